This is an optimization exercise on Yosys and OpenROAD, whose aim is small area, a short achievable clock period and few clock cycles, not a production implementation.
At most, simulation tests tie the RTL to the original design; equivalence was not proved.
Runs are listed by start time; runs that overlapped did not see each other's results, and the first one shown may already differ from the original design.
The series may have gaps, and a smaller design here may also do less where the tests do not look.
For runs 4 to 7, 11 to 14, 17 to 19 and 21 to 26, only the layout was checked, not whether the RTL still works.
Power and IR drop assume default switching activity.

==> flow/design.v <==
module processor (
    input         clk,
    input         rst,
    output [15:0] imem_addr,
    input  [15:0] imem_rdata,
    output [15:0] dmem_addr,
    input  [15:0] dmem_rdata,
    output [15:0] dmem_wdata,
    output        dmem_we
);
    reg  [15:0] pc;         
    reg  [15:0] ir;
    reg         iv;         
    reg         ld2;        
    reg         br2;        
    reg  [3:0]  brd;        
    reg  [15:0] maddr;
    reg  [15:0] wdata_r;
    reg         we_r;
    reg  [15:0] rf [0:15];
    wire [3:0] op = ir[15:12];
    wire [3:0] fd = ir[11:8];
    wire [3:0] fa = ir[7:4];
    wire [3:0] fb = ir[3:0];
    wire op_rr  = (op == 4'h8) | (op == 4'hB) | (op == 4'hC) | (op == 4'hF);
    wire op_br  = (op == 4'h4) | (op == 4'h5);
    wire op_mem = (op == 4'h1) | (op == 4'h2);
    reg [3:0] ra_addr;
    always @(*) begin
        if (br2)                 ra_addr = brd;
        else if (op_mem)         ra_addr = {2'b10, fd[1:0]};
        else if (op_rr | op_br)  ra_addr = fa;
        else                     ra_addr = fd;
    end
    wire [3:0]  rb_addr = (op == 4'h2) ? {2'b11, fd[3:2]} : fb;
    wire [15:0] ra = rf[ra_addr];
    wire [15:0] rb = rf[rb_addr];
    wire [15:0] sx8 = {{8{ir[7]}}, ir[7:0]};
    wire [15:0] zx8 = {8'h00, ir[7:0]};
    wire        zimm = (op == 4'hA) | (op == 4'hE);
    wire [15:0] opb = op_rr ? rb : op_mem ? {sx8[14:0], 1'b0} : zimm ? zx8 : sx8;
    wire        sub = (op == 4'hC) | (op == 4'hD) | (op == 4'hE);
    wire [15:0] sum = ra + (sub ? ~opb : opb) + {15'b0, sub};
    wire [15:0] lor = ra | opb;
    wire [15:0] lnand = ~(ra & opb);
    wire        sh_left = (fb[1:0] == 2'b01);
    wire        sh_fill = (fb[1:0] == 2'b11) & ra[15];
    wire [15:0] ra_rev;
    wire [15:0] shr;
    wire [15:0] shr_rev;
    genvar gi;
    generate for (gi = 0; gi < 16; gi = gi + 1) begin : g_rev
        assign ra_rev[gi] = ra[15 - gi];
        assign shr_rev[gi] = shr[15 - gi];
    end endgenerate
    wire [15:0] sh_in = sh_left ? ra_rev : ra;
    wire [15:0] sh1 = fa[0] ? {sh_fill, sh_in[15:1]} : sh_in;
    wire [15:0] sh2 = fa[1] ? {{2{sh_fill}}, sh1[15:2]} : sh1;
    wire [15:0] sh4 = fa[2] ? {{4{sh_fill}}, sh2[15:4]} : sh2;
    assign shr      = fa[3] ? {{8{sh_fill}}, sh4[15:8]} : sh4;
    wire [15:0] shres = sh_left ? shr_rev : shr;
    reg [15:0] alu;
    always @(*) begin
        case (op)
            4'h0:        alu = shres;
            4'h6, 4'hF:  alu = lor;
            4'h7, 4'hB:  alu = lnand;
            default:     alu = sum;
        endcase
    end
    wire alu_wr = iv & ~br2 & ~ld2 & ((op == 4'h0) | (op[3] | (op[2] & op[1])));
    wire rf_we = alu_wr | ld2;
    wire [3:0]  waddr = ld2 ? {2'b11, fd[3:2]} : fd;
    wire [15:0] wdata = ld2 ? dmem_rdata : alu;
    always @(posedge clk)
        if (rf_we) rf[waddr] <= wdata;
    wire eq     = (ra == rb);
    wire ex     = iv & ~br2 & ~ld2;
    wire taken  = ex & op_br & (eq ^ op[0]);
    wire is_ld  = ex & (op == 4'h1);
    wire is_jmp = ex & (op == 4'h3);
    wire [15:0] pc_inc = pc + (is_jmp ? {{4{ir[11]}}, ir[11:0]} : 16'd2);
    always @(posedge clk) begin
        maddr   <= sum;
        wdata_r <= rb;
        brd     <= fd;
        if (rst) begin
            pc  <= 16'h0000;
            iv  <= 1'b0;
            ld2 <= 1'b0;
            br2 <= 1'b0;
            we_r <= 1'b0;
        end else begin
            we_r <= ex & (op == 4'h2);
            ld2  <= is_ld;
            br2  <= taken;
            if (br2) begin
                pc <= ra;
                iv <= 1'b0;
            end else if (is_jmp) begin
                pc <= pc_inc;
                iv <= 1'b0;
            end else if (!is_ld) begin
                pc <= pc_inc;
                ir <= imem_rdata;
                iv <= ~taken;
            end
        end
    end
    assign imem_addr  = pc;
    assign dmem_addr  = maddr;
    assign dmem_wdata = wdata_r;
    assign dmem_we    = we_r;
endmodule
==> flow/run.sh <==
#!/bin/bash
# synth_recipe.tcl (not shown) runs the flow's synth.tcl, then flattens the netlist and writes it again
# the make line also repeats each setting of config.mk as NAME=value (left out here)
make -C /OpenROAD-flow-scripts/flow DESIGN_CONFIG=/design/flow/config.mk WORK_HOME=/design/flow/orfs CLKGATE_MAP_FILE= SYNTH_SCRIPT=/design/flow/synth_recipe.tcl finish
==> flow/config.mk <==
export PLATFORM = sky130hd
export DESIGN_NAME = processor
export DESIGN_NICKNAME = processor
export VERILOG_FILES = /design/flow/design.v
export SDC_FILE = /design/flow/constraint.sdc
export NUM_CORES = 4
export LEC_CHECK = 0
export CAP_MARGIN = 20
export CORE_MARGIN = 2
export CORE_UTILIZATION = 40
export SLEW_MARGIN = 20
==> flow/constraint.sdc <==
create_clock -name core_clock -period 11.0 [get_ports {clk}]
set_input_delay 2.2000 -clock core_clock [delete_from_list [all_inputs] [get_ports {clk}]]
set_output_delay 2.2000 -clock core_clock [all_outputs]
set_load 0.01 [all_outputs]
==> results.py, run 1 <==
metrics = {
    "sta": {
        "rsz0062_at_grt": "no",
        "tns_ns": 0,
        "clock-skew-final_ns": 0.03520,
        "fmax_ghz": 0.1276,
        "tightest_slew_ns": 1.118,
        "setup_slack_ns": 3.160,
        "setup_viol": 0,
        "slew_violations": 0,
        "whs_ns": 0.4773,
        "relSlewSlack": 0.2550,
        "finalCritPeriodShare": 0.7127,
        "finalCriticalPeriod_ns": 7.840,
        "hold_viol": 0,
    },
    "critical_path": {
        "crit_family": "compound AO/OA/AOI/OAI gates",
        "critPathKind": "reg2reg",
        "end_kind": "register",
        "critPathArrivalTime_ns": 8.10,
        "r2r_setup_slack_ns": 3.16,
        "cp-start-kind": "register",
        "critPathBufInv": 3,
        "slowest_stage": "edfxtp_1",
        "critical_path.max_fanout": 40,
        "worst_ep_required_time_ns": 11.26,
        "r2r_cells": 20,
        "slowest_delay_ns": 0.85,
        "crit_chain": "nor4b_4 > buf_6 > mux2_4 > buf_4 > buf_4 > mux2i_1 > mux2i_1 > mux2i_1 > mux2i_1 > nand2_1 > o21ai_0 > xnor2_1 > ha_1 > and3_1 > a41oi_1 > o311ai_1 > a32o_1 > o211ai_1 > o21ai_0 > a211oi_4",
        "rr_endpoint": "rf[2][7]$_DFFE_PP_",
        "reg2reg_from": "ir[13]$_DFFE_PP_",
        "crit_top_cell": "mux2i_1",
    },
    "flow_run": {
        "drv_cap": 0,
    },
    "floorplan": {
        "dieWidth_um": 227.4,
        "rows": 81,
        "fp.coreArea_um2": 49150,
        "io_pins": 83,
        "fp.dieH_um": 227.4,
        "start_util": 0.4062,
        "dieArea_um2": 51710,
    },
    "power": {
        "p_per_area_nw_per_um2": 189.4,
        "vdd_drop_max_uv": 105.0,
        "leakage_nw": 8.225,
    },
    "synth": {
        "synth_top_area_share": 0.4091,
        "syn-cell-area_um2": 19960,
        "synth.top_cells.by_count": "edfxtp_1, mux2i_1, nand2_1",
        "yosysMostFrequentCell": "edfxtp_1",
        "synth_seq_cells": 328,
        "async_flop_share": 0,
        "yosysUniqueCellTypes": 89,
        "yosys_warnings": 1,
        "ys_seq_area_frac": 0.4653,
        "synth_edf_count": 272,
        "synth_top_flop_cell": "edfxtp_1",
        "netlist_instances": 1723,
        "avgSynthCellArea_um2": 11.59,
        "syn-num-nets": 1787,
        "synth_area_leaders": "edfxtp_1, mux2i_1, mux4_2",
        "yosysTopAreaCell": "edfxtp_1",
    },
    "drt": {
        "drc": 0,
        "post_drt_wl_per_cell_um": 28.71,
        "vias": 15830,
        "drtAntennaViolNets": 0,
        "finalWirelength_um": 71060,
        "drt_pass1_iterations": 8,
        "routed_via_density": 6.396,
        "dr.first_iter.drc_count": 1646,
    },
    "clock_tree": {
        "cts_root_buf": "clkbuf_16",
        "cts_tree": "yes",
        "cts.path.max_buffers": 3,
        "cts_resized": 0,
        "cts_setup_buffers": 0,
        "htree_levels": 2,
        "postCtsHoldBufs": 0,
        "clock_latency_ns": 0.57,
        "cts_sinks": 328,
        "numCtsBuffers": 37,
        "path_clk_slew_ns": 0.07,
    },
    "hold_path": {
        "holdPathStages": 0,
        "min-delay-start": "ir[8]$_DFFE_PP_",
        "hp-class": "reg2reg",
        "whs_endpoint": "brd[0]$_DFF_P_",
    },
    "placement": {
        "dp_hpwl_um": 48220,
        "io_buffers": 82,
        "dp_slack_ns": 2.845,
        "gp_congestion": 0.9497,
    },
    "grt": {
        "grt_pass1_wl_um": 102900,
        "antenna_found_initial": 0,
        "overflow": 0,
        "grt.total_usage": 0.2754,
        "grt_pass1_vias": 15380,
        "grt_max_degree": 53,
    },
    "final_layout": {
        "multi_input_area_um2": 10190,
        "syn2layout_area_growth_pct": 14.40,
        "layout.nets": 1846,
        "fin_util": 0.4646,
        "n_fill_cell": 4400,
        "layout-drive-gt1-share": 0.1409,
        "seq_area_um2": 9290,
    },
    "status": {
        "outcome": "no timing/DRC/antenna violations",
    },
}
-- logic make-up after synthesis --
family	synth area share
xor+xnor	0.02720
mux	0.2162
simple gates	0.09946
buf+inv	0.03541
compound gates	0.1373
flops	0.4653
fa+ha+maj	0.01918
-- flip-flops by register name, indices dropped and copies added (netlist names) --
name and flops:
ir 16, brd 4, pc 16, iv 1
rf 256, we_r 1, ld2 1, wdata_r 16
maddr 16, br2 1
-- stage by stage --
step / total power [mW] / cell area (um2) / cells
final: 4.326 / 22840 / 2475
after global routing: 4.497 / 22840 / 2474
after CTS: 4.313 / 22790 / 2472
after detailed placement: 3.134 / 21660 / 2405
after global placement: 3.114 / 21640 / 2403
after floorplan: 2.551 / 19960 / 1723
-- cell usage in the layout, fill, tap and decap left out, types with 17 or more instances in the layout --
cell | synthesis | final
and2_1 | 19 | 19
a211oi_1 | 36 | 35
a21oi_1 | 86 | 84
nand3_1 | 35 | 35
nor3_1 | 40 | 36
a31oi_1 | 23 | 22
clkdlybuf4s50_1 | 0 | 82
dfxtp_1 | 56 | 55
clkbuf_16 | 0 | 38
o21ai_0 | 53 | 53
xnor2_1 | 41 | 41
xor2_1 | 21 | 21
a22oi_1 | 26 | 26
nor2_1 | 108 | 96
mux4_2 | 76 | 76
inv_1 | 30 | 30
mux2i_1 | 234 | 232
ha_1 | 29 | 29
nand2_1 | 151 | 151
edfxtp_1 | 272 | 272
buf_4 | 17 | 56
mux2_2 | 20 | 19
o211ai_1 | 17 | 17
-- metal layers --
layer	up-vias	GRT usage	part of all wire	wire (um)
li1	6857	-	-	-
met4	0	0.1400	0.049	3508
met2	864	0.4488	0.47	33190
met3	167	0.04066	0.085	6074
met5	-	0	0	0
met1	7942	0.3580	0.40	28290
-- final cells by class --
type	count	area share
repair buffers	142	0.05605
clock buffers	41	0.04213
inverters	32	0.005259
clock inverters	26	0.007013
multi-input cells	1241	0.4463
well taps	664	0.03638
diodes	1	0.0001096
flip-flops and latches	328	0.4068
-- power breakdown --
part | switching (mW) | internal [mW]
clock | 0.521 | 0.655
sequential | 0.0462 | 1.62
combinational | 0.952 | 0.536
-- worst max path at each step --
stage	start	endpoint	depth (start not counted)
2_1_floorplan	ir[15]$_DFFE_PP_	rf[0][14]$_DFFE_PP_	25
3_3_place_gp	ir[13]$_DFFE_PP_	rf[6][7]$_DFFE_PP_	19
3_5_place_dp	ir[13]$_DFFE_PP_	rf[5][7]$_DFFE_PP_	19
4_1_cts	ir[13]$_DFFE_PP_	rf[15][7]$_DFFE_PP_	19
5_1_grt	ir[13]$_DFFE_PP_	rf[1][7]$_DFFE_PP_	20
6_report	ir[13]$_DFFE_PP_	rf[2][7]$_DFFE_PP_	20
Testbench counts, summed over its fixed seeds: cycles 37,232.
==> inputs of run 2 (changes only) <==
==> flow/design.v (replaced) <==
module processor (
    input         clk,
    input         rst,
    output [15:0] imem_addr,
    input  [15:0] imem_rdata,
    output [15:0] dmem_addr,
    input  [15:0] dmem_rdata,
    output [15:0] dmem_wdata,
    output        dmem_we
);
    reg  [15:0] rf [0:15];
    reg  [15:0] pc;         
    reg  [15:0] ir;
    reg         dv;         
    reg  [3:0]  ra_a;       
    reg  [3:0]  rb_a;       
    reg         br2;        
    wire [3:0] nop = imem_rdata[15:12];
    wire       n_mem = (nop == 4'h1) | (nop == 4'h2);
    wire       n_ra  = (nop == 4'h4) | (nop == 4'h5) | (nop == 4'h8) |
                       (nop == 4'hB) | (nop == 4'hC) | (nop == 4'hF);
    wire [3:0] n_ra_a = n_mem ? {2'b10, imem_rdata[9:8]} :
                        n_ra  ? imem_rdata[7:4] : imem_rdata[11:8];
    wire [3:0] n_rb_a = (nop == 4'h2) ? {2'b11, imem_rdata[11:10]} : imem_rdata[3:0];
    reg  [15:0] opa, opb;
    reg         e_cin;
    reg  [1:0]  e_sel;      
    reg  [3:0]  e_sham;
    reg         e_shl, e_fill;
    reg         e_wen, e_ld, e_st;
    reg  [3:0]  e_wd;
    reg  [15:0] maddr;
    wire [15:0] sum   = opa + opb + {15'b0, e_cin};
    wire [15:0] lor   = opa | opb;
    wire [15:0] lnand = ~(opa & opb);
    wire [15:0] sh1 = e_sham[0] ? {e_fill, opa[15:1]} : opa;
    wire [15:0] sh2 = e_sham[1] ? {{2{e_fill}}, sh1[15:2]} : sh1;
    wire [15:0] sh4 = e_sham[2] ? {{4{e_fill}}, sh2[15:4]} : sh2;
    wire [15:0] sh8 = e_sham[3] ? {{8{e_fill}}, sh4[15:8]} : sh4;
    wire [15:0] sh8_rev;
    genvar gi;
    generate for (gi = 0; gi < 16; gi = gi + 1) begin : g_rev
        assign sh8_rev[gi] = sh8[15 - gi];
    end endgenerate
    wire [15:0] shres = e_shl ? sh8_rev : sh8;
    reg  [15:0] alu;
    always @(*) begin
        case (e_sel)
            2'd0: alu = sum;
            2'd1: alu = lor;
            2'd2: alu = lnand;
            default: alu = shres;
        endcase
    end
    wire [15:0] wdata = e_ld ? dmem_rdata : alu;
    always @(posedge clk)
        if (e_wen) rf[e_wd] <= wdata;
    wire [3:0] op = ir[15:12];
    wire [3:0] fd = ir[11:8];
    wire [3:0] fa = ir[7:4];
    wire       dval = dv & ~br2;
    wire [15:0] ra = rf[ra_a];
    wire [15:0] rb = rf[rb_a];
    wire        hza = e_wen & (e_wd == ra_a);
    wire        hzb = e_wen & (e_wd == rb_a);
    wire [15:0] fwa = hza ? wdata : ra;
    wire [15:0] fwb = hzb ? wdata : rb;
    wire d_mem = (op == 4'h1) | (op == 4'h2);
    wire d_br  = (op == 4'h4) | (op == 4'h5);
    wire d_jmp = (op == 4'h3);
    wire d_rr  = (op == 4'h8) | (op == 4'hB) | (op == 4'hC) | (op == 4'hF);
    wire d_zx  = (op == 4'hA) | (op == 4'hE);
    wire d_sub = (op == 4'hC) | (op == 4'hD) | (op == 4'hE);
    wire d_alu = (op == 4'h0) | (op[3] | (op[2] & op[1]));
    wire d_shl = (ir[1:0] == 2'b01);
    wire d_sha = (ir[1:0] == 2'b11);
    wire stall = dval & e_wen & ((d_mem & (e_wd == ra_a)) |
                                 (d_br & ((e_wd == ra_a) | (e_wd == rb_a))));
    wire go    = dval & ~stall;
    wire taken = go & d_br & ((ra == rb) ^ op[0]);
    wire jump  = go & d_jmp;
    wire [15:0] sx8 = {{8{ir[7]}}, ir[7:0]};
    wire [15:0] imm = d_zx ? {8'h00, ir[7:0]} : sx8;
    wire [15:0] bsrc = (d_rr | (op == 4'h2)) ? fwb : imm;
    wire [15:0] fwa_rev;
    generate for (gi = 0; gi < 16; gi = gi + 1) begin : g_rev2
        assign fwa_rev[gi] = fwa[15 - gi];
    end endgenerate
    wire [15:0] pc_next = pc + (jump ? {{4{ir[11]}}, ir[11:0]} : 16'd2);
    always @(posedge clk) begin
        opa    <= (op == 4'h0 && d_shl) ? fwa_rev : fwa;
        opb    <= d_sub ? ~bsrc : bsrc;
        e_cin  <= d_sub;
        e_sel  <= (op == 4'h0) ? 2'd3 :
                  ((op == 4'h6) | (op == 4'hF)) ? 2'd1 :
                  ((op == 4'h7) | (op == 4'hB)) ? 2'd2 : 2'd0;
        e_sham <= fa;
        e_shl  <= d_shl;
        e_fill <= d_sha & fwa[15];
        e_ld   <= (op == 4'h1);
        e_wd   <= (op == 4'h1) ? {2'b11, fd[3:2]} : fd;
        maddr  <= ra + {sx8[14:0], 1'b0};
        if (rst) begin
            pc    <= 16'h0000;
            dv    <= 1'b0;
            br2   <= 1'b0;
            e_wen <= 1'b0;
            e_st  <= 1'b0;
        end else begin
            e_wen <= go & (d_alu | (op == 4'h1));
            e_st  <= go & (op == 4'h2);
            br2   <= taken;
            if (br2) begin
                pc <= ra;
                dv <= 1'b0;
            end else if (!stall) begin
                pc   <= pc_next;
                ir   <= imem_rdata;
                dv   <= ~(taken | jump);
                ra_a <= taken ? fd : n_ra_a;
                rb_a <= n_rb_a;
            end
        end
    end
    assign imem_addr  = pc;
    assign dmem_addr  = maddr;
    assign dmem_wdata = opb;
    assign dmem_we    = e_st;
endmodule
==> run 2 against run 1 <==
  * Critical path depth shrank 2
  * Sequential power grew 13%
  * Utilization grew 0.42 points
  * Via count shrank 16%
  * Die area shrank 0.47%
  * Design area grew 0.49%
  * Register-to-register slack gained 2.7 ns
  * First-iteration DRC count shrank 20%
  * Synthesized cell count shrank 14%
  * Routed wire length shrank 20%
  * Power grew 4.8%
==> results.py, run 2 <==
metrics = {
    "clock_tree": {
        "cts_resized": 0,
        "cts_tree": "yes",
        "htree_levels": 2,
        "cts.path.max_buffers": 3,
        "clock_latency_ns": 0.58,
        "cts_sinks": 366,
        "path_clk_slew_ns": 0.06,
        "cts_setup_buffers": 0,
        "cts_root_buf": "clkbuf_16",
        "numCtsBuffers": 41,
        "postCtsHoldBufs": 0,
    },
    "final_layout": {
        "antennaDiodeCount": 0,
        "layout-drive-gt1-share": 0.2105,
        "seq_area_um2": 10130,
        "mostFrequentLayoutCells": "edfxtp_1, mux4_2, nand2_1",
        "layout_commonest_cell": "edfxtp_1",
        "multi_input_area_um2": 9246,
        "largest_register_ffs": 256,
        "n_fill_cell": 4333,
        "regMostFlops": "rf",
        "syn2layout_area_growth_pct": 15.50,
        "fin_cells": 2265,
        "layout.nets": 1665,
    },
    "drt": {
        "drc": 0,
        "post_drt_wl_per_cell_um": 25.09,
        "routed_via_density": 5.905,
        "dr.first_iter.drc_count": 1314,
        "drt_pass1_iterations": 5,
        "finalWirelength_um": 56820,
        "vias": 13380,
        "drtAntennaViolNets": 0,
    },
    "synth": {
        "synth_seq_cells": 366,
        "synth.top_cells.by_count": "edfxtp_1, mux4_2, nand2_1",
        "ys_seq_area_frac": 0.5098,
        "netlist_instances": 1485,
        "yosysUniqueCellTypes": 72,
        "synth_edf_count": 280,
        "synth_top_area_share": 0.4232,
        "yosysMostFrequentCell": "edfxtp_1",
        "synth_top_flop_cell": "edfxtp_1",
        "syn-cell-area_um2": 19870,
        "yosys_warnings": 1,
        "avgSynthCellArea_um2": 13.38,
        "syn-num-nets": 1580,
        "synth_area_leaders": "edfxtp_1, mux4_2, dfxtp_1",
        "async_flop_share": 0,
        "yosysTopAreaCell": "edfxtp_1",
    },
    "sta": {
        "finalCriticalPeriod_ns": 5.117,
        "rsz0062_at_grt": "no",
        "hold_viol": 0,
        "clock-skew-final_ns": 0.01552,
        "setup_slack_ns": 5.883,
        "fmax_ghz": 0.1954,
        "whs_ns": 0.5235,
        "setup_viol": 0,
        "finalCritPeriodShare": 0.4652,
        "relSlewSlack": 0.2912,
        "tightest_slew_ns": 1.063,
        "slew_violations": 0,
        "tns_ns": 0,
    },
    "floorplan": {
        "fp.dieH_um": 226.9,
        "rows": 81,
        "dieWidth_um": 226.9,
        "io_pins": 83,
        "dieArea_um2": 51470,
        "start_util": 0.4059,
        "fp.coreArea_um2": 48950,
    },
    "status": {
        "outcome": "no timing/DRC/antenna violations",
    },
    "grt": {
        "grt_max_degree": 42,
        "grt_pass1_vias": 13070,
        "grt_pass1_wl_um": 83080,
        "overflow": 0,
        "antenna_found_initial": 0,
        "grt.total_usage": 0.2225,
    },
    "flow_run": {
        "drv_cap": 0,
    },
    "critical_path": {
        "crit_family": "compound AO/OA/AOI/OAI gates",
        "reg2reg_from": "rb_a[0]$_DFFE_PP_",
        "crit_top_cell": "a21o_1",
        "worst_ep_required_time_ns": 11.42,
        "crit_path_start": "rb_a[0]$_DFFE_PP_",
        "cp-start-kind": "register",
        "critPathBufInv": 1,
        "slowest_delay_ns": 0.56,
        "critPathArrivalTime_ns": 5.54,
        "crit_chain": "buf_4 > xor2_1 > nor4_1 > a21o_1 > a2111oi_4 > and2_1 > ha_1 > fa_1 > a21o_1 > a21oi_1 > nor2b_1 > o21a_1 > o41a_1 > nand4_1 > and4b_1 > mux2i_1 > nor3_1 > a2111oi_0",
        "slowest_stage": "buf_4",
        "end_kind": "register",
        "critPathKind": "reg2reg",
        "critical_path.max_fanout": 35,
    },
    "placement": {
        "dp_slack_ns": 5.739,
        "dpl.cell_count": 2191,
        "io_buffers": 82,
        "gp_congestion": 0.9262,
        "dp_hpwl_um": 38840,
    },
    "power": {
        "p_per_area_nw_per_um2": 197.6,
        "leakage_nw": 7.988,
        "vdd_drop_max_uv": 101.4,
    },
    "hold_path": {
        "min-delay-start": "pc[4]$_SDFFE_PP0P_",
        "hp-class": "reg2reg",
    },
}
==> run 2: changes by cell type after synthesis, moves of 15 or more <==
cell      change
buf_4        -15
nor2_1       -22
dfxtp_1      +30
mux2i_1     -184
a22oi_1      +30
ha_1         +28
a21oi_1      -40
inv_1        +34
a31oi_1      -18
a211oi_1     -24
mux4_2       +80
nand2_1      -47
nand3_1      -15
nor3_1       -18
==> run 2: report_power, final <==
group | switching (mW) | leakage (nW) | internal (mW) | total (mW)
clock network | 0.554 | 0.654 | 0.784 | 1.34
registers | 0.104 | 3.25 | 1.77 | 1.88
logic | 0.782 | 4.08 | 0.539 | 1.32
total | 1.44 | 7.99 | 3.09 | 4.54
==> run 2: path summary, 6_finish.rpt <==
| kind | end | slack [ns] | depth (start not counted) |
|---|---|---|---|
| max | pc[14]$_SDFFE_PP0P_ | 5.88 | 18 |
| min | pc[4]$_SDFFE_PP0P_ | 0.52 | 2 |
| max reg2reg | pc[14]$_SDFFE_PP0P_ | 5.88 | 18 |
| min reg2reg | pc[4]$_SDFFE_PP0P_ | 0.52 | 2 |
==> run 2: worst register-to-register path, stage by stage, from the launching register on <==
cell and delay, ns:
edfxtp_1 0.33, buf_4 0.56, xor2_1 0.14, nor4_1 0.56, a21o_1 0.29, a2111oi_4 0.16
and2_1 0.20, ha_1 0.21, fa_1 0.43, a21o_1 0.18, a21oi_1 0.22, nor2b_1 0.07
o21a_1 0.18, o41a_1 0.36, nand4_1 0.11, and4b_1 0.25, mux2i_1 0.23, nor3_1 0.06
a2111oi_0 0.42
==> run 2: final cells by class <==
cell class | count | share of cell area
inverters | 65 | 0.01063
repair buffers | 128 | 0.05081
flip-flops and latches | 366 | 0.4416
clock buffers | 57 | 0.05185
multi-input cells | 968 | 0.4029
well taps | 664 | 0.03620
clock inverters | 17 | 0.005997
==> run 2: logic make-up after synthesis <==
family / synth area share
buffers and inverters: 0.02997
and+or+nand+nor: 0.08224
adders and majority gates: 0.03992
muxes: 0.2185
xor gates and xnor gates: 0.03086
AOI/OAI and AO/OA: 0.08873
DFF: 0.5098
==> run 2: per-layer routing <==
metal | GRT usage | wire [um] | up-vias | part of all wire
met5 | 0 | 0 | - | 0
li1 | - | - | 5957 | -
met4 | 0.07789 | 1877 | 0 | 0.033
met2 | 0.3716 | 27390 | 575 | 0.48
met1 | 0.2903 | 22850 | 6733 | 0.40
met3 | 0.04199 | 4698 | 110 | 0.083
==> run 2: through the flow <==
stage | total power [mW] | instance area [um2] | util
floorplan | 2.680 | 19870 | -
global placement | 3.193 | 21610 | 0.4415
detailed placement | 3.214 | 21610 | 0.4415
CTS | 4.549 | 22940 | 0.4686
global route | 4.735 | 22950 | 0.4688
finish | 4.535 | 22950 | 0.4688
Testbench counts for the RTL of run 2, summed over its fixed seeds: cycles 35,302.
==> inputs of run 3 (changes only) <==
--- a/flow/config.mk
+++ b/flow/config.mk
@@ -8,4 +8,5 @@
 export CAP_MARGIN = 20
 export CORE_MARGIN = 2
 export CORE_UTILIZATION = 40
+export SETUP_SLACK_MARGIN = 5
 export SLEW_MARGIN = 20
==> run 3 against run 2 <==
  * Clock-buffer cell count stayed put
  * Clock power hardly changed
  * Highest routed layer unchanged
  * Routed wire length stayed put
  * Power stayed put
  * Worst hold slack stayed put
  * Area after synthesis stayed put
  * Maximum frequency stayed put
  * Worst setup slack stayed put
  * Synthesized cell count stayed put
  * Critical path depth stayed put
  * Largest cell class unchanged
  * Global-route usage stayed put
  * Utilization stayed put
==> results.py, run 3 <==
metrics = {
    "status": {
        "outcome": "no timing/DRC/antenna violations",
    },
    "clock_tree": {
        "cts_sinks": 366,
        "cts_root_buf": "clkbuf_16",
        "cts.path.max_buffers": 3,
        "numCtsBuffers": 41,
        "htree_levels": 2,
        "cts_setup_buffers": 0,
        "clock_latency_ns": 0.58,
        "cts_tree": "yes",
        "cts_resized": 0,
        "postCtsHoldBufs": 0,
        "path_clk_slew_ns": 0.06,
    },
    "synth": {
        "ys_seq_area_frac": 0.5098,
        "synth_edf_count": 280,
        "syn-num-nets": 1580,
        "synth_area_leaders": "edfxtp_1, mux4_2, dfxtp_1",
        "synth_top_flop_cell": "edfxtp_1",
        "syn-cell-area_um2": 19870,
        "synth_seq_cells": 366,
        "avgSynthCellArea_um2": 13.38,
        "async_flop_share": 0,
        "synth_top_area_share": 0.4232,
        "netlist_instances": 1485,
        "yosysTopAreaCell": "edfxtp_1",
        "yosysMostFrequentCell": "edfxtp_1",
        "synth.top_cells.by_count": "edfxtp_1, mux4_2, nand2_1",
        "yosys_warnings": 1,
        "yosysUniqueCellTypes": 72,
    },
    "sta": {
        "rsz0062_at_grt": "no",
        "finalCritPeriodShare": 0.4652,
        "clock-skew-final_ns": 0.01552,
        "slew_violations": 0,
        "relSlewSlack": 0.2912,
        "fmax_ghz": 0.1954,
        "whs_ns": 0.5235,
        "tns_ns": 0,
        "hold_viol": 0,
        "setup_viol": 0,
        "setup_slack_ns": 5.883,
        "tightest_slew_ns": 1.063,
        "finalCriticalPeriod_ns": 5.117,
    },
    "critical_path": {
        "slowest_stage": "buf_4",
        "crit_chain": "buf_4 > xor2_1 > nor4_1 > a21o_1 > a2111oi_4 > and2_1 > ha_1 > fa_1 > a21o_1 > a21oi_1 > nor2b_1 > o21a_1 > o41a_1 > nand4_1 > and4b_1 > mux2i_1 > nor3_1 > a2111oi_0",
        "critPathKind": "reg2reg",
        "slowest_delay_ns": 0.56,
        "crit_top_cell": "a21o_1",
        "cp-start-kind": "register",
        "critical_path.max_fanout": 35,
        "r2r_cells": 18,
        "end_kind": "register",
        "rr_endpoint": "pc[14]$_SDFFE_PP0P_",
        "critPathBufInv": 1,
        "worst_ep_required_time_ns": 11.42,
        "reg2reg_from": "rb_a[0]$_DFFE_PP_",
        "crit_family": "compound AO/OA/AOI/OAI gates",
        "r2r_setup_slack_ns": 5.88,
        "critPathArrivalTime_ns": 5.54,
    },
    "placement": {
        "dp_hpwl_um": 38840,
        "placed_area_um2": 21610,
        "dp_slack_ns": 5.739,
        "io_buffers": 82,
        "gp_congestion": 0.9262,
    },
    "grt": {
        "grt_max_degree": 42,
        "grt.total_usage": 0.2225,
        "antenna_found_initial": 0,
        "grt_pass1_vias": 13070,
        "overflow": 0,
        "grt_pass1_wl_um": 83080,
    },
    "power": {
        "p_int_mw": 3.095,
        "vdd_drop_max_uv": 101.4,
        "p_sw_frac": 0.3176,
        "p_per_area_nw_per_um2": 197.6,
        "pwr-share-clk": 0.295,
        "leakage_nw": 7.988,
        "seqPwrFrac": 0.414,
        "p_comb_frac": 0.291,
        "p_sw_mw": 1.440,
    },
    "drt": {
        "drc": 0,
        "vias": 13380,
        "routed_via_density": 5.905,
        "post_drt_wl_per_cell_um": 25.09,
        "dr.first_iter.drc_count": 1314,
        "drtAntennaViolNets": 0,
        "finalWirelength_um": 56820,
        "drt_pass1_iterations": 5,
    },
    "final_layout": {
        "antennaDiodeCount": 0,
        "syn2layout_area_growth_pct": 15.50,
        "mostFrequentLayoutCells": "edfxtp_1, mux4_2, nand2_1",
        "layout.nets": 1665,
        "layout-drive-gt1-share": 0.2105,
        "layout_commonest_cell": "edfxtp_1",
        "seq_area_um2": 10130,
        "multi_input_area_um2": 9246,
        "regMostFlops": "rf",
        "n_fill_cell": 4333,
        "fin_area_um2": 22950,
        "largest_register_ffs": 256,
    },
    "floorplan": {
        "dieWidth_um": 226.9,
        "io_pins": 83,
        "fp.coreArea_um2": 48950,
        "dieArea_um2": 51470,
        "fp.dieH_um": 226.9,
        "start_util": 0.4059,
        "rows": 81,
    },
    "flow_run": {
        "drv_cap": 0,
    },
    "hold_path": {
        "hp-class": "reg2reg",
        "holdPathStages": 2,
        "min-delay-start": "pc[4]$_SDFFE_PP0P_",
        "whs_endpoint": "pc[4]$_SDFFE_PP0P_",
    },
}
run 3: cell counts after synthesis:
No cell type changed its count.
run 3: power groups by stage:
stage	Sequential, mW	Combinational (mW)	Clock (mW)
after floorplan	1.87	0.811	0
after global placement	1.90	1.29	0
after detailed placement	1.91	1.31	0
after CTS	1.88	1.31	1.36
after global routing	1.89	1.43	1.42
final	1.88	1.32	1.34
run 3: how the worst max path moves through the flow:
stage / start / endpoint / slack [ns] / cells past startpoint
floorplan: rst / register / 6.25 / 2
global placement: rb_a[0]$_DFFE_PP_ / pc[14]$_SDFFE_PP0P_ / 5.87 / 17
detailed placement: rb_a[0]$_DFFE_PP_ / pc[14]$_SDFFE_PP0P_ / 5.74 / 17
CTS: rb_a[0]$_DFFE_PP_ / pc[14]$_SDFFE_PP0P_ / 5.70 / 17
global route: rb_a[0]$_DFFE_PP_ / pc[14]$_SDFFE_PP0P_ / 5.43 / 18
finish: rb_a[0]$_DFFE_PP_ / pc[14]$_SDFFE_PP0P_ / 5.88 / 18
run 3: per-layer routing:
layer / up-vias / share of wire / track usage
met5: - / 0 / 0
met4: 0 / 0.033 / 0.07789
met3: 110 / 0.083 / 0.04199
met2: 575 / 0.48 / 0.3716
met1: 6733 / 0.40 / 0.2903
li1: 5957 / - / -
run 3: through the flow:
step	instances	total power [mW]	util
floorplan	1485	2.680	-
global placement	2191	3.193	0.4415
detailed placement	2191	3.214	0.4415
CTS	2265	4.549	0.4686
global route	2265	4.735	0.4688
finish	2265	4.535	0.4688
run 3: cells by family (layout without fill, tap and decap cells):
| family | after synthesis | count (layout) | share of synthesized area |
|---|---|---|---|
| flops | 366 | 366 | 0.5098 |
| simple gates | 337 | 337 | 0.08224 |
| compound gates | 265 | 265 | 0.08873 |
| mux | 235 | 235 | 0.2185 |
| buf+inv | 151 | 267 | 0.02997 |
| xor+xnor | 70 | 70 | 0.03086 |
| fa+ha+maj | 61 | 61 | 0.03992 |
run 3: worst min-delay path, stage by stage (launching register included):
cell	delay [ns]
dfxtp_1	0.32
nor2_1	0.10
a211oi_1	0.05
run 3: area by class of cell:
type,count,share of cell area
multi-input combinational,968,0.4029
clock buffer,57,0.05185
inverter,65,0.01063
clock inverter,17,0.005997
sequential,366,0.4416
tap,664,0.03620
timing repair buffer,128,0.05081
==> inputs of run 4 (changes only) <==
--- a/flow/design.v
+++ b/flow/design.v
@@ -15,12 +15,12 @@
     reg  [3:0]  ra_a;       
     reg  [3:0]  rb_a;       
     reg         br2;        
+    reg         hz;         
     wire [3:0] nop = imem_rdata[15:12];
     wire       n_mem = (nop == 4'h1) | (nop == 4'h2);
     wire       n_ra  = (nop == 4'h4) | (nop == 4'h5) | (nop == 4'h8) |
                        (nop == 4'hB) | (nop == 4'hC) | (nop == 4'hF);
-    wire [3:0] n_ra_a = n_mem ? {2'b10, imem_rdata[9:8]} :
-                        n_ra  ? imem_rdata[7:4] : imem_rdata[11:8];
+    wire [3:0] n_ra_a = n_ra ? imem_rdata[7:4] : imem_rdata[11:8];
     wire [3:0] n_rb_a = (nop == 4'h2) ? {2'b11, imem_rdata[11:10]} : imem_rdata[3:0];
     reg  [15:0] opa, opb;
     reg         e_cin;
@@ -74,11 +74,25 @@
     wire d_alu = (op == 4'h0) | (op[3] | (op[2] & op[1]));
     wire d_shl = (ir[1:0] == 2'b01);
     wire d_sha = (ir[1:0] == 2'b11);
-    wire stall = dval & e_wen & ((d_mem & (e_wd == ra_a)) |
-                                 (d_br & ((e_wd == ra_a) | (e_wd == rb_a))));
-    wire go    = dval & ~stall;
+    wire stall = dval & hz;
+    wire go    = dval & ~hz;
     wire taken = go & d_br & ((ra == rb) ^ op[0]);
-    wire jump  = go & d_jmp;
+    wire jump  = dval & d_jmp;
+    wire       d_wen = d_alu | (op == 4'h1);
+    wire [3:0] d_wd  = (op == 4'h1) ? {2'b11, fd[3:2]} : fd;
+    wire       n_hz  = go & d_wen &
+                       ((n_mem & (d_wd[3:2] == 2'b10) & (imem_rdata[9:8] == d_wd[1:0])) |
+                        ((nop == 4'h4 || nop == 4'h5) &
+                         ((imem_rdata[7:4] == d_wd) | (imem_rdata[3:0] == d_wd))));
+    reg [15:0] base;
+    always @(*) begin
+        case (fd[1:0])
+            2'd0: base = rf[8];
+            2'd1: base = rf[9];
+            2'd2: base = rf[10];
+            default: base = rf[11];
+        endcase
+    end
     wire [15:0] sx8 = {{8{ir[7]}}, ir[7:0]};
     wire [15:0] imm = d_zx ? {8'h00, ir[7:0]} : sx8;
     wire [15:0] bsrc = (d_rr | (op == 4'h2)) ? fwb : imm;
@@ -98,22 +112,25 @@
         e_shl  <= d_shl;
         e_fill <= d_sha & fwa[15];
         e_ld   <= (op == 4'h1);
-        e_wd   <= (op == 4'h1) ? {2'b11, fd[3:2]} : fd;
-        maddr  <= ra + {sx8[14:0], 1'b0};
+        e_wd   <= d_wd;
+        maddr  <= base + {sx8[14:0], 1'b0};
         if (rst) begin
             pc    <= 16'h0000;
             dv    <= 1'b0;
             br2   <= 1'b0;
+            hz    <= 1'b0;
             e_wen <= 1'b0;
             e_st  <= 1'b0;
         end else begin
-            e_wen <= go & (d_alu | (op == 4'h1));
+            e_wen <= go & d_wen;
             e_st  <= go & (op == 4'h2);
             br2   <= taken;
+            hz    <= 1'b0;
             if (br2) begin
                 pc <= ra;
                 dv <= 1'b0;
             end else if (!stall) begin
+                hz   <= n_hz;
                 pc   <= pc_next;
                 ir   <= imem_rdata;
                 dv   <= ~(taken | jump);
==> flow/flow/run.sh (new file) <==
#!/bin/bash
# Standard ORFS layout (standard.sh), with repair_timing asked for
# a larger setup margin so that it shortens the critical paths further.
set -euo pipefail
echo "export SETUP_SLACK_MARGIN = 7.7" >> config.mk
bash standard.sh finish > standard_flow.log 2>&1 || { tail -50 standard_flow.log; exit 1; }
tail -5 standard_flow.log
==> flow/standard.sh (new file) <==
#!/bin/bash
# synth_recipe.tcl (not shown) runs the flow's synth.tcl, then flattens the netlist and writes it again
# the make line also repeats each setting of config.mk as NAME=value (left out here)
make -C /OpenROAD-flow-scripts/flow DESIGN_CONFIG=/design/flow/config.mk WORK_HOME=/design/flow/orfs CLKGATE_MAP_FILE= SYNTH_SCRIPT=/design/flow/synth_recipe.tcl "${@:-finish}"
--- a/flow/config.mk
+++ b/flow/config.mk
@@ -8,5 +8,5 @@
 export CAP_MARGIN = 20
 export CORE_MARGIN = 2
 export CORE_UTILIZATION = 40
-export SETUP_SLACK_MARGIN = 5
 export SLEW_MARGIN = 20
+export SETUP_SLACK_MARGIN = 7.7
removed: flow/run.sh
==> run 4 against run 3 <==
  * Still clean on timing, DRC and antenna
  * Power increased by 0.51%
  * Combinational power about the same
  * Clock skew down 0.0032 ns
  * Clock power grew 7%
  * Via count increased by 14%
  * Utilization increased by 2.8 points
  * Clock-buffer cell count fell by 1
  * Sequential share of layout area fell by 4.2 points
  * Global-route usage up 2.5 points
  * Cell count up 10%
  * Worst setup slack improved by 1.4 ns
  * Critical path type unchanged
==> results.py, run 4 <==
metrics = {
    "drt": {
        "drc": 0,
        "finalWirelength_um": 67840,
        "routed_via_density": 6.088,
        "dr.first_iter.drc_count": 1662,
        "drtAntennaViolNets": 0,
        "vias": 15220,
        "post_drt_wl_per_cell_um": 27.14,
        "drt_pass1_iterations": 5,
    },
    "sta": {
        "slew_violations": 0,
        "setup_slack_ns": 7.310,
        "setup_viol": 0,
        "relSlewSlack": 0.2286,
        "finalCritPeriodShare": 0.3355,
        "clock-skew-final_ns": 0.01228,
        "tns_ns": 0,
        "tightest_slew_ns": 1.153,
        "fmax_ghz": 0.2710,
        "finalCriticalPeriod_ns": 3.690,
        "hold_viol": 0,
        "rsz0062_at_grt": "yes",
    },
    "floorplan": {
        "start_util": 0.4047,
        "fp.dieH_um": 232.1,
        "rows": 83,
        "io_pins": 83,
        "dieArea_um2": 53850,
        "fp.coreArea_um2": 51410,
        "dieWidth_um": 232.1,
    },
    "synth": {
        "yosysMostFrequentCell": "edfxtp_1",
        "yosysUniqueCellTypes": 83,
        "yosys_warnings": 1,
        "netlist_instances": 1609,
        "synth_top_flop_cell": "edfxtp_1",
        "synth_top_area_share": 0.4042,
        "syn-num-nets": 1708,
        "yosysTopAreaCell": "edfxtp_1",
        "synth_area_leaders": "edfxtp_1, mux4_2, dfxtp_1",
        "async_flop_share": 0,
        "avgSynthCellArea_um2": 12.93,
        "ys_seq_area_frac": 0.4879,
        "synth_seq_cells": 367,
        "syn-cell-area_um2": 20800,
        "synth_edf_count": 280,
        "synth.top_cells.by_count": "edfxtp_1, mux4_2, nor2_1",
    },
    "grt": {
        "grt.total_usage": 0.2479,
        "grt_pass1_vias": 15100,
        "overflow": 0,
        "grt_pass1_wl_um": 98410,
        "grt_max_degree": 35,
        "antenna_found_initial": 0,
    },
    "flow_run": {
        "drv_cap": 0,
    },
    "final_layout": {
        "largest_register_ffs": 256,
        "syn2layout_area_growth_pct": 22.83,
        "antennaDiodeCount": 0,
        "layout.nets": 1887,
        "n_fill_cell": 4468,
        "layout-drive-gt1-share": 0.3357,
        "layout_commonest_cell": "edfxtp_1",
        "multi_input_area_um2": 10500,
        "mostFrequentLayoutCells": "edfxtp_1, mux4_2, buf_4",
        "seq_area_um2": 10220,
        "regMostFlops": "rf",
    },
    "critical_path": {
        "critical_path.max_fanout": 11,
        "worst_ep_required_time_ns": 11.46,
        "critPathArrivalTime_ns": 4.15,
        "r2r_cells": 11,
        "end_kind": "register",
        "critPathKind": "reg2reg",
        "cp-start-kind": "register",
    },
    "power": {
        "leakage_nw": 9.472,
        "vdd_drop_max_uv": 107.0,
        "p_per_area_nw_per_um2": 178.4,
    },
    "placement": {
        "gp_congestion": 0.9155,
        "io_buffers": 82,
        "dp_slack_ns": 6.148,
        "dp_hpwl_um": 43850,
    },
    "clock_tree": {
        "htree_levels": 2,
        "clock_latency_ns": 0.57,
        "cts_sinks": 367,
        "path_clk_slew_ns": 0.06,
        "postCtsHoldBufs": 0,
        "cts.path.max_buffers": 3,
        "numCtsBuffers": 41,
        "cts_tree": "yes",
        "cts_root_buf": "clkbuf_16",
    },
    "hold_path": {
        "holdPathStages": 2,
        "min-delay-start": "pc[2]$_SDFFE_PP0P_",
        "hp-class": "reg2reg",
    },
    "status": {
        "outcome": "no timing/DRC/antenna violations",
    },
}
run 4: changes by cell type after synthesis, moves of 8 or more:
cell,delta
a21oi_1,+17
a221oi_1,+23
a22oi_1,-17
buf_2,-9
buf_4,+8
buf_6,+8
inv_1,+15
mux2_2,-8
mux2i_1,+50
mux4_2,-12
nand2_1,-9
nor2_1,+18
nor3_1,+11
o21a_1,+12
run 4: routing by layer:
metal  wire [um]  track usage
met4        2252      0.08494
met5           0            0
met1       27220       0.3222
met2       33240       0.4200
met3        5128      0.04101
run 4: cells by family after synthesis:
logic type      after synthesis  share of synthesized area
buf+inv                     176                    0.03879
flops                       367                     0.4879
simple gates                339                    0.07669
mux                         272                     0.2215
xor+xnor                     70                    0.02947
compound gates              320                     0.1051
fa+ha+maj                    65                    0.04054
run 4: power by group:
part | internal [mW] | switching (mW)
combinational | 0.544 | 0.768
clock | 0.868 | 0.576
sequential | 1.73 | 0.0767
total | 3.14 | 1.42
run 4: worst paths after layout:
| check | slack, ns | end |
|---|---|---|
| setup / recovery | 7.31 | register |
| hold / removal | 0.47 | pc[2]$_SDFFE_PP0P_ |
| setup reg to reg | 7.31 | register |
| hold reg to reg | 0.47 | pc[2]$_SDFFE_PP0P_ |
run 4: critical path, cell delays in order (launching register included):
cell	delay [ns]
dfxtp_4	0.42
buf_4	0.15
bufbuf_16	0.30
mux4_2	0.50
a22oi_1	0.22
o21a_1	0.27
xor2_1	0.24
nand4_1	0.20
nor3_2	0.31
mux2_4	0.39
mux2_4	0.32
mux2_2	0.26
run 4: layout make-up:
cell class	count	area share
multi-input combinational	1066	0.4108
clock buffer	56	0.04598
sequential	367	0.4001
tap	680	0.03330
timing repair inverter	2	0.0005876
timing repair buffer	229	0.08775
inverter	81	0.01249
clock inverter	19	0.009059
run 4: what timing repair did:
item,in CTS,in global routing
endpoints found under the setup margin,271,116
cloned,9,4
buffers inserted,67,23
pin swaps,31,47
resized for setup,353,90
run 4: through the flow:
step | total power [mW] | std cells | hold slack [ns] | instance area (um2) | util
2_1_floorplan | 2.531 | 1609 | 0.3904 | 20890 | -
3_3_place_gp | 2.932 | 2322 | 0.4746 | 22440 | 0.4366
3_5_place_dp | 2.952 | 2322 | 0.4691 | 22440 | 0.4366
4_1_cts | 4.484 | 2473 | 0.4648 | 24890 | 0.4842
5_1_grt | 4.725 | 2500 | 0.4822 | 25550 | 0.4970
6_report | 4.558 | 2500 | 0.4665 | 25550 | 0.4970
==> inputs of run 5 (changes only) <==
==> flow/flow/run.sh (replaced) <==
#!/bin/bash
# Standard ORFS layout (standard.sh), with repair_timing asked for
# a larger setup margin so that it shortens the critical paths further.
set -euo pipefail
echo "export SETUP_SLACK_MARGIN = 7.0" >> config.mk
bash standard.sh finish > standard_flow.log 2>&1 || { tail -50 standard_flow.log; exit 1; }
tail -5 standard_flow.log
--- a/flow/config.mk
+++ b/flow/config.mk
@@ -9,4 +9,4 @@
 export CORE_MARGIN = 2
 export CORE_UTILIZATION = 40
 export SLEW_MARGIN = 20
-export SETUP_SLACK_MARGIN = 7.7
+export SETUP_SLACK_MARGIN = 7.0
==> run 5 against run 4 <==
  * Clock power about the same
  * Clock skew up 0.022 ns
  * Power down 3.2%
  * Area after synthesis unchanged
  * Worst setup slack worse by 0.26 ns
  * Non-clock buffer count down 81
  * Utilization down 2.4 points
  * Critical path type unchanged
  * Via count down 3.4%
  * Global-route usage down 1.0 points
  * Routed wire length down 5.2%
  * Largest cell class is now registers
  * Largest power group unchanged
==> results.py, run 5 <==
metrics = {
    "drt": {
        "routed_via_density": 6.085,
        "finalWirelength_um": 64300,
        "vias": 14710,
        "drc": 0,
        "drt_pass1_iterations": 7,
        "dr.first_iter.drc_count": 1495,
        "post_drt_wl_per_cell_um": 26.60,
        "drtAntennaViolNets": 0,
    },
    "critical_path": {
        "crit_family": "multiplexers",
        "r2r_cells": 12,
        "critical_path.max_fanout": 17,
        "cp-start-kind": "register",
        "reg2reg_from": "rb_a[0]$_DFFE_PP_",
        "crit_path_start": "rb_a[0]$_DFFE_PP_",
        "critPathKind": "reg2reg",
        "critPathBufInv": 3,
        "crit_cells": 12,
        "critPathArrivalTime_ns": 4.41,
        "worst_ep_required_time_ns": 11.46,
        "slowest_stage": "mux4_2",
        "end_kind": "register",
        "crit_chain": "buf_4 > buf_4 > bufbuf_16 > mux4_2 > a22oi_1 > o21ai_0 > xor2_1 > nand4_1 > nor3_2 > mux2_4 > mux2_4 > mux2_2",
        "slowest_delay_ns": 0.53,
        "r2r_setup_slack_ns": 7.05,
    },
    "grt": {
        "grt.busiest_layer": "met2",
        "antenna_found_initial": 0,
        "grt_pass1_vias": 14500,
        "globalRouteMet3Util": 0.03905,
        "grt_max_degree": 49,
        "grt_pass1_wl_um": 94350,
        "grt.total_usage": 0.2377,
        "overflow": 0,
        "use_met2": 0.3984,
        "use_met1": 0.3144,
    },
    "clock_tree": {
        "htree_levels": 2,
        "cts_sinks": 367,
        "cts_root_buf": "clkbuf_16",
        "clock_latency_ns": 0.58,
        "numCtsBuffers": 40,
        "cts_tree": "yes",
        "path_clk_slew_ns": 0.06,
        "cts.path.max_buffers": 3,
    },
    "synth": {
        "avgSynthCellArea_um2": 12.93,
        "synth_top_area_share": 0.4042,
        "async_flop_share": 0,
        "synth_area_leaders": "edfxtp_1, mux4_2, dfxtp_1",
        "yosys_warnings": 1,
        "synth_top_flop_cell": "edfxtp_1",
        "synth_seq_cells": 367,
        "syn-num-nets": 1708,
        "yosysUniqueCellTypes": 83,
        "synth_edf_count": 280,
        "netlist_instances": 1609,
        "ys_seq_area_frac": 0.4879,
        "yosysTopAreaCell": "edfxtp_1",
        "syn-cell-area_um2": 20800,
        "synth.top_cells.by_count": "edfxtp_1, mux4_2, nor2_1",
        "yosysMostFrequentCell": "edfxtp_1",
    },
    "sta": {
        "hold_viol": 0,
        "tightest_slew_ns": 0.9464,
        "fmax_ghz": 0.2534,
        "clock-skew-final_ns": 0.03460,
        "tns_ns": 0,
        "setup_viol": 0,
        "finalCritPeriodShare": 0.3587,
        "relSlewSlack": 0.3624,
        "rsz0062_at_grt": "yes",
        "finalCriticalPeriod_ns": 3.946,
        "slew_violations": 0,
    },
    "hold_path": {
        "hp-class": "reg2reg",
    },
    "final_layout": {
        "syn2layout_area_growth_pct": 16.85,
        "largest_register_ffs": 256,
        "layout-drive-gt1-share": 0.2097,
        "fin_cells": 2417,
        "mostFrequentLayoutCells": "edfxtp_1, mux4_2, mux2i_1",
        "layout_commonest_cell": "edfxtp_1",
        "layout.nets": 1803,
        "regMostFlops": "rf",
    },
    "floorplan": {
        "rows": 83,
        "start_util": 0.4047,
        "io_pins": 83,
        "dieWidth_um": 232.1,
        "dieArea_um2": 53850,
        "fp.dieH_um": 232.1,
        "fp.coreArea_um2": 51410,
    },
    "power": {
        "p_int_mw": 3.043,
        "p_comb_frac": 0.268,
        "vdd_drop_max_uv": 94.76,
        "p_sw_frac": 0.3104,
        "leakage_nw": 8.761,
        "p_per_area_nw_per_um2": 181.5,
        "p_sw_mw": 1.369,
        "pwr-share-clk": 0.322,
        "seqPwrFrac": 0.410,
    },
    "placement": {
        "gp_congestion": 0.8823,
        "dp_hpwl_um": 43530,
        "dpl.cell_count": 2315,
        "io_buffers": 82,
    },
    "status": {
        "outcome": "no timing/DRC/antenna violations",
    },
    "flow_run": {
        "drv_cap": 0,
    },
}
run 5: cell count changes in the layout (fill, tap and decap cells not counted), moves of 9 or more:
| cell | before | now |
|---|---|---|
| buf_2 | 45 | 0 |
| buf_6 | 12 | 0 |
| buf_12 | 15 | 6 |
| buf_4 | 109 | 52 |
| nand2_1 | 79 | 94 |
| dfxtp_4 | 10 | 1 |
| dfxtp_2 | 28 | 3 |
| clkdlybuf4s50_1 | 29 | 81 |
| o21ai_0 | 44 | 58 |
| o21ai_2 | 12 | 0 |
| dfxtp_1 | 49 | 83 |
| nand2_2 | 14 | 1 |
run 5: repair_timing:
action                     4_1_cts  5_1_grt
gates cloned                     5        0
hold buffers                     0        0
gates resized for setup         34       25
setup buffers                   14        8
setup endpoints to repair       89       67
pin swaps                        1        5
run 5: worst reg2reg max path: cells and delay by family, from the launching register on:
family | cells | cell delay (ns)
AO/OA/AOI/OAI | 2 | 0.54
AND/OR/NAND/NOR | 2 | 0.48
XOR/XNOR | 1 | 0.30
buffers and inverters | 3 | 0.60
flip-flops | 1 | 0.41
multiplexers | 4 | 1.51
run 5: logic make-up (layout without fill, tap and decap cells):
logic type	Yosys count	in the layout	share of synthesized area
and+or+nand+nor	339	339	0.07669
other	0	1	0
AOI/OAI and AO/OA	320	320	0.1051
DFF	367	367	0.4879
buffers and inverters	176	303	0.03879
adders and majority gates	65	65	0.04054
xor gates and xnor gates	70	70	0.02947
muxes	272	272	0.2215
run 5: metrics by stage:
step	setup slack [ns]	total power [mW]	instance area, um2	util	hold WS [ns]
CTS	7.001	4.410	24180	0.4703	0.4914
finish	7.054	4.412	24310	0.4729	0.4929
global route	6.922	4.578	24310	0.4728	0.5242
global placement	5.892	2.928	22330	0.4343	0.4762
detailed placement	5.860	2.955	22340	0.4346	0.4820
floorplan	7.218	2.526	20800	-	0.3904
run 5: how the worst min path moves through the flow:
stage                                   from                 end  slack, ns  depth (start not counted)
after global routing      pc[2]$_SDFFE_PP0P_  pc[2]$_SDFFE_PP0P_       0.52                          2
final                     pc[2]$_SDFFE_PP0P_  pc[2]$_SDFFE_PP0P_       0.49                          2
after detailed placement  pc[2]$_SDFFE_PP0P_  pc[2]$_SDFFE_PP0P_       0.48                          2
after global placement    pc[2]$_SDFFE_PP0P_  pc[2]$_SDFFE_PP0P_       0.48                          2
after CTS                 pc[2]$_SDFFE_PP0P_  pc[2]$_SDFFE_PP0P_       0.49                          2
after floorplan              ir[5]$_DFFE_PP_   e_sham[1]$_DFF_P_       0.39                          0
run 5: per-layer routing:
layer	share of wire	vias to the layer above
met5	0	-
met4	0.032	0
met3	0.077	130
met2	0.49	710
met1	0.41	7405
li1	-	6463
run 5: final cells by class:
class                      count  area [um2]
antenna                        1       2.502
multi-input combinational   1066       10020
clock buffer                  51        1135
clock inverter                23       251.5
timing repair buffer         148        1575
inverter                      81       312.8
sequential                   367       10160
fill                        4509       27100
tap                          680       850.8
run 5: power by group through the flow:
stage          logic, mW  clock network [mW]  registers, mW
6_report            1.18                1.42           1.81
5_1_grt             1.27                1.50           1.82
3_3_place_gp        1.09                   0           1.84
4_1_cts             1.16                1.44           1.81
2_1_floorplan      0.723                   0           1.80
3_5_place_dp        1.11                   0           1.84
==> inputs of run 6 (changes only) <==
--- a/flow/design.v
+++ b/flow/design.v
@@ -28,6 +28,8 @@
     reg  [3:0]  e_sham;
     reg         e_shl, e_fill;
     reg         e_wen, e_ld, e_st;
+    reg         e_br, e_bne;    
+    reg  [3:0]  e_brd;          
     reg  [3:0]  e_wd;
     reg  [15:0] maddr;
     wire [15:0] sum   = opa + opb + {15'b0, e_cin};
@@ -74,16 +76,14 @@
     wire d_alu = (op == 4'h0) | (op[3] | (op[2] & op[1]));
     wire d_shl = (ir[1:0] == 2'b01);
     wire d_sha = (ir[1:0] == 2'b11);
+    wire taken = e_br & ((opa == opb) ^ e_bne);
     wire stall = dval & hz;
-    wire go    = dval & ~hz;
-    wire taken = go & d_br & ((ra == rb) ^ op[0]);
-    wire jump  = dval & d_jmp;
+    wire go    = dval & ~hz & ~taken;
+    wire jump  = dval & d_jmp & ~taken;
     wire       d_wen = d_alu | (op == 4'h1);
     wire [3:0] d_wd  = (op == 4'h1) ? {2'b11, fd[3:2]} : fd;
     wire       n_hz  = go & d_wen &
-                       ((n_mem & (d_wd[3:2] == 2'b10) & (imem_rdata[9:8] == d_wd[1:0])) |
-                        ((nop == 4'h4 || nop == 4'h5) &
-                         ((imem_rdata[7:4] == d_wd) | (imem_rdata[3:0] == d_wd))));
+                       n_mem & (d_wd[3:2] == 2'b10) & (imem_rdata[9:8] == d_wd[1:0]);
     reg [15:0] base;
     always @(*) begin
         case (fd[1:0])
@@ -95,7 +95,7 @@
     end
     wire [15:0] sx8 = {{8{ir[7]}}, ir[7:0]};
     wire [15:0] imm = d_zx ? {8'h00, ir[7:0]} : sx8;
-    wire [15:0] bsrc = (d_rr | (op == 4'h2)) ? fwb : imm;
+    wire [15:0] bsrc = (d_rr | d_br | (op == 4'h2)) ? fwb : imm;
     wire [15:0] fwa_rev;
     generate for (gi = 0; gi < 16; gi = gi + 1) begin : g_rev2
         assign fwa_rev[gi] = fwa[15 - gi];
@@ -113,6 +113,8 @@
         e_fill <= d_sha & fwa[15];
         e_ld   <= (op == 4'h1);
         e_wd   <= d_wd;
+        e_bne  <= op[0];
+        e_brd  <= fd;
         maddr  <= base + {sx8[14:0], 1'b0};
         if (rst) begin
             pc    <= 16'h0000;
@@ -121,7 +123,9 @@
             hz    <= 1'b0;
             e_wen <= 1'b0;
             e_st  <= 1'b0;
+            e_br  <= 1'b0;
         end else begin
+            e_br  <= go & d_br;
             e_wen <= go & d_wen;
             e_st  <= go & (op == 4'h2);
             br2   <= taken;
@@ -129,12 +133,12 @@
             if (br2) begin
                 pc <= ra;
                 dv <= 1'b0;
-            end else if (!stall) begin
+            end else if (!stall | taken) begin
                 hz   <= n_hz;
                 pc   <= pc_next;
                 ir   <= imem_rdata;
                 dv   <= ~(taken | jump);
-                ra_a <= taken ? fd : n_ra_a;
+                ra_a <= taken ? e_brd : n_ra_a;
                 rb_a <= n_rb_a;
             end
         end
==> flow/flow/run.sh (replaced) <==
#!/bin/bash
# Standard ORFS layout (standard.sh), with repair_timing asked for
# a larger setup margin so that it shortens the critical paths further.
set -euo pipefail
echo "export SETUP_SLACK_MARGIN = 7.7" >> config.mk
bash standard.sh finish > standard_flow.log 2>&1 || { tail -50 standard_flow.log; exit 1; }
tail -5 standard_flow.log
--- a/flow/config.mk
+++ b/flow/config.mk
@@ -9,4 +9,4 @@
 export CORE_MARGIN = 2
 export CORE_UTILIZATION = 40
 export SLEW_MARGIN = 20
-export SETUP_SLACK_MARGIN = 7.0
+export SETUP_SLACK_MARGIN = 7.7
==> run 6 against run 5 <==
  * Still clean
  * Sequential share of layout area grew 0.64 points
  * Sequential power is essentially flat
  * Sequential cell count grew 6
  * Critical path depth grew 6
  * Via count shrank 6.1%
  * Cell count shrank 5.4%
  * Power grew 1.6%
  * Clock power shrank 7%
  * Area after synthesis shrank 1.7%
  * Clock skew shrank 0.010 ns
  * Utilization grew 1.4 points
  * Non-clock buffer count grew 29
==> results.py, run 6 <==
metrics = {
    "status": {
        "outcome": "no timing/DRC/antenna violations",
    },
    "final_layout": {
        "antennaDiodeCount": 0,
        "syn2layout_area_growth_pct": 19.87,
        "mostFrequentLayoutCells": "edfxtp_1, mux4_2, nor2_1",
        "largest_register_ffs": 256,
        "layout-drive-gt1-share": 0.3699,
        "layout.nets": 1680,
        "fin_cells": 2286,
        "n_fill_cell": 4359,
        "layout_commonest_cell": "edfxtp_1",
        "regMostFlops": "rf",
    },
    "drt": {
        "routed_via_density": 6.040,
        "post_drt_wl_per_cell_um": 28.23,
        "vias": 13810,
        "drt_pass1_iterations": 5,
        "drc": 0,
        "finalWirelength_um": 64530,
        "drtAntennaViolNets": 0,
        "dr.first_iter.drc_count": 1119,
    },
    "floorplan": {
        "dieArea_um2": 52920,
        "rows": 82,
        "start_util": 0.4066,
        "io_pins": 83,
        "fp.coreArea_um2": 50270,
        "dieWidth_um": 230.1,
        "fp.dieH_um": 230.1,
    },
    "synth": {
        "yosysTopAreaCell": "edfxtp_1",
        "synth_top_flop_cell": "edfxtp_1",
        "synth_top_area_share": 0.4114,
        "yosysUniqueCellTypes": 75,
        "synth_area_leaders": "edfxtp_1, mux4_2, dfxtp_1",
        "yosysMostFrequentCell": "edfxtp_1",
        "syn-cell-area_um2": 20440,
        "async_flop_share": 0,
        "netlist_instances": 1457,
        "synth_edf_count": 280,
        "ys_seq_area_frac": 0.5024,
        "synth_seq_cells": 373,
        "synth.top_cells.by_count": "edfxtp_1, mux4_2, nor2_1",
        "yosys_warnings": 1,
        "syn-num-nets": 1552,
        "avgSynthCellArea_um2": 14.03,
    },
    "sta": {
        "finalCriticalPeriod_ns": 4.056,
        "tns_ns": 0,
        "setup_slack_ns": 6.944,
        "setup_viol": 0,
        "slew_violations": 0,
        "relSlewSlack": 0.2975,
        "clock-skew-final_ns": 0.02443,
        "finalCritPeriodShare": 0.3687,
        "tightest_slew_ns": 1.051,
        "rsz0062_at_grt": "yes",
        "fmax_ghz": 0.2465,
        "hold_viol": 0,
    },
    "clock_tree": {
        "path_clk_slew_ns": 0.07,
        "cts_sinks": 373,
        "postCtsHoldBufs": 0,
        "numCtsBuffers": 40,
        "clock_latency_ns": 0.55,
        "htree_levels": 2,
        "cts_root_buf": "clkbuf_16",
        "cts_tree": "yes",
        "cts.path.max_buffers": 3,
    },
    "critical_path": {
        "critPathKind": "reg2reg",
        "crit_family": "simple AND/OR/NAND/NOR gates",
        "rr_endpoint": "pc[14]$_SDFFE_PP0P_",
        "r2r_cells": 18,
        "r2r_setup_slack_ns": 6.94,
        "reg2reg_from": "opa[12]$_DFF_P_",
        "slowest_stage": "dfxtp_4",
        "cp-start-kind": "register",
        "crit_path_end": "pc[14]$_SDFFE_PP0P_",
        "critical_path.max_fanout": 7,
        "critPathBufInv": 1,
        "worst_ep_required_time_ns": 11.40,
        "slowest_delay_ns": 0.38,
        "critPathArrivalTime_ns": 4.46,
        "crit_cells": 18,
        "end_kind": "register",
        "crit_chain": "inv_4 > ha_4 > nor4_4 > nand4_1 > xnor2_2 > a21oi_4 > and2_4 > ha_4 > fa_2 > a21o_1 > nand4_1 > a31oi_2 > and4_4 > a2111oi_4 > mux2i_1 > o21ai_1 > a222oi_1 > nor2_1",
        "crit_path_start": "opa[12]$_DFF_P_",
    },
    "flow_run": {
        "drv_cap": 0,
    },
    "grt": {
        "use_met2": 0.4160,
        "globalRouteMet3Util": 0.03299,
        "grt_max_degree": 66,
        "overflow": 0,
        "grt.total_usage": 0.2412,
        "grt_pass1_wl_um": 93520,
        "grt_pass1_vias": 13890,
        "grt.busiest_layer": "met2",
        "antenna_found_initial": 0,
        "use_met1": 0.3014,
    },
    "placement": {
        "dp_hpwl_um": 42950,
        "gp_congestion": 0.9223,
        "dp_slack_ns": 6.149,
        "dpl.cell_count": 2156,
        "io_buffers": 82,
    },
    "power": {
        "p_per_area_nw_per_um2": 183.1,
        "vdd_drop_max_uv": 94.29,
        "leakage_nw": 8.672,
    },
    "hold_path": {
        "hp-class": "reg2reg",
    },
}
-- run 6: changes by cell type after synthesis, moves of 9 or more --
cell      before  now
a221oi_1      28    5
a22oi_1       39    6
buf_4         10    1
inv_1         79   61
mux2i_1      100   62
mux4_2       144  184
nand2_1       95   60
o21ai_0       66   51
xnor2_1       47   24
-- run 6: worst min-delay path by stage --
stage	from	to	slack, ns	depth (start not counted)
after CTS	pc[2]$_SDFFE_PP0P_	pc[2]$_SDFFE_PP0P_	0.50	2
after floorplan	ir[8]$_DFFE_PP_	e_brd[0]$_DFF_P_	0.35	0
final	pc[2]$_SDFFE_PP0P_	pc[2]$_SDFFE_PP0P_	0.50	2
after global routing	pc[8]$_SDFFE_PP0P_	pc[8]$_SDFFE_PP0P_	0.53	2
after detailed placement	ir[12]$_DFFE_PP_	e_bne$_DFF_P_	0.51	0
after global placement	ir[12]$_DFFE_PP_	e_bne$_DFF_P_	0.51	0
-- run 6: final cells by class --
type | count | area, um2 | share of cell area
repair buffers | 177 | 1464 | 0.05975
clock inverters | 13 | 103.9 | 0.004239
repair inverters | 1 | 7.507 | 0.0003064
inverters | 61 | 247.7 | 0.01011
multi-input cells | 931 | 10270 | 0.4191
well taps | 672 | 840.8 | 0.03432
clock buffers | 58 | 1174 | 0.04790
flip-flops and latches | 373 | 10400 | 0.4243
-- run 6: metal layers --
| layer | vias to the layer above | routed length, um |
|---|---|---|
| met3 | 142 | 4173 |
| met4 | 0 | 3420 |
| met2 | 581 | 32260 |
| met1 | 7076 | 24670 |
| met5 | - | 0 |
| li1 | 6009 | - |
-- run 6: metrics by stage --
| stage | hold slack (ns) | utilization | total power [mW] | instance area [um2] |
|---|---|---|---|---|
| after global routing | 0.5327 | 0.4874 | 4.651 | 24500 |
| after CTS | 0.5026 | 0.4823 | 4.428 | 24250 |
| after global placement | 0.5059 | 0.4406 | 2.958 | 22150 |
| after detailed placement | 0.5148 | 0.4406 | 2.961 | 22150 |
| final | 0.5018 | 0.4874 | 4.485 | 24500 |
| after floorplan | 0.3462 | - | 2.530 | 20620 |
-- run 6: timing repair --
item,4_1_cts,5_1_grt
gates resized for setup,343,62
gates cloned,1,0
endpoints found under the hold margin,0,0
setup buffers,42,16
endpoints found under the setup margin,363,206
pin swaps,36,29
-- run 6: tightest hold or removal path, cell delays in order (launching register included) --
cell,delay [ns]
dfxtp_2,0.35
nand2_1,0.06
a21oi_1,0.05
-- run 6: kinds of logic after synthesis --
group	share of synthesized area
and+or+nand+nor	0.07468
adders and majority gates	0.03881
buffers and inverters	0.03312
muxes	0.2528
DFF	0.5024
xor gates and xnor gates	0.02057
AOI/OAI and AO/OA	0.07762
-- run 6: report_power, final --
part	switching, mW	internal, mW	total (mW)
clock	0.554	0.768	1.32
combinational	0.774	0.557	1.33
sequential	0.0846	1.75	1.83
total	1.41	3.07	4.49
==> inputs of run 7 (changes only) <==
==> flow/flow/run.sh (replaced) <==
#!/bin/bash
# Standard ORFS layout (standard.sh), with repair_timing asked for
# a larger setup margin so that it shortens the critical paths further.
set -euo pipefail
echo "export SETUP_SLACK_MARGIN = 8.0" >> config.mk
bash standard.sh finish > standard_flow.log 2>&1 || { tail -50 standard_flow.log; exit 1; }
tail -5 standard_flow.log
--- a/flow/config.mk
+++ b/flow/config.mk
@@ -9,4 +9,4 @@
 export CORE_MARGIN = 2
 export CORE_UTILIZATION = 40
 export SLEW_MARGIN = 20
-export SETUP_SLACK_MARGIN = 7.7
+export SETUP_SLACK_MARGIN = 8.0
==> run 7 against run 6 <==
  * Still clean
  * Clock-buffer cell count shrank 3
  * Design area up 6.6%
  * Routed wire length up 1.4%
  * Worst hold slack better by 0.030 ns
  * Non-clock buffer count up 82
  * Sequential power hardly changed
  * Sequential share of layout area decreased by 2.6 points
  * Via count grew 3.1%
  * Cell count increased by 3.7%
  * Clock power about the same
==> results.py, run 7 <==
metrics = {
    "critical_path": {
        "critPathArrivalTime_ns": 4.58,
        "crit_path_start": "opb[13]$_DFF_P_",
        "crit_chain": "inv_2 > ha_4 > nor4_4 > nand4_1 > xnor2_2 > a21oi_4 > buf_4 > buf_4 > and2_4 > ha_4 > and3_1 > a21oi_2 > a31oi_4 > and4_4 > a2111oi_4 > mux2i_1 > o21ai_1 > a222oi_1 > nor2_1",
        "slowest_delay_ns": 0.37,
        "critical_path.max_fanout": 4,
        "slowest_stage": "nor4_4",
        "end_kind": "register",
        "critPathBufInv": 3,
        "r2r_setup_slack_ns": 6.83,
        "cp-start-kind": "register",
        "crit_family": "simple AND/OR/NAND/NOR gates",
        "worst_ep_required_time_ns": 11.41,
        "critPathKind": "reg2reg",
        "reg2reg_from": "opb[13]$_DFF_P_",
    },
    "floorplan": {
        "fp.dieH_um": 230.1,
        "fp.coreArea_um2": 50270,
        "io_pins": 83,
        "rows": 82,
        "start_util": 0.4066,
        "dieWidth_um": 230.1,
        "dieArea_um2": 52920,
    },
    "clock_tree": {
        "path_clk_slew_ns": 0.06,
        "numCtsBuffers": 40,
        "cts.path.max_buffers": 3,
        "cts_root_buf": "clkbuf_16",
        "htree_levels": 2,
        "postCtsHoldBufs": 0,
        "clock_latency_ns": 0.55,
        "cts_sinks": 373,
        "cts_tree": "yes",
    },
    "sta": {
        "tns_ns": 0,
        "setup_viol": 0,
        "clock-skew-final_ns": 0.02309,
        "rsz0062_at_grt": "yes",
        "finalCriticalPeriod_ns": 4.167,
        "fmax_ghz": 0.2400,
        "tightest_slew_ns": 0.9669,
        "finalCritPeriodShare": 0.3788,
        "relSlewSlack": 0.3519,
        "slew_violations": 0,
        "hold_viol": 0,
    },
    "synth": {
        "synth_seq_cells": 373,
        "yosys_warnings": 1,
        "async_flop_share": 0,
        "yosysUniqueCellTypes": 75,
        "synth.top_cells.by_count": "edfxtp_1, mux4_2, nor2_1",
        "syn-cell-area_um2": 20440,
        "yosysTopAreaCell": "edfxtp_1",
        "synth_top_area_share": 0.4114,
        "yosysMostFrequentCell": "edfxtp_1",
        "ys_seq_area_frac": 0.5024,
        "avgSynthCellArea_um2": 14.03,
        "synth_edf_count": 280,
        "syn-num-nets": 1552,
        "netlist_instances": 1457,
        "synth_top_flop_cell": "edfxtp_1",
        "synth_area_leaders": "edfxtp_1, mux4_2, dfxtp_1",
    },
    "drt": {
        "vias": 14240,
        "dr.first_iter.drc_count": 1390,
        "routed_via_density": 6.004,
        "drtAntennaViolNets": 0,
        "drc": 0,
        "drt_pass1_iterations": 7,
        "finalWirelength_um": 65460,
        "post_drt_wl_per_cell_um": 27.61,
    },
    "power": {
        "total_power_mw": 4.802,
        "vdd_drop_max_uv": 94.05,
        "p_per_area_nw_per_um2": 183.9,
        "leakage_nw": 9.286,
    },
    "placement": {
        "io_buffers": 82,
        "gp_congestion": 0.8863,
        "dp_hpwl_um": 42440,
    },
    "flow_run": {
        "drv_cap": 0,
    },
    "grt": {
        "overflow": 0,
        "grt_pass1_vias": 14160,
        "antenna_found_initial": 0,
        "grt_max_degree": 47,
        "grt.total_usage": 0.2416,
        "grt_pass1_wl_um": 93880,
    },
    "final_layout": {
        "layout.nets": 1765,
        "seq_area_um2": 10410,
        "mostFrequentLayoutCells": "edfxtp_1, mux4_2, buf_4",
        "syn2layout_area_growth_pct": 27.75,
        "multi_input_area_um2": 10830,
        "regMostFlops": "rf",
        "largest_register_ffs": 256,
        "layout_commonest_cell": "edfxtp_1",
        "antennaDiodeCount": 0,
        "layout-drive-gt1-share": 0.4503,
        "n_fill_cell": 4173,
    },
    "status": {
        "outcome": "no timing/DRC/antenna violations",
    },
    "hold_path": {
        "hp-class": "reg2reg",
        "min-delay-start": "ra_a[3]$_DFFE_PP_",
    },
}
==> run 7: cell counts after synthesis <==
No cell type changed its count.
==> run 7: timing repair <==
action / CTS / global route
resized for setup: 489 / 138
setup endpoints to repair: 372 / 295
cloned: 5 / 2
pin swaps: 65 / 62
endpoints found under the hold margin: 0 / 0
setup buffers: 91 / 43
==> run 7: layer usage <==
metal  vias to the layer above  track usage  routed length (um)
met5                         -            0                   0
met4                         0       0.1107                3399
met3                       151      0.03398                4190
met2                       616       0.4211               32740
met1                      7290       0.2976               25130
li1                       6179            -                   -
==> run 7: kinds of logic after synthesis <==
kind of cell / after synthesis / share of synthesized area
AOI/OAI and AO/OA: 241 / 0.07762
buffers and inverters: 153 / 0.03312
and+or+nand+nor: 310 / 0.07468
xor gates and xnor gates: 48 / 0.02057
muxes: 271 / 0.2528
DFF: 373 / 0.5024
adders and majority gates: 61 / 0.03881
==> run 7: path summary, 6_finish.rpt <==
| kind | to | depth (start not counted) |
|---|---|---|
| worst max-delay path | pc[14]$_SDFFE_PP0P_ | 19 |
| worst min-delay path | register | 1 |
| worst max register to register | pc[14]$_SDFFE_PP0P_ | 19 |
| worst min register to register | register | 1 |
==> run 7: cell type report <==
type | instances | share of cell area
Multi-Input combinational cell | 933 | 0.4146
Timing Repair inverter | 2 | 0.0004792
Inverter | 61 | 0.01030
Clock inverter | 16 | 0.005750
Clock buffer | 55 | 0.04169
Sequential cell | 373 | 0.3986
Timing Repair Buffer | 259 | 0.09636
Tap cell | 672 | 0.03220
==> run 7: where the power goes <==
part	switching, mW	total (mW)	leakage (nW)	internal, mW
clock	0.549	1.29	0.600	0.743
combinational	0.888	1.68	5.36	0.797
sequential	0.0786	1.82	3.32	1.75
total	1.51	4.80	9.29	3.29
==> run 7: stage by stage <==
step / setup WS [ns] / std cells / hold slack, ns / util / instance area [um2]
final: 6.834 / 2371 / 0.5318 / 0.5194 / 26110
after global routing: 6.695 / 2371 / 0.5541 / 0.5194 / 26110
after CTS: 6.894 / 2326 / 0.5346 / 0.5013 / 25200
after detailed placement: 6.107 / 2159 / 0.4804 / 0.4427 / 22260
after global placement: 6.175 / 2159 / 0.4979 / 0.4427 / 22260
after floorplan: 7.050 / 1457 / 0.3462 / - / 20720
==> inputs of run 8 (changes only) <==
--- a/flow/design.v
+++ b/flow/design.v
@@ -29,7 +29,6 @@
     reg         e_shl, e_fill;
     reg         e_wen, e_ld, e_st;
     reg         e_br, e_bne;    
-    reg  [3:0]  e_brd;          
     reg  [3:0]  e_wd;
     reg  [15:0] maddr;
     wire [15:0] sum   = opa + opb + {15'b0, e_cin};
@@ -79,7 +78,7 @@
     wire taken = e_br & ((opa == opb) ^ e_bne);
     wire stall = dval & hz;
     wire go    = dval & ~hz & ~taken;
-    wire jump  = dval & d_jmp & ~taken;
+    wire jump  = dval & d_jmp;    
     wire       d_wen = d_alu | (op == 4'h1);
     wire [3:0] d_wd  = (op == 4'h1) ? {2'b11, fd[3:2]} : fd;
     wire       n_hz  = go & d_wen &
@@ -114,7 +113,6 @@
         e_ld   <= (op == 4'h1);
         e_wd   <= d_wd;
         e_bne  <= op[0];
-        e_brd  <= fd;
         maddr  <= base + {sx8[14:0], 1'b0};
         if (rst) begin
             pc    <= 16'h0000;
@@ -133,13 +131,21 @@
             if (br2) begin
                 pc <= ra;
                 dv <= 1'b0;
-            end else if (!stall | taken) begin
-                hz   <= n_hz;
-                pc   <= pc_next;
-                ir   <= imem_rdata;
-                dv   <= ~(taken | jump);
-                ra_a <= taken ? e_brd : n_ra_a;
-                rb_a <= n_rb_a;
+            end else begin
+                if (!stall) begin
+                    hz   <= n_hz;
+                    pc   <= pc_next;
+                    ir   <= imem_rdata;
+                    rb_a <= n_rb_a;
+                end
+                if (taken) begin
+                    hz   <= 1'b0;
+                    dv   <= 1'b0;
+                    ra_a <= e_wd;
+                end else if (!stall) begin
+                    dv   <= ~jump;
+                    ra_a <= n_ra_a;
+                end
             end
         end
     end
==> run 8 against run 7 <==
  * Worst setup slack improved by 0.89 ns
  * Area after synthesis increased by 0.18%
  * Sequential share of layout area increased by 0.58 points
  * Highest routed layer unchanged
==> results.py, run 8 <==
metrics = {
    "synth": {
        "avgSynthCellArea_um2": 13.86,
        "synth.top_cells.by_count": "edfxtp_1, mux4_2, nor2_1",
        "yosysUniqueCellTypes": 72,
        "yosysMostFrequentCell": "edfxtp_1",
        "yosysTopAreaCell": "edfxtp_1",
        "syn-num-nets": 1576,
        "synth_seq_cells": 369,
        "syn-cell-area_um2": 20480,
        "ys_seq_area_frac": 0.4976,
        "yosys_warnings": 1,
        "synth_edf_count": 280,
        "netlist_instances": 1477,
        "synth_area_leaders": "edfxtp_1, mux4_2, dfxtp_1",
        "async_flop_share": 0,
        "synth_top_area_share": 0.4106,
        "synth_top_flop_cell": "edfxtp_1",
    },
    "drt": {
        "post_drt_wl_per_cell_um": 26.83,
        "routed_via_density": 6.011,
        "drtAntennaViolNets": 0,
        "dr.first_iter.drc_count": 1342,
        "drt_pass1_iterations": 6,
        "drc": 0,
        "finalWirelength_um": 63220,
        "vias": 14160,
    },
    "hold_path": {
        "hp-class": "reg2reg",
        "holdPathStages": 1,
    },
    "critical_path": {
        "crit_family": "flip-flops",
        "critPathArrivalTime_ns": 1.07,
        "crit_chain": "buf_6",
        "critPathKind": "reg2out",
        "r2r_cells": 9,
        "critical_path.max_fanout": 3,
        "slowest_delay_ns": 0.38,
        "worst_ep_required_time_ns": 8.80,
        "crit_cells": 1,
        "slowest_stage": "dfxtp_4",
        "cp-start-kind": "register",
        "end_kind": "output pin",
        "r2r_setup_slack_ns": 7.80,
        "critPathBufInv": 1,
    },
    "final_layout": {
        "layout.nets": 1750,
        "seq_area_um2": 10310,
        "mostFrequentLayoutCells": "edfxtp_1, mux4_2, buf_4",
        "layout_commonest_cell": "edfxtp_1",
        "n_fill_cell": 4246,
        "regMostFlops": "rf",
        "layout-drive-gt1-share": 0.4103,
        "largest_register_ffs": 256,
        "syn2layout_area_growth_pct": 24.54,
        "fin_cells": 2356,
        "multi_input_area_um2": 10600,
        "antennaDiodeCount": 0,
    },
    "power": {
        "p_per_area_nw_per_um2": 184.5,
        "vdd_drop_max_uv": 121.6,
        "leakage_nw": 9.098,
    },
    "sta": {
        "hold_viol": 0,
        "relSlewSlack": 0.3278,
        "fmax_ghz": 0.3057,
        "setup_viol": 0,
        "tns_ns": 0,
        "tightest_slew_ns": 1.008,
        "slew_violations": 0,
        "finalCritPeriodShare": 0.2974,
        "clock-skew-final_ns": 0.02025,
        "finalCriticalPeriod_ns": 3.272,
        "whs_ns": 0.5398,
        "rsz0062_at_grt": "yes",
    },
    "grt": {
        "globalRouteMet3Util": 0.03497,
        "grt.total_usage": 0.2379,
        "grt.busiest_layer": "met2",
        "grt_pass1_vias": 14120,
        "grt_pass1_wl_um": 93070,
        "antenna_found_initial": 0,
        "overflow": 0,
        "use_met2": 0.4036,
        "use_met1": 0.3130,
        "grt_max_degree": 67,
    },
    "status": {
        "outcome": "no timing/DRC/antenna violations",
    },
    "clock_tree": {
        "cts_root_buf": "clkbuf_16",
        "cts_sinks": 369,
        "htree_levels": 2,
        "postCtsHoldBufs": 0,
        "cts.path.max_buffers": 3,
        "path_clk_slew_ns": 0.06,
        "clock_latency_ns": 0.58,
        "cts_tree": "yes",
        "numCtsBuffers": 41,
    },
    "placement": {
        "gp_congestion": 0.9392,
        "dpl.cell_count": 2178,
        "io_buffers": 82,
        "dp_hpwl_um": 42650,
    },
    "floorplan": {
        "fp.dieH_um": 230.3,
        "dieArea_um2": 53020,
        "start_util": 0.4065,
        "dieWidth_um": 230.3,
        "rows": 82,
        "fp.coreArea_um2": 50380,
        "io_pins": 83,
    },
    "flow_run": {
        "drv_cap": 0,
    },
}
## run 8: cell types whose count changed after synthesis, moves of 9 or more
cell and change:
xnor2_1 +15, mux2i_1 -24, clkbuf_1 +9, nand3_1 +10, xor2_1 -11, a21oi_1 -13, mux4_2 +11, nand2_1 +13
## run 8: final cells by class
class | instances | share of cell area
multi-input combinational | 953 | 0.4155
timing repair buffer | 216 | 0.07977
clock buffer | 49 | 0.04386
tap | 672 | 0.03297
clock inverter | 27 | 0.01295
inverter | 70 | 0.01055
sequential | 369 | 0.4044
## run 8: kinds of logic (layout without fill, tap and decap cells)
family	Yosys count	count (layout)	share of synthesized area
flops	369	369	0.4976
simple gates	320	321	0.07534
compound gates	254	254	0.08463
mux	261	261	0.2495
fa+ha+maj	65	65	0.04118
xor+xnor	52	52	0.02224
buf+inv	156	362	0.02945
## run 8: final timing paths
| path | start | to |
|---|---|---|
| worst min register to register | ra_a[0]$_DFFE_PP_ | register |
| worst min-delay path | ra_a[0]$_DFFE_PP_ | register |
| worst max-delay path | opb[11]$_DFF_P_ | dmem_wdata[11] |
| worst max register to register | e_sham[0]$_DFF_P_ | opa[1]$_DFF_P_ |
## run 8: timing repair
action / CTS / global route
cloned: 2 / 0
setup buffers: 68 / 32
pin swaps: 31 / 28
gates resized for setup: 440 / 83
endpoints found under the setup margin: 368 / 185
## run 8: per-stage QoR
| stage | worst slack [ns] | util | cell area (um2) | power (mW) |
|---|---|---|---|---|
| after floorplan | 7.652 | - | 20780 | 2.549 |
| after global placement | 6.539 | 0.4440 | 22370 | 2.974 |
| after detailed placement | 6.496 | 0.4443 | 22380 | 2.990 |
| after CTS | 7.636 | 0.4951 | 24940 | 4.619 |
| after global routing | 7.670 | 0.5063 | 25500 | 4.884 |
| final | 7.728 | 0.5063 | 25500 | 4.705 |
## run 8: metal layers
layer / vias up / wire length (um)
met1: 7279 / 25630
met3: 117 / 4190
met2: 543 / 31390
li1: 6224 / -
met5: - / 0
met4: 0 / 2014
## run 8: report_power, final
| part | switching [mW] | internal, mW |
|---|---|---|
| clock network | 0.590 | 0.877 |
| logic | 0.790 | 0.618 |
| registers | 0.0912 | 1.74 |
| total | 1.47 | 3.23 |
Testbench counts for the RTL of run 8, summed over its fixed seeds: cycles 36,361.
==> inputs of run 9 (changes only) <==
==> flow/flow/run.sh (replaced) <==
#!/bin/bash
# Standard ORFS layout (standard.sh), with repair_timing asked for
# a larger setup margin so that it shortens the critical paths further.
set -euo pipefail
echo "export SETUP_SLACK_MARGIN = 7.7" >> config.mk
bash standard.sh finish > standard_flow.log 2>&1 || { tail -50 standard_flow.log; exit 1; }
tail -5 standard_flow.log
--- a/flow/config.mk
+++ b/flow/config.mk
@@ -9,4 +9,4 @@
 export CORE_MARGIN = 2
 export CORE_UTILIZATION = 40
 export SLEW_MARGIN = 20
-export SETUP_SLACK_MARGIN = 8.0
+export SETUP_SLACK_MARGIN = 7.7
==> run 9 against run 8 <==
  * Maximum frequency down 2.2%
  * Area after synthesis unchanged
  * Routed wire length up 0.94%
  * Worst setup slack worse by 0.074 ns
  * Largest power group unchanged
==> results.py, run 9 <==
metrics = {
    "drt": {
        "routed_via_density": 6.195,
        "dr.first_iter.drc_count": 1523,
        "vias": 14310,
        "drc": 0,
        "drtAntennaViolNets": 0,
        "post_drt_wl_per_cell_um": 27.63,
        "finalWirelength_um": 63820,
        "drt_pass1_iterations": 5,
    },
    "critical_path": {
        "critical_path.max_fanout": 7,
        "reg2reg_from": "ir[13]$_DFFE_PP_",
        "end_kind": "register",
        "critPathKind": "reg2reg",
        "cp-start-kind": "register",
        "crit_path_start": "ir[13]$_DFFE_PP_",
        "r2r_cells": 12,
        "critPathArrivalTime_ns": 3.79,
        "crit_path_end": "pc[14]$_SDFFE_PP0P_",
        "rr_endpoint": "pc[14]$_SDFFE_PP0P_",
        "r2r_setup_slack_ns": 7.65,
        "worst_ep_required_time_ns": 11.45,
    },
    "status": {
        "outcome": "no timing/DRC/antenna violations",
    },
    "hold_path": {
        "hp-class": "reg2reg",
    },
    "synth": {
        "synth_top_flop_cell": "edfxtp_1",
        "avgSynthCellArea_um2": 13.86,
        "synth_top_area_share": 0.4106,
        "syn-cell-area_um2": 20480,
        "synth_edf_count": 280,
        "synth_area_leaders": "edfxtp_1, mux4_2, dfxtp_1",
        "synth.top_cells.by_count": "edfxtp_1, mux4_2, nor2_1",
        "yosysUniqueCellTypes": 72,
        "ys_seq_area_frac": 0.4976,
        "yosys_warnings": 1,
        "async_flop_share": 0,
        "yosysMostFrequentCell": "edfxtp_1",
        "yosysTopAreaCell": "edfxtp_1",
        "netlist_instances": 1477,
        "synth_seq_cells": 369,
        "syn-num-nets": 1576,
    },
    "flow_run": {
        "drv_cap": 0,
    },
    "final_layout": {
        "fin_cells": 2310,
        "largest_register_ffs": 256,
        "fin_util": 0.4814,
        "n_fill_cell": 4341,
        "layout-drive-gt1-share": 0.3394,
        "antennaDiodeCount": 0,
        "layout.nets": 1704,
        "mostFrequentLayoutCells": "edfxtp_1, mux4_2, nor2_1",
        "fin_area_um2": 24250,
        "regMostFlops": "rf",
        "layout_commonest_cell": "edfxtp_1",
        "syn2layout_area_growth_pct": 18.43,
    },
    "grt": {
        "grt_max_degree": 67,
        "grt_pass1_vias": 14230,
        "grt_pass1_wl_um": 94940,
        "grt.total_usage": 0.2423,
        "antenna_found_initial": 1,
        "overflow": 0,
    },
    "floorplan": {
        "fp.coreArea_um2": 50380,
        "dieArea_um2": 53020,
        "start_util": 0.4065,
        "dieWidth_um": 230.3,
        "rows": 82,
        "fp.dieH_um": 230.3,
        "io_pins": 83,
    },
    "clock_tree": {
        "cts_tree": "yes",
        "clock_latency_ns": 0.58,
        "htree_levels": 2,
        "cts.path.max_buffers": 3,
        "cts_root_buf": "clkbuf_16",
        "numCtsBuffers": 42,
        "cts_sinks": 369,
        "postCtsHoldBufs": 0,
        "path_clk_slew_ns": 0.06,
    },
    "placement": {
        "dp_slack_ns": 6.337,
        "gp_congestion": 0.9353,
        "io_buffers": 82,
        "dpl.cell_count": 2177,
        "placed_area_um2": 22170,
        "dp_hpwl_um": 42360,
    },
    "sta": {
        "setup_slack_ns": 7.654,
        "rsz0062_at_grt": "yes",
        "hold_viol": 0,
        "finalCriticalPeriod_ns": 3.346,
        "clock-skew-final_ns": 0.02571,
        "relSlewSlack": 0.2826,
        "finalCritPeriodShare": 0.3042,
        "fmax_ghz": 0.2989,
        "setup_viol": 0,
        "tns_ns": 0,
        "slew_violations": 0,
        "tightest_slew_ns": 1.076,
    },
    "power": {
        "leakage_nw": 8.581,
        "vdd_drop_max_uv": 101.5,
        "p_per_area_nw_per_um2": 182.0,
    },
}
-- run 9: cells by family after synthesis --
logic type	share of synthesized area
compound gates	0.08463
simple gates	0.07534
fa+ha+maj	0.04118
buf+inv	0.02945
mux	0.2495
flops	0.4976
xor+xnor	0.02224
-- run 9: timing repair --
action	4_1_cts	5_1_grt
endpoints found under the setup margin	292	110
pin swaps	11	18
setup buffers	38	17
resized for setup	302	64
cloned	1	0
-- run 9: how the worst min path moves through the flow --
stage / startpoint / end / slack (ns) / cells after the start
finish: pc[13]$_SDFFE_PP0P_ / pc[13]$_SDFFE_PP0P_ / 0.51 / 2
global route: ir[10]$_DFFE_PP_ / e_wd[2]$_DFF_P_ / 0.55 / 1
CTS: pc[13]$_SDFFE_PP0P_ / pc[13]$_SDFFE_PP0P_ / 0.51 / 2
detailed placement: ir[12]$_DFFE_PP_ / e_bne$_DFF_P_ / 0.51 / 0
global placement: pc[2]$_SDFFE_PP0P_ / pc[2]$_SDFFE_PP0P_ / 0.49 / 2
floorplan: ir[4]$_DFFE_PP_ / e_sham[0]$_DFF_P_ / 0.39 / 0
-- run 9: routing by layer --
layer | routed length, um | up-vias | track usage
met1 | 25140 | 7377 | 0.3208
met2 | 31050 | 683 | 0.3950
met3 | 5007 | 119 | 0.04191
met4 | 2614 | 2 | 0.1016
met5 | 7 | - | 0
li1 | - | 6129 | -
-- run 9: where the power goes --
part	leakage (nW)	switching, mW	internal, mW
clock network	0.630	0.570	0.759
registers	3.29	0.0974	1.74
logic	4.67	0.726	0.525
total	8.58	1.39	3.02
-- run 9: critical path: stages, from the launching register on --
cell	delay, ns
edfxtp_1	0.42
and4_4	0.26
and2_4	0.17
ha_4	0.15
fa_2	0.35
a21o_1	0.22
a221oi_4	0.32
o21ai_2	0.09
a21o_1	0.19
a221o_1	0.35
a211oi_2	0.22
xor2_1	0.11
a2111oi_2	0.38
-- run 9: through the flow --
step,hold WS (ns),power (mW)
2_1_floorplan,0.3900,2.528
3_3_place_gp,0.4882,2.959
3_5_place_dp,0.5066,2.980
4_1_cts,0.5068,4.358
5_1_grt,0.5455,4.589
6_report,0.5067,4.413
-- run 9: layout make-up --
class                   count  area [um2]  area share
clock inverters            19       140.1    0.005779
inverters                  70       270.3     0.01114
flip-flops and latches    369       10280      0.4241
repair buffers            169        1399     0.05768
clock buffers              58        1152     0.04752
multi-input cells         953       10160      0.4191
well taps                 672       840.8     0.03467
==> inputs of run 10 (changes only) <==
--- a/flow/config.mk
+++ b/flow/config.mk
@@ -8,5 +8,7 @@
 export CAP_MARGIN = 20
 export CORE_MARGIN = 2
 export CORE_UTILIZATION = 40
+export CTS_BUF_LIST = sky130_fd_sc_hd__clkbuf_4 sky130_fd_sc_hd__clkbuf_8
+export CTS_CLUSTER_SIZE = 30
 export SLEW_MARGIN = 20
 export SETUP_SLACK_MARGIN = 7.7
==> run 10 against run 9 <==
  * Still clean on timing, DRC and antenna
  * Critical path depth rose by 1
  * Routed wire length rose by 0.95%
  * Design area rose by 1.0%
  * Sequential cell count did not move
==> results.py, run 10 <==
metrics = {
    "critical_path": {
        "r2r_setup_slack_ns": 7.64,
        "reg2reg_from": "ir[14]$_DFFE_PP_",
        "crit_path_start": "ir[14]$_DFFE_PP_",
        "critical_path.max_fanout": 7,
        "critPathArrivalTime_ns": 3.87,
        "rr_endpoint": "pc[14]$_SDFFE_PP0P_",
        "r2r_cells": 13,
        "critPathKind": "reg2reg",
        "worst_ep_required_time_ns": 11.51,
        "end_kind": "register",
        "cp-start-kind": "register",
        "crit_path_end": "pc[14]$_SDFFE_PP0P_",
    },
    "power": {
        "p_comb_frac": 0.288,
        "leakage_nw": 8.737,
        "p_sw_mw": 1.413,
        "seqPwrFrac": 0.416,
        "pwr-share-clk": 0.296,
        "vdd_drop_max_uv": 78.60,
        "p_sw_frac": 0.3207,
        "p_per_area_nw_per_um2": 179.8,
        "p_int_mw": 2.993,
    },
    "sta": {
        "fmax_ghz": 0.2975,
        "setup_viol": 0,
        "rsz0062_at_grt": "yes",
        "slew_violations": 0,
        "hold_viol": 0,
        "tightest_slew_ns": 1.078,
        "clock-skew-final_ns": 0.03430,
        "tns_ns": 0,
        "finalCriticalPeriod_ns": 3.361,
        "relSlewSlack": 0.2813,
        "finalCritPeriodShare": 0.3055,
    },
    "clock_tree": {
        "numCtsBuffers": 66,
        "path_clk_slew_ns": 0.07,
        "cts_sinks": 369,
        "htree_levels": 3,
        "cts.path.max_buffers": 3,
        "postCtsHoldBufs": 0,
        "clock_latency_ns": 0.63,
        "cts_tree": "yes",
        "cts_root_buf": "clkbuf_8",
    },
    "drt": {
        "drc": 0,
        "drtAntennaViolNets": 0,
        "routed_via_density": 6.082,
        "vias": 14380,
        "finalWirelength_um": 64420,
        "dr.first_iter.drc_count": 1486,
        "drt_pass1_iterations": 5,
        "post_drt_wl_per_cell_um": 27.25,
    },
    "grt": {
        "grt_max_degree": 67,
        "grt_pass1_vias": 14580,
        "grt.total_usage": 0.2454,
        "antenna_found_initial": 0,
        "overflow": 0,
        "grt_pass1_wl_um": 95900,
    },
    "final_layout": {
        "seq_area_um2": 10290,
        "fin_area_um2": 24500,
        "regMostFlops": "rf",
        "layout.nets": 1742,
        "layout_commonest_cell": "edfxtp_1",
        "layout-drive-gt1-share": 0.3641,
        "fin_util": 0.4864,
        "multi_input_area_um2": 10130,
        "syn2layout_area_growth_pct": 19.65,
        "n_fill_cell": 4346,
        "mostFrequentLayoutCells": "edfxtp_1, mux4_2, buf_4",
        "antennaDiodeCount": 0,
        "largest_register_ffs": 256,
    },
    "flow_run": {
        "drv_cap": 0,
    },
    "synth": {
        "synth_edf_count": 280,
        "synth_seq_cells": 369,
        "async_flop_share": 0,
        "synth.top_cells.by_count": "edfxtp_1, mux4_2, nor2_1",
        "synth_top_area_share": 0.4106,
        "ys_seq_area_frac": 0.4976,
        "synth_top_flop_cell": "edfxtp_1",
        "yosysMostFrequentCell": "edfxtp_1",
        "syn-cell-area_um2": 20480,
        "syn-num-nets": 1576,
        "yosys_warnings": 1,
        "avgSynthCellArea_um2": 13.86,
        "yosysTopAreaCell": "edfxtp_1",
        "netlist_instances": 1477,
        "synth_area_leaders": "edfxtp_1, mux4_2, dfxtp_1",
        "yosysUniqueCellTypes": 72,
    },
    "placement": {
        "gp_congestion": 0.9353,
        "placed_area_um2": 22170,
        "dp_hpwl_um": 42360,
        "io_buffers": 82,
    },
    "floorplan": {
        "rows": 82,
        "fp.coreArea_um2": 50380,
        "start_util": 0.4065,
        "dieArea_um2": 53020,
        "dieWidth_um": 230.3,
        "fp.dieH_um": 230.3,
        "io_pins": 83,
    },
    "hold_path": {
        "hp-class": "reg2reg",
    },
    "status": {
        "outcome": "no timing/DRC/antenna violations",
    },
}
-- run 10: cell count changes in the layout (fill, tap and decap cells not counted), moves of 13 or more --
cell | previous run | this run
clkbuf_1 | 13 | 0
buf_6 | 14 | 38
clkbuf_16 | 43 | 0
clkbuf_4 | 0 | 13
buf_2 | 35 | 13
clkbuf_8 | 2 | 72
buf_4 | 79 | 92
-- run 10: worst min path at each step --
| stage | startpoint | to | slack [ns] | cells past startpoint |
|---|---|---|---|---|
| final | ir[10]$_DFFE_PP_ | e_wd[2]$_DFF_P_ | 0.53 | 1 |
| after global routing | ir[10]$_DFFE_PP_ | e_wd[2]$_DFF_P_ | 0.54 | 1 |
| after CTS | ir[10]$_DFFE_PP_ | e_wd[2]$_DFF_P_ | 0.53 | 1 |
| after detailed placement | ir[12]$_DFFE_PP_ | e_bne$_DFF_P_ | 0.51 | 0 |
| after global placement | pc[2]$_SDFFE_PP0P_ | pc[2]$_SDFFE_PP0P_ | 0.49 | 2 |
| after floorplan | ir[4]$_DFFE_PP_ | e_sham[0]$_DFF_P_ | 0.39 | 0 |
-- run 10: through the flow --
stage,setup slack (ns),hold WS [ns],total power [mW],std cells
after CTS,7.606,0.5314,4.360,2349
after global routing,7.495,0.5371,4.586,2364
after detailed placement,6.337,0.5066,2.980,2177
after global placement,6.404,0.4882,2.959,2177
after floorplan,7.621,0.3900,2.528,1477
final,7.639,0.5340,4.406,2364
-- run 10: final cells by class --
type                            instances  share of cell area
Tap cell                              672             0.03432
Clock buffer                           85             0.04443
Sequential cell                       369              0.4201
Timing Repair Buffer                  183             0.06710
Clock inverter                         32            0.009703
Inverter                               70             0.01088
Multi-Input combinational cell        953              0.4134
-- run 10: routing by layer --
metal  share of wire  wire [um]  vias to the layer above  track usage
met2            0.49      31250                      641       0.3992
met1            0.40      25670                     7390       0.3214
met5               0          0                        -            0
met4           0.044       2855                        0       0.1125
li1                -          -                     6217            -
met3           0.072       4647                      130      0.04278
-- run 10: kinds of logic after synthesis --
group | after synthesis | synth area share
XOR/XNOR | 52 | 0.02224
multiplexers | 261 | 0.2495
adder cells (fa/ha/maj) | 65 | 0.04118
AO/OA/AOI/OAI | 254 | 0.08463
AND/OR/NAND/NOR | 320 | 0.07534
buffers and inverters | 156 | 0.02945
flip-flops | 369 | 0.4976
-- run 10: critical path: stages (launching register included) --
cell and delay, ns:
edfxtp_1 0.44, nor2_4 0.06, and4_4 0.22, and2_4 0.17, ha_4 0.15, fa_2 0.34, a21o_1 0.21, a221oi_4 0.32
o21ai_2 0.09, a21o_1 0.19, a221o_1 0.35, a211oi_2 0.22, xor2_1 0.11, a2111oi_2 0.38
-- run 10: power by group through the flow --
stage                     registers (mW)  clock network, mW  logic [mW]
after floorplan                     1.81                  0       0.716
after global placement              1.86                  0        1.10
after detailed placement            1.86                  0        1.11
after CTS                           1.83               1.33        1.20
after global routing                1.84               1.39        1.36
final                               1.83               1.30        1.27
-- run 10: what timing repair did --
item                                    4_1_cts  5_1_grt
gates cloned                                  1        0
setup buffers                                54       15
endpoints found under the setup margin      276      127
gates resized for setup                     335       52
pin swaps                                    12       16
==> inputs of run 11 (changes only) <==
--- a/flow/design.v
+++ b/flow/design.v
@@ -14,8 +14,11 @@
     reg         dv;         
     reg  [3:0]  ra_a;       
     reg  [3:0]  rb_a;       
-    reg         br2;        
+    reg         bp;         
     reg         hz;         
+    reg         dj;         
+    reg         dbr;        
+    reg         dshl;       
     wire [3:0] nop = imem_rdata[15:12];
     wire       n_mem = (nop == 4'h1) | (nop == 4'h2);
     wire       n_ra  = (nop == 4'h4) | (nop == 4'h5) | (nop == 4'h8) |
@@ -59,16 +62,22 @@
     wire [3:0] op = ir[15:12];
     wire [3:0] fd = ir[11:8];
     wire [3:0] fa = ir[7:4];
-    wire       dval = dv & ~br2;
     wire [15:0] ra = rf[ra_a];
     wire [15:0] rb = rf[rb_a];
     wire        hza = e_wen & (e_wd == ra_a);
     wire        hzb = e_wen & (e_wd == rb_a);
     wire [15:0] fwa = hza ? wdata : ra;
+    wire [15:0] wdata_rev, ra_rev;
+    reg  [15:0] opa_n;
+    always @(*) begin
+        case ({hza, dshl})
+            2'b00: opa_n = ra;
+            2'b01: opa_n = ra_rev;
+            2'b10: opa_n = wdata;
+            default: opa_n = wdata_rev;
+        endcase
+    end
     wire [15:0] fwb = hzb ? wdata : rb;
-    wire d_mem = (op == 4'h1) | (op == 4'h2);
-    wire d_br  = (op == 4'h4) | (op == 4'h5);
-    wire d_jmp = (op == 4'h3);
     wire d_rr  = (op == 4'h8) | (op == 4'hB) | (op == 4'hC) | (op == 4'hF);
     wire d_zx  = (op == 4'hA) | (op == 4'hE);
     wire d_sub = (op == 4'hC) | (op == 4'hD) | (op == 4'hE);
@@ -76,9 +85,9 @@
     wire d_shl = (ir[1:0] == 2'b01);
     wire d_sha = (ir[1:0] == 2'b11);
     wire taken = e_br & ((opa == opb) ^ e_bne);
-    wire stall = dval & hz;
-    wire go    = dval & ~hz & ~taken;
-    wire jump  = dval & d_jmp;    
+    wire stall = dv & (hz | (dbr & ~bp));
+    wire go    = dv & ~hz & ~bp;
+    wire jump  = dv & dj;
     wire       d_wen = d_alu | (op == 4'h1);
     wire [3:0] d_wd  = (op == 4'h1) ? {2'b11, fd[3:2]} : fd;
     wire       n_hz  = go & d_wen &
@@ -94,14 +103,14 @@
     end
     wire [15:0] sx8 = {{8{ir[7]}}, ir[7:0]};
     wire [15:0] imm = d_zx ? {8'h00, ir[7:0]} : sx8;
-    wire [15:0] bsrc = (d_rr | d_br | (op == 4'h2)) ? fwb : imm;
-    wire [15:0] fwa_rev;
+    wire [15:0] bsrc = (d_rr | dbr | (op == 4'h2)) ? fwb : imm;
     generate for (gi = 0; gi < 16; gi = gi + 1) begin : g_rev2
-        assign fwa_rev[gi] = fwa[15 - gi];
+        assign ra_rev[gi] = ra[15 - gi];
+        assign wdata_rev[gi] = wdata[15 - gi];
     end endgenerate
     wire [15:0] pc_next = pc + (jump ? {{4{ir[11]}}, ir[11:0]} : 16'd2);
     always @(posedge clk) begin
-        opa    <= (op == 4'h0 && d_shl) ? fwa_rev : fwa;
+        opa    <= opa_n;
         opb    <= d_sub ? ~bsrc : bsrc;
         e_cin  <= d_sub;
         e_sel  <= (op == 4'h0) ? 2'd3 :
@@ -117,35 +126,32 @@
         if (rst) begin
             pc    <= 16'h0000;
             dv    <= 1'b0;
-            br2   <= 1'b0;
+            bp    <= 1'b0;
             hz    <= 1'b0;
             e_wen <= 1'b0;
             e_st  <= 1'b0;
             e_br  <= 1'b0;
         end else begin
-            e_br  <= go & d_br;
+            e_br  <= go & dbr;
             e_wen <= go & d_wen;
             e_st  <= go & (op == 4'h2);
-            br2   <= taken;
+            bp    <= go & dbr;
             hz    <= 1'b0;
-            if (br2) begin
-                pc <= ra;
+            if (taken) begin
+                pc <= ra;               
                 dv <= 1'b0;
-            end else begin
-                if (!stall) begin
-                    hz   <= n_hz;
-                    pc   <= pc_next;
-                    ir   <= imem_rdata;
-                    rb_a <= n_rb_a;
-                end
-                if (taken) begin
-                    hz   <= 1'b0;
-                    dv   <= 1'b0;
-                    ra_a <= e_wd;
-                end else if (!stall) begin
-                    dv   <= ~jump;
-                    ra_a <= n_ra_a;
-                end
+            end else if (!stall) begin
+                hz   <= n_hz;
+                pc   <= pc_next;
+                ir   <= imem_rdata;
+                dv   <= ~jump;
+                dj   <= (nop == 4'h3);
+                dbr  <= (nop == 4'h4) | (nop == 4'h5);
+                dshl <= (nop == 4'h0) & (imem_rdata[1:0] == 2'b01);
+                ra_a <= n_ra_a;
+                rb_a <= n_rb_a;
+            end else if (go & dbr) begin
+                ra_a <= fd;
             end
         end
     end
--- a/flow/config.mk
+++ b/flow/config.mk
@@ -8,7 +8,5 @@
 export CAP_MARGIN = 20
 export CORE_MARGIN = 2
 export CORE_UTILIZATION = 40
-export CTS_BUF_LIST = sky130_fd_sc_hd__clkbuf_4 sky130_fd_sc_hd__clkbuf_8
-export CTS_CLUSTER_SIZE = 30
 export SLEW_MARGIN = 20
 export SETUP_SLACK_MARGIN = 7.7
==> run 11 against run 10 <==
  * Global-route usage shrank 0.48 points
  * Critical path depth shrank 1
  * Sequential power grew 5%
  * Clock skew shrank 0.0043 ns
  * Worst setup slack gained 0.051 ns
  * Critical endpoint is now maddr[15]$_DFF_P_
  * Highest routed layer is now met5
==> results.py, run 11 <==
metrics = {
    "clock_tree": {
        "cts.path.max_buffers": 3,
        "htree_levels": 2,
        "path_clk_slew_ns": 0.07,
        "cts_sinks": 371,
        "cts_tree": "yes",
        "clock_latency_ns": 0.57,
        "cts_root_buf": "clkbuf_16",
        "numCtsBuffers": 42,
    },
    "critical_path": {
        "worst_ep_required_time_ns": 11.45,
        "r2r_setup_slack_ns": 7.69,
        "cp-start-kind": "register",
        "critical_path.max_fanout": 3,
        "critPathKind": "reg2reg",
        "critPathArrivalTime_ns": 3.76,
        "end_kind": "register",
    },
    "floorplan": {
        "dieArea_um2": 53600,
        "io_pins": 83,
        "rows": 83,
        "fp.coreArea_um2": 51200,
        "fp.dieH_um": 231.5,
        "start_util": 0.4044,
        "dieWidth_um": 231.5,
    },
    "grt": {
        "grt_max_degree": 65,
        "grt.total_usage": 0.2406,
        "antenna_found_initial": 2,
        "grt_pass1_vias": 14250,
        "overflow": 0,
        "grt_pass1_wl_um": 94260,
    },
    "synth": {
        "yosysTopAreaCell": "edfxtp_1",
        "yosysUniqueCellTypes": 84,
        "async_flop_share": 0,
        "ys_seq_area_frac": 0.4955,
        "yosysMostFrequentCell": "edfxtp_1",
        "syn-cell-area_um2": 20710,
        "yosys_warnings": 1,
        "netlist_instances": 1494,
        "synth_top_area_share": 0.4104,
        "synth_seq_cells": 371,
        "synth_top_flop_cell": "edfxtp_1",
        "avgSynthCellArea_um2": 13.86,
        "synth_edf_count": 283,
        "syn-num-nets": 1593,
        "synth.top_cells.by_count": "edfxtp_1, mux4_2, nand2_1",
        "synth_area_leaders": "edfxtp_1, mux4_2, dfxtp_1",
    },
    "final_layout": {
        "layout.nets": 1716,
        "syn2layout_area_growth_pct": 17.51,
        "mostFrequentLayoutCells": "edfxtp_1, mux4_2, nand2_1",
        "layout-drive-gt1-share": 0.3269,
        "regMostFlops": "rf",
        "layout_commonest_cell": "edfxtp_1",
        "antennaDiodeCount": 0,
        "largest_register_ffs": 256,
        "fin_cells": 2329,
    },
    "hold_path": {
        "hp-class": "reg2reg",
    },
    "sta": {
        "relSlewSlack": 0.2800,
        "tightest_slew_ns": 1.080,
        "slew_violations": 0,
        "finalCritPeriodShare": 0.3009,
        "clock-skew-final_ns": 0.03001,
        "finalCriticalPeriod_ns": 3.310,
        "tns_ns": 0,
        "fmax_ghz": 0.3021,
        "setup_viol": 0,
        "hold_viol": 0,
        "rsz0062_at_grt": "yes",
    },
    "drt": {
        "drtAntennaViolNets": 0,
        "vias": 14320,
        "route.met2.wl_um": 32050,
        "wl_met1_um": 25040,
        "dr.first_iter.drc_count": 1372,
        "routed_via_density": 6.149,
        "finalWirelength_um": 64040,
        "top_layer": "met5",
        "drc": 0,
        "drt_pass1_iterations": 7,
        "met3WireLength_um": 4309,
        "post_drt_wl_per_cell_um": 27.50,
    },
    "flow_run": {
        "drv_cap": 0,
    },
    "placement": {
        "dpl.cell_count": 2210,
        "gp_congestion": 0.9239,
        "dp_hpwl_um": 43300,
        "io_buffers": 82,
    },
    "status": {
        "outcome": "no timing/DRC/antenna violations",
    },
    "power": {
        "vdd_drop_max_uv": 98.11,
        "leakage_nw": 8.753,
        "p_per_area_nw_per_um2": 201.2,
    },
}
## run 11: cell types whose count changed in the layout (fill, tap and decap cells not counted), moves of 13 or more
cell / change
clkbuf_8: -69
o21ai_0: -14
a21oi_1: -14
buf_2: +30
buf_6: -31
clkbuf_16: +46
nand2_1: +27
clkbuf_4: -13
## run 11: worst max-delay path: stages (launching register included)
cell,delay (ns)
edfxtp_1,0.38
buf_12,0.13
mux4_2,0.54
ha_2,0.22
fa_2,0.37
a21o_1,0.23
a21oi_2,0.20
o21bai_2,0.10
a31oi_2,0.24
o21ai_2,0.11
o41ai_4,0.27
mux2i_1,0.15
a2111oi_2,0.27
## run 11: final cells by class
cell class	instances	area [um2]
fill	4467	26870
sequential	371	10350
multi-input combinational	965	10090
timing repair buffer	169	1320
clock buffer	56	1209
tap	680	850.8
inverter	65	251.5
clock inverter	20	232.7
timing repair inverter	3	22.52
## run 11: cells by family after synthesis
group | share of synthesized area
fa+ha+maj | 0.04073
compound gates | 0.08913
simple gates | 0.07922
xor+xnor | 0.02284
mux | 0.2409
flops | 0.4955
buf+inv | 0.03172
## run 11: what timing repair did
action / CTS / global route
resized for setup: 295 / 39
gates cloned: 2 / 1
buffers inserted: 33 / 7
hold buffers: 0 / 0
setup endpoints to repair: 232 / 182
pin swaps: 10 / 7
## run 11: layer usage
| metal | up-vias | track usage |
|---|---|---|
| met5 | - | 0 |
| met4 | 4 | 0.08911 |
| met3 | 141 | 0.03912 |
| met2 | 601 | 0.4120 |
| met1 | 7360 | 0.3074 |
| li1 | 6215 | - |
## run 11: worst paths after layout
check / startpoint / to / cells past startpoint
worst max-delay path: ir[8]$_DFFE_PP_ / maddr[15]$_DFF_P_ / 12
worst min-delay path: pc[11]$_SDFFE_PP0P_ / pc[11]$_SDFFE_PP0P_ / 2
worst max register to register: ir[8]$_DFFE_PP_ / maddr[15]$_DFF_P_ / 12
worst min register to register: pc[11]$_SDFFE_PP0P_ / pc[11]$_SDFFE_PP0P_ / 2
## run 11: per-stage QoR
stage / worst slack [ns] / total power, mW / cell area, um2 / hold slack, ns / util
floorplan: 7.654 / 2.779 / 20740 / 0.3854 / -
global placement: 6.489 / 3.322 / 22400 / 0.5040 / 0.4374
detailed placement: 6.481 / 3.343 / 22410 / 0.4984 / 0.4376
CTS: 7.542 / 4.866 / 24150 / 0.5039 / 0.4718
global route: 7.597 / 5.084 / 24330 / 0.5324 / 0.4752
finish: 7.690 / 4.895 / 24330 / 0.5005 / 0.4752
## run 11: power breakdown
group | total (mW) | internal [mW] | leakage (nW) | switching [mW]
clock | 1.47 | 0.891 | 0.703 | 0.574
sequential | 1.92 | 1.81 | 3.31 | 0.111
combinational | 1.51 | 0.605 | 4.74 | 0.906
==> inputs of run 12 (changes only) <==
--- a/flow/config.mk
+++ b/flow/config.mk
@@ -5,6 +5,7 @@
 export SDC_FILE = /design/flow/constraint.sdc
 export NUM_CORES = 4
 export LEC_CHECK = 0
+export ABC_AREA = 1
 export CAP_MARGIN = 20
 export CORE_MARGIN = 2
 export CORE_UTILIZATION = 40
==> run 12 against run 11 <==
  * Largest power group unchanged
  * Still clean
  * First-iteration DRC count up 69%
  * Power fell by 8.1%
  * Combinational power shrank 16%
  * Area after synthesis is 4.7% higher
  * Via count is 40% higher
  * Clock power down 5%
==> results.py, run 12 <==
metrics = {
    "final_layout": {
        "largest_register_ffs": 256,
        "antennaDiodeCount": 0,
        "layout.nets": 2833,
        "regMostFlops": "rf",
        "layout-drive-gt1-share": 0.09581,
        "layout_commonest_cell": "nand2_1",
        "multi_input_area_um2": 9562,
        "seq_area_um2": 10340,
        "mostFrequentLayoutCells": "nand2_1, nand3_1, inv_1",
        "fin_cells": 3462,
        "n_fill_cell": 5164,
        "syn2layout_area_growth_pct": 13.27,
    },
    "drt": {
        "drc": 0,
        "routed_via_density": 5.800,
        "drt_pass1_iterations": 6,
        "vias": 20080,
        "dr.first_iter.drc_count": 2324,
        "finalWirelength_um": 76460,
        "drtAntennaViolNets": 0,
        "post_drt_wl_per_cell_um": 22.09,
    },
    "synth": {
        "synth_edf_count": 283,
        "synth_area_leaders": "edfxtp_1, nand2_1, nand3_1",
        "synth_seq_cells": 371,
        "avgSynthCellArea_um2": 8.064,
        "syn-num-nets": 2787,
        "synth_top_flop_cell": "edfxtp_1",
        "yosysMostFrequentCell": "nand2_1",
        "yosys_warnings": 1,
        "async_flop_share": 0,
        "netlist_instances": 2688,
        "yosysTopAreaCell": "edfxtp_1",
        "syn-cell-area_um2": 21680,
        "yosysUniqueCellTypes": 50,
        "synth.top_cells.by_count": "nand2_1, nand3_1, inv_1",
        "synth_top_area_share": 0.3921,
        "ys_seq_area_frac": 0.4733,
    },
    "critical_path": {
        "cp-start-kind": "register",
        "slowest_stage": "dfxtp_4",
        "worst_ep_required_time_ns": 8.80,
        "slowest_delay_ns": 0.41,
        "critPathKind": "reg2out",
        "end_kind": "output pin",
        "crit_family": "flip-flops",
        "crit_chain": "buf_6",
        "critical_path.max_fanout": 3,
        "critPathArrivalTime_ns": 1.10,
        "critPathBufInv": 1,
    },
    "sta": {
        "finalCritPeriodShare": 0.2999,
        "finalCriticalPeriod_ns": 3.299,
        "hold_viol": 0,
        "rsz0062_at_grt": "yes",
        "clock-skew-final_ns": 0.01829,
        "slew_violations": 0,
        "tns_ns": 0,
        "tightest_slew_ns": 1.057,
        "setup_viol": 0,
        "fmax_ghz": 0.3031,
        "relSlewSlack": 0.2948,
    },
    "grt": {
        "antenna_found_initial": 1,
        "grt_pass1_vias": 18640,
        "grt_max_degree": 115,
        "grt.total_usage": 0.2692,
        "overflow": 0,
        "grt_pass1_wl_um": 114700,
    },
    "floorplan": {
        "dieWidth_um": 236.8,
        "dieArea_um2": 56070,
        "fp.coreArea_um2": 53710,
        "rows": 85,
        "io_pins": 83,
        "start_util": 0.4036,
        "fp.dieH_um": 236.8,
    },
    "clock_tree": {
        "cts_tree": "yes",
        "path_clk_slew_ns": 0.06,
        "clock_latency_ns": 0.58,
        "cts.path.max_buffers": 3,
        "cts_root_buf": "clkbuf_16",
        "postCtsHoldBufs": 0,
        "cts_sinks": 371,
        "htree_levels": 2,
        "numCtsBuffers": 42,
    },
    "placement": {
        "gp_congestion": 0.9278,
        "dp_hpwl_um": 51110,
        "dpl.cell_count": 3358,
        "io_buffers": 82,
    },
    "power": {
        "p_per_area_nw_per_um2": 183.3,
        "p_comb_frac": 0.283,
        "vdd_drop_max_uv": 109.5,
        "p_int_mw": 2.912,
        "leakage_nw": 10.38,
        "p_sw_frac": 0.3529,
        "seqPwrFrac": 0.408,
        "pwr-share-clk": 0.309,
        "p_sw_mw": 1.588,
    },
    "hold_path": {
        "hp-class": "reg2reg",
    },
    "status": {
        "outcome": "no timing/DRC/antenna violations",
    },
    "flow_run": {
        "drv_cap": 0,
    },
}
## run 12: final cells by class
cell class / count / share of cell area
Timing Repair Buffer: 146 / 0.04607
Inverter: 344 / 0.05325
Sequential cell: 371 / 0.4213
Multi-Input combinational cell: 1829 / 0.3894
Clock inverter: 20 / 0.006982
Clock buffer: 56 / 0.04750
Tap cell: 696 / 0.03547
## run 12: metal layers
metal	up-vias	part of all wire	GRT usage
li1	9350	-	-
met1	9574	0.42	0.3658
met2	997	0.46	0.4323
met3	160	0.088	0.04173
met4	0	0.036	0.1051
met5	-	0	0
## run 12: per-stage QoR
step / util / setup WS (ns) / instance area, um2 / hold WS, ns / power [mW]
final: 0.4571 / 7.701 / 24550 / 0.4493 / 4.500
after global routing: 0.4571 / 7.611 / 24550 / 0.4671 / 4.696
after CTS: 0.4556 / 7.552 / 24470 / 0.4387 / 4.485
after detailed placement: 0.4288 / 6.925 / 23030 / 0.4259 / 3.103
after global placement: 0.4288 / 6.975 / 23030 / 0.4167 / 3.084
after floorplan: - / 7.736 / 21680 / 0.3765 / 2.600
## run 12: what timing repair did
action / in CTS / in global routing
resized for setup: 243 / 39
endpoints found under the hold margin: 0 / 0
gates cloned: 1 / 0
pin swaps: 1 / 3
endpoints found under the setup margin: 105 / 83
buffers inserted: 20 / 7
## run 12: final timing paths
kind	startpoint	to	slack (ns)	cells past startpoint
worst max-delay path	opb[10]$_DFF_P_	dmem_wdata[10]	7.70	1
worst min-delay path	ir[12]$_DFFE_PP_	e_bne$_DFF_P_	0.45	0
worst max register to register	opa[12]$_DFF_P_	ir[8]$_DFFE_PP_	7.82	10
worst min register to register	ir[12]$_DFFE_PP_	e_bne$_DFF_P_	0.45	0
## run 12: kinds of logic (layout without fill, tap and decap cells)
family | after synthesis | after routing | synth area share
AO/OA/AOI/OAI | 624 | 624 | 0.1605
XOR/XNOR | 28 | 28 | 0.01131
adder cells (fa/ha/maj) | 65 | 65 | 0.03891
buffers and inverters | 489 | 566 | 0.09091
flip-flops | 371 | 371 | 0.4733
multiplexers | 3 | 3 | 0.001385
AND/OR/NAND/NOR | 1108 | 1109 | 0.2237
## run 12: power by group through the flow
stage / Clock [mW] / Combinational (mW) / Sequential [mW]
detailed placement: 0 / 1.24 / 1.86
finish: 1.39 / 1.27 / 1.83
CTS: 1.41 / 1.25 / 1.83
global placement: 0 / 1.22 / 1.86
global route: 1.46 / 1.39 / 1.84
floorplan: 0 / 0.786 / 1.81
==> inputs of run 13 (changes only) <==
--- a/flow/design.v
+++ b/flow/design.v
@@ -28,13 +28,14 @@
     reg  [15:0] opa, opb;
     reg         e_cin;
     reg  [1:0]  e_sel;      
-    reg  [3:0]  e_sham;
-    reg         e_shl, e_fill;
+    reg         e_fill;
     reg         e_wen, e_ld, e_st;
     reg         e_br, e_bne;    
     reg  [3:0]  e_wd;
     reg  [15:0] maddr;
     wire [15:0] sum   = opa + opb + {15'b0, e_cin};
+    wire [3:0]  e_sham = opb[7:4];
+    wire        e_shl  = (opb[1:0] == 2'b01);
     wire [15:0] lor   = opa | opb;
     wire [15:0] lnand = ~(opa & opb);
     wire [15:0] sh1 = e_sham[0] ? {e_fill, opa[15:1]} : opa;
@@ -61,7 +62,6 @@
         if (e_wen) rf[e_wd] <= wdata;
     wire [3:0] op = ir[15:12];
     wire [3:0] fd = ir[11:8];
-    wire [3:0] fa = ir[7:4];
     wire [15:0] ra = rf[ra_a];
     wire [15:0] rb = rf[rb_a];
     wire        hza = e_wen & (e_wd == ra_a);
@@ -82,7 +82,6 @@
     wire d_zx  = (op == 4'hA) | (op == 4'hE);
     wire d_sub = (op == 4'hC) | (op == 4'hD) | (op == 4'hE);
     wire d_alu = (op == 4'h0) | (op[3] | (op[2] & op[1]));
-    wire d_shl = (ir[1:0] == 2'b01);
     wire d_sha = (ir[1:0] == 2'b11);
     wire taken = e_br & ((opa == opb) ^ e_bne);
     wire stall = dv & (hz | (dbr & ~bp));
@@ -116,8 +115,6 @@
         e_sel  <= (op == 4'h0) ? 2'd3 :
                   ((op == 4'h6) | (op == 4'hF)) ? 2'd1 :
                   ((op == 4'h7) | (op == 4'hB)) ? 2'd2 : 2'd0;
-        e_sham <= fa;
-        e_shl  <= d_shl;
         e_fill <= d_sha & fwa[15];
         e_ld   <= (op == 4'h1);
         e_wd   <= d_wd;
--- a/flow/config.mk
+++ b/flow/config.mk
@@ -5,9 +5,10 @@
 export SDC_FILE = /design/flow/constraint.sdc
 export NUM_CORES = 4
 export LEC_CHECK = 0
-export ABC_AREA = 1
 export CAP_MARGIN = 20
 export CORE_MARGIN = 2
 export CORE_UTILIZATION = 40
+export CTS_CLUSTER_DIAMETER = 80
+export CTS_CLUSTER_SIZE = 24
 export SLEW_MARGIN = 20
 export SETUP_SLACK_MARGIN = 7.7
==> run 13 against run 12 <==
  * Still clean
  * Sequential share of layout area is 0.18 points lower
  * Non-clock buffer count is 50 higher
  * Routed wire length is 13% lower
  * Sequential power hardly changed
  * Combinational power is 36% higher
  * Critical path depth is 1 higher
  * Clock power is 28% lower
  * Largest cell class is now multi-input gates
  * Largest power group unchanged
  * Highest routed layer unchanged
==> results.py, run 13 <==
metrics = {
    "sta": {
        "rsz0062_at_grt": "yes",
        "clock-skew-final_ns": 0.02501,
        "fmax_ghz": 0.2965,
        "tns_ns": 0,
        "finalCriticalPeriod_ns": 3.373,
        "relSlewSlack": 0.2971,
        "slew_violations": 0,
        "whs_ns": 0.5628,
        "setup_slack_ns": 7.627,
        "finalCritPeriodShare": 0.3066,
        "tightest_slew_ns": 1.054,
        "setup_viol": 0,
        "hold_viol": 0,
    },
    "clock_tree": {
        "clock_latency_ns": 0.58,
        "numCtsBuffers": 25,
        "cts_root_buf": "clkbuf_16",
        "postCtsHoldBufs": 0,
        "path_clk_slew_ns": 0.10,
        "cts_sinks": 366,
        "cts.path.max_buffers": 3,
        "cts_tree": "yes",
        "htree_levels": 1,
    },
    "final_layout": {
        "fin_cells": 2334,
        "fin_util": 0.4778,
        "layout-drive-gt1-share": 0.3368,
        "largest_register_ffs": 256,
        "fin_area_um2": 24410,
        "syn2layout_area_growth_pct": 18.47,
        "layout_commonest_cell": "edfxtp_1",
        "mostFrequentLayoutCells": "edfxtp_1, mux4_2, nand2_1",
        "antennaDiodeCount": 0,
        "regMostFlops": "rf",
        "layout.nets": 1735,
    },
    "synth": {
        "yosysMostFrequentCell": "edfxtp_1",
        "synth.top_cells.by_count": "edfxtp_1, mux4_2, nand2_1",
        "avgSynthCellArea_um2": 13.63,
        "synth_seq_cells": 366,
        "synth_top_flop_cell": "edfxtp_1",
        "yosys_warnings": 1,
        "synth_edf_count": 283,
        "syn-cell-area_um2": 20610,
        "synth_area_leaders": "edfxtp_1, mux4_2, dfxtp_1",
        "ys_seq_area_frac": 0.4930,
        "async_flop_share": 0,
        "yosysTopAreaCell": "edfxtp_1",
        "netlist_instances": 1512,
        "synth_top_area_share": 0.4124,
        "syn-num-nets": 1611,
        "yosysUniqueCellTypes": 74,
    },
    "drt": {
        "drtAntennaViolNets": 0,
        "post_drt_wl_per_cell_um": 28.62,
        "drt_pass1_iterations": 7,
        "vias": 14570,
        "drc": 0,
        "finalWirelength_um": 66800,
        "dr.first_iter.drc_count": 1576,
        "routed_via_density": 6.243,
    },
    "grt": {
        "overflow": 0,
        "grt_max_degree": 65,
        "grt_pass1_vias": 14160,
        "grt.total_usage": 0.2472,
        "antenna_found_initial": 0,
        "grt_pass1_wl_um": 96620,
    },
    "hold_path": {
        "hp-class": "reg2reg",
    },
    "floorplan": {
        "dieWidth_um": 231.0,
        "io_pins": 83,
        "rows": 83,
        "dieArea_um2": 53350,
        "start_util": 0.4033,
        "fp.coreArea_um2": 51090,
        "fp.dieH_um": 231.0,
    },
    "power": {
        "vdd_drop_max_uv": 99.50,
        "p_sw_mw": 1.668,
        "total_power_mw": 4.595,
        "pwr-share-clk": 0.218,
        "seqPwrFrac": 0.405,
        "leakage_nw": 8.647,
        "p_sw_frac": 0.3629,
        "p_comb_frac": 0.377,
        "p_int_mw": 2.927,
        "p_per_area_nw_per_um2": 188.2,
    },
    "placement": {
        "io_buffers": 82,
        "placed_area_um2": 22270,
        "dp_slack_ns": 6.631,
        "dpl.cell_count": 2212,
        "gp_congestion": 0.9424,
        "dp_hpwl_um": 43790,
    },
    "critical_path": {
        "cp-start-kind": "register",
        "critPathArrivalTime_ns": 1.17,
        "worst_ep_required_time_ns": 8.80,
        "end_kind": "output pin",
        "critical_path.max_fanout": 3,
        "critPathKind": "reg2out",
    },
    "status": {
        "outcome": "no timing/DRC/antenna violations",
    },
    "flow_run": {
        "drv_cap": 0,
    },
}
[run 13: cell count changes after synthesis, sizes merged, moves of 23 or more]
| cell | delta |
|---|---|
| a21oi | -188 |
| o211ai | -59 |
| xnor2 | +34 |
| inv | -279 |
| nand2 | -460 |
| buf | -51 |
| a31oi | +23 |
| nand3 | -396 |
| mux2i | +39 |
| mux4 | +191 |
| o21ai | -198 |
[run 13: what timing repair did]
item | 4_1_cts | 5_1_grt
resized for setup | 339 | 58
setup endpoints to repair | 295 | 151
hold endpoints to repair | 0 | 0
pin swaps | 10 | 20
buffers inserted | 49 | 21
gates cloned | 5 | 2
[run 13: cells by family after synthesis]
| logic type | share of synthesized area |
|---|---|
| AOI/OAI and AO/OA | 0.09538 |
| buffers and inverters | 0.03260 |
| DFF | 0.4930 |
| and+or+nand+nor | 0.07443 |
| xor gates and xnor gates | 0.02252 |
| muxes | 0.2412 |
| adders and majority gates | 0.04092 |
[run 13: worst paths after layout]
kind | depth (start not counted) | slack, ns | start | endpoint
worst max register to register | 13 | 7.69 | opb[0]$_DFF_P_ | opa[7]$_DFF_P_
worst min register to register | 1 | 0.56 | ra_a[2]$_DFFE_PP_ | register
worst min-delay path | 1 | 0.56 | ra_a[2]$_DFFE_PP_ | register
worst max-delay path | 2 | 7.63 | opb[7]$_DFF_P_ | dmem_wdata[7]
[run 13: power by group through the flow]
stage	registers, mW	clock network [mW]	logic, mW
2_1_floorplan	1.85	0	0.937
3_3_place_gp	1.89	0	1.46
3_5_place_dp	1.89	0	1.47
4_1_cts	1.86	1.02	1.61
5_1_grt	1.87	1.07	1.83
6_report	1.86	1.00	1.73
[run 13: layer usage]
metal,share of wire,track usage,vias up,wire length [um]
met5,0,0,-,0
met1,0.39,0.3190,7557,26340
met4,0.044,0.09577,0,2918
li1,-,-,6263,-
met2,0.49,0.4162,636,32620
met3,0.074,0.04249,115,4916
[run 13: critical path, stage by stage (launching register included)]
cell and delay [ns]:
dfxtp_4 0.36, buf_12 0.12, buf_6 0.11
[run 13: layout make-up]
type,count,area (um2)
tap,680,850.8
inverter,62,240.2
clock buffer,30,654.4
timing repair buffer,196,1810
multi-input combinational,984,10410
sequential,366,10240
fill,4428,26680
timing repair inverter,1,7.507
clock inverter,15,197.7
==> inputs of run 14 (changes only) <==
--- a/flow/config.mk
+++ b/flow/config.mk
@@ -8,7 +8,5 @@
 export CAP_MARGIN = 20
 export CORE_MARGIN = 2
 export CORE_UTILIZATION = 40
-export CTS_CLUSTER_DIAMETER = 80
-export CTS_CLUSTER_SIZE = 24
 export SLEW_MARGIN = 20
 export SETUP_SLACK_MARGIN = 7.7
==> run 14 against run 13 <==
  * Still clean
  * First-iteration DRC count fell by 0.63%
  * Non-clock buffer count shrank 14
  * Sequential share of layout area is 0.54 points lower
  * Synthesized cell count unchanged
  * Register-to-register slack better by 0.04 ns
  * Via count decreased by 0.14%
  * Clock-buffer cell count up 29
  * Sequential cell count unchanged
  * Critical path depth stayed put
  * Clock power rose by 33%
==> results.py, run 14 <==
metrics = {
    "synth": {
        "synth_top_area_share": 0.4124,
        "ys_seq_area_frac": 0.4930,
        "async_flop_share": 0,
        "yosysUniqueCellTypes": 74,
        "yosysMostFrequentCell": "edfxtp_1",
        "yosysTopAreaCell": "edfxtp_1",
        "avgSynthCellArea_um2": 13.63,
        "synth_seq_cells": 366,
        "synth_top_flop_cell": "edfxtp_1",
        "syn-cell-area_um2": 20610,
        "synth.top_cells.by_count": "edfxtp_1, mux4_2, nand2_1",
        "yosys_warnings": 1,
        "syn-num-nets": 1611,
        "netlist_instances": 1512,
        "synth_area_leaders": "edfxtp_1, mux4_2, dfxtp_1",
        "synth_edf_count": 283,
    },
    "grt": {
        "overflow": 0,
        "grt_pass1_vias": 14220,
        "grt_pass1_wl_um": 96810,
        "grt_max_degree": 65,
        "grt.total_usage": 0.2498,
        "antenna_found_initial": 0,
    },
    "drt": {
        "post_drt_wl_per_cell_um": 28.54,
        "vias": 14550,
        "wl_met1_um": 26520,
        "drc": 0,
        "finalWirelength_um": 67090,
        "route.met2.wl_um": 32840,
        "drtAntennaViolNets": 0,
        "top_layer": "met4",
        "routed_via_density": 6.189,
        "dr.first_iter.drc_count": 1566,
        "drt_pass1_iterations": 5,
        "met3WireLength_um": 4815,
    },
    "sta": {
        "relSlewSlack": 0.2802,
        "slew_violations": 0,
        "setup_viol": 0,
        "hold_viol": 0,
        "tightest_slew_ns": 1.080,
        "finalCritPeriodShare": 0.3047,
        "clock-skew-final_ns": 0.02489,
        "fmax_ghz": 0.2983,
        "rsz0062_at_grt": "yes",
        "tns_ns": 0,
        "finalCriticalPeriod_ns": 3.352,
    },
    "final_layout": {
        "syn2layout_area_growth_pct": 19.98,
        "largest_register_ffs": 256,
        "antennaDiodeCount": 0,
        "layout.nets": 1739,
        "mostFrequentLayoutCells": "edfxtp_1, mux4_2, nand2_1",
        "layout-drive-gt1-share": 0.3375,
        "layout_commonest_cell": "edfxtp_1",
        "regMostFlops": "rf",
        "n_fill_cell": 4403,
    },
    "power": {
        "pwr-share-clk": 0.269,
        "p_per_area_nw_per_um2": 199.2,
        "total_power_mw": 4.926,
        "p_int_mw": 3.235,
        "p_sw_frac": 0.3433,
        "leakage_nw": 8.780,
        "vdd_drop_max_uv": 98.20,
        "seqPwrFrac": 0.379,
        "p_comb_frac": 0.351,
        "p_sw_mw": 1.691,
    },
    "flow_run": {
        "drv_cap": 0,
    },
    "critical_path": {
        "critical_path.max_fanout": 3,
        "slowest_stage": "dfxtp_4",
        "end_kind": "output pin",
        "rr_endpoint": "maddr[15]$_DFF_P_",
        "r2r_cells": 14,
        "r2r_setup_slack_ns": 7.73,
        "critPathArrivalTime_ns": 1.15,
        "reg2reg_from": "ir[8]$_DFFE_PP_",
        "slowest_delay_ns": 0.35,
        "worst_ep_required_time_ns": 8.80,
        "crit_chain": "buf_12 > buf_6",
        "critPathKind": "reg2out",
        "cp-start-kind": "register",
    },
    "clock_tree": {
        "cts_sinks": 366,
        "cts_root_buf": "clkbuf_16",
        "clock_latency_ns": 0.57,
        "htree_levels": 2,
        "path_clk_slew_ns": 0.06,
        "cts.path.max_buffers": 3,
        "cts_tree": "yes",
        "numCtsBuffers": 42,
    },
    "placement": {
        "io_buffers": 82,
        "dp_hpwl_um": 43790,
        "gp_congestion": 0.9424,
    },
    "hold_path": {
        "hp-class": "reg2reg",
        "min-delay-start": "pc[5]$_SDFFE_PP0P_",
        "whs_endpoint": "pc[5]$_SDFFE_PP0P_",
        "holdPathStages": 2,
    },
    "floorplan": {
        "dieArea_um2": 53350,
        "rows": 83,
        "fp.coreArea_um2": 51090,
        "fp.dieH_um": 231.0,
        "dieWidth_um": 231.0,
        "io_pins": 83,
        "start_util": 0.4033,
    },
    "status": {
        "outcome": "no timing/DRC/antenna violations",
    },
}
==> run 14: changes by cell type in the layout (fill, tap and decap cells not counted), sizes merged <==
cell | before | now
inv | 68 | 62
clkinv | 7 | 10
or2 | 7 | 8
clkinvlp | 3 | 6
clkbuf | 33 | 62
bufinv | 0 | 1
buf | 158 | 143
clkdlybuf4s15 | 1 | 2
==> run 14: through the flow <==
stage	hold slack (ns)	setup slack [ns]	instances	utilization	area, um2
2_1_floorplan	0.4797	7.647	1512	-	20630
3_3_place_gp	0.4997	6.661	2212	0.4355	22250
3_5_place_dp	0.5025	6.631	2212	0.4358	22270
4_1_cts	0.4963	7.616	2326	0.4747	24250
5_1_grt	0.5300	7.593	2351	0.4839	24730
6_report	0.4985	7.648	2351	0.4839	24730
==> run 14: worst max-delay path by stage <==
stage,startpoint,endpoint,slack [ns],cells past startpoint
CTS,opb[6]$_DFF_P_,dmem_wdata[6],7.62,2
global route,ir[8]$_DFFE_PP_,maddr[15]$_DFF_P_,7.59,14
finish,opb[4]$_DFF_P_,dmem_wdata[4],7.65,2
global placement,rst,ir[7]$_DFFE_PP_,6.66,4
detailed placement,rst,ir[7]$_DFFE_PP_,6.63,4
floorplan,imem_rdata[15],register,7.65,6
==> run 14: area by class of cell <==
cell class,instances,area [um2],share of cell area
Timing Repair inverter,1,7.507,0.0003036
Clock buffer,59,1166,0.04716
Inverter,62,240.2,0.009716
Tap cell,680,850.8,0.03441
Clock inverter,16,118.9,0.004807
Multi-Input combinational cell,985,10430,0.4219
Sequential cell,366,10240,0.4141
Timing Repair Buffer,182,1673,0.06765
==> run 14: power by group through the flow <==
stage / Clock [mW] / Combinational (mW) / Sequential (mW)
floorplan: 0 / 0.937 / 1.85
global placement: 0 / 1.46 / 1.89
detailed placement: 0 / 1.47 / 1.89
CTS: 1.34 / 1.60 / 1.87
global route: 1.40 / 1.83 / 1.88
finish: 1.33 / 1.73 / 1.87
==> run 14: routing by layer <==
layer / vias to the layer above / GRT usage
met3: 120 / 0.04681
met4: 0 / 0.1105
met2: 633 / 0.4163
met1: 7507 / 0.3177
met5: - / 0
li1: 6291 / -
==> run 14: repair_timing <==
item	4_1_cts	5_1_grt
gates resized for setup	333	65
buffers inserted	34	23
endpoints found under the setup margin	297	189
gates cloned	5	2
pin swaps	12	24
hold buffers	0	0
==> run 14: cell families (layout without fill, tap and decap cells) <==
logic type | Yosys count | after routing | share of synthesized area
mux | 253 | 253 | 0.2412
fa+ha+maj | 65 | 65 | 0.04092
buf+inv | 163 | 320 | 0.03260
compound gates | 286 | 287 | 0.09538
xor+xnor | 53 | 53 | 0.02252
simple gates | 326 | 327 | 0.07443
flops | 366 | 366 | 0.4930
==> run 14: worst max-delay path: cells and delay by family (launching register included) <==
kind,cells,cell delay (ns)
buffers and inverters,2,0.23
flip-flops,1,0.35
==> inputs of run 15 (changes only) <==
--- a/flow/design.v
+++ b/flow/design.v
@@ -14,10 +14,9 @@
     reg         dv;         
     reg  [3:0]  ra_a;       
     reg  [3:0]  rb_a;       
-    reg         bp;         
+    reg         br2;        
     reg         hz;         
     reg         dj;         
-    reg         dbr;        
     reg         dshl;       
     wire [3:0] nop = imem_rdata[15:12];
     wire       n_mem = (nop == 4'h1) | (nop == 4'h2);
@@ -28,14 +27,13 @@
     reg  [15:0] opa, opb;
     reg         e_cin;
     reg  [1:0]  e_sel;      
-    reg         e_fill;
+    reg  [3:0]  e_sham;
+    reg         e_shl, e_fill;
     reg         e_wen, e_ld, e_st;
     reg         e_br, e_bne;    
     reg  [3:0]  e_wd;
     reg  [15:0] maddr;
     wire [15:0] sum   = opa + opb + {15'b0, e_cin};
-    wire [3:0]  e_sham = opb[7:4];
-    wire        e_shl  = (opb[1:0] == 2'b01);
     wire [15:0] lor   = opa | opb;
     wire [15:0] lnand = ~(opa & opb);
     wire [15:0] sh1 = e_sham[0] ? {e_fill, opa[15:1]} : opa;
@@ -62,6 +60,8 @@
         if (e_wen) rf[e_wd] <= wdata;
     wire [3:0] op = ir[15:12];
     wire [3:0] fd = ir[11:8];
+    wire [3:0] fa = ir[7:4];
+    wire       dval = dv & ~br2;
     wire [15:0] ra = rf[ra_a];
     wire [15:0] rb = rf[rb_a];
     wire        hza = e_wen & (e_wd == ra_a);
@@ -78,15 +78,19 @@
         endcase
     end
     wire [15:0] fwb = hzb ? wdata : rb;
+    wire d_mem = (op == 4'h1) | (op == 4'h2);
+    wire d_br  = (op == 4'h4) | (op == 4'h5);
+    wire d_jmp = (op == 4'h3);
     wire d_rr  = (op == 4'h8) | (op == 4'hB) | (op == 4'hC) | (op == 4'hF);
     wire d_zx  = (op == 4'hA) | (op == 4'hE);
     wire d_sub = (op == 4'hC) | (op == 4'hD) | (op == 4'hE);
     wire d_alu = (op == 4'h0) | (op[3] | (op[2] & op[1]));
+    wire d_shl = (ir[1:0] == 2'b01);
     wire d_sha = (ir[1:0] == 2'b11);
     wire taken = e_br & ((opa == opb) ^ e_bne);
-    wire stall = dv & (hz | (dbr & ~bp));
-    wire go    = dv & ~hz & ~bp;
-    wire jump  = dv & dj;
+    wire stall = dval & hz;
+    wire go    = dval & ~hz & ~taken;
+    wire jump  = dval & dj;       
     wire       d_wen = d_alu | (op == 4'h1);
     wire [3:0] d_wd  = (op == 4'h1) ? {2'b11, fd[3:2]} : fd;
     wire       n_hz  = go & d_wen &
@@ -102,7 +106,7 @@
     end
     wire [15:0] sx8 = {{8{ir[7]}}, ir[7:0]};
     wire [15:0] imm = d_zx ? {8'h00, ir[7:0]} : sx8;
-    wire [15:0] bsrc = (d_rr | dbr | (op == 4'h2)) ? fwb : imm;
+    wire [15:0] bsrc = (d_rr | d_br | (op == 4'h2)) ? fwb : imm;
     generate for (gi = 0; gi < 16; gi = gi + 1) begin : g_rev2
         assign ra_rev[gi] = ra[15 - gi];
         assign wdata_rev[gi] = wdata[15 - gi];
@@ -115,6 +119,8 @@
         e_sel  <= (op == 4'h0) ? 2'd3 :
                   ((op == 4'h6) | (op == 4'hF)) ? 2'd1 :
                   ((op == 4'h7) | (op == 4'hB)) ? 2'd2 : 2'd0;
+        e_sham <= fa;
+        e_shl  <= d_shl;
         e_fill <= d_sha & fwa[15];
         e_ld   <= (op == 4'h1);
         e_wd   <= d_wd;
@@ -123,32 +129,37 @@
         if (rst) begin
             pc    <= 16'h0000;
             dv    <= 1'b0;
-            bp    <= 1'b0;
+            br2   <= 1'b0;
             hz    <= 1'b0;
             e_wen <= 1'b0;
             e_st  <= 1'b0;
             e_br  <= 1'b0;
         end else begin
-            e_br  <= go & dbr;
+            e_br  <= go & d_br;
             e_wen <= go & d_wen;
             e_st  <= go & (op == 4'h2);
-            bp    <= go & dbr;
+            br2   <= taken;
             hz    <= 1'b0;
-            if (taken) begin
-                pc <= ra;               
+            if (br2) begin
+                pc <= ra;
                 dv <= 1'b0;
-            end else if (!stall) begin
-                hz   <= n_hz;
-                pc   <= pc_next;
-                ir   <= imem_rdata;
-                dv   <= ~jump;
-                dj   <= (nop == 4'h3);
-                dbr  <= (nop == 4'h4) | (nop == 4'h5);
-                dshl <= (nop == 4'h0) & (imem_rdata[1:0] == 2'b01);
-                ra_a <= n_ra_a;
-                rb_a <= n_rb_a;
-            end else if (go & dbr) begin
-                ra_a <= fd;
+            end else begin
+                if (!stall) begin
+                    hz   <= n_hz;
+                    pc   <= pc_next;
+                    ir   <= imem_rdata;
+                    dj   <= (nop == 4'h3);
+                    dshl <= (nop == 4'h0) & (imem_rdata[1:0] == 2'b01);
+                    rb_a <= n_rb_a;
+                end
+                if (taken) begin
+                    hz   <= 1'b0;
+                    dv   <= 1'b0;
+                    ra_a <= e_wd;
+                end else if (!stall) begin
+                    dv   <= ~jump;
+                    ra_a <= n_ra_a;
+                end
             end
         end
     end
==> run 15 against run 14 <==
  * Worst hold slack gained 0.012 ns
  * Routed wire length shrank 7.9%
  * Cell count shrank 5.4%
  * First-iteration DRC count shrank 2.3%
  * Register-to-register slack lost 0.04 ns
  * Non-clock buffer count shrank 42
  * Largest cell class is now registers
==> results.py, run 15 <==
metrics = {
    "drt": {
        "drtAntennaViolNets": 0,
        "dr.first_iter.drc_count": 1530,
        "post_drt_wl_per_cell_um": 27.78,
        "routed_via_density": 6.071,
        "drt_pass1_iterations": 5,
        "finalWirelength_um": 61780,
        "drc": 0,
        "vias": 13500,
    },
    "power": {
        "p_sw_mw": 1.382,
        "p_int_mw": 3.053,
        "seqPwrFrac": 0.418,
        "p_per_area_nw_per_um2": 185.9,
        "leakage_nw": 8.518,
        "p_comb_frac": 0.281,
        "pwr-share-clk": 0.301,
        "p_sw_frac": 0.3117,
        "vdd_drop_max_uv": 102.9,
    },
    "clock_tree": {
        "htree_levels": 2,
        "path_clk_slew_ns": 0.06,
        "cts.path.max_buffers": 3,
        "postCtsHoldBufs": 0,
        "cts_tree": "yes",
        "cts_root_buf": "clkbuf_16",
        "numCtsBuffers": 41,
        "clock_latency_ns": 0.56,
        "cts_sinks": 371,
    },
    "critical_path": {
        "worst_ep_required_time_ns": 11.44,
        "slowest_stage": "mux4_2",
        "crit_top_cell": "a21oi_2",
        "critical_path.max_fanout": 3,
        "cp-start-kind": "register",
        "critPathKind": "reg2reg",
        "slowest_delay_ns": 0.49,
        "critPathArrivalTime_ns": 3.75,
        "critPathBufInv": 2,
        "crit_chain": "buf_12 > buf_4 > mux4_2 > ha_1 > a21o_1 > a21oi_2 > nor2b_1 > o21a_1 > o311a_1 > o31ai_2 > o21bai_1 > a21oi_2 > xnor2_2",
        "r2r_cells": 13,
        "crit_cells": 13,
        "crit_family": "compound AO/OA/AOI/OAI gates",
        "end_kind": "register",
    },
    "floorplan": {
        "dieWidth_um": 229.8,
        "io_pins": 83,
        "start_util": 0.4056,
        "dieArea_um2": 52800,
        "rows": 82,
        "fp.dieH_um": 229.8,
        "fp.coreArea_um2": 50270,
    },
    "flow_run": {
        "drv_cap": 0,
    },
    "final_layout": {
        "syn2layout_area_growth_pct": 16.98,
        "mostFrequentLayoutCells": "edfxtp_1, mux4_2, mux2i_1",
        "n_fill_cell": 4356,
        "largest_register_ffs": 256,
        "antennaDiodeCount": 0,
        "multi_input_area_um2": 9957,
        "fin_area_um2": 23860,
        "regMostFlops": "rf",
        "fin_cells": 2224,
        "layout.nets": 1623,
        "seq_area_um2": 10340,
        "layout_commonest_cell": "edfxtp_1",
        "layout-drive-gt1-share": 0.3222,
    },
    "grt": {
        "grt_pass1_wl_um": 90210,
        "grt.total_usage": 0.2326,
        "grt_max_degree": 65,
        "grt_pass1_vias": 13480,
        "antenna_found_initial": 1,
        "overflow": 0,
    },
    "synth": {
        "synth_edf_count": 282,
        "ys_seq_area_frac": 0.5026,
        "yosysTopAreaCell": "edfxtp_1",
        "synth.top_cells.by_count": "edfxtp_1, mux4_2, dfxtp_1",
        "yosys_warnings": 1,
        "avgSynthCellArea_um2": 14.30,
        "synth_area_leaders": "edfxtp_1, mux4_2, dfxtp_1",
        "synth_top_area_share": 0.4153,
        "netlist_instances": 1426,
        "synth_seq_cells": 371,
        "syn-num-nets": 1525,
        "yosysUniqueCellTypes": 71,
        "yosysMostFrequentCell": "edfxtp_1",
        "syn-cell-area_um2": 20390,
        "async_flop_share": 0,
        "synth_top_flop_cell": "edfxtp_1",
    },
    "placement": {
        "gp_congestion": 0.9609,
        "placed_area_um2": 22090,
        "io_buffers": 82,
        "dpl.cell_count": 2121,
        "dp_hpwl_um": 41090,
    },
    "sta": {
        "tightest_slew_ns": 1.103,
        "setup_viol": 0,
        "hold_viol": 0,
        "rsz0062_at_grt": "yes",
        "tns_ns": 0,
        "slew_violations": 0,
        "finalCritPeriodShare": 0.3010,
        "clock-skew-final_ns": 0.02936,
        "finalCriticalPeriod_ns": 3.311,
        "relSlewSlack": 0.2572,
        "fmax_ghz": 0.3020,
    },
    "hold_path": {
        "hp-class": "reg2reg",
        "holdPathStages": 2,
    },
    "status": {
        "outcome": "no timing/DRC/antenna violations",
    },
}
-- run 15: per-stage QoR --
step | setup slack (ns) | total power [mW] | hold WS [ns] | utilization
2_1_floorplan | 7.651 | 2.570 | 0.3462 | -
3_3_place_gp | 6.508 | 3.008 | 0.5109 | 0.4393
3_5_place_dp | 6.492 | 3.025 | 0.5220 | 0.4393
4_1_cts | 7.579 | 4.400 | 0.5131 | 0.4700
5_1_grt | 7.584 | 4.590 | 0.5570 | 0.4745
6_report | 7.689 | 4.435 | 0.5107 | 0.4745
-- run 15: final timing paths --
check	endpoint	start	slack, ns
min	pc[9]$_SDFFE_PP0P_	pc[9]$_SDFFE_PP0P_	0.51
min reg2reg	pc[9]$_SDFFE_PP0P_	pc[9]$_SDFFE_PP0P_	0.51
max reg2reg	maddr[14]$_DFF_P_	ir[8]$_DFFE_PP_	7.69
max	maddr[14]$_DFF_P_	ir[8]$_DFFE_PP_	7.69
-- run 15: power by group through the flow --
| stage | logic, mW | clock network [mW] | registers (mW) |
|---|---|---|---|
| 2_1_floorplan | 0.730 | 0 | 1.84 |
| 3_3_place_gp | 1.13 | 0 | 1.88 |
| 3_5_place_dp | 1.14 | 0 | 1.88 |
| 4_1_cts | 1.19 | 1.36 | 1.85 |
| 5_1_grt | 1.33 | 1.40 | 1.86 |
| 6_report | 1.25 | 1.33 | 1.85 |
-- run 15: metal layers --
| layer | vias to the layer above | part of all wire | global-route usage |
|---|---|---|---|
| li1 | 5872 | - | - |
| met1 | 6933 | 0.40 | 0.3053 |
| met2 | 585 | 0.49 | 0.3910 |
| met3 | 110 | 0.070 | 0.03906 |
| met4 | 2 | 0.036 | 0.08266 |
| met5 | - | 0.00021 | 0 |
-- run 15: final cells by class --
class	instances	area share
sequential	371	0.4336
clock inverter	18	0.007081
timing repair buffer	140	0.04867
multi-input combinational	900	0.4174
clock buffer	53	0.04668
inverter	70	0.01133
tap	672	0.03525
-- run 15: kinds of logic (layout without fill, tap and decap cells) --
family          count (synthesis)  in the layout  synth area share
flops                         371            371            0.5026
mux                           290            290            0.2667
simple gates                  272            273           0.06393
compound gates                219            219           0.07142
buf+inv                       156            281           0.03123
fa+ha+maj                      65             65           0.04135
xor+xnor                       53             53           0.02276
-- run 15: timing repair --
item | 4_1_cts | 5_1_grt
pin swaps | 12 | 10
cloned | 1 | 1
resized for setup | 299 | 45
setup endpoints to repair | 275 | 72
buffers inserted | 21 | 9
-- run 15: tightest hold or removal path: stages, from the launching register on --
cell and delay [ns]:
dfxtp_2 0.33, nor2_1 0.09, nor3_1 0.05
Testbench counts for the RTL of run 15, summed over its fixed seeds: cycles 36,361.
==> inputs of run 16 (changes only) <==
--- a/flow/config.mk
+++ b/flow/config.mk
@@ -7,6 +7,7 @@
 export LEC_CHECK = 0
 export CAP_MARGIN = 20
 export CORE_MARGIN = 2
-export CORE_UTILIZATION = 40
+export CORE_UTILIZATION = 60
+export PLACE_DENSITY = 0.75
 export SLEW_MARGIN = 20
 export SETUP_SLACK_MARGIN = 7.7
==> run 16 against run 15 <==
  * Worst setup slack gained 0.041 ns
  * Via count grew 4.3%
  * Area after synthesis is the same
  * Critical path type is now reg2out
  * Still clean on timing, DRC and antenna
  * Global-route usage grew 11 points
==> results.py, run 16 <==
metrics = {
    "critical_path": {
        "crit_path_start": "maddr[10]$_DFF_P_",
        "crit_chain": "clkdlybuf4s15_1",
        "critPathArrivalTime_ns": 1.07,
        "slowest_delay_ns": 0.31,
        "critical_path.max_fanout": 1,
        "r2r_setup_slack_ns": 7.73,
        "critPathKind": "reg2out",
        "crit_family": "flip-flops",
        "cp-start-kind": "register",
        "worst_ep_required_time_ns": 8.80,
        "crit_cells": 1,
        "end_kind": "output pin",
        "r2r_cells": 13,
        "rr_endpoint": "maddr[14]$_DFF_P_",
        "critPathBufInv": 1,
        "slowest_stage": "dfxtp_1",
        "crit_path_end": "dmem_addr[10]",
        "reg2reg_from": "ir[8]$_DFFE_PP_",
    },
    "synth": {
        "yosys_warnings": 1,
        "synth_seq_cells": 371,
        "avgSynthCellArea_um2": 14.30,
        "synth_top_flop_cell": "edfxtp_1",
        "netlist_instances": 1426,
        "yosysUniqueCellTypes": 71,
        "synth.top_cells.by_count": "edfxtp_1, mux4_2, dfxtp_1",
        "synth_top_area_share": 0.4153,
        "async_flop_share": 0,
        "synth_edf_count": 282,
        "yosysMostFrequentCell": "edfxtp_1",
        "synth_area_leaders": "edfxtp_1, mux4_2, dfxtp_1",
        "syn-cell-area_um2": 20390,
        "ys_seq_area_frac": 0.5026,
        "syn-num-nets": 1525,
        "yosysTopAreaCell": "edfxtp_1",
    },
    "floorplan": {
        "dieWidth_um": 188.4,
        "dieArea_um2": 35480,
        "io_pins": 83,
        "start_util": 0.6081,
        "fp.dieH_um": 188.4,
        "rows": 67,
        "fp.coreArea_um2": 33530,
    },
    "clock_tree": {
        "clock_latency_ns": 0.56,
        "postCtsHoldBufs": 0,
        "cts_sinks": 371,
        "numCtsBuffers": 40,
        "cts_root_buf": "clkbuf_16",
        "path_clk_slew_ns": 0.06,
        "htree_levels": 2,
        "cts_tree": "yes",
        "cts.path.max_buffers": 3,
    },
    "sta": {
        "clock-skew-final_ns": 0.02319,
        "slew_violations": 0,
        "finalCriticalPeriod_ns": 3.270,
        "tightest_slew_ns": 1.090,
        "setup_viol": 0,
        "setup_slack_ns": 7.730,
        "finalCritPeriodShare": 0.2973,
        "fmax_ghz": 0.3058,
        "hold_viol": 0,
        "rsz0062_at_grt": "yes",
        "relSlewSlack": 0.2691,
        "tns_ns": 0,
    },
    "grt": {
        "globalRouteMet3Util": 0.06593,
        "overflow": 0,
        "grt.busiest_layer": "met2",
        "grt_pass1_wl_um": 87990,
        "grt_pass1_vias": 13900,
        "use_met1": 0.4541,
        "use_met2": 0.5478,
        "grt_max_degree": 66,
        "antenna_found_initial": 0,
        "grt.total_usage": 0.3385,
    },
    "drt": {
        "drtAntennaViolNets": 0,
        "drc": 0,
        "dr.first_iter.drc_count": 1592,
        "drt_pass1_iterations": 5,
        "post_drt_wl_per_cell_um": 29.43,
        "vias": 14080,
        "finalWirelength_um": 59440,
        "routed_via_density": 6.971,
    },
    "power": {
        "leakage_nw": 8.606,
        "total_power_mw": 4.423,
        "p_per_area_nw_per_um2": 187.2,
        "vdd_drop_max_uv": 158.9,
    },
    "final_layout": {
        "largest_register_ffs": 256,
        "layout.nets": 1645,
        "regMostFlops": "rf",
        "fin_util": 0.7047,
        "layout_commonest_cell": "edfxtp_1",
        "syn2layout_area_growth_pct": 15.88,
        "layout-drive-gt1-share": 0.3270,
        "fin_cells": 2020,
        "antennaDiodeCount": 0,
        "mostFrequentLayoutCells": "edfxtp_1, mux4_2, mux2i_1",
    },
    "placement": {
        "dp_hpwl_um": 38520,
        "gp_congestion": 0.9069,
        "dpl.cell_count": 1905,
        "dp_slack_ns": 6.484,
        "io_buffers": 82,
    },
    "flow_run": {
        "drv_cap": 0,
    },
    "hold_path": {
        "hp-class": "reg2reg",
    },
    "status": {
        "outcome": "no timing/DRC/antenna violations",
    },
}
[run 16: cell types whose count changed in the layout (fill, tap and decap cells not counted), moves of 5 or more]
cell	before	now
buf_4	51	71
buf_6	9	3
clkbuf_1	10	5
clkbuf_2	3	8
clkdlybuf4s15_1	0	7
nor2_2	4	13
nor2_4	9	0
[run 16: area by class of cell]
| type | instances | area [um2] |
|---|---|---|
| inverter | 70 | 270.3 |
| timing repair buffer | 163 | 1300 |
| fill | 2271 | 9902 |
| multi-input combinational | 900 | 9911 |
| clock inverter | 20 | 177.7 |
| clock buffer | 48 | 1072 |
| sequential | 371 | 10340 |
| tap | 448 | 560.5 |
[run 16: metrics by stage]
stage / instance area (um2) / hold WS [ns]
2_1_floorplan: 20500 / 0.3462
3_3_place_gp: 21820 / 0.4988
3_5_place_dp: 21820 / 0.5045
4_1_cts: 23470 / 0.5091
5_1_grt: 23630 / 0.5237
6_report: 23630 / 0.5059
[run 16: worst min path at each step]
stage | from | endpoint | cells after the start
after floorplan | ir[12]$_DFFE_PP_ | e_bne$_DFF_P_ | 0
after global placement | ir[10]$_DFFE_PP_ | e_wd[2]$_DFF_P_ | 1
after detailed placement | ra_a[0]$_DFFE_PP_ | register | 1
after CTS | pc[10]$_SDFFE_PP0P_ | pc[10]$_SDFFE_PP0P_ | 2
after global routing | pc[10]$_SDFFE_PP0P_ | pc[10]$_SDFFE_PP0P_ | 2
final | pc[10]$_SDFFE_PP0P_ | pc[10]$_SDFFE_PP0P_ | 2
[run 16: logic make-up after synthesis]
| group | share of synthesized area |
|---|---|
| buffers and inverters | 0.03123 |
| XOR/XNOR | 0.02276 |
| multiplexers | 0.2667 |
| flip-flops | 0.5026 |
| AND/OR/NAND/NOR | 0.06393 |
| adder cells (fa/ha/maj) | 0.04135 |
| AO/OA/AOI/OAI | 0.07142 |
[run 16: worst reg2reg max path, delay by kind of cell, from the launching register on]
kind	cells	cell delay, ns
compound gates	7	1.42
xor+xnor	1	0.15
fa+ha+maj	1	0.31
buf+inv	2	0.29
flops	1	0.44
mux	1	0.51
simple gates	1	0.07
[run 16: power breakdown]
| group | leakage (nW) | internal (mW) | switching (mW) |
|---|---|---|---|
| sequential | 3.30 | 1.76 | 0.0915 |
| combinational | 4.68 | 0.531 | 0.744 |
| clock | 0.619 | 0.744 | 0.552 |
[run 16: layer usage]
layer,routed length (um),part of all wire
met1,22210,0.37
met2,28580,0.48
met3,5927,0.10
met4,2730,0.046
met5,0,0
[run 16: timing repair]
item / 4_1_cts / 5_1_grt
setup endpoints to repair: 249 / 39
gates cloned: 1 / 0
setup buffers: 31 / 15
pin swaps: 13 / 18
resized for setup: 265 / 50
==> inputs of run 17 (changes only) <==
==> flow/design.v (replaced) <==
module processor (
    input         clk,
    input         rst,
    output [15:0] imem_addr,
    input  [15:0] imem_rdata,
    output [15:0] dmem_addr,
    input  [15:0] dmem_rdata,
    output [15:0] dmem_wdata,
    output        dmem_we
);
    wire [255:0] rf;
    reg  [15:0] pc;         
    reg  [15:0] ir;
    reg         dv;         
    reg  [3:0]  ra_a;       
    reg  [3:0]  rb_a;       
    reg         bp;         
    reg         hz;         
    reg         dj;         
    reg         dbr;        
    reg         dshl;       
    wire [3:0] nop = imem_rdata[15:12];
    wire       n_mem = (nop == 4'h1) | (nop == 4'h2);
    wire       n_ra  = (nop == 4'h4) | (nop == 4'h5) | (nop == 4'h8) |
                       (nop == 4'hB) | (nop == 4'hC) | (nop == 4'hF);
    wire [3:0] n_ra_a = n_ra ? imem_rdata[7:4] : imem_rdata[11:8];
    wire [3:0] n_rb_a = (nop == 4'h2) ? {2'b11, imem_rdata[11:10]} : imem_rdata[3:0];
    reg  [15:0] opa, opb;
    reg         e_cin;
    reg  [1:0]  e_sel;      
    reg         e_fill;
    reg         e_wen, e_ld, e_st;
    reg         e_br, e_bne;    
    reg  [3:0]  e_wd;
    reg  [15:0] maddr;
    wire [15:0] sum   = opa + opb + {15'b0, e_cin};
    wire [3:0]  e_sham = opb[7:4];
    wire        e_shl  = (opb[1:0] == 2'b01);
    wire [15:0] lor   = opa | opb;
    wire [15:0] lnand = ~(opa & opb);
    wire [15:0] sh1 = e_sham[0] ? {e_fill, opa[15:1]} : opa;
    wire [15:0] sh2 = e_sham[1] ? {{2{e_fill}}, sh1[15:2]} : sh1;
    wire [15:0] sh4 = e_sham[2] ? {{4{e_fill}}, sh2[15:4]} : sh2;
    wire [15:0] sh8 = e_sham[3] ? {{8{e_fill}}, sh4[15:8]} : sh4;
    wire [15:0] sh8_rev;
    genvar gi;
    generate for (gi = 0; gi < 16; gi = gi + 1) begin : g_rev
        assign sh8_rev[gi] = sh8[15 - gi];
    end endgenerate
    wire [15:0] shres = e_shl ? sh8_rev : sh8;
    reg  [15:0] alu;
    always @(*) begin
        case (e_sel)
            2'd0: alu = sum;
            2'd1: alu = lor;
            2'd2: alu = lnand;
            default: alu = shres;
        endcase
    end
    wire [15:0] wdata = e_ld ? dmem_rdata : alu;
    genvar gr;
    generate for (gr = 0; gr < 16; gr = gr + 1) begin : g_rf
        reg [15:0] r;
        always @(posedge clk)
            if (e_wen && e_wd == gr) r <= wdata;
        assign rf[16*gr +: 16] = r;
    end endgenerate
    wire [3:0] op = ir[15:12];
    wire [3:0] fd = ir[11:8];
    wire [15:0] ra = rf[16*ra_a +: 16];
    wire [15:0] rb = rf[16*rb_a +: 16];
    wire        hza = e_wen & (e_wd == ra_a);
    wire        hzb = e_wen & (e_wd == rb_a);
    wire [15:0] fwa = hza ? wdata : ra;
    wire [15:0] wdata_rev, ra_rev;
    reg  [15:0] opa_n;
    always @(*) begin
        case ({hza, dshl})
            2'b00: opa_n = ra;
            2'b01: opa_n = ra_rev;
            2'b10: opa_n = wdata;
            default: opa_n = wdata_rev;
        endcase
    end
    wire [15:0] fwb = hzb ? wdata : rb;
    wire d_rr  = (op == 4'h8) | (op == 4'hB) | (op == 4'hC) | (op == 4'hF);
    wire d_zx  = (op == 4'hA) | (op == 4'hE);
    wire d_sub = (op == 4'hC) | (op == 4'hD) | (op == 4'hE);
    wire d_alu = (op == 4'h0) | (op[3] | (op[2] & op[1]));
    wire d_sha = (ir[1:0] == 2'b11);
    wire taken = e_br & ((opa == opb) ^ e_bne);
    wire stall = dv & (hz | (dbr & ~bp));
    wire go    = dv & ~hz & ~bp;
    wire jump  = dv & dj;
    wire       d_wen = d_alu | (op == 4'h1);
    wire [3:0] d_wd  = (op == 4'h1) ? {2'b11, fd[3:2]} : fd;
    wire       n_hz  = go & d_wen &
                       n_mem & (d_wd[3:2] == 2'b10) & (imem_rdata[9:8] == d_wd[1:0]);
    wire [15:0] base = rf[128 + 16*fd[1:0] +: 16];
    wire [15:0] sx8 = {{8{ir[7]}}, ir[7:0]};
    wire [15:0] imm = d_zx ? {8'h00, ir[7:0]} : sx8;
    wire [15:0] bsrc = (d_rr | dbr | (op == 4'h2)) ? fwb : imm;
    generate for (gi = 0; gi < 16; gi = gi + 1) begin : g_rev2
        assign ra_rev[gi] = ra[15 - gi];
        assign wdata_rev[gi] = wdata[15 - gi];
    end endgenerate
    wire [15:0] pc_next = pc + (jump ? {{4{ir[11]}}, ir[11:0]} : 16'd2);
    always @(posedge clk) begin
        opa    <= opa_n;
        opb    <= d_sub ? ~bsrc : bsrc;
        e_cin  <= d_sub;
        e_sel  <= (op == 4'h0) ? 2'd3 :
                  ((op == 4'h6) | (op == 4'hF)) ? 2'd1 :
                  ((op == 4'h7) | (op == 4'hB)) ? 2'd2 : 2'd0;
        e_fill <= d_sha & fwa[15];
        e_ld   <= (op == 4'h1);
        e_wd   <= d_wd;
        e_bne  <= op[0];
        maddr  <= base + {sx8[14:0], 1'b0};
        if (rst) begin
            pc    <= 16'h0000;
            dv    <= 1'b0;
            bp    <= 1'b0;
            hz    <= 1'b0;
            e_wen <= 1'b0;
            e_st  <= 1'b0;
            e_br  <= 1'b0;
        end else begin
            e_br  <= go & dbr;
            e_wen <= go & d_wen;
            e_st  <= go & (op == 4'h2);
            bp    <= go & dbr;
            hz    <= 1'b0;
            if (taken) begin
                pc <= ra;               
                dv <= 1'b0;
            end else if (!stall) begin
                hz   <= n_hz;
                pc   <= pc_next;
                dv   <= ~jump;
            end
        end
        if (!stall) begin
            ir   <= imem_rdata;
            dj   <= (nop == 4'h3);
            dbr  <= (nop == 4'h4) | (nop == 4'h5);
            dshl <= (nop == 4'h0) & (imem_rdata[1:0] == 2'b01);
            ra_a <= n_ra_a;
            rb_a <= n_rb_a;
        end else if (go & dbr) begin
            ra_a <= fd;
        end
    end
    assign imem_addr  = pc;
    assign dmem_addr  = maddr;
    assign dmem_wdata = opb;
    assign dmem_we    = e_st;
endmodule
--- a/flow/config.mk
+++ b/flow/config.mk
@@ -7,7 +7,6 @@
 export LEC_CHECK = 0
 export CAP_MARGIN = 20
 export CORE_MARGIN = 2
-export CORE_UTILIZATION = 60
-export PLACE_DENSITY = 0.75
+export CORE_UTILIZATION = 40
 export SLEW_MARGIN = 20
 export SETUP_SLACK_MARGIN = 7.7
==> run 17 against run 16 <==
  * Largest cell class unchanged
  * Combinational power is 48% higher
  * Clock skew is 0.0025 ns lower
  * Sequential cell count down 9
  * Critical path type unchanged
  * Clock-buffer cell count is 3 higher
  * Design area up 3.2%
  * Register-to-register slack better by 0.07 ns
  * Worst setup slack got worse by 0.081 ns
  * Power grew 16%
  * Synthesized cell count grew 3.0%
  * Sequential share of layout area down 2.1 points
  * Clock power is 5% higher
  * Maximum frequency fell by 2.4%
==> results.py, run 17 <==
metrics = {
    "status": {
        "outcome": "no timing/DRC/antenna violations",
    },
    "power": {
        "p_per_area_nw_per_um2": 210.3,
        "leakage_nw": 8.742,
        "vdd_drop_max_uv": 88.54,
        "total_power_mw": 5.131,
    },
    "placement": {
        "dp_hpwl_um": 42690,
        "dp_slack_ns": 6.590,
        "io_buffers": 82,
        "gp_congestion": 0.9362,
    },
    "critical_path": {
        "slowest_delay_ns": 0.35,
        "critPathBufInv": 2,
        "crit_family": "flip-flops",
        "critPathArrivalTime_ns": 1.15,
        "end_kind": "output pin",
        "crit_chain": "buf_12 > buf_6",
        "cp-start-kind": "register",
        "worst_ep_required_time_ns": 8.80,
        "critical_path.max_fanout": 3,
        "critPathKind": "reg2out",
        "slowest_stage": "dfxtp_4",
    },
    "drt": {
        "drt_pass1_iterations": 6,
        "drtAntennaViolNets": 0,
        "post_drt_wl_per_cell_um": 27.27,
        "vias": 14180,
        "drc": 0,
        "routed_via_density": 6.099,
        "dr.first_iter.drc_count": 1574,
        "finalWirelength_um": 63370,
    },
    "final_layout": {
        "layout_commonest_cell": "edfxtp_1",
        "layout.nets": 1711,
        "multi_input_area_um2": 10100,
        "regMostFlops": "g_rf.r",
        "mostFrequentLayoutCells": "edfxtp_1, mux4_2, buf_4",
        "syn2layout_area_growth_pct": 18.70,
        "n_fill_cell": 4441,
        "largest_register_ffs": 256,
        "seq_area_um2": 10150,
        "layout-drive-gt1-share": 0.3230,
        "antennaDiodeCount": 0,
    },
    "clock_tree": {
        "cts_sinks": 362,
        "cts.path.max_buffers": 3,
        "cts_tree": "yes",
        "htree_levels": 2,
        "postCtsHoldBufs": 0,
        "clock_latency_ns": 0.56,
        "path_clk_slew_ns": 0.06,
        "numCtsBuffers": 41,
        "cts_root_buf": "clkbuf_16",
    },
    "floorplan": {
        "fp.dieH_um": 230.7,
        "dieArea_um2": 53210,
        "fp.coreArea_um2": 51090,
        "dieWidth_um": 230.7,
        "io_pins": 83,
        "rows": 83,
        "start_util": 0.4022,
    },
    "synth": {
        "ys_seq_area_frac": 0.4904,
        "syn-cell-area_um2": 20550,
        "synth_area_leaders": "edfxtp_1, mux4_2, dfxtp_1",
        "synth_top_flop_cell": "edfxtp_1",
        "synth_top_area_share": 0.4135,
        "synth_seq_cells": 362,
        "yosysMostFrequentCell": "edfxtp_1",
        "netlist_instances": 1469,
        "syn-num-nets": 1568,
        "yosysTopAreaCell": "edfxtp_1",
        "yosys_warnings": 1,
        "synth_edf_count": 283,
        "synth.top_cells.by_count": "edfxtp_1, mux4_2, nand2_1",
        "avgSynthCellArea_um2": 13.99,
        "yosysUniqueCellTypes": 84,
        "async_flop_share": 0,
    },
    "sta": {
        "fmax_ghz": 0.2984,
        "slew_violations": 0,
        "rsz0062_at_grt": "yes",
        "finalCritPeriodShare": 0.3046,
        "clock-skew-final_ns": 0.02071,
        "whs_ns": 0.5135,
        "relSlewSlack": 0.2877,
        "tightest_slew_ns": 1.063,
        "setup_slack_ns": 7.649,
        "hold_viol": 0,
        "finalCriticalPeriod_ns": 3.351,
        "setup_viol": 0,
        "tns_ns": 0,
    },
    "grt": {
        "overflow": 0,
        "grt.total_usage": 0.2388,
        "grt_pass1_wl_um": 92980,
        "antenna_found_initial": 0,
        "grt_max_degree": 45,
        "grt_pass1_vias": 14080,
    },
    "flow_run": {
        "drv_cap": 0,
    },
    "hold_path": {
        "hp-class": "reg2reg",
    },
}
## run 17: changes by cell type after synthesis, sizes merged, moves of 7 or more
cell / change
nand2b: -8
mux2i: -19
buf: +12
a311oi: +7
nand2: +13
a31oi: +8
mux2: -7
nand3: +12
o21a: +8
dfxtp: -10
## run 17: timing repair
item / 4_1_cts / 5_1_grt
endpoints found under the setup margin: 234 / 124
gates cloned: 4 / 1
pin swaps: 6 / 5
setup buffers: 40 / 22
gates resized for setup: 277 / 44
## run 17: area by class of cell
type | count | share of cell area
flip-flops and latches | 362 | 0.4161
well taps | 680 | 0.03488
clock inverters | 24 | 0.009027
inverters | 66 | 0.01031
clock buffers | 51 | 0.04534
repair buffers | 194 | 0.07016
multi-input cells | 947 | 0.4142
## run 17: path summary, 6_finish.rpt
kind | end | depth (start not counted) | slack, ns | start
setup / recovery | dmem_wdata[7] | 2 | 7.65 | opb[7]$_DFF_P_
hold / removal | pc[11]$_SDFFE_PP0P_ | 2 | 0.51 | pc[11]$_SDFFE_PP0P_
setup reg to reg | pc[15]$_SDFFE_PP0P_ | 11 | 7.80 | opb[4]$_DFF_P_
hold reg to reg | pc[11]$_SDFFE_PP0P_ | 2 | 0.51 | pc[11]$_SDFFE_PP0P_
## run 17: kinds of logic after synthesis
family,Yosys count,share of synthesized area
xor+xnor,55,0.02344
fa+ha+maj,65,0.04103
simple gates,310,0.07342
flops,362,0.4904
compound gates,250,0.08474
mux,266,0.2531
buf+inv,161,0.03379
## run 17: where the power goes
group	internal, mW	switching (mW)
logic	0.797	1.09
clock network	0.807	0.548
registers	1.79	0.0965
## run 17: routing by layer
metal	vias to the layer above	global-route usage	share of wire
li1	6170	-	-
met1	7256	0.3157	0.40
met2	617	0.4016	0.49
met3	132	0.03261	0.068
met4	0	0.08992	0.039
met5	-	0	0
## run 17: worst register-to-register path: stages, from the launching register on
cell and delay, ns:
dfxtp_4 0.35, buf_12 0.13, buf_4 0.13, inv_1 0.20
ha_1 0.34, nor4_2 0.35, nand4_1 0.37, xor2_2 0.29
nand2b_4 0.26, nand2_1 0.15, or3_1 0.38, o221ai_1 0.14
## run 17: per-stage QoR
step / std cells / area [um2] / util
after detailed placement: 2182 / 22230 / 0.4350
after floorplan: 1469 / 20600 / -
after global placement: 2181 / 22220 / 0.4349
after global routing: 2324 / 24390 / 0.4774
final: 2324 / 24390 / 0.4774
after CTS: 2301 / 24190 / 0.4735
==> inputs of run 18 (changes only) <==
==> flow/config.mk (replaced) <==
export PLATFORM = sky130hd
export DESIGN_NAME = processor
export DESIGN_NICKNAME = processor
export VERILOG_FILES = /design/flow/design.v
export SDC_FILE = /design/flow/constraint.sdc
export NUM_CORES = 4
export LEC_CHECK = 0
export CAP_MARGIN = 10
export CORE_MARGIN = 2
export CORE_UTILIZATION = 60
export PLACE_DENSITY = 0.75
export SLEW_MARGIN = 10
export SETUP_SLACK_MARGIN = 7.7
==> run 18 against run 17 <==
  * Design area decreased by 2.1%
  * Sequential share of layout area rose by 0.90 points
  * Highest routed layer unchanged
  * Die area decreased by 33%
  * Power down 2.4%
  * First-iteration DRC count rose by 17%
  * Combinational power decreased by 4%
  * Largest power group unchanged
  * Area after synthesis stayed put
  * Routed wire length fell by 4.5%
==> results.py, run 18 <==
metrics = {
    "status": {
        "outcome": "no timing/DRC/antenna violations",
    },
    "final_layout": {
        "layout.nets": 1694,
        "multi_input_area_um2": 10080,
        "regMostFlops": "g_rf.r",
        "n_fill_cell": 2179,
        "fin_area_um2": 23880,
        "largest_register_ffs": 256,
        "syn2layout_area_growth_pct": 16.17,
        "fin_cells": 2070,
        "layout-drive-gt1-share": 0.3115,
        "fin_util": 0.7102,
        "seq_area_um2": 10150,
        "layout_commonest_cell": "edfxtp_1",
        "mostFrequentLayoutCells": "edfxtp_1, mux4_2, buf_4",
    },
    "power": {
        "vdd_drop_max_uv": 140.1,
        "leakage_nw": 8.610,
        "p_per_area_nw_per_um2": 209.8,
    },
    "synth": {
        "synth_top_flop_cell": "edfxtp_1",
        "synth_top_area_share": 0.4135,
        "yosys_warnings": 1,
        "yosysTopAreaCell": "edfxtp_1",
        "synth_seq_cells": 362,
        "yosysMostFrequentCell": "edfxtp_1",
        "synth_area_leaders": "edfxtp_1, mux4_2, dfxtp_1",
        "async_flop_share": 0,
        "yosysUniqueCellTypes": 84,
        "syn-cell-area_um2": 20550,
        "ys_seq_area_frac": 0.4904,
        "avgSynthCellArea_um2": 13.99,
        "synth.top_cells.by_count": "edfxtp_1, mux4_2, nand2_1",
        "synth_edf_count": 283,
        "syn-num-nets": 1568,
        "netlist_instances": 1469,
    },
    "critical_path": {
        "critPathBufInv": 2,
        "critPathKind": "reg2out",
        "rr_endpoint": "g_rf[12].r[11]$_DFFE_PP_",
        "crit_family": "flip-flops",
        "reg2reg_from": "opb[7]$_DFF_P_",
        "end_kind": "output pin",
        "critical_path.max_fanout": 5,
        "critPathArrivalTime_ns": 1.13,
        "r2r_setup_slack_ns": 7.75,
        "worst_ep_required_time_ns": 8.80,
        "slowest_stage": "dfxtp_4",
        "slowest_delay_ns": 0.36,
        "crit_chain": "buf_12 > buf_6",
        "r2r_cells": 12,
        "cp-start-kind": "register",
    },
    "drt": {
        "post_drt_wl_per_cell_um": 29.24,
        "drt_pass1_iterations": 6,
        "routed_via_density": 7.066,
        "drc": 0,
        "vias": 14630,
        "drtAntennaViolNets": 0,
        "dr.first_iter.drc_count": 1847,
        "finalWirelength_um": 60530,
    },
    "sta": {
        "hold_viol": 0,
        "slew_violations": 0,
        "rsz0062_at_grt": "yes",
        "tns_ns": 0,
        "fmax_ghz": 0.3005,
        "finalCriticalPeriod_ns": 3.327,
        "relSlewSlack": 0.1458,
        "finalCritPeriodShare": 0.3025,
        "setup_slack_ns": 7.673,
        "clock-skew-final_ns": 0.01821,
        "tightest_slew_ns": 1.274,
        "setup_viol": 0,
    },
    "clock_tree": {
        "htree_levels": 2,
        "numCtsBuffers": 38,
        "cts_root_buf": "clkbuf_16",
        "cts_sinks": 362,
        "clock_latency_ns": 0.54,
        "cts_tree": "yes",
        "cts.path.max_buffers": 3,
        "path_clk_slew_ns": 0.06,
    },
    "floorplan": {
        "io_pins": 83,
        "start_util": 0.6114,
        "fp.dieH_um": 189.1,
        "fp.coreArea_um2": 33620,
        "dieWidth_um": 189.1,
        "dieArea_um2": 35750,
        "rows": 67,
    },
    "grt": {
        "antenna_found_initial": 1,
        "grt_pass1_vias": 14210,
        "grt.total_usage": 0.3437,
        "overflow": 0,
        "grt_max_degree": 67,
        "grt_pass1_wl_um": 90070,
    },
    "hold_path": {
        "whs_endpoint": "pc[0]$_SDFFE_PP0P_",
        "hp-class": "reg2reg",
        "holdPathStages": 2,
        "min-delay-start": "pc[0]$_SDFFE_PP0P_",
    },
    "placement": {
        "io_buffers": 82,
        "gp_congestion": 0.9358,
        "dpl.cell_count": 1944,
        "placed_area_um2": 21890,
        "dp_hpwl_um": 39650,
        "dp_slack_ns": 6.504,
    },
    "flow_run": {
        "drv_cap": 0,
    },
}
run 18: cell families after synthesis:
kind of cell,Yosys count,synth area share
AOI/OAI and AO/OA,250,0.08474
xor gates and xnor gates,55,0.02344
adders and majority gates,65,0.04103
buffers and inverters,161,0.03379
DFF,362,0.4904
muxes,266,0.2531
and+or+nand+nor,310,0.07342
run 18: worst max path at each step:
stage              startpoint       endpoint  slack, ns  depth (start not counted)
2_1_floorplan             rst  hz$_SDFF_PP0_       7.63                          4
3_3_place_gp              rst  hz$_SDFF_PP0_       6.56                          5
3_5_place_dp              rst  hz$_SDFF_PP0_       6.50                          5
4_1_cts        opb[5]$_DFF_P_  dmem_wdata[5]       7.49                          2
5_1_grt        opb[7]$_DFF_P_  dmem_wdata[7]       7.66                          2
6_report       opb[7]$_DFF_P_  dmem_wdata[7]       7.67                          2
run 18: tightest hold or removal path, cell delays in order, from the launching register on:
cell and delay [ns]:
dfxtp_2 0.33, nand2_1 0.05, a311oi_1 0.07
run 18: area by class of cell:
class / instances / area share
Antenna cell: 1 / 0.0001048
Clock buffer: 51 / 0.04360
Clock inverter: 15 / 0.007808
Inverter: 66 / 0.01053
Multi-Input combinational cell: 947 / 0.4221
Sequential cell: 362 / 0.4251
Tap cell: 448 / 0.02348
Timing Repair Buffer: 180 / 0.06729
run 18: per-stage QoR:
stage | power, mW | hold WS, ns
6_report | 5.010 | 0.4947
5_1_grt | 5.183 | 0.5158
4_1_cts | 4.892 | 0.4994
3_5_place_dp | 3.491 | 0.5050
3_3_place_gp | 3.465 | 0.4975
2_1_floorplan | 2.941 | 0.4625
run 18: report_power, final:
group / total (mW) / internal [mW] / switching, mW
combinational: 1.82 / 0.766 / 1.05
sequential: 1.91 / 1.80 / 0.112
clock: 1.28 / 0.760 / 0.524
total: 5.01 / 3.32 / 1.69
run 18: metal layers:
metal	vias to the layer above	wire, um	GRT usage
li1	6124	-	-
met1	7248	22040	0.4625
met2	1024	28570	0.5516
met3	230	6956	0.07025
met4	0	2968	0.1445
met5	-	0	0
run 18: repair_timing:
action / 4_1_cts / 5_1_grt
gates resized for setup: 230 / 58
setup buffers: 33 / 20
pin swaps: 1 / 8
gates cloned: 5 / 1
endpoints found under the hold margin: 0 / 0
hold buffers: 0 / 0
endpoints found under the setup margin: 216 / 125
==> inputs of run 19 (changes only) <==
==> flow/flow/run.sh (replaced) <==
#!/bin/bash
# Standard ORFS layout (standard.sh), with repair_timing asked for
# a larger setup margin so that it shortens the critical paths further.
set -euo pipefail
echo "export SETUP_SLACK_MARGIN = 8.0" >> config.mk
bash standard.sh finish > standard_flow.log 2>&1 || { tail -50 standard_flow.log; exit 1; }
tail -5 standard_flow.log
--- a/flow/config.mk
+++ b/flow/config.mk
@@ -10,4 +10,4 @@
 export CORE_UTILIZATION = 60
 export PLACE_DENSITY = 0.75
 export SLEW_MARGIN = 10
-export SETUP_SLACK_MARGIN = 7.7
+export SETUP_SLACK_MARGIN = 8.0
==> run 19 against run 18 <==
  * Non-clock buffer count is 33 higher
  * Clock power grew 7%
  * Critical endpoint is now dmem_wdata[6]
  * Register-to-register slack improved by 0.12 ns
  * Utilization is 3.0 points higher
  * Synthesized cell count unchanged
  * First-iteration DRC count is 12% higher
==> results.py, run 19 <==
metrics = {
    "power": {
        "leakage_nw": 9.025,
        "p_per_area_nw_per_um2": 212.4,
        "vdd_drop_max_uv": 138.3,
    },
    "grt": {
        "overflow": 0,
        "grt_pass1_wl_um": 93490,
        "grt_max_degree": 67,
        "grt.total_usage": 0.3597,
        "grt_pass1_vias": 14380,
        "antenna_found_initial": 1,
    },
    "sta": {
        "rsz0062_at_grt": "yes",
        "finalCriticalPeriod_ns": 3.328,
        "tns_ns": 0,
        "fmax_ghz": 0.3005,
        "finalCritPeriodShare": 0.3025,
        "tightest_slew_ns": 1.177,
        "setup_slack_ns": 7.672,
        "relSlewSlack": 0.2040,
        "slew_violations": 0,
        "setup_viol": 0,
        "hold_viol": 0,
        "clock-skew-final_ns": 0.02121,
    },
    "synth": {
        "synth-simple-area-share": 0.07342,
        "avgSynthCellArea_um2": 13.99,
        "synth.top_cells.by_count": "edfxtp_1, mux4_2, nand2_1",
        "synth_xor_area_frac": 0.02344,
        "yosysMostFrequentCell": "edfxtp_1",
        "synth.area.mux_share": 0.2531,
        "yosysTopAreaCell": "edfxtp_1",
        "syn-num-nets": 1568,
        "synth_top_flop_cell": "edfxtp_1",
        "ys_seq_area_frac": 0.4904,
        "synth_top_family_by_area": "multiplexers",
        "async_flop_share": 0,
        "synth_area_leaders": "edfxtp_1, mux4_2, dfxtp_1",
        "synth_compound_area_frac": 0.08474,
        "yosysUniqueCellTypes": 84,
        "syn-cell-area_um2": 20550,
        "netlist_instances": 1469,
        "synth_top_area_share": 0.4135,
        "synth_seq_cells": 362,
        "synthAdderAreaFrac": 0.04103,
        "synth_edf_count": 283,
        "yosys_warnings": 1,
    },
    "placement": {
        "io_buffers": 82,
        "gp_congestion": 0.9205,
        "dp_slack_ns": 6.668,
        "dp_hpwl_um": 39850,
        "dpl.cell_count": 1944,
        "placed_area_um2": 22080,
    },
    "clock_tree": {
        "numCtsBuffers": 39,
        "cts_root_buf": "clkbuf_16",
        "clock_latency_ns": 0.55,
        "path_clk_slew_ns": 0.06,
        "cts_tree": "yes",
        "htree_levels": 2,
        "cts_sinks": 362,
        "cts.path.max_buffers": 3,
    },
    "critical_path": {
        "slowest_stage": "dfxtp_4",
        "critical_path.max_fanout": 2,
        "worst_ep_required_time_ns": 8.80,
        "slowest_delay_ns": 0.35,
        "cp-start-kind": "register",
        "critPathArrivalTime_ns": 1.13,
        "crit_family": "flip-flops",
        "crit_chain": "buf_12 > buf_6",
        "critPathBufInv": 2,
        "end_kind": "output pin",
        "critPathKind": "reg2out",
    },
    "final_layout": {
        "antennaDiodeCount": 0,
        "layout_commonest_cell": "edfxtp_1",
        "mostFrequentLayoutCells": "edfxtp_1, mux4_2, buf_4",
        "regMostFlops": "g_rf.r",
        "fin_area_um2": 24870,
        "fin_cells": 2106,
        "layout.nets": 1728,
        "largest_register_ffs": 256,
        "layout-drive-gt1-share": 0.3721,
        "syn2layout_area_growth_pct": 21.03,
    },
    "floorplan": {
        "start_util": 0.6114,
        "io_pins": 83,
        "fp.coreArea_um2": 33620,
        "rows": 67,
        "dieWidth_um": 189.1,
        "fp.dieH_um": 189.1,
        "dieArea_um2": 35750,
    },
    "status": {
        "outcome": "no timing/DRC/antenna violations",
    },
    "drt": {
        "drc": 0,
        "dr.first_iter.drc_count": 2075,
        "drt_pass1_iterations": 5,
        "routed_via_density": 7.091,
        "finalWirelength_um": 63850,
        "post_drt_wl_per_cell_um": 30.32,
        "vias": 14930,
        "drtAntennaViolNets": 0,
    },
    "flow_run": {
        "drv_cap": 0,
    },
    "hold_path": {
        "hp-class": "reg2reg",
    },
}
run 19: power by group:
group | internal (mW) | switching, mW
clock network | 0.829 | 0.538
registers | 1.79 | 0.115
logic | 0.879 | 1.13
total | 3.50 | 1.78
run 19: cell families (layout without fill, tap and decap cells):
group,Yosys count,after routing
AO/OA/AOI/OAI,250,250
adder cells (fa/ha/maj),65,65
flip-flops,362,362
XOR/XNOR,55,55
multiplexers,266,266
buffers and inverters,161,349
AND/OR/NAND/NOR,310,311
run 19: metal layers:
metal  track usage  part of all wire  wire length, um  up-vias
li1              -                 -                -     6219
met1        0.4744              0.36            22700     7435
met2        0.5861              0.48            30620     1030
met3       0.06803              0.11             7025      250
met4        0.1638             0.055             3501        0
met5             0                 0                0        -
run 19: final cells by class:
cell class / count / area, um2
multi-input combinational: 947 / 10460
sequential: 362 / 10170
fill: 2088 / 8742
timing repair buffer: 213 / 2085
clock buffer: 48 / 1062
tap: 448 / 560.5
clock inverter: 22 / 272.8
inverter: 66 / 265.3
run 19: final timing paths:
kind,slack [ns],to,from,depth (start not counted)
worst min-delay path,0.59,e_br$_SDFF_PP0_,dbr$_DFFE_PN_,1
worst max register to register,7.87,pc[15]$_SDFFE_PP0P_,opa[11]$_DFF_P_,9
worst max-delay path,7.67,dmem_wdata[6],opb[6]$_DFF_P_,2
worst min register to register,0.59,e_br$_SDFF_PP0_,dbr$_DFFE_PN_,1
run 19: worst reg2reg max path: stages, from the launching register on:
cell and delay (ns):
dfxtp_1 0.57, inv_1 0.11, ha_1 0.42, nor4_2 0.37, nand4_1 0.30, xor2_2 0.28
nand2b_4 0.28, nand2_1 0.16, or3_1 0.38, o221ai_1 0.17
run 19: repair_timing:
| action | 4_1_cts | 5_1_grt |
|---|---|---|
| pin swaps | 20 | 27 |
| resized for setup | 364 | 89 |
| endpoints found under the setup margin | 303 | 219 |
| gates cloned | 4 | 1 |
| hold buffers | 0 | 0 |
| buffers inserted | 61 | 26 |
run 19: stage by stage:
stage,hold WS (ns),total power [mW],utilization
after floorplan,0.4625,2.984,-
after global placement,0.4980,3.512,0.6569
after detailed placement,0.5011,3.540,0.6569
after CTS,0.5855,5.119,0.7250
after global routing,0.6003,5.461,0.7399
final,0.5897,5.284,0.7399
==> inputs of run 20 (changes only) <==
--- a/flow/design.v
+++ b/flow/design.v
@@ -137,18 +137,16 @@
             end else if (!stall) begin
                 hz   <= n_hz;
                 pc   <= pc_next;
+                ir   <= imem_rdata;
                 dv   <= ~jump;
+                dj   <= (nop == 4'h3);
+                dbr  <= (nop == 4'h4) | (nop == 4'h5);
+                dshl <= (nop == 4'h0) & (imem_rdata[1:0] == 2'b01);
+                ra_a <= n_ra_a;
+                rb_a <= n_rb_a;
+            end else if (go & dbr) begin
+                ra_a <= fd;
             end
-        end
-        if (!stall) begin
-            ir   <= imem_rdata;
-            dj   <= (nop == 4'h3);
-            dbr  <= (nop == 4'h4) | (nop == 4'h5);
-            dshl <= (nop == 4'h0) & (imem_rdata[1:0] == 2'b01);
-            ra_a <= n_ra_a;
-            rb_a <= n_rb_a;
-        end else if (go & dbr) begin
-            ra_a <= fd;
         end
     end
     assign imem_addr  = pc;
==> flow/flow/run.sh (replaced) <==
#!/bin/bash
# Standard ORFS layout (standard.sh), with repair_timing asked for
# a larger setup margin so that it shortens the critical paths further.
set -euo pipefail
echo "export SETUP_SLACK_MARGIN = 7.7" >> config.mk
bash standard.sh finish > standard_flow.log 2>&1 || { tail -50 standard_flow.log; exit 1; }
tail -5 standard_flow.log
--- a/flow/config.mk
+++ b/flow/config.mk
@@ -10,4 +10,4 @@
 export CORE_UTILIZATION = 60
 export PLACE_DENSITY = 0.75
 export SLEW_MARGIN = 10
-export SETUP_SLACK_MARGIN = 8.0
+export SETUP_SLACK_MARGIN = 7.7
==> run 20 against run 19 <==
  * Die area shrank 1.2%
  * Worst hold slack lost 0.10 ns
  * Critical path type unchanged
  * Still clean
  * Design area shrank 5.1%
  * Sequential share of layout area grew 2.1 points
  * Utilization shrank 3.4 points
  * Critical endpoint is now dmem_wdata[4]
  * Global-route usage shrank 1.5 points
==> results.py, run 20 <==
metrics = {
    "critical_path": {
        "r2r_setup_slack_ns": 7.75,
        "r2r_cells": 13,
        "critPathArrivalTime_ns": 1.14,
        "reg2reg_from": "opb[0]$_DFF_P_",
        "crit_path_start": "opb[4]$_DFF_P_",
        "critical_path.max_fanout": 3,
        "end_kind": "output pin",
        "crit_path_end": "dmem_wdata[4]",
        "cp-start-kind": "register",
        "worst_ep_required_time_ns": 8.80,
        "rr_endpoint": "opa[7]$_DFF_P_",
        "critPathKind": "reg2out",
    },
    "final_layout": {
        "n_fill_cell": 2194,
        "multi_input_area_um2": 9953,
        "fin_cells": 2049,
        "regMostFlops": "g_rf.r",
        "mostFrequentLayoutCells": "edfxtp_1, mux4_2, nand2_1",
        "largest_register_ffs": 256,
        "layout.nets": 1668,
        "layout-drive-gt1-share": 0.3200,
        "seq_area_um2": 10140,
        "layout_commonest_cell": "edfxtp_1",
        "syn2layout_area_growth_pct": 16.23,
    },
    "synth": {
        "synth_area_leaders": "edfxtp_1, mux4_2, dfxtp_1",
        "yosysUniqueCellTypes": 79,
        "syn-num-nets": 1551,
        "netlist_instances": 1452,
        "synth_seq_cells": 362,
        "synth_edf_count": 283,
        "yosysTopAreaCell": "edfxtp_1",
        "synth_top_flop_cell": "edfxtp_1",
        "syn-cell-area_um2": 20300,
        "yosysMostFrequentCell": "edfxtp_1",
        "yosys_warnings": 1,
        "synth_top_area_share": 0.4185,
        "ys_seq_area_frac": 0.4964,
        "synth.top_cells.by_count": "edfxtp_1, mux4_2, nand2_1",
        "avgSynthCellArea_um2": 13.98,
        "async_flop_share": 0,
    },
    "grt": {
        "grt.total_usage": 0.3448,
        "use_met1": 0.4564,
        "grt_pass1_vias": 14140,
        "grt_max_degree": 66,
        "globalRouteMet3Util": 0.05484,
        "overflow": 0,
        "use_met2": 0.5651,
        "antenna_found_initial": 0,
        "grt_pass1_wl_um": 89410,
        "grt.busiest_layer": "met2",
    },
    "clock_tree": {
        "path_clk_slew_ns": 0.06,
        "htree_levels": 2,
        "numCtsBuffers": 39,
        "cts_sinks": 362,
        "postCtsHoldBufs": 0,
        "clock_latency_ns": 0.55,
        "cts_tree": "yes",
        "cts.path.max_buffers": 3,
        "cts_root_buf": "clkbuf_16",
    },
    "floorplan": {
        "dieArea_um2": 35330,
        "start_util": 0.6070,
        "rows": 67,
        "dieWidth_um": 188.0,
        "io_pins": 83,
        "fp.dieH_um": 188.0,
        "fp.coreArea_um2": 33450,
    },
    "drt": {
        "dr.first_iter.drc_count": 1589,
        "finalWirelength_um": 60550,
        "drtAntennaViolNets": 0,
        "drt_pass1_iterations": 7,
        "drc": 0,
        "routed_via_density": 6.943,
        "vias": 14230,
        "post_drt_wl_per_cell_um": 29.55,
    },
    "status": {
        "outcome": "no timing/DRC/antenna violations",
    },
    "hold_path": {
        "hp-class": "reg2reg",
        "min-delay-start": "pc[9]$_SDFFE_PP0P_",
    },
    "sta": {
        "rsz0062_at_grt": "yes",
        "clock-skew-final_ns": 0.04286,
        "finalCritPeriodShare": 0.3038,
        "tightest_slew_ns": 1.069,
        "relSlewSlack": 0.2874,
        "fmax_ghz": 0.2992,
        "tns_ns": 0,
        "slew_violations": 0,
        "setup_viol": 0,
        "hold_viol": 0,
        "finalCriticalPeriod_ns": 3.342,
    },
    "flow_run": {
        "drv_cap": 0,
    },
    "placement": {
        "io_buffers": 82,
        "dp_hpwl_um": 39730,
        "dpl.cell_count": 1927,
        "gp_congestion": 0.9337,
    },
    "power": {
        "vdd_drop_max_uv": 126.4,
        "total_power_mw": 4.593,
        "p_per_area_nw_per_um2": 194.6,
        "leakage_nw": 8.631,
    },
}
==> run 20: cell types whose count changed after synthesis, sizes merged, moves of 9 or more <==
cell and delta:
clkbuf +10, buf -12, mux2 +9, a211oi -14, inv -10
==> run 20: worst max-delay path: stages (launching register included) <==
cell	delay, ns
dfxtp_4	0.36
buf_12	0.13
buf_6	0.11
==> run 20: where the power goes <==
group	switching (mW)	internal, mW	total, mW
sequential	0.0854	1.74	1.82
clock	0.540	0.805	1.34
combinational	0.842	0.586	1.43
total	1.47	3.13	4.59
==> run 20: how the worst min path moves through the flow <==
stage	end	cells past startpoint
after detailed placement	pc[7]$_SDFFE_PP0P_	2
after global routing	pc[5]$_SDFFE_PP0P_	2
after CTS	pc[9]$_SDFFE_PP0P_	2
after global placement	pc[7]$_SDFFE_PP0P_	2
final	pc[9]$_SDFFE_PP0P_	2
after floorplan	e_br$_SDFF_PP0_	1
==> run 20: cell type report <==
type | count | share of cell area
sequential | 362 | 0.4298
clock buffer | 59 | 0.04925
antenna | 1 | 0.0001060
inverter | 54 | 0.008589
multi-input combinational | 944 | 0.4217
tap | 448 | 0.02375
clock inverter | 13 | 0.007316
timing repair buffer | 168 | 0.05948
==> run 20: kinds of logic after synthesis <==
family                   count (synthesis)  share of synthesized area
flip-flops                             362                     0.4964
adder cells (fa/ha/maj)                 65                    0.04153
multiplexers                           265                     0.2511
buffers and inverters                  147                    0.02976
AO/OA/AOI/OAI                          246                    0.08270
AND/OR/NAND/NOR                        308                    0.07302
XOR/XNOR                                59                    0.02545
==> run 20: per-stage QoR <==
stage / setup slack [ns] / hold slack, ns / area, um2 / utilization
after global placement: 6.727 / 0.4921 / 21690 / 0.6484
after floorplan: 7.635 / 0.4743 / 20390 / -
after global routing: 7.647 / 0.5128 / 23600 / 0.7055
after CTS: 7.529 / 0.4962 / 23460 / 0.7013
after detailed placement: 6.699 / 0.4983 / 21690 / 0.6484
final: 7.658 / 0.4879 / 23600 / 0.7056
==> run 20: what timing repair did <==
action                                  in CTS  in global routing
endpoints found under the setup margin     259                 85
resized for setup                          246                 53
buffers inserted                            29                 17
pin swaps                                    5                  8
gates cloned                                 3                  0
==> run 20: metal layers <==
metal,share of wire,wire (um)
met4,0.052,3128
met3,0.096,5783
met1,0.37,22390
met5,0,0
met2,0.48,29250
Testbench counts for the RTL of run 20, summed over its fixed seeds: cycles 36,054.
==> inputs of run 21 (changes only) <==
--- a/flow/design.v
+++ b/flow/design.v
@@ -23,7 +23,8 @@
     wire       n_mem = (nop == 4'h1) | (nop == 4'h2);
     wire       n_ra  = (nop == 4'h4) | (nop == 4'h5) | (nop == 4'h8) |
                        (nop == 4'hB) | (nop == 4'hC) | (nop == 4'hF);
-    wire [3:0] n_ra_a = n_ra ? imem_rdata[7:4] : imem_rdata[11:8];
+    wire [3:0] n_ra_a = n_mem ? {2'b10, imem_rdata[9:8]} :
+                        n_ra  ? imem_rdata[7:4] : imem_rdata[11:8];
     wire [3:0] n_rb_a = (nop == 4'h2) ? {2'b11, imem_rdata[11:10]} : imem_rdata[3:0];
     reg  [15:0] opa, opb;
     reg         e_cin;
@@ -96,7 +97,7 @@
     wire [3:0] d_wd  = (op == 4'h1) ? {2'b11, fd[3:2]} : fd;
     wire       n_hz  = go & d_wen &
                        n_mem & (d_wd[3:2] == 2'b10) & (imem_rdata[9:8] == d_wd[1:0]);
-    wire [15:0] base = rf[128 + 16*fd[1:0] +: 16];
+    wire [15:0] base = ra;
     wire [15:0] sx8 = {{8{ir[7]}}, ir[7:0]};
     wire [15:0] imm = d_zx ? {8'h00, ir[7:0]} : sx8;
     wire [15:0] bsrc = (d_rr | dbr | (op == 4'h2)) ? fwb : imm;
@@ -137,16 +138,18 @@
             end else if (!stall) begin
                 hz   <= n_hz;
                 pc   <= pc_next;
-                ir   <= imem_rdata;
                 dv   <= ~jump;
-                dj   <= (nop == 4'h3);
-                dbr  <= (nop == 4'h4) | (nop == 4'h5);
-                dshl <= (nop == 4'h0) & (imem_rdata[1:0] == 2'b01);
-                ra_a <= n_ra_a;
-                rb_a <= n_rb_a;
-            end else if (go & dbr) begin
-                ra_a <= fd;
             end
+        end
+        if (!stall) begin
+            ir   <= imem_rdata;
+            dj   <= (nop == 4'h3);
+            dbr  <= (nop == 4'h4) | (nop == 4'h5);
+            dshl <= (nop == 4'h0) & (imem_rdata[1:0] == 2'b01);
+            ra_a <= n_ra_a;
+            rb_a <= n_rb_a;
+        end else if (go & dbr) begin
+            ra_a <= fd;
         end
     end
     assign imem_addr  = pc;
==> run 21 against run 20 <==
  * Still clean
  * Sequential power grew 5%
  * Synthesized cell count shrank 0.41%
  * Die area shrank 0.69%
  * Area after synthesis shrank 0.70%
  * Cell count grew 1.9%
  * Global-route usage shrank 0.19 points
  * Critical endpoint is now maddr[15]$_DFF_P_
  * Highest routed layer unchanged
==> results.py, run 21 <==
metrics = {
    "synth": {
        "netlist_instances": 1446,
        "synth.top_cells.by_count": "edfxtp_1, mux4_2, nand2_1",
        "synth_top_flop_cell": "edfxtp_1",
        "syn-cell-area_um2": 20160,
        "yosysUniqueCellTypes": 79,
        "yosysTopAreaCell": "edfxtp_1",
        "yosysMostFrequentCell": "edfxtp_1",
        "syn-num-nets": 1545,
        "avgSynthCellArea_um2": 13.94,
        "synth_seq_cells": 362,
        "synth_top_area_share": 0.4215,
        "synth_edf_count": 283,
        "synth_area_leaders": "edfxtp_1, mux4_2, dfxtp_1",
        "yosys_warnings": 1,
        "async_flop_share": 0,
        "ys_seq_area_frac": 0.4999,
    },
    "clock_tree": {
        "clock_latency_ns": 0.54,
        "postCtsHoldBufs": 0,
        "cts_root_buf": "clkbuf_16",
        "numCtsBuffers": 39,
        "htree_levels": 2,
        "path_clk_slew_ns": 0.06,
        "cts_sinks": 362,
        "cts_tree": "yes",
        "cts.path.max_buffers": 3,
    },
    "drt": {
        "drc": 0,
        "met3WireLength_um": 6175,
        "routed_via_density": 6.893,
        "vias": 14390,
        "wl_met1_um": 21640,
        "drt_pass1_iterations": 5,
        "top_layer": "met4",
        "route.met2.wl_um": 28530,
        "dr.first_iter.drc_count": 1824,
        "finalWirelength_um": 59670,
        "post_drt_wl_per_cell_um": 28.59,
        "drtAntennaViolNets": 0,
    },
    "sta": {
        "finalCritPeriodShare": 0.3505,
        "hold_viol": 0,
        "fmax_ghz": 0.2593,
        "slew_violations": 0,
        "tns_ns": 0,
        "setup_viol": 0,
        "setup_slack_ns": 7.144,
        "finalCriticalPeriod_ns": 3.856,
        "clock-skew-final_ns": 0.02920,
        "relSlewSlack": 0.2881,
        "rsz0062_at_grt": "yes",
        "tightest_slew_ns": 1.066,
    },
    "grt": {
        "grt_max_degree": 66,
        "overflow": 0,
        "grt_pass1_wl_um": 89420,
        "antenna_found_initial": 1,
        "grt_pass1_vias": 14320,
        "grt.total_usage": 0.3429,
    },
    "critical_path": {
        "r2r_setup_slack_ns": 7.14,
        "cp-start-kind": "register",
        "critPathBufInv": 3,
        "slowest_delay_ns": 0.63,
        "critical_path.max_fanout": 4,
        "critPathKind": "reg2reg",
        "critPathArrivalTime_ns": 4.25,
        "crit_chain": "buf_4 > bufbuf_16 > buf_4 > mux4_2 > mux4_2 > ha_1 > o21a_1 > o211ai_1 > a21oi_2 > o31ai_2 > mux2i_1 > a2111oi_1",
        "worst_ep_required_time_ns": 11.40,
        "slowest_stage": "mux4_2",
        "crit_family": "multiplexers",
        "end_kind": "register",
    },
    "floorplan": {
        "fp.dieH_um": 187.3,
        "fp.coreArea_um2": 33280,
        "rows": 67,
        "start_util": 0.6058,
        "dieArea_um2": 35090,
        "dieWidth_um": 187.3,
        "io_pins": 83,
    },
    "power": {
        "total_power_mw": 5.232,
        "leakage_nw": 8.864,
        "p_comb_frac": 0.388,
        "p_per_area_nw_per_um2": 217.6,
        "p_sw_mw": 1.792,
        "seqPwrFrac": 0.365,
        "pwr-share-clk": 0.247,
        "p_sw_frac": 0.3426,
        "vdd_drop_max_uv": 143.5,
        "p_int_mw": 3.440,
    },
    "placement": {
        "dp_slack_ns": 6.143,
        "gp_congestion": 0.9737,
        "io_buffers": 82,
        "dp_hpwl_um": 36790,
        "placed_area_um2": 21440,
    },
    "final_layout": {
        "regMostFlops": "g_rf.r",
        "largest_register_ffs": 256,
        "syn2layout_area_growth_pct": 19.22,
        "layout_commonest_cell": "edfxtp_1",
        "fin_area_um2": 24040,
        "layout.nets": 1707,
        "mostFrequentLayoutCells": "edfxtp_1, mux4_2, buf_4",
        "n_fill_cell": 2133,
        "layout-drive-gt1-share": 0.3339,
    },
    "hold_path": {
        "hp-class": "reg2reg",
    },
    "status": {
        "outcome": "no timing/DRC/antenna violations",
    },
    "flow_run": {
        "drv_cap": 0,
    },
}
[run 21: power groups by stage]
stage / clock [mW] / combinational, mW / sequential (mW)
after floorplan: 0 / 1.10 / 1.91
after global placement: 0 / 1.60 / 1.94
after detailed placement: 0 / 1.63 / 1.94
after CTS: 1.30 / 1.87 / 1.91
after global routing: 1.35 / 2.15 / 1.92
final: 1.29 / 2.03 / 1.91
[run 21: worst paths after layout]
check                          start                 end  cells past startpoint
setup / recovery   ra_a[0]$_DFFE_PP_   maddr[15]$_DFF_P_                     12
hold / removal    pc[7]$_SDFFE_PP0P_  pc[7]$_SDFFE_PP0P_                      2
setup reg to reg   ra_a[0]$_DFFE_PP_   maddr[15]$_DFF_P_                     12
hold reg to reg   pc[7]$_SDFFE_PP0P_  pc[7]$_SDFFE_PP0P_                      2
[run 21: layout make-up]
type	instances	area, um2	share of cell area
Tap cell	448	560.5	0.02332
Multi-Input combinational cell	928	9818	0.4084
Antenna cell	1	2.502	0.0001041
Sequential cell	362	10140	0.4217
Clock buffer	51	1084	0.04507
Clock inverter	20	177.7	0.007391
Inverter	64	252.7	0.01051
Timing Repair Buffer	213	2007	0.08348
[run 21: cells by family after synthesis]
kind of cell	Yosys count	share of synthesized area
XOR/XNOR	54	0.02346
AO/OA/AOI/OAI	236	0.08036
multiplexers	248	0.2384
AND/OR/NAND/NOR	324	0.07738
flip-flops	362	0.4999
adder cells (fa/ha/maj)	65	0.04182
buffers and inverters	157	0.03866
[run 21: timing repair]
action / in CTS / in global routing
resized for setup: 270 / 50
gates cloned: 8 / 0
setup buffers: 59 / 27
setup endpoints to repair: 329 / 153
endpoints found under the hold margin: 0 / 0
pin swaps: 22 / 23
[run 21: routing by layer]
metal  vias to the layer above  track usage
met5                         -            0
met3                       233      0.05666
met2                      1007       0.5575
met1                      7073       0.4549
li1                       6073            -
met4                         0       0.1664
[run 21: stage by stage]
step	hold slack, ns	instances	util
5_1_grt	0.5310	2086	0.7222
6_report	0.5038	2087	0.7223
3_3_place_gp	0.4973	1921	0.6443
2_1_floorplan	0.4669	1446	-
4_1_cts	0.5061	2059	0.7153
3_5_place_dp	0.5075	1921	0.6443
[run 21: worst register-to-register path, cell delays in order, from the launching register on]
cell and delay [ns]:
edfxtp_1 0.39, buf_4 0.15, bufbuf_16 0.27, buf_4 0.15, mux4_2 0.52, mux4_2 0.63
ha_1 0.39, o21a_1 0.15, o211ai_1 0.25, a21oi_2 0.11, o31ai_2 0.25, mux2i_1 0.12
a2111oi_1 0.34
==> inputs of run 22 (changes only) <==
--- a/flow/design.v
+++ b/flow/design.v
@@ -23,8 +23,7 @@
     wire       n_mem = (nop == 4'h1) | (nop == 4'h2);
     wire       n_ra  = (nop == 4'h4) | (nop == 4'h5) | (nop == 4'h8) |
                        (nop == 4'hB) | (nop == 4'hC) | (nop == 4'hF);
-    wire [3:0] n_ra_a = n_mem ? {2'b10, imem_rdata[9:8]} :
-                        n_ra  ? imem_rdata[7:4] : imem_rdata[11:8];
+    wire [3:0] n_ra_a = n_ra ? imem_rdata[7:4] : imem_rdata[11:8];
     wire [3:0] n_rb_a = (nop == 4'h2) ? {2'b11, imem_rdata[11:10]} : imem_rdata[3:0];
     reg  [15:0] opa, opb;
     reg         e_cin;
@@ -97,7 +96,7 @@
     wire [3:0] d_wd  = (op == 4'h1) ? {2'b11, fd[3:2]} : fd;
     wire       n_hz  = go & d_wen &
                        n_mem & (d_wd[3:2] == 2'b10) & (imem_rdata[9:8] == d_wd[1:0]);
-    wire [15:0] base = ra;
+    wire [15:0] base = rf[128 + 16*fd[1:0] +: 16];
     wire [15:0] sx8 = {{8{ir[7]}}, ir[7:0]};
     wire [15:0] imm = d_zx ? {8'h00, ir[7:0]} : sx8;
     wire [15:0] bsrc = (d_rr | dbr | (op == 4'h2)) ? fwb : imm;
--- a/flow/config.mk
+++ b/flow/config.mk
@@ -8,6 +8,7 @@
 export CAP_MARGIN = 10
 export CORE_MARGIN = 2
 export CORE_UTILIZATION = 60
+export CTS_BUF_LIST = sky130_fd_sc_hd__clkbuf_8
 export PLACE_DENSITY = 0.75
 export SLEW_MARGIN = 10
 export SETUP_SLACK_MARGIN = 7.7
==> run 22 against run 21 <==
  * Cell count is 1.1% higher
  * Design area is 1.2% lower
  * Die area is 1.9% higher
  * First-iteration DRC count is 13% lower
  * Via count is 1.1% higher
  * Power is 9.3% lower
  * Critical path type is now reg2out
  * Worst hold slack better by 0.072 ns
  * Critical endpoint is now dmem_wdata[7]
  * Routed wire length is 0.14% lower
  * Synthesized cell count is 1.6% higher
  * Area after synthesis is 1.9% higher
  * Clock power is 21% lower
==> results.py, run 22 <==
metrics = {
    "status": {
        "outcome": "no timing/DRC/antenna violations",
    },
    "final_layout": {
        "largest_register_ffs": 256,
        "regMostFlops": "g_rf.r",
        "layout.nets": 1715,
        "syn2layout_area_growth_pct": 15.54,
        "layout_commonest_cell": "edfxtp_1",
        "fin_cells": 2111,
        "mostFrequentLayoutCells": "edfxtp_1, mux4_2, buf_4",
        "layout-drive-gt1-share": 0.3143,
    },
    "synth": {
        "netlist_instances": 1469,
        "yosysUniqueCellTypes": 84,
        "synth_seq_cells": 362,
        "avgSynthCellArea_um2": 13.99,
        "synth_top_flop_cell": "edfxtp_1",
        "syn-num-nets": 1568,
        "yosysMostFrequentCell": "edfxtp_1",
        "yosysTopAreaCell": "edfxtp_1",
        "async_flop_share": 0,
        "synth_area_leaders": "edfxtp_1, mux4_2, dfxtp_1",
        "synth_top_area_share": 0.4135,
        "synth.top_cells.by_count": "edfxtp_1, mux4_2, nand2_1",
        "ys_seq_area_frac": 0.4904,
        "yosys_warnings": 1,
        "syn-cell-area_um2": 20550,
        "synth_edf_count": 283,
    },
    "hold_path": {
        "hp-class": "reg2reg",
        "holdPathStages": 0,
    },
    "critical_path": {
        "worst_ep_required_time_ns": 8.80,
        "crit_chain": "buf_12 > buf_6",
        "critPathKind": "reg2out",
        "critical_path.max_fanout": 3,
        "crit_cells": 2,
        "crit_family": "flip-flops",
        "slowest_delay_ns": 0.36,
        "end_kind": "output pin",
        "r2r_cells": 9,
        "cp-start-kind": "register",
        "critPathBufInv": 2,
        "critPathArrivalTime_ns": 1.21,
        "slowest_stage": "dfxtp_4",
    },
    "floorplan": {
        "fp.coreArea_um2": 33620,
        "dieArea_um2": 35750,
        "dieWidth_um": 189.1,
        "fp.dieH_um": 189.1,
        "rows": 67,
        "start_util": 0.6114,
        "io_pins": 83,
    },
    "sta": {
        "setup_viol": 0,
        "clock-skew-final_ns": 0.02590,
        "tns_ns": 0,
        "tightest_slew_ns": 1.286,
        "slew_violations": 0,
        "rsz0062_at_grt": "yes",
        "finalCritPeriodShare": 0.3103,
        "setup_slack_ns": 7.586,
        "hold_viol": 0,
        "finalCriticalPeriod_ns": 3.414,
        "fmax_ghz": 0.2929,
        "relSlewSlack": 0.1378,
        "whs_ns": 0.5754,
    },
    "grt": {
        "grt_pass1_wl_um": 88660,
        "grt.total_usage": 0.3384,
        "grt_max_degree": 67,
        "antenna_found_initial": 5,
        "grt_pass1_vias": 14300,
        "overflow": 0,
    },
    "clock_tree": {
        "cts_tree": "yes",
        "postCtsHoldBufs": 0,
        "cts_sinks": 362,
        "htree_levels": 2,
        "clock_latency_ns": 0.63,
        "path_clk_slew_ns": 0.06,
        "cts.path.max_buffers": 3,
        "numCtsBuffers": 56,
        "cts_root_buf": "clkbuf_8",
    },
    "placement": {
        "dpl.cell_count": 1944,
        "dp_hpwl_um": 39650,
        "gp_congestion": 0.9358,
        "io_buffers": 82,
        "dp_slack_ns": 6.504,
    },
    "drt": {
        "dr.first_iter.drc_count": 1578,
        "drt_pass1_iterations": 7,
        "finalWirelength_um": 59590,
        "routed_via_density": 6.890,
        "drtAntennaViolNets": 0,
        "vias": 14550,
        "drc": 0,
        "post_drt_wl_per_cell_um": 28.23,
    },
    "power": {
        "vdd_drop_max_uv": 115.2,
        "leakage_nw": 8.629,
        "p_per_area_nw_per_um2": 199.8,
        "total_power_mw": 4.745,
    },
    "flow_run": {
        "drv_cap": 0,
    },
}
## run 22: final timing paths
kind	slack, ns	end	startpoint
max	7.59	dmem_wdata[7]	opb[7]$_DFF_P_
min	0.58	e_bne$_DFF_P_	ir[12]$_DFFE_PN_
max reg2reg	7.66	pc[15]$_SDFFE_PP0P_	opa[11]$_DFF_P_
min reg2reg	0.58	e_bne$_DFF_P_	ir[12]$_DFFE_PN_
## run 22: worst reg2reg max path: stages (launching register included)
cell      delay [ns]
dfxtp_1         0.56
inv_1           0.09
ha_1            0.42
nor4_1          0.49
nand4_1         0.33
xor2_1          0.27
nand2b_4        0.36
nand2_1         0.19
or3_1           0.40
o221ai_1        0.16
## run 22: layout make-up
| type | count | area [um2] |
|---|---|---|
| fill | 2231 | 9871 |
| multi-input combinational | 946 | 10040 |
| timing repair buffer | 184 | 1734 |
| inverter | 66 | 251.5 |
| clock buffer | 58 | 798.3 |
| clock inverter | 45 | 206.4 |
| antenna | 2 | 5.005 |
| tap | 448 | 560.5 |
| sequential | 362 | 10150 |
## run 22: metrics by stage
stage,util,instance area (um2)
CTS,0.6987,23490
floorplan,-,20600
global route,0.7063,23740
finish,0.7064,23750
global placement,0.6512,21890
detailed placement,0.6512,21890
## run 22: cells by family after synthesis
| family | Yosys count | synth area share |
|---|---|---|
| DFF | 362 | 0.4904 |
| and+or+nand+nor | 310 | 0.07342 |
| muxes | 266 | 0.2531 |
| AOI/OAI and AO/OA | 250 | 0.08474 |
| buffers and inverters | 161 | 0.03379 |
| adders and majority gates | 65 | 0.04103 |
| xor gates and xnor gates | 55 | 0.02344 |
## run 22: what timing repair did
item | 4_1_cts | 5_1_grt
buffers inserted | 41 | 17
resized for setup | 298 | 35
pin swaps | 1 | 6
gates cloned | 4 | 0
setup endpoints to repair | 181 | 117
## run 22: metal layers
metal,vias to the layer above,share of wire,global-route usage
li1,6181,-,-
met1,7229,0.36,0.4527
met5,-,0.00022,0
met2,913,0.47,0.5351
met4,2,0.052,0.1563
met3,220,0.12,0.07525
## run 22: report_power, final
group / switching [mW] / leakage (nW) / total, mW / internal (mW)
sequential: 0.113 / 3.25 / 1.91 / 1.80
combinational: 1.05 / 4.80 / 1.82 / 0.768
clock: 0.530 / 0.579 / 1.02 / 0.491
==> inputs of run 23 (changes only) <==
--- a/flow/design.v
+++ b/flow/design.v
@@ -23,7 +23,8 @@
     wire       n_mem = (nop == 4'h1) | (nop == 4'h2);
     wire       n_ra  = (nop == 4'h4) | (nop == 4'h5) | (nop == 4'h8) |
                        (nop == 4'hB) | (nop == 4'hC) | (nop == 4'hF);
-    wire [3:0] n_ra_a = n_ra ? imem_rdata[7:4] : imem_rdata[11:8];
+    wire [3:0] n_ra_a = n_mem ? {2'b10, imem_rdata[9:8]} :
+                        n_ra  ? imem_rdata[7:4] : imem_rdata[11:8];
     wire [3:0] n_rb_a = (nop == 4'h2) ? {2'b11, imem_rdata[11:10]} : imem_rdata[3:0];
     reg  [15:0] opa, opb;
     reg         e_cin;
@@ -67,7 +68,11 @@
     end endgenerate
     wire [3:0] op = ir[15:12];
     wire [3:0] fd = ir[11:8];
-    wire [15:0] ra = rf[16*ra_a +: 16];
+    wire [63:0] ra_g;
+    generate for (gi = 0; gi < 4; gi = gi + 1) begin : g_ra
+        assign ra_g[16*gi +: 16] = rf[64*gi + 16*ra_a[1:0] +: 16];
+    end endgenerate
+    wire [15:0] ra = ra_g[16*ra_a[3:2] +: 16];
     wire [15:0] rb = rf[16*rb_a +: 16];
     wire        hza = e_wen & (e_wd == ra_a);
     wire        hzb = e_wen & (e_wd == rb_a);
@@ -96,7 +101,7 @@
     wire [3:0] d_wd  = (op == 4'h1) ? {2'b11, fd[3:2]} : fd;
     wire       n_hz  = go & d_wen &
                        n_mem & (d_wd[3:2] == 2'b10) & (imem_rdata[9:8] == d_wd[1:0]);
-    wire [15:0] base = rf[128 + 16*fd[1:0] +: 16];
+    wire [15:0] base = ra_g[32 +: 16];
     wire [15:0] sx8 = {{8{ir[7]}}, ir[7:0]};
     wire [15:0] imm = d_zx ? {8'h00, ir[7:0]} : sx8;
     wire [15:0] bsrc = (d_rr | dbr | (op == 4'h2)) ? fwb : imm;
@@ -137,18 +142,16 @@
             end else if (!stall) begin
                 hz   <= n_hz;
                 pc   <= pc_next;
+                ir   <= imem_rdata;
                 dv   <= ~jump;
+                dj   <= (nop == 4'h3);
+                dbr  <= (nop == 4'h4) | (nop == 4'h5);
+                dshl <= (nop == 4'h0) & (imem_rdata[1:0] == 2'b01);
+                ra_a <= n_ra_a;
+                rb_a <= n_rb_a;
+            end else if (go & dbr) begin
+                ra_a <= fd;
             end
-        end
-        if (!stall) begin
-            ir   <= imem_rdata;
-            dj   <= (nop == 4'h3);
-            dbr  <= (nop == 4'h4) | (nop == 4'h5);
-            dshl <= (nop == 4'h0) & (imem_rdata[1:0] == 2'b01);
-            ra_a <= n_ra_a;
-            rb_a <= n_rb_a;
-        end else if (go & dbr) begin
-            ra_a <= fd;
         end
     end
     assign imem_addr  = pc;
--- a/flow/config.mk
+++ b/flow/config.mk
@@ -8,7 +8,6 @@
 export CAP_MARGIN = 10
 export CORE_MARGIN = 2
 export CORE_UTILIZATION = 60
-export CTS_BUF_LIST = sky130_fd_sc_hd__clkbuf_8
 export PLACE_DENSITY = 0.75
 export SLEW_MARGIN = 10
 export SETUP_SLACK_MARGIN = 7.7
==> run 23 against run 22 <==
  * Clock skew decreased by 0.0048 ns
  * Critical endpoint is now maddr[15]$_DFF_P_
  * Cell count decreased by 3.6%
  * Power decreased by 2.1%
  * Clock power increased by 31%
  * Utilization increased by 1.7 points
  * Sequential cell count unchanged
  * Sequential share of layout area increased by 0.38 points
  * Synthesized cell count decreased by 3.8%
  * Via count decreased by 3.4%
==> results.py, run 23 <==
metrics = {
    "status": {
        "outcome": "no timing/DRC/antenna violations",
    },
    "floorplan": {
        "fp.coreArea_um2": 32540,
        "fp.dieH_um": 186.0,
        "dieWidth_um": 186.0,
        "start_util": 0.6108,
        "dieArea_um2": 34590,
        "io_pins": 83,
        "rows": 66,
    },
    "critical_path": {
        "critical_path.max_fanout": 7,
        "critPathKind": "reg2reg",
        "cp-start-kind": "register",
        "r2r_cells": 12,
        "critPathArrivalTime_ns": 3.84,
        "end_kind": "register",
        "worst_ep_required_time_ns": 11.47,
    },
    "grt": {
        "grt_pass1_vias": 14010,
        "grt.total_usage": 0.3576,
        "grt_pass1_wl_um": 88570,
        "grt_max_degree": 65,
        "overflow": 0,
        "antenna_found_initial": 0,
    },
    "drt": {
        "finalWirelength_um": 60340,
        "dr.first_iter.drc_count": 1713,
        "drtAntennaViolNets": 0,
        "drc": 0,
        "drt_pass1_iterations": 6,
        "vias": 14050,
        "post_drt_wl_per_cell_um": 29.64,
        "routed_via_density": 6.901,
    },
    "power": {
        "leakage_nw": 8.591,
        "p_per_area_nw_per_um2": 197.4,
        "vdd_drop_max_uv": 185.2,
    },
    "sta": {
        "setup_slack_ns": 7.635,
        "relSlewSlack": 0.2646,
        "finalCriticalPeriod_ns": 3.365,
        "fmax_ghz": 0.2972,
        "tns_ns": 0,
        "tightest_slew_ns": 1.101,
        "rsz0062_at_grt": "yes",
        "setup_viol": 0,
        "clock-skew-final_ns": 0.02106,
        "hold_viol": 0,
        "slew_violations": 0,
        "finalCritPeriodShare": 0.3059,
    },
    "synth": {
        "syn-num-nets": 1512,
        "async_flop_share": 0,
        "synth.top_cells.by_count": "edfxtp_1, mux4_2, nand2_1",
        "syn-cell-area_um2": 19870,
        "synth_top_flop_cell": "edfxtp_1",
        "yosysTopAreaCell": "edfxtp_1",
        "synth_area_leaders": "edfxtp_1, mux4_2, dfxtp_1",
        "synth_edf_count": 283,
        "yosysMostFrequentCell": "edfxtp_1",
        "ys_seq_area_frac": 0.5072,
        "avgSynthCellArea_um2": 14.06,
        "yosys_warnings": 1,
        "synth_top_area_share": 0.4277,
        "synth_seq_cells": 362,
        "yosysUniqueCellTypes": 82,
        "netlist_instances": 1413,
    },
    "final_layout": {
        "layout_commonest_cell": "edfxtp_1",
        "largest_register_ffs": 256,
        "layout.nets": 1663,
        "antennaDiodeCount": 0,
        "syn2layout_area_growth_pct": 18.44,
        "regMostFlops": "g_rf.r",
        "layout-drive-gt1-share": 0.3375,
        "mostFrequentLayoutCells": "edfxtp_1, mux4_2, nand2_1",
    },
    "clock_tree": {
        "cts_tree": "yes",
        "clock_latency_ns": 0.55,
        "cts_root_buf": "clkbuf_16",
        "numCtsBuffers": 39,
        "cts.path.max_buffers": 3,
        "htree_levels": 2,
        "path_clk_slew_ns": 0.06,
        "cts_sinks": 362,
    },
    "hold_path": {
        "hp-class": "reg2reg",
        "holdPathStages": 2,
    },
    "placement": {
        "dp_slack_ns": 6.717,
        "gp_congestion": 0.9727,
        "io_buffers": 82,
        "dp_hpwl_um": 37270,
    },
    "flow_run": {
        "drv_cap": 0,
    },
}
==> run 23: cell types whose count changed after synthesis, moves of 9 or more <==
cell | previous run | this run
nand2_1 | 83 | 93
o21ai_1 | 5 | 16
o21ai_0 | 47 | 26
o22ai_1 | 10 | 1
mux4_2 | 192 | 179
==> run 23: timing repair <==
action                     4_1_cts  5_1_grt
hold buffers                     0        0
setup endpoints to repair      265      168
pin swaps                        6       12
buffers inserted                33       27
cloned                           6        2
gates resized for setup        260       66
==> run 23: per-layer routing <==
metal,routed length [um],vias up,GRT usage
met5,0,-,0
met4,3751,0,0.1817
met3,5857,251,0.07611
met2,28930,893,0.5826
met1,21800,6990,0.4569
li1,-,5917,-
==> run 23: worst paths after layout <==
path | end | start | slack [ns]
max | maddr[15]$_DFF_P_ | ra_a[0]$_DFFE_PP_ | 7.63
min | pc[13]$_SDFFE_PP0P_ | pc[13]$_SDFFE_PP0P_ | 0.50
max reg2reg | maddr[15]$_DFF_P_ | ra_a[0]$_DFFE_PP_ | 7.63
min reg2reg | pc[13]$_SDFFE_PP0P_ | pc[13]$_SDFFE_PP0P_ | 0.50
==> run 23: critical path: stages, from the launching register on <==
cell and delay, ns:
edfxtp_1 0.47, buf_12 0.19, mux4_2 0.55, ha_1 0.24, fa_1 0.43, a21oi_1 0.19
o21bai_2 0.12, a21oi_2 0.21, o21ai_2 0.13, a211oi_2 0.28, o41ai_1 0.14, a21oi_1 0.19
xnor2_1 0.14
==> run 23: cell families (layout without fill, tap and decap cells) <==
family          Yosys count  count (layout)  share of synthesized area
compound gates          222             222                    0.07959
simple gates            320             321                    0.07776
fa+ha+maj                65              65                    0.04244
xor+xnor                 57              57                    0.02512
flops                   362             362                     0.5072
buf+inv                 141             321                    0.03010
mux                     246             246                     0.2378
==> run 23: layout make-up <==
type	count	area [um2]
multi-input cells	911	9533
repair buffers	191	1737
inverters	59	227.7
well taps	442	553.0
flip-flops and latches	362	10150
fillers	2134	9001
clock buffers	51	1082
clock inverters	20	249.0
==> run 23: report_power, final <==
| part | total (mW) | switching [mW] | internal, mW |
|---|---|---|---|
| logic | 1.48 | 0.852 | 0.625 |
| clock network | 1.34 | 0.546 | 0.796 |
| registers | 1.83 | 0.0894 | 1.74 |
==> run 23: metrics by stage <==
step | area (um2) | util | total power, mW | hold WS, ns | std cells
after global routing | 23540 | 0.7234 | 4.816 | 0.5186 | 2036
final | 23540 | 0.7234 | 4.646 | 0.4971 | 2036
after floorplan | 19950 | - | 2.655 | 0.4797 | 1413
after CTS | 23230 | 0.7140 | 4.546 | 0.4965 | 2007
after detailed placement | 21310 | 0.6549 | 3.116 | 0.5026 | 1897
after global placement | 21310 | 0.6549 | 3.092 | 0.5030 | 1897
==> inputs of run 24 (changes only) <==
==> flow/config.mk (replaced) <==
export PLATFORM = sky130hd
export DESIGN_NAME = processor
export DESIGN_NICKNAME = processor
export VERILOG_FILES = /design/flow/design.v
export SDC_FILE = /design/flow/constraint.sdc
export NUM_CORES = 4
export LEC_CHECK = 0
export CAP_MARGIN = 20
export CORE_MARGIN = 2
export CORE_UTILIZATION = 40
export SLEW_MARGIN = 20
export SETUP_SLACK_MARGIN = 7.7
==> run 24 against run 23 <==
  * Utilization fell by 24 points
  * Power grew 0.28%
  * Die area grew 49%
  * Highest routed layer unchanged
  * Worst setup slack got worse by 0.087 ns
  * Design area up 0.72%
  * Register-to-register slack improved by 0.12 ns
  * Clock power hardly changed
  * Sequential share of layout area decreased by 0.25 points
  * Sequential power is essentially flat
  * Area after synthesis unchanged
==> results.py, run 24 <==
metrics = {
    "floorplan": {
        "fp.coreArea_um2": 48950,
        "fp.dieH_um": 226.9,
        "start_util": 0.4060,
        "dieWidth_um": 226.9,
        "dieArea_um2": 51480,
        "rows": 81,
        "io_pins": 83,
    },
    "final_layout": {
        "fin_area_um2": 23700,
        "largest_register_ffs": 256,
        "layout_commonest_cell": "edfxtp_1",
        "antennaDiodeCount": 0,
        "n_fill_cell": 4228,
        "regMostFlops": "g_rf.r",
        "layout.nets": 1655,
        "layout-drive-gt1-share": 0.3344,
        "seq_area_um2": 10170,
        "fin_cells": 2252,
        "mostFrequentLayoutCells": "edfxtp_1, mux4_2, nand2_1",
        "multi_input_area_um2": 9584,
        "syn2layout_area_growth_pct": 19.29,
    },
    "clock_tree": {
        "cts.path.max_buffers": 3,
        "htree_levels": 2,
        "numCtsBuffers": 41,
        "cts_sinks": 362,
        "postCtsHoldBufs": 0,
        "cts_tree": "yes",
        "path_clk_slew_ns": 0.06,
        "clock_latency_ns": 0.57,
        "cts_root_buf": "clkbuf_16",
    },
    "sta": {
        "finalCritPeriodShare": 0.3138,
        "tightest_slew_ns": 1.006,
        "relSlewSlack": 0.3268,
        "fmax_ghz": 0.2897,
        "finalCriticalPeriod_ns": 3.452,
        "clock-skew-final_ns": 0.03244,
        "slew_violations": 0,
        "whs_ns": 0.4978,
        "tns_ns": 0,
        "rsz0062_at_grt": "yes",
        "setup_viol": 0,
        "hold_viol": 0,
    },
    "drt": {
        "post_drt_wl_per_cell_um": 27.32,
        "finalWirelength_um": 61540,
        "vias": 13550,
        "drtAntennaViolNets": 0,
        "drt_pass1_iterations": 5,
        "drc": 0,
        "dr.first_iter.drc_count": 1425,
        "routed_via_density": 6.017,
    },
    "synth": {
        "yosysMostFrequentCell": "edfxtp_1",
        "synth_area_leaders": "edfxtp_1, mux4_2, dfxtp_1",
        "syn-num-nets": 1512,
        "synth_top_area_share": 0.4277,
        "synth.top_cells.by_count": "edfxtp_1, mux4_2, nand2_1",
        "yosysUniqueCellTypes": 82,
        "yosys_warnings": 1,
        "synth_top_flop_cell": "edfxtp_1",
        "async_flop_share": 0,
        "netlist_instances": 1413,
        "avgSynthCellArea_um2": 14.06,
        "synth_edf_count": 283,
        "syn-cell-area_um2": 19870,
        "ys_seq_area_frac": 0.5072,
        "synth_seq_cells": 362,
        "yosysTopAreaCell": "edfxtp_1",
    },
    "grt": {
        "antenna_found_initial": 1,
        "grt_pass1_wl_um": 89050,
        "overflow": 0,
        "grt.total_usage": 0.2409,
        "grt_pass1_vias": 13490,
        "grt_max_degree": 49,
    },
    "placement": {
        "gp_congestion": 0.9279,
        "placed_area_um2": 21600,
        "dpl.cell_count": 2117,
        "dp_hpwl_um": 39520,
        "io_buffers": 82,
    },
    "power": {
        "p_per_area_nw_per_um2": 196.5,
        "vdd_drop_max_uv": 90.68,
        "leakage_nw": 8.489,
    },
    "critical_path": {
        "crit_chain": "dlygate4sd2_1",
        "cp-start-kind": "register",
        "worst_ep_required_time_ns": 8.80,
        "crit_family": "flip-flops",
        "critPathArrivalTime_ns": 1.25,
        "r2r_setup_slack_ns": 7.75,
        "critical_path.max_fanout": 8,
        "slowest_stage": "dfxtp_4",
        "slowest_delay_ns": 0.39,
        "end_kind": "output pin",
        "critPathKind": "reg2out",
        "critPathBufInv": 1,
    },
    "status": {
        "outcome": "no timing/DRC/antenna violations",
    },
    "flow_run": {
        "drv_cap": 0,
    },
    "hold_path": {
        "hp-class": "reg2reg",
    },
}
run 24: cell counts after synthesis:
No cell type changed its count.
run 24: final cells by class:
type / instances / area share
Timing Repair Buffer: 180 / 0.06683
Inverter: 59 / 0.009607
Clock buffer: 50 / 0.04603
Tap cell: 664 / 0.03505
Multi-Input combinational cell: 912 / 0.4043
Clock inverter: 25 / 0.009290
Sequential cell: 362 / 0.4289
run 24: report_power, final:
group          leakage (nW)  internal [mW]  switching (mW)
clock network         0.640          0.780           0.565
registers              3.23           1.74          0.0914
logic                  4.62          0.616           0.870
run 24: per-stage QoR:
stage,utilization,worst slack [ns],power (mW)
floorplan,-,7.547,2.655
global placement,0.4412,6.811,3.132
detailed placement,0.4412,6.765,3.146
CTS,0.4777,7.435,4.581
global route,0.4842,7.525,4.843
finish,0.4842,7.548,4.659
run 24: final timing paths:
path / start / endpoint / depth (start not counted)
worst max-delay path: opb[6]$_DFF_P_ / dmem_wdata[6] / 1
worst min-delay path: pc[12]$_SDFFE_PP0P_ / pc[12]$_SDFFE_PP0P_ / 2
worst max register to register: opb[0]$_DFF_P_ / opa[2]$_DFF_P_ / 10
worst min register to register: pc[12]$_SDFFE_PP0P_ / pc[12]$_SDFFE_PP0P_ / 2
run 24: worst min-delay path, stage by stage, from the launching register on:
cell and delay (ns):
dfxtp_2 0.33, nand2_1 0.05, a311oi_1 0.08
run 24: kinds of logic (layout without fill, tap and decap cells):
family | Yosys count | count (layout) | synth area share
compound gates | 222 | 222 | 0.07959
fa+ha+maj | 65 | 65 | 0.04244
flops | 362 | 362 | 0.5072
mux | 246 | 246 | 0.2378
buf+inv | 141 | 314 | 0.03010
simple gates | 320 | 322 | 0.07776
xor+xnor | 57 | 57 | 0.02512
run 24: metal layers:
metal  GRT usage  wire [um]  vias up
met5           0          0        -
met4      0.1008       2630        0
met3     0.04846       5218      143
met2      0.3986      29840      611
met1      0.3091      23840     6893
li1            -          -     5904
run 24: what timing repair did:
action	in CTS	in global routing
cloned	5	1
gates resized for setup	288	40
buffers inserted	35	19
endpoints found under the setup margin	264	144
pin swaps	10	11
==> inputs of run 25 (changes only) <==
==> flow/flow/run.sh (replaced) <==
#!/bin/bash
# Standard ORFS layout (standard.sh), with repair_timing asked for
# a larger setup margin so that it shortens the critical paths further.
set -euo pipefail
echo "export SETUP_SLACK_MARGIN = 7.8" >> config.mk
bash standard.sh finish > standard_flow.log 2>&1 || { tail -50 standard_flow.log; exit 1; }
tail -5 standard_flow.log
==> flow/config.mk (replaced) <==
export PLATFORM = sky130hd
export DESIGN_NAME = processor
export DESIGN_NICKNAME = processor
export VERILOG_FILES = /design/flow/design.v
export SDC_FILE = /design/flow/constraint.sdc
export NUM_CORES = 4
export LEC_CHECK = 0
export CAP_MARGIN = 10
export CORE_MARGIN = 2
export CORE_UTILIZATION = 60
export PLACE_DENSITY = 0.75
export SLEW_MARGIN = 10
export SETUP_SLACK_MARGIN = 7.8
==> run 25 against run 24 <==
  * Maximum frequency rose by 3.6%
  * Synthesized cell count did not move
  * Via count rose by 3.4%
  * Combinational power rose by 5%
  * Clock-buffer cell count rose by 1
  * Design area rose by 1.7%
  * Worst setup slack improved by 0.12 ns
==> results.py, run 25 <==
metrics = {
    "critical_path": {
        "crit_path_start": "opb[4]$_DFF_P_",
        "critPathArrivalTime_ns": 1.13,
        "worst_ep_required_time_ns": 8.80,
        "critPathKind": "reg2out",
        "critical_path.max_fanout": 5,
        "cp-start-kind": "register",
        "end_kind": "output pin",
        "reg2reg_from": "ra_a[0]$_DFFE_PP_",
    },
    "sta": {
        "slew_violations": 0,
        "fmax_ghz": 0.3001,
        "setup_slack_ns": 7.668,
        "hold_viol": 0,
        "finalCritPeriodShare": 0.3030,
        "relSlewSlack": 0.1787,
        "setup_viol": 0,
        "tightest_slew_ns": 1.231,
        "clock-skew-final_ns": 0.02535,
        "rsz0062_at_grt": "yes",
        "finalCriticalPeriod_ns": 3.332,
        "tns_ns": 0,
    },
    "placement": {
        "dp_hpwl_um": 38080,
        "gp_congestion": 0.9437,
        "io_buffers": 82,
        "dp_slack_ns": 6.606,
    },
    "synth": {
        "netlist_instances": 1413,
        "synth_top_flop_cell": "edfxtp_1",
        "yosys_warnings": 1,
        "synth_seq_cells": 362,
        "syn-num-nets": 1512,
        "synth_area_leaders": "edfxtp_1, mux4_2, dfxtp_1",
        "yosysMostFrequentCell": "edfxtp_1",
        "synth_edf_count": 283,
        "async_flop_share": 0,
        "ys_seq_area_frac": 0.5072,
        "synth_top_area_share": 0.4277,
        "synth.top_cells.by_count": "edfxtp_1, mux4_2, nand2_1",
        "syn-cell-area_um2": 19870,
        "avgSynthCellArea_um2": 14.06,
        "yosysTopAreaCell": "edfxtp_1",
        "yosysUniqueCellTypes": 82,
    },
    "drt": {
        "post_drt_wl_per_cell_um": 29.35,
        "vias": 14020,
        "drtAntennaViolNets": 0,
        "routed_via_density": 6.821,
        "dr.first_iter.drc_count": 1657,
        "drt_pass1_iterations": 6,
        "drc": 0,
        "finalWirelength_um": 60310,
    },
    "final_layout": {
        "syn2layout_area_growth_pct": 21.28,
        "largest_register_ffs": 256,
        "layout_commonest_cell": "edfxtp_1",
        "layout.nets": 1681,
        "mostFrequentLayoutCells": "edfxtp_1, mux4_2, buf_4",
        "layout-drive-gt1-share": 0.3592,
        "n_fill_cell": 2105,
        "multi_input_area_um2": 9653,
        "seq_area_um2": 10170,
        "regMostFlops": "g_rf.r",
    },
    "grt": {
        "overflow": 0,
        "grt_pass1_vias": 13940,
        "grt_max_degree": 65,
        "grt.total_usage": 0.3570,
        "grt_pass1_wl_um": 88220,
        "antenna_found_initial": 1,
    },
    "clock_tree": {
        "postCtsHoldBufs": 0,
        "cts.path.max_buffers": 3,
        "cts_root_buf": "clkbuf_16",
        "path_clk_slew_ns": 0.06,
        "numCtsBuffers": 39,
        "clock_latency_ns": 0.54,
        "cts_sinks": 362,
        "cts_tree": "yes",
        "htree_levels": 2,
    },
    "floorplan": {
        "io_pins": 83,
        "start_util": 0.6108,
        "rows": 66,
        "dieArea_um2": 34590,
        "dieWidth_um": 186.0,
        "fp.coreArea_um2": 32540,
        "fp.dieH_um": 186.0,
    },
    "power": {
        "total_power_mw": 4.774,
        "leakage_nw": 8.821,
        "p_per_area_nw_per_um2": 198.1,
        "vdd_drop_max_uv": 190.0,
    },
    "flow_run": {
        "drv_cap": 0,
    },
    "hold_path": {
        "hp-class": "reg2reg",
        "min-delay-start": "pc[1]$_SDFFE_PP0P_",
    },
    "status": {
        "outcome": "no timing/DRC/antenna violations",
    },
}
[run 25: worst paths after layout]
path	to	slack (ns)	depth (start not counted)
setup / recovery	dmem_wdata[4]	7.67	2
hold / removal	pc[1]$_SDFFE_PP0P_	0.53	2
setup reg to reg	maddr[15]$_DFF_P_	7.75	14
hold reg to reg	pc[1]$_SDFFE_PP0P_	0.53	2
[run 25: layout make-up]
| cell class | count | share of cell area |
|---|---|---|
| timing repair buffer | 209 | 0.08888 |
| tap | 442 | 0.02295 |
| multi-input combinational | 911 | 0.4005 |
| clock inverter | 20 | 0.009241 |
| antenna | 1 | 0.0001038 |
| inverter | 59 | 0.009553 |
| sequential | 362 | 0.4220 |
| clock buffer | 51 | 0.04667 |
[run 25: metrics by stage]
step,cells,utilization,instance area (um2),hold WS (ns)
after global placement,1895,0.6552,21320,0.5028
after floorplan,1413,-,19990,0.4797
final,2055,0.7407,24100,0.5317
after global routing,2054,0.7406,24100,0.5346
after detailed placement,1895,0.6552,21320,0.5074
after CTS,2018,0.7236,23540,0.5477
[run 25: routing by layer]
layer	up-vias	global-route usage	part of all wire
met2	804	0.5894	0.49
li1	5957	-	-
met4	0	0.1518	0.049
met5	-	0	0
met1	7070	0.4597	0.36
met3	186	0.07963	0.10
[run 25: cells by family after synthesis]
logic type	count (synthesis)	share of synthesized area
xor+xnor	57	0.02512
compound gates	222	0.07959
mux	246	0.2378
fa+ha+maj	65	0.04244
flops	362	0.5072
simple gates	320	0.07776
buf+inv	141	0.03010
[run 25: worst max-delay path, stage by stage (launching register included)]
cell and delay [ns]:
dfxtp_4 0.36, buf_12 0.13, buf_6 0.11
[run 25: where the power goes]
group          leakage [nW]  internal, mW  switching, mW
combinational          4.91         0.698          0.874
clock                 0.680         0.821          0.545
sequential             3.23          1.74         0.0962
[run 25: timing repair]
action,4_1_cts,5_1_grt
resized for setup,335,64
gates cloned,8,0
pin swaps,12,19
setup endpoints to repair,332,138
buffers inserted,44,36
==> inputs of run 26 (changes only) <==
==> flow/flow/run.sh (replaced) <==
#!/bin/bash
# Standard ORFS layout (standard.sh), with repair_timing asked for
# a larger setup margin so that it shortens the critical paths further.
set -euo pipefail
echo "export SETUP_SLACK_MARGIN = 7.9" >> config.mk
bash standard.sh finish > standard_flow.log 2>&1 || { tail -50 standard_flow.log; exit 1; }
tail -5 standard_flow.log
--- a/flow/config.mk
+++ b/flow/config.mk
@@ -10,4 +10,4 @@
 export CORE_UTILIZATION = 60
 export PLACE_DENSITY = 0.75
 export SLEW_MARGIN = 10
-export SETUP_SLACK_MARGIN = 7.8
+export SETUP_SLACK_MARGIN = 7.9
==> run 26 against run 25 <==
  * Combinational power is 6% higher
  * Non-clock buffer count grew 16
  * Worst hold slack gained 0.047 ns
  * Routed wire length up 0.33%
  * Clock-buffer cell count fell by 9
  * Sequential power hardly changed
  * Power increased by 0.72%
  * Critical path type unchanged
  * Largest power group unchanged
  * Highest routed layer unchanged
==> results.py, run 26 <==
metrics = {
    "status": {
        "outcome": "no timing/DRC/antenna violations",
    },
    "clock_tree": {
        "path_clk_slew_ns": 0.06,
        "cts.path.max_buffers": 3,
        "htree_levels": 2,
        "cts_root_buf": "clkbuf_16",
        "cts_tree": "yes",
        "cts_sinks": 362,
        "numCtsBuffers": 37,
        "clock_latency_ns": 0.54,
        "postCtsHoldBufs": 0,
    },
    "synth": {
        "async_flop_share": 0,
        "synth.top_cells.by_count": "edfxtp_1, mux4_2, nand2_1",
        "syn-num-nets": 1512,
        "ys_seq_area_frac": 0.5072,
        "synth_edf_count": 283,
        "yosysMostFrequentCell": "edfxtp_1",
        "synth_area_leaders": "edfxtp_1, mux4_2, dfxtp_1",
        "synth_top_flop_cell": "edfxtp_1",
        "syn-cell-area_um2": 19870,
        "netlist_instances": 1413,
        "yosysUniqueCellTypes": 82,
        "yosysTopAreaCell": "edfxtp_1",
        "synth_top_area_share": 0.4277,
        "synth_seq_cells": 362,
        "yosys_warnings": 1,
        "avgSynthCellArea_um2": 14.06,
    },
    "final_layout": {
        "syn2layout_area_growth_pct": 23.06,
        "fin_area_um2": 24450,
        "layout-drive-gt1-share": 0.3908,
        "seq_area_um2": 10170,
        "regMostFlops": "g_rf.r",
        "antennaDiodeCount": 0,
        "layout.nets": 1695,
        "n_fill_cell": 1994,
        "fin_cells": 2067,
        "fin_util": 0.7516,
        "layout_commonest_cell": "edfxtp_1",
        "multi_input_area_um2": 9877,
        "largest_register_ffs": 256,
        "mostFrequentLayoutCells": "edfxtp_1, mux4_2, buf_4",
    },
    "critical_path": {
        "r2r_setup_slack_ns": 7.74,
        "critPathKind": "reg2out",
        "worst_ep_required_time_ns": 8.80,
        "critPathArrivalTime_ns": 1.11,
        "end_kind": "output pin",
        "crit_path_start": "opb[4]$_DFF_P_",
        "cp-start-kind": "register",
        "rr_endpoint": "maddr[15]$_DFF_P_",
        "reg2reg_from": "ra_a[0]$_DFFE_PP_",
        "critical_path.max_fanout": 2,
        "crit_path_end": "dmem_wdata[4]",
        "r2r_cells": 13,
    },
    "power": {
        "p_sw_mw": 1.544,
        "pwr-share-clk": 0.272,
        "p_per_area_nw_per_um2": 196.6,
        "p_int_mw": 3.264,
        "seqPwrFrac": 0.383,
        "p_comb_frac": 0.345,
        "leakage_nw": 8.875,
        "vdd_drop_max_uv": 145.5,
        "total_power_mw": 4.808,
        "p_sw_frac": 0.3211,
    },
    "sta": {
        "finalCritPeriodShare": 0.3012,
        "clock-skew-final_ns": 0.02714,
        "tightest_slew_ns": 1.105,
        "slew_violations": 0,
        "tns_ns": 0,
        "hold_viol": 0,
        "fmax_ghz": 0.3018,
        "setup_viol": 0,
        "rsz0062_at_grt": "yes",
        "relSlewSlack": 0.2606,
        "whs_ns": 0.5786,
        "finalCriticalPeriod_ns": 3.314,
        "setup_slack_ns": 7.686,
    },
    "floorplan": {
        "fp.dieH_um": 186.0,
        "fp.coreArea_um2": 32540,
        "rows": 66,
        "io_pins": 83,
        "start_util": 0.6108,
        "dieArea_um2": 34590,
        "dieWidth_um": 186.0,
    },
    "placement": {
        "dp_hpwl_um": 37620,
        "placed_area_um2": 21370,
        "gp_congestion": 0.9606,
        "dpl.cell_count": 1894,
        "io_buffers": 82,
        "dp_slack_ns": 6.092,
    },
    "drt": {
        "drt_pass1_iterations": 6,
        "dr.first_iter.drc_count": 1627,
        "post_drt_wl_per_cell_um": 29.27,
        "drc": 0,
        "finalWirelength_um": 60510,
        "vias": 14300,
        "routed_via_density": 6.916,
        "drtAntennaViolNets": 0,
    },
    "flow_run": {
        "drv_cap": 0,
    },
    "grt": {
        "grt_pass1_vias": 13880,
        "antenna_found_initial": 0,
        "grt.total_usage": 0.3513,
        "grt_max_degree": 66,
        "grt_pass1_wl_um": 87420,
        "overflow": 0,
    },
    "hold_path": {
        "hp-class": "reg2reg",
    },
}
run 26: routing by layer:
layer  track usage  wire, um
met1        0.4594     21580
met2        0.5761     29390
met3       0.06809      6053
met4        0.1581      3481
met5             0         0
run 26: power by group through the flow:
stage | combinational [mW] | sequential, mW | clock, mW
4_1_cts | 1.53 | 1.83 | 1.31
2_1_floorplan | 0.848 | 1.82 | 0
5_1_grt | 1.75 | 1.84 | 1.37
6_report | 1.66 | 1.84 | 1.31
3_3_place_gp | 1.24 | 1.86 | 0
3_5_place_dp | 1.26 | 1.86 | 0
run 26: worst max-delay path, cell delays in order, from the launching register on:
cell and delay, ns:
dfxtp_4 0.35, buf_12 0.12, buf_6 0.11
run 26: cell type report:
| type | count | share of cell area |
|---|---|---|
| flip-flops and latches | 362 | 0.4161 |
| inverters | 59 | 0.009977 |
| well taps | 442 | 0.02261 |
| clock inverters | 26 | 0.01269 |
| multi-input cells | 911 | 0.4039 |
| clock buffers | 42 | 0.03863 |
| repair buffers | 225 | 0.09614 |
run 26: cells by family (layout without fill, tap and decap cells):
group / Yosys count / after routing / synth area share
adders and majority gates: 65 / 65 / 0.04244
xor gates and xnor gates: 57 / 57 / 0.02512
DFF: 362 / 362 / 0.5072
buffers and inverters: 141 / 352 / 0.03010
AOI/OAI and AO/OA: 222 / 222 / 0.07959
and+or+nand+nor: 320 / 321 / 0.07776
muxes: 246 / 246 / 0.2378
run 26: worst min-delay path by stage:
stage | from | endpoint | slack, ns | cells past startpoint
6_report | dv$_SDFFE_PP0N_ | dv$_SDFFE_PP0N_ | 0.58 | 1
5_1_grt | ir[10]$_DFFE_PP_ | e_wd[2]$_DFF_P_ | 0.61 | 1
4_1_cts | dbr$_DFFE_PP_ | e_br$_SDFF_PP0_ | 0.58 | 1
3_5_place_dp | pc[8]$_SDFFE_PP0P_ | pc[8]$_SDFFE_PP0P_ | 0.51 | 2
3_3_place_gp | pc[8]$_SDFFE_PP0P_ | pc[8]$_SDFFE_PP0P_ | 0.50 | 2
2_1_floorplan | ir[12]$_DFFE_PP_ | e_bne$_DFF_P_ | 0.48 | 0
run 26: timing repair:
| action | in CTS | in global routing |
|---|---|---|
| pin swaps | 23 | 30 |
| gates cloned | 6 | 1 |
| endpoints found under the setup margin | 340 | 202 |
| resized for setup | 396 | 81 |
| buffers inserted | 70 | 28 |
==> inputs of run 27 (changes only) <==
--- a/flow/design.v
+++ b/flow/design.v
@@ -23,8 +23,7 @@
     wire       n_mem = (nop == 4'h1) | (nop == 4'h2);
     wire       n_ra  = (nop == 4'h4) | (nop == 4'h5) | (nop == 4'h8) |
                        (nop == 4'hB) | (nop == 4'hC) | (nop == 4'hF);
-    wire [3:0] n_ra_a = n_mem ? {2'b10, imem_rdata[9:8]} :
-                        n_ra  ? imem_rdata[7:4] : imem_rdata[11:8];
+    wire [3:0] n_ra_a = n_ra ? imem_rdata[7:4] : imem_rdata[11:8];
     wire [3:0] n_rb_a = (nop == 4'h2) ? {2'b11, imem_rdata[11:10]} : imem_rdata[3:0];
     reg  [15:0] opa, opb;
     reg         e_cin;
@@ -68,11 +67,7 @@
     end endgenerate
     wire [3:0] op = ir[15:12];
     wire [3:0] fd = ir[11:8];
-    wire [63:0] ra_g;
-    generate for (gi = 0; gi < 4; gi = gi + 1) begin : g_ra
-        assign ra_g[16*gi +: 16] = rf[64*gi + 16*ra_a[1:0] +: 16];
-    end endgenerate
-    wire [15:0] ra = ra_g[16*ra_a[3:2] +: 16];
+    wire [15:0] ra = rf[16*ra_a +: 16];
     wire [15:0] rb = rf[16*rb_a +: 16];
     wire        hza = e_wen & (e_wd == ra_a);
     wire        hzb = e_wen & (e_wd == rb_a);
@@ -101,7 +96,7 @@
     wire [3:0] d_wd  = (op == 4'h1) ? {2'b11, fd[3:2]} : fd;
     wire       n_hz  = go & d_wen &
                        n_mem & (d_wd[3:2] == 2'b10) & (imem_rdata[9:8] == d_wd[1:0]);
-    wire [15:0] base = ra_g[32 +: 16];
+    wire [15:0] base = rf[128 + 16*fd[1:0] +: 16];
     wire [15:0] sx8 = {{8{ir[7]}}, ir[7:0]};
     wire [15:0] imm = d_zx ? {8'h00, ir[7:0]} : sx8;
     wire [15:0] bsrc = (d_rr | dbr | (op == 4'h2)) ? fwb : imm;
==> flow/flow/run.sh (replaced) <==
#!/bin/bash
# Standard ORFS layout (standard.sh), with repair_timing asked for
# a larger setup margin so that it shortens the critical paths further.
set -euo pipefail
echo "export SETUP_SLACK_MARGIN = 7.75" >> config.mk
bash standard.sh finish > standard_flow.log 2>&1 || { tail -50 standard_flow.log; exit 1; }
tail -5 standard_flow.log
--- a/flow/config.mk
+++ b/flow/config.mk
@@ -10,4 +10,4 @@
 export CORE_UTILIZATION = 60
 export PLACE_DENSITY = 0.75
 export SLEW_MARGIN = 10
-export SETUP_SLACK_MARGIN = 7.9
+export SETUP_SLACK_MARGIN = 7.75
==> run 27 against run 26 <==
  * Clock power about the same
  * Critical path depth unchanged
  * Sequential power barely moved
  * Sequential cell count stayed put
  * Power down 4.4%
  * Cell count down 1.0%
  * Register-to-register slack improved by 0.09 ns
  * Worst setup slack worse by 0.052 ns
  * Routed wire length is 0.80% higher
  * Sequential share of layout area increased by 1.3 points
  * Global-route usage down 0.24 points
  * Synthesized cell count rose by 2.8%
==> results.py, run 27 <==
metrics = {
    "clock_tree": {
        "path_clk_slew_ns": 0.06,
        "postCtsHoldBufs": 0,
        "cts_tree": "yes",
        "numCtsBuffers": 39,
        "cts_sinks": 362,
        "cts_root_buf": "clkbuf_16",
        "htree_levels": 2,
        "clock_latency_ns": 0.56,
        "cts.path.max_buffers": 3,
    },
    "placement": {
        "dp_hpwl_um": 39240,
        "gp_congestion": 0.9369,
        "io_buffers": 82,
    },
    "final_layout": {
        "largest_register_ffs": 256,
        "mostFrequentLayoutCells": "edfxtp_1, mux4_2, nand2_1",
        "antennaDiodeCount": 0,
        "fin_util": 0.7070,
        "n_fill_cell": 2200,
        "layout-drive-gt1-share": 0.3154,
        "layout.nets": 1668,
        "syn2layout_area_growth_pct": 16.47,
        "layout_commonest_cell": "edfxtp_1",
        "regMostFlops": "g_rf.r",
        "seq_area_um2": 10140,
        "multi_input_area_um2": 9972,
    },
    "synth": {
        "netlist_instances": 1452,
        "synth_top_area_share": 0.4185,
        "yosysTopAreaCell": "edfxtp_1",
        "syn-num-nets": 1551,
        "yosys_warnings": 1,
        "yosysUniqueCellTypes": 79,
        "ys_seq_area_frac": 0.4964,
        "synth_area_leaders": "edfxtp_1, mux4_2, dfxtp_1",
        "async_flop_share": 0,
        "yosysMostFrequentCell": "edfxtp_1",
        "avgSynthCellArea_um2": 13.98,
        "synth_edf_count": 283,
        "syn-cell-area_um2": 20300,
        "synth.top_cells.by_count": "edfxtp_1, mux4_2, nand2_1",
        "synth_seq_cells": 362,
        "synth_top_flop_cell": "edfxtp_1",
    },
    "sta": {
        "finalCriticalPeriod_ns": 3.366,
        "tightest_slew_ns": 1.090,
        "hold_viol": 0,
        "rsz0062_at_grt": "yes",
        "relSlewSlack": 0.2736,
        "clock-skew-final_ns": 0.03694,
        "slew_violations": 0,
        "fmax_ghz": 0.2971,
        "setup_viol": 0,
        "tns_ns": 0,
        "finalCritPeriodShare": 0.3060,
    },
    "grt": {
        "overflow": 0,
        "grt_pass1_vias": 14350,
        "grt_pass1_wl_um": 90380,
        "grt_max_degree": 66,
        "antenna_found_initial": 3,
        "grt.total_usage": 0.3489,
    },
    "critical_path": {
        "reg2reg_from": "opa[14]$_DFF_P_",
        "rr_endpoint": "dbr$_DFFE_PP_",
        "critPathArrivalTime_ns": 1.17,
        "r2r_cells": 9,
        "critPathKind": "reg2out",
        "cp-start-kind": "register",
        "worst_ep_required_time_ns": 8.80,
        "critical_path.max_fanout": 6,
        "r2r_setup_slack_ns": 7.83,
        "end_kind": "output pin",
    },
    "floorplan": {
        "rows": 67,
        "dieWidth_um": 188.0,
        "io_pins": 83,
        "dieArea_um2": 35330,
        "start_util": 0.6070,
        "fp.dieH_um": 188.0,
        "fp.coreArea_um2": 33450,
    },
    "hold_path": {
        "whs_endpoint": "pc[10]$_SDFFE_PP0P_",
        "hp-class": "reg2reg",
        "holdPathStages": 2,
        "min-delay-start": "pc[10]$_SDFFE_PP0P_",
    },
    "status": {
        "outcome": "no timing/DRC/antenna violations",
    },
    "flow_run": {
        "drv_cap": 0,
    },
    "drt": {
        "drtAntennaViolNets": 0,
        "dr.first_iter.drc_count": 1746,
        "vias": 14310,
        "routed_via_density": 6.996,
        "drc": 0,
        "post_drt_wl_per_cell_um": 29.81,
        "finalWirelength_um": 61000,
        "drt_pass1_iterations": 8,
    },
    "power": {
        "vdd_drop_max_uv": 157.4,
        "p_per_area_nw_per_um2": 194.3,
        "leakage_nw": 8.663,
    },
}
==> run 27: cell types whose count changed in the layout (fill, tap and decap cells not counted), moves of 9 or more <==
cell | before | now
buf_2 | 4 | 35
buf_4 | 110 | 70
buf_6 | 57 | 16
dfxtp_1 | 29 | 45
dfxtp_2 | 37 | 26
ha_1 | 48 | 60
ha_4 | 9 | 0
mux4_2 | 179 | 192
o21ai_0 | 19 | 40
o31ai_1 | 0 | 11
xor2_1 | 19 | 31
==> run 27: logic make-up (layout without fill, tap and decap cells) <==
family,Yosys count,count (layout),synth area share
xor+xnor,59,59,0.02545
flops,362,362,0.4964
compound gates,246,246,0.08270
fa+ha+maj,65,65,0.04153
buf+inv,147,292,0.02976
simple gates,308,309,0.07302
mux,265,265,0.2511
==> run 27: critical path, stage by stage, from the launching register on <==
cell	delay [ns]
dfxtp_4	0.35
buf_12	0.14
buf_6	0.12
==> run 27: worst max path at each step <==
| stage | start | to | slack [ns] | depth (start not counted) |
|---|---|---|---|---|
| final | opb[6]$_DFF_P_ | dmem_wdata[6] | 7.63 | 2 |
| after global routing | opb[6]$_DFF_P_ | dmem_wdata[6] | 7.62 | 2 |
| after CTS | opb[5]$_DFF_P_ | dmem_wdata[5] | 7.46 | 2 |
| after detailed placement | rst | hz$_SDFF_PP0_ | 6.68 | 4 |
| after global placement | rst | rb_a[2]$_SDFFCE_PN1P_ | 6.77 | 3 |
| after floorplan | imem_rdata[15] | ra_a[0]$_DFFE_PP_ | 7.64 | 6 |
==> run 27: cell type report <==
type                       instances  area share
clock buffer                      47     0.04344
clock inverter                    23    0.009365
inverter                          54    0.008730
multi-input combinational        944      0.4217
sequential                       362      0.4289
tap                              448     0.02370
timing repair buffer             168     0.06418
==> run 27: metrics by stage <==
stage	instances	area (um2)	power (mW)	hold WS, ns	setup WS (ns)
6_report	2046	23650	4.594	0.4876	7.634
5_1_grt	2046	23650	4.746	0.5164	7.623
4_1_cts	2023	23320	4.492	0.4888	7.458
3_5_place_dp	1927	21710	3.128	0.4937	6.678
3_3_place_gp	1927	21710	3.103	0.4864	6.772
2_1_floorplan	1452	20440	2.664	0.4743	7.636
==> run 27: what timing repair did <==
action	in CTS	in global routing
buffers inserted	21	23
cloned	5	0
setup endpoints to repair	236	69
pin swaps	5	8
resized for setup	290	42
==> run 27: where the power goes <==
part	switching [mW]	total, mW	internal (mW)	leakage [nW]
Sequential	0.0926	1.83	1.73	3.23
Combinational	0.858	1.47	0.615	4.82
Clock	0.569	1.29	0.725	0.609
==> run 27: metal layers <==
metal	global-route usage	routed length, um
met4	0.1672	3366
met2	0.5661	29140
met5	0	29
met3	0.07524	6814
met1	0.4527	21650
Testbench counts for the RTL of run 27, summed over its fixed seeds: cycles 36,054.
==> inputs of run 28 (changes only) <==
==> flow/flow/run.sh (replaced) <==
#!/bin/bash
# Standard ORFS layout (standard.sh), with repair_timing asked for
# a larger setup margin so that it shortens the critical paths further.
set -euo pipefail
echo "export SETUP_SLACK_MARGIN = 7.7" >> config.mk
bash standard.sh finish > standard_flow.log 2>&1 || { tail -50 standard_flow.log; exit 1; }
tail -5 standard_flow.log
==> flow/config.mk (replaced) <==
export PLATFORM = sky130hd
export DESIGN_NAME = processor
export DESIGN_NICKNAME = processor
export VERILOG_FILES = /design/flow/design.v
export SDC_FILE = /design/flow/constraint.sdc
export NUM_CORES = 4
export LEC_CHECK = 0
export CAP_MARGIN = 5
export CORE_MARGIN = 2
export CORE_UTILIZATION = 50
export PLACE_DENSITY = 0.7
export SLEW_MARGIN = 5
export SETUP_SLACK_MARGIN = 7.7
==> run 28 against run 27 <==
  * First-iteration DRC count increased by 4.2%
  * Still clean
  * Critical path depth unchanged
  * Largest power group unchanged
  * Cell count grew 4.0%
==> results.py, run 28 <==
metrics = {
    "status": {
        "outcome": "no timing/DRC/antenna violations",
    },
    "synth": {
        "synth.area.mux_share": 0.2511,
        "synth_edf_count": 283,
        "netlist_instances": 1452,
        "synth_xor_area_frac": 0.02545,
        "synth.top_cells.by_count": "edfxtp_1, mux4_2, nand2_1",
        "yosys_warnings": 1,
        "yosysMostFrequentCell": "edfxtp_1",
        "synth-simple-area-share": 0.07302,
        "synth_compound_area_frac": 0.08270,
        "async_flop_share": 0,
        "synth_seq_cells": 362,
        "synth_top_family_by_area": "multiplexers",
        "synth_top_flop_cell": "edfxtp_1",
        "avgSynthCellArea_um2": 13.98,
        "ys_seq_area_frac": 0.4964,
        "synth_top_area_share": 0.4185,
        "syn-num-nets": 1551,
        "yosysUniqueCellTypes": 79,
        "syn-cell-area_um2": 20300,
        "synthAdderAreaFrac": 0.04153,
        "yosysTopAreaCell": "edfxtp_1",
        "synth_area_leaders": "edfxtp_1, mux4_2, dfxtp_1",
    },
    "floorplan": {
        "fp.dieH_um": 205.5,
        "rows": 73,
        "dieWidth_um": 205.5,
        "start_util": 0.5087,
        "io_pins": 83,
        "fp.coreArea_um2": 39910,
        "dieArea_um2": 42240,
    },
    "clock_tree": {
        "numCtsBuffers": 39,
        "clock_latency_ns": 0.55,
        "cts.path.max_buffers": 3,
        "postCtsHoldBufs": 0,
        "cts_tree": "yes",
        "cts_root_buf": "clkbuf_16",
        "path_clk_slew_ns": 0.07,
        "htree_levels": 2,
        "cts_sinks": 362,
    },
    "drt": {
        "drc": 0,
        "vias": 14230,
        "dr.first_iter.drc_count": 1820,
        "drt_pass1_iterations": 5,
        "post_drt_wl_per_cell_um": 29.07,
        "finalWirelength_um": 61840,
        "drtAntennaViolNets": 0,
        "routed_via_density": 6.689,
    },
    "sta": {
        "relSlewSlack": 0.1463,
        "slew_violations": 0,
        "setup_slack_ns": 7.664,
        "finalCritPeriodShare": 0.3033,
        "setup_viol": 0,
        "tns_ns": 0,
        "tightest_slew_ns": 1.275,
        "finalCriticalPeriod_ns": 3.336,
        "clock-skew-final_ns": 0.02285,
        "hold_viol": 0,
        "rsz0062_at_grt": "yes",
        "fmax_ghz": 0.2998,
    },
    "power": {
        "p_per_area_nw_per_um2": 195.0,
        "leakage_nw": 8.680,
        "total_power_mw": 4.628,
        "vdd_drop_max_uv": 105.4,
    },
    "placement": {
        "dp_slack_ns": 6.699,
        "io_buffers": 82,
        "dp_hpwl_um": 39730,
        "placed_area_um2": 21780,
        "gp_congestion": 0.9669,
    },
    "grt": {
        "overflow": 0,
        "grt_pass1_vias": 14100,
        "grt.total_usage": 0.2955,
        "antenna_found_initial": 1,
        "grt_pass1_wl_um": 90710,
        "grt_max_degree": 65,
    },
    "final_layout": {
        "layout.nets": 1670,
        "largest_register_ffs": 256,
        "fin_area_um2": 23730,
        "layout_commonest_cell": "edfxtp_1",
        "mostFrequentLayoutCells": "edfxtp_1, mux4_2, nand2_1",
        "regMostFlops": "g_rf.r",
        "fin_util": 0.5946,
        "antennaDiodeCount": 0,
        "syn2layout_area_growth_pct": 16.89,
        "layout-drive-gt1-share": 0.3146,
        "n_fill_cell": 3012,
    },
    "critical_path": {
        "critPathArrivalTime_ns": 1.14,
        "critPathKind": "reg2out",
        "worst_ep_required_time_ns": 8.80,
        "critical_path.max_fanout": 2,
        "end_kind": "output pin",
        "cp-start-kind": "register",
    },
    "hold_path": {
        "hp-class": "reg2reg",
    },
    "flow_run": {
        "drv_cap": 0,
    },
}
==> run 28: cell counts after synthesis <==
Identical to the previous run, type by type.
==> run 28: path summary, 6_finish.rpt <==
| path | start | to | slack [ns] | cells after the start |
|---|---|---|---|---|
| worst min-delay path | pc[12]$_SDFFE_PP0P_ | pc[12]$_SDFFE_PP0P_ | 0.49 | 2 |
| worst max register to register | ir[9]$_DFFE_PP_ | maddr[15]$_DFF_P_ | 7.77 | 13 |
| worst min register to register | pc[12]$_SDFFE_PP0P_ | pc[12]$_SDFFE_PP0P_ | 0.49 | 2 |
| worst max-delay path | opb[7]$_DFF_P_ | dmem_wdata[7] | 7.66 | 2 |
==> run 28: critical path, cell delays in order (launching register included) <==
cell	delay (ns)
dfxtp_4	0.36
buf_12	0.12
buf_6	0.11
==> run 28: final cells by class <==
| type | count | area, um2 | share of cell area |
|---|---|---|---|
| clock buffers | 54 | 1114 | 0.04692 |
| clock inverters | 18 | 210.2 | 0.008857 |
| inverters | 54 | 203.9 | 0.008593 |
| multi-input cells | 944 | 9893 | 0.4168 |
| flip-flops and latches | 362 | 10140 | 0.4274 |
| well taps | 525 | 656.9 | 0.02768 |
| repair buffers | 170 | 1511 | 0.06368 |
==> run 28: where the power goes <==
part / switching, mW / leakage [nW] / internal, mW / total (mW)
logic: 0.845 / 4.80 / 0.598 / 1.44
registers: 0.0893 / 3.23 / 1.74 / 1.82
clock network: 0.554 / 0.653 / 0.807 / 1.36
total: 1.49 / 8.68 / 3.14 / 4.63
==> run 28: logic make-up (layout without fill, tap and decap cells) <==
| logic type | count (synthesis) | after routing |
|---|---|---|
| DFF | 362 | 362 |
| AOI/OAI and AO/OA | 246 | 246 |
| buffers and inverters | 147 | 296 |
| muxes | 265 | 265 |
| adders and majority gates | 65 | 65 |
| xor gates and xnor gates | 59 | 59 |
| and+or+nand+nor | 308 | 309 |
==> run 28: what timing repair did <==
item	CTS	global route
setup endpoints to repair	237	69
cloned	4	1
gates resized for setup	253	41
setup buffers	39	8
hold endpoints to repair	0	0
pin swaps	7	5
==> run 28: metal layers <==
| metal | GRT usage | up-vias | routed length [um] |
|---|---|---|---|
| li1 | - | 6026 | - |
| met1 | 0.3854 | 7185 | 23060 |
| met2 | 0.4931 | 846 | 30240 |
| met3 | 0.04450 | 171 | 5482 |
| met4 | 0.1303 | 0 | 3057 |
| met5 | 0 | - | 0 |
==> run 28: metrics by stage <==
| stage | instances | hold WS [ns] |
|---|---|---|
| after floorplan | 1452 | 0.4743 |
| after global placement | 2003 | 0.4935 |
| final | 2127 | 0.4923 |
| after CTS | 2118 | 0.4964 |
| after detailed placement | 2003 | 0.4958 |
| after global routing | 2127 | 0.5038 |

-- afterwards: timing with drivers on the ports --
In the flow no input, the clock included, has a driving cell. The finished layouts below were timed again as built, in two steps.
Step 1 (the two cells are an assumption about what drives the block):
set clk [get_ports {clk}]
set_driving_cell -lib_cell sky130_fd_sc_hd__clkbuf_16 $clk
set_driving_cell -lib_cell sky130_fd_sc_hd__buf_2 [delete_from_list [all_inputs] $clk]
Step 2 adds t to the input delays and takes it off the output delays; t is the mean of the earliest and latest rising clock arrival at the registers after step 1. Input paths then give back, and output paths get back, about the clock's delay inside the block.
Slacks: ideal ports / drivers / drivers and shift; pairs: ideal ports / drivers.
| run | t (ns) | setup slack, ns | worst setup path after step 2 | worst slew at a driven data input, ns |
|---|---|---|---|---|
| run 1 | 0.613 | 3.160 / 3.160 / 3.160 | register to register | 0.05 |
| run 2 | 0.620 | 5.883 / 5.883 / 5.883 | register to register | 0.05 |
| run 3 | 0.620 | 5.883 / 5.883 / 5.883 | register to register | 0.05 |
| run 4 | 0.617 | 7.310 / 7.310 / 6.828 | input to register | 0.07 |
| run 5 | 0.621 | 7.054 / 7.054 / 6.523 | input to register | 0.05 |
| run 6 | 0.595 | 6.944 / 6.944 / 6.944 | register to register | 0.05 |
| run 7 | 0.592 | 6.833 / 6.834 / 6.834 | register to register | 0.06 |
| run 8 | 0.625 | 7.728 / 7.669 / 7.371 | input to register | 0.06 |
| run 9 | 0.621 | 7.654 / 7.654 / 7.190 | input to register | 0.05 |
| run 10 | 0.673 | 7.639 / 7.624 / 7.155 | input to register | 0.05 |
| run 11 | 0.610 | 7.690 / 7.665 / 7.161 | input to register | 0.04 |
| run 12 | 0.628 | 7.701 / 7.642 / 7.180 | input to register | 0.05 |
| run 13 | 0.623 | 7.627 / 7.569 / 7.194 | input to register | 0.06 |
| run 14 | 0.615 | 7.648 / 7.593 / 7.195 | input to register | 0.06 |
| run 15 | 0.601 | 7.689 / 7.676 / 7.134 | input to register | 0.06 |
| run 16 | 0.597 | 7.730 / 7.679 / 7.181 | input to register | 0.04 |
| run 17 | 0.609 | 7.649 / 7.589 / 7.140 | input to register | 0.06 |
| run 18 | 0.582 | 7.673 / 7.619 / 7.182 | input to register | 0.04 |
| run 19 | 0.592 | 7.672 / 7.618 / 7.431 | input to register | 0.04 |
| run 20 | 0.582 | 7.658 / 7.605 / 7.145 | input to register | 0.06 |
| run 21 | 0.581 | 7.144 / 7.144 / 7.143 | input to register | 0.04 |
| run 22 | 0.671 | 7.586 / 7.537 / 7.062 | input to register | 0.04 |
| run 23 | 0.589 | 7.635 / 7.629 / 7.209 | input to register | 0.04 |
| run 24 | 0.609 | 7.548 / 7.489 / 7.173 | input to register | 0.04 |
| run 25 | 0.580 | 7.668 / 7.617 / 7.252 | input to register | 0.04 |
| run 26 | 0.583 | 7.686 / 7.632 / 7.365 | input to register | 0.04 |
| run 27 | 0.598 | 7.634 / 7.582 / 7.217 | input to register | 0.06 |
| run 28 | 0.591 | 7.664 / 7.609 / 7.154 | input to register | 0.05 |
After both steps setup and hold are still met in every run listed. For run 15, which loses most, drivers alone change the setup slack by -0.013 ns; drivers and shift together by -0.555 ns.
